Source: an optimization exercise on an open RTL-to-GDS flow (aim: small area). Production flows keep margins and buffers that such runs may drop. RTL that was checked went through simulation tests only; none was proved equivalent to the original. Runs are listed by start time; runs that overlapped did not see each other's results, and the first one shown may already differ from the original design. Some runs may be left out. An edit can pass the tests and still lose a function that they never use. For runs 3, 4 and 14 to 17, only the layout was checked, not whether the RTL still works.

<file path="design/flow/run.sh">
#!/bin/bash
# synth_recipe.tcl (not shown) runs the flow's synth.tcl, then flattens the netlist and writes it again
# the make line also repeats each setting of config.mk as NAME=value (left out here)
make -C /OpenROAD-flow-scripts/flow DESIGN_CONFIG=/design/flow/config.mk WORK_HOME=/design/flow/orfs CLKGATE_MAP_FILE= SYNTH_SCRIPT=/design/flow/synth_recipe.tcl finish
</file>
<file path="design/flow/config.mk">
export PLATFORM = sky130hd
export DESIGN_NAME = missile_predictor_fpga
export DESIGN_NICKNAME = missile_predictor_fpga
export VERILOG_FILES = /design/flow/design.v
export SDC_FILE = /design/flow/constraint.sdc
export NUM_CORES = 4
export LEC_CHECK = 0
export CAP_MARGIN = 20
export CORE_MARGIN = 2
export CORE_UTILIZATION = 40
export SLEW_MARGIN = 20
</file>
<file path="design/flow/constraint.sdc">
create_clock -name core_clock -period 20.0 [get_ports {clk50mhz}]
set_input_delay 4.0000 -clock core_clock [delete_from_list [all_inputs] [get_ports {clk50mhz}]]
set_output_delay 4.0000 -clock core_clock [all_outputs]
set_load 0.01 [all_outputs]
</file>
<file path="design/flow/design.v">
module missile_predictor_fpga(
    input clk50mhz,
    input rst,
    input uart_rx,
    output reg servo_pwm_out_x,
    output reg servo_pwm_out_y
);
    parameter CLK_FREQ = 50000000;
    parameter BAUD_RATE = 9600;
    parameter BAUD_TICK = CLK_FREQ / BAUD_RATE;
    reg [12:0] baud_cnt;
    reg [3:0] bit_cnt;
    reg [9:0] rx_shift;
    reg receiving;
    reg [7:0] rx_data;
    reg data_ready;
    reg byte_state;
    reg [7:0] uart_x;
    reg [7:0] uart_y;
    always @(posedge clk50mhz) begin
        if (rst) begin
            baud_cnt <= 0;
            bit_cnt <= 0;
            rx_shift <= 10'b1111111111;
            receiving <= 0;
            rx_data <= 0;
            data_ready <= 0;
        end else begin
        data_ready <= 0;
        if (!receiving) begin
            if (uart_rx == 0) begin
                receiving <= 1;
                baud_cnt <= BAUD_TICK / 2;
                bit_cnt <= 0;
            end
        end else begin
            if (baud_cnt == 0) begin
                baud_cnt <= BAUD_TICK - 1;
                rx_shift <= {uart_rx, rx_shift[9:1]};
                bit_cnt <= bit_cnt + 1;
                if (bit_cnt == 9) begin
                    receiving <= 0;
                    rx_data <= rx_shift[8:1];
                    data_ready <= 1;
                end
            end else begin
                baud_cnt <= baud_cnt - 1;
            end
        end
        end
    end
    reg [7:0] x_history [0:19];
    reg [7:0] y_history [0:19];
    integer i;
    reg [4:0] sample_count;
    reg [7:0] last_x;
    reg [7:0] last_y;
    reg [3:0] predict_counter;
    reg [7:0] x_pos;
    reg [7:0] y_pos;
    reg reset_samples;
    wire signed [8:0] dx = x_history[19] - x_history[0];
    wire signed [8:0] dy = y_history[19] - y_history[0];
    wire signed [8:0] vx = dx >>> 4;   
    wire signed [8:0] vy = dy >>> 4;
    wire signed [8:0] pred_x = x_history[19] + vx * 10;
    wire signed [8:0] pred_y = y_history[19] + vy * 10;
    wire [7:0] final_x = (pred_x < 0) ? 0 : (pred_x > 255) ? 255 : pred_x[7:0];
    wire [7:0] final_y = (pred_y < 0) ? 0 : (pred_y > 255) ? 255 : pred_y[7:0];
    always @(posedge clk50mhz) begin
        if (rst) begin
            byte_state <= 0;
            uart_x <= 128;
            uart_y <= 128;
            sample_count <= 0;
            last_x <= 128;
            last_y <= 128;
            predict_counter <= 0;
            x_pos <= 128;
            y_pos <= 128;
            reset_samples <= 0;
        end else begin
        if (reset_samples) begin
            sample_count <= 0;
            reset_samples <= 0;
        end
        if (data_ready) begin
            if (byte_state == 0) begin
                uart_x <= rx_data;
                byte_state <= 1;
            end else begin
                uart_y <= rx_data;
                byte_state <= 0;
                if ((uart_x != last_x) || (uart_y != last_y)) begin
                    last_x <= uart_x;
                    last_y <= uart_y;
                    if (sample_count < 20)
                        sample_count <= sample_count + 1;
                    for (i = 0; i < 19; i = i + 1) begin
                        x_history[i] <= x_history[i+1];
                        y_history[i] <= y_history[i+1];
                    end
                    x_history[19] <= uart_x;
                    y_history[19] <= uart_y;
                end
            end
        end
        if (data_ready && byte_state == 0 && sample_count == 20) begin
            predict_counter <= predict_counter + 1;
            if (predict_counter == 10) begin
                x_pos <= final_x;
                y_pos <= final_y;
                predict_counter <= 0;
                reset_samples <= 1;
            end
        end
        end
    end
    reg [19:0] pwm_cnt;
    always @(posedge clk50mhz) begin
        if (rst)
            pwm_cnt <= 0;
        else if (pwm_cnt >= 20'd999_999)
            pwm_cnt <= 0;
        else
            pwm_cnt <= pwm_cnt + 1;
    end
    wire [19:0] pulse_x = 20'd25000 + x_pos * 20'd294;  
    wire [19:0] pulse_y = 20'd50000 + y_pos * 20'd294;
    always @(posedge clk50mhz) begin
        if (rst) begin
            servo_pwm_out_x <= 0;
            servo_pwm_out_y <= 0;
        end else begin
            servo_pwm_out_x <= (pwm_cnt < pulse_x);
            servo_pwm_out_y <= (pwm_cnt < pulse_y);
        end
    end
endmodule
</file>
==> impl_results.md, run 1 <==
- Total CTS buffers: 46
- Sequential-to-total area share from yosys stat: 0.628
- Post-CTS resize count: 0
- R2r startpoint: y_pos[4]$_SDFFE_PP0P_
- Hold-fix buffers, CTS: 0
- Total track usage: 0.126
- N_diodes: 0
- I/O pin cnt: 5
- Vias in the first global route: 9978
- Sink Count: 437
- Critical path origin: rst
- GP Congestion: 0.760
- Synth unique cells: 66
- CTS tree: yes
- Minimum clock period: 5890 ps
- First-pass GRT wire length: 50.8 mm
- CP startpoint kind: primary input
- Core area: 46800 sq um
- Post-route ant nets: 0
- Flop2flop setup slack: 15100 ps
- DRT Pass-1 Iters: 5
- Synth async-reset ratio: 0
- DRC viols: 0
- Top-count cell post-synth: edfxtp_1
- Via count: 10500
- Synth area leaders: edfxtp_1 50%, dfxtp_1 12%, ha_1 11%, xnor2_1 2.7%, nand2_1 2.2%
- Max Slew Vio Count: 0
- Critical path endpoint: y_history[6][6]$_DFFE_PP_
- Yosys warnings: 3
- Syn-to-layout area delta: 12.3%
- H-tree Lvls: 2
- DIE AREA: 49400 sq um
- Clk buf depth: 3
- Placed insts: 2025
- IO Port Bufs: 4
- Slew headroom: 0.224
- WP data required: 20200 ps
- Final Cycle Share: 0.294
- Reg2reg end: servo_pwm_out_y$_SDFF_PP0_
- Worst slew pin tran: 1150 ps
- Mapped Nets: 1614
- Top cell type by total area after synthesis: edfxtp_1
- GRT overflow: 0
- Clock slew at reported path FFs: 60 ps
- Top_reg_cell synth: edfxtp_1
- Yosys reg bits: 437
- Max FO, Critical Path: 85
- FF-to-FF path depth: 18
- Core Util, Final: 0.457
- Layout filler cell count: 4161
- Gate Count Post-Synth: 1433
- Max cap viols: 0
- Syn avg cell area: 13.3 sq um
- Post-DP HPWL: 19.9 mm
- Crit Path Class: primary input to register
- Via density: 4.98
- Postcts setup bufs: 0
- Number of enable flip-flop cells after synthesis: 320
- Row count: 79
- Final wirelength: 30.7 mm
- Die W: 222 microns
- Final non-filler cell total: 2107
- Initial antenna violation count: 0
- # nets final: 1647
- Final TNS setup: 0 ps
- Status: timing/DRC/antenna clean
- Drt wl/cell: 14.6 microns
- Ratio of cells with drive above 1 in the final layout: 0.0680
- RSZ-0062 raised after global routing: false
- First DRT Iteration DRCs: 643
- Fmax: 0.170 GHz
- Largest net degree at the start of global routing: 96
- Final setup viols: 0
- Starting Density: 0.407
- CTS root buffer: clkbuf_16
- Crit path capture type: register
- Fin. Hold Viols: 0
- Critical Path AT: 6080 ps
- Synth top cells by count: 320 x edfxtp_1, 162 x ha_1, 117 x dfxtp_1
- Hold crit path type: register to register
- Chip Height: 222 microns
- Fin Clk Skew: 24.1 ps
- Synth top area share: 0.505
- Worst skew pair latency: 580 ps
- Cell Area, Synth: 19000 sq um
-- critical path, stage by stage --
cell and delay [ps]:
buf_2 140, nor3_4 170, buf_4 790, buf_4 900
-- kinds of logic (layout without fill, tap and decap cells) --
family,count (synthesis),after routing,synth area share
buffers and inverters,108,175,0.0216
AND/OR/NAND/NOR,369,369,0.0945
AO/OA/AOI/OAI,231,231,0.0803
adder cells (fa/ha/maj),178,178,0.123
flip-flops,437,437,0.628
XOR/XNOR,95,95,0.0449
multiplexers,15,15,0.00795
-- sequential cells by signal, summed over array words and instances (netlist names), 4 cells and up --
signal and count:
sample_count 5, rx_data 8, last_x 8, rx_shift 9
y_pos 8, last_y 8, uart_y 8, pwm_cnt 20
predict_counter 4, bit_cnt 4, y_history 160, x_pos 8
x_history 160, uart_x 8, baud_cnt 13
-- layout by cell type, fill, tap and decap left out, types with 7 or more instances in the layout --
cell type | netlist | routed
edfxtp_1 | 320 | 320
ha_1 | 162 | 162
dfxtp_1 | 117 | 117
nand2_1 | 111 | 111
nor2_1 | 104 | 103
inv_1 | 81 | 81
a21oi_1 | 76 | 76
xnor2_1 | 58 | 58
clkbuf_16 | 0 | 46
o21ai_0 | 36 | 36
xor2_1 | 34 | 34
a21o_1 | 31 | 31
nor2b_1 | 22 | 22
nor3_1 | 20 | 19
nand3_1 | 19 | 19
fa_1 | 16 | 16
nand2b_1 | 15 | 15
o21a_1 | 15 | 15
mux2i_1 | 14 | 14
nand4_1 | 13 | 13
nand3b_1 | 12 | 12
o31ai_1 | 11 | 11
or3_1 | 10 | 10
clkbuf_1 | 22 | 9
and3_1 | 8 | 8
a31oi_1 | 8 | 8
a22o_1 | 8 | 8
bufinv_16 | 0 | 8
o211ai_1 | 7 | 7
clkinv_2 | 0 | 7
buf_4 | 1 | 7
-- metrics by stage --
| step | area [sq um] | setup WS (ps) | hold slack [ps] |
|---|---|---|---|
| CTS | 21400 | 13960 | 405 |
| detailed placement | 19800 | 13340 | 405 |
| global route | 21400 | 13940 | 404 |
| global placement | 19800 | 13470 | 401 |
| finish | 21400 | 14110 | 405 |
| floorplan | 19100 | 2360 | 400 |
-- final cells by class --
class                      count  area [sq um]  share of cell area
sequential                   437         12000               0.559
multi-input combinational    888          6700               0.313
clock buffer                  56          1200              0.0561
tap                          607           759              0.0355
clock inverter                26           370              0.0173
inverter                      81           304              0.0142
timing repair buffer          12          98.8             0.00462
-- worst min path at each step --
stage                                           from                         end  cells after the start
after floorplan            x_history[1][0]$_DFFE_PP_   x_history[0][0]$_DFFE_PP_                      0
after global placement    x_history[18][1]$_DFFE_PP_  x_history[17][1]$_DFFE_PP_                      0
after detailed placement  x_history[13][3]$_DFFE_PP_  x_history[12][3]$_DFFE_PP_                      0
after CTS                 y_history[17][4]$_DFFE_PP_  y_history[16][4]$_DFFE_PP_                      0
after global routing      y_history[17][4]$_DFFE_PP_  y_history[16][4]$_DFFE_PP_                      0
final                     y_history[11][2]$_DFFE_PP_  y_history[10][2]$_DFFE_PP_                      0
-- metal layers --
metal  vias to the layer above  global-route usage  wire (microns)
li1                       5272                   -               -
met1                      5061               0.184           15600
met2                       112               0.186           13300
met3                        52              0.0286            1220
met4                         0              0.0368             611
met5                         -                   0               0
Power of run 1 is not shown: the default activity estimate is doubtful for this run.
==> run 2: changes to the inputs <==
==> design/flow/design.v (replaced) <==
module missile_predictor_fpga(
    input clk50mhz,
    input rst,
    input uart_rx,
    output reg servo_pwm_out_x,
    output reg servo_pwm_out_y
);
    reg [12:0] baud_cnt;
    reg [3:0]  bit_cnt;
    reg        byte_state;      
    reg        diff_x;          
    reg [7:0]  last_x;
    reg [7:0]  last_y;
    reg [7:0]  uart_y;
    wire rx_idle = bit_cnt[3] & bit_cnt[1];
    wire done    = rx_idle & ~bit_cnt[0];
    wire tick    = ~rx_idle & (baud_cnt == 13'd0);
    wire shift   = tick & ~bit_cnt[3];
    always @(posedge clk50mhz) begin
        if (rx_idle)
            baud_cnt <= 13'd2604;
        else if (baud_cnt == 13'd0)
            baud_cnt <= 13'd5207;
        else
            baud_cnt <= baud_cnt - 13'd1;
    end
    always @(posedge clk50mhz) begin
        if (rst)
            bit_cnt <= 4'd15;
        else if (rx_idle)
            bit_cnt <= uart_rx ? 4'd15 : 4'd0;
        else if (baud_cnt == 13'd0)
            bit_cnt <= bit_cnt + 4'd1;
    end
    always @(posedge clk50mhz) begin
        if (shift & ~byte_state)
            diff_x <= ((bit_cnt[2:0] != 3'd0) & diff_x) | (last_x[0] ^ uart_rx);
    end
    reg [4:0] cnt;
    wire x_done  = done & ~byte_state;
    wire push    = diff_x | (uart_y != last_y);
    wire cnt_hi  = cnt[4] & (cnt[3] | cnt[2]);           
    wire cnt_end = cnt[4] & cnt[3] & cnt[2] & cnt[1];    
    wire predict = x_done & cnt_end;
    wire pop     = x_done & push & cnt_hi & ~cnt_end;
    always @(posedge clk50mhz) begin
        if (rst) begin
            byte_state <= 1'b0;
            last_x <= 8'd128;
            last_y <= 8'd128;
            uart_y <= 8'd128;
            cnt <= 5'd0;
        end else begin
            if (done)
                byte_state <= ~byte_state;
            if (shift & ~byte_state)
                last_x <= {uart_rx, last_x[7:1]};
            if (shift & byte_state)
                uart_y <= {uart_rx, uart_y[7:1]};
            if (x_done) begin
                last_y <= uart_y;
                if (cnt_end)
                    cnt <= {4'd0, push};
                else if (cnt_hi | push)
                    cnt <= cnt + 5'd1;
            end
        end
    end
    reg [7:0] ring_x [0:10];
    reg [7:0] ring_y [0:10];
    reg [3:0] slot;
    integer i;
    always @(posedge clk50mhz) begin
        if (rst)
            slot <= 4'd0;
        else if (!pop)
            slot <= (slot == 4'd10) ? 4'd0 : slot + 4'd1;
    end
    wire wr = byte_state & ({1'b0, slot} + 5'd1 == cnt);
    always @(posedge clk50mhz) begin
        for (i = 0; i < 10; i = i + 1) begin
            ring_x[i] <= ring_x[i+1];
            ring_y[i] <= ring_y[i+1];
        end
        ring_x[10] <= wr ? last_x : ring_x[0];
        ring_y[10] <= wr ? last_y : ring_y[0];
    end
    function [7:0] extrap(input [7:0] h19, input [7:0] h0);
        reg [8:0] d, v, p;
        begin
            d = {1'b0, h19} - {1'b0, h0};
            v = {{4{d[8]}}, d[8:4]};
            p = {1'b0, h19} + {v[5:0], 3'b000} + {v[7:0], 1'b0};
            extrap = p[7:0] & {8{~p[8]}};
        end
    endfunction
    reg [7:0] pred_x, pred_y;
    always @(posedge clk50mhz) begin
        if (byte_state & (slot == 4'd0)) begin
            pred_x <= extrap(last_x, ring_x[0]);
            pred_y <= extrap(last_y, ring_y[0]);
        end
    end
    reg [7:0] x_pos, y_pos;
    always @(posedge clk50mhz) begin
        if (rst) begin
            x_pos <= 8'd128;
            y_pos <= 8'd128;
        end else if (predict) begin
            x_pos <= pred_x;
            y_pos <= pred_y;
        end
    end
    reg [8:0]  pr;
    reg [11:0] pq;
    wire pr_end = &(pr | ~9'd293);
    wire pq_end = &(pq | ~12'd3401);
    always @(posedge clk50mhz) begin
        if (rst | (pq_end & (pr == 9'd105))) begin
            pr <= 9'd0;
            pq <= 12'd0;
        end else if (pr_end) begin
            pr <= 9'd0;
            pq <= pq + 12'd1;
        end else
            pr <= pr + 9'd1;
    end
    wire [8:0] kx = {1'b0, x_pos} + 9'd85;
    wire [8:0] ky = {1'b0, y_pos} + 9'd170;
    always @(posedge clk50mhz) begin
        if (rst) begin
            servo_pwm_out_x <= 1'b0;
            servo_pwm_out_y <= 1'b0;
        end else begin
            servo_pwm_out_x <= {pq, pr >= 9'd10} < {3'b000, kx, 1'b1};
            servo_pwm_out_y <= {pq, pr >= 9'd20} < {3'b000, ky, 1'b1};
        end
    end
endmodule
==> impl_results.md, run 2 <==
- Synth area leaders: dfxtp_1 52%, ha_1 7.9%, edfxtp_1 5.0%, xor2_1 4.4%, a21oi_1 2.8%
- # nets final: 1029
- Clock slew at reported path FFs: 70 ps
- CP startpoint kind: register
- Core Util, Final: 0.462
- Largest net degree at the start of global routing: 53
- H-tree Lvls: 1
- Total track usage: 0.132
- Top_reg_cell synth: dfxtp_1
- Top-count cell post-synth: dfxtp_1
- Hold crit path type: register to register
- Mapped Nets: 1019
- Syn-to-layout area delta: 13.6%
- First DRT Iteration DRCs: 189
- Synth top area share: 0.520
- Synth unique cells: 55
- First-pass GRT wire length: 29.1 mm
- Max FO, Critical Path: 1
- Slowest CP cell: clkdlybuf4s50_1
- Syn avg cell area: 10.8 sq um
- Core area: 25200 sq um
- Yosys warnings: 3
- Ratio of cells with drive above 1 in the final layout: 0.0869
- Drt wl/cell: 13.1 microns
- Post-CTS resize count: 0
- DIE AREA: 26900 sq um
- Fmax: 0.186 GHz
- Yosys reg bits: 283
- Initial antenna violation count: 0
- Number of enable flip-flop cells after synthesis: 17
- Sequential-to-total area share from yosys stat: 0.570
- WP data required: 16000 ps
- Clk buf depth: 3
- Post-DP HPWL: 11.6 mm
- Hold-fix buffers, CTS: 0
- DRT Pass-1 Iters: 4
- Row count: 58
- Post-route ant nets: 0
- Max cap viols: 0
- Max Slew Vio Count: 0
- I/O pin cnt: 5
- Top cell type by total area after synthesis: dfxtp_1
- Synth async-reset ratio: 0
- Total CTS buffers: 29
- Fin. Hold Viols: 0
- Biggest regs: ring_x: 88 flops, ring_y: 88 flops, baud_cnt: 13 flops
- Die W: 164 microns
- Gate Count Post-Synth: 945
- Via count: 6271
- Status: timing/DRC/antenna clean
- GRT overflow: 0
- Final wirelength: 17.1 mm
- Minimum clock period: 5370 ps
- Crit path capture type: primary output
- RSZ-0062 raised after global routing: false
- Worst skew pair latency: 540 ps
- CTS tree: yes
- Postcts setup bufs: 0
- Starting Density: 0.407
- Chip Height: 164 microns
- Cell Area, Synth: 10200 sq um
- Final setup viols: 0
- Critical Path Max Stage Delay: 520 ps
- Sink Count: 283
- CTS root buffer: clkbuf_16
- Vias in the first global route: 6112
- DRC viols: 0
- N_diodes: 0
- Commonest non-fill, non-tap cell in the layout: dfxtp_1
- GP Congestion: 0.783
- Largest delay share family, worst path: buffers and inverters
- Final TNS setup: 0 ps
- Slew headroom: 0.289
- Via density: 4.79
- Commonest non-fill, non-tap cells in the layout: 266 x dfxtp_1, 74 x nand2_1, 65 x ha_1
- Final Cycle Share: 0.268
- Synth top cells by count: 266 x dfxtp_1, 74 x nand2_1, 65 x ha_1
- Critical Path AT: 1370 ps
- Crit path cell chain: clkdlybuf4s50_1
- Worst path bufs/invs: 1
- Fin Clk Skew: 10.0 ps
- Crit Path Class: register to primary output
- Worst slew pin tran: 1060 ps
- IO Port Bufs: 4
## run 2: cell count changes after synthesis, sizes merged, moves of 22 or more
| cell | delta |
|---|---|
| dfxtp | +149 |
| nand2 | -37 |
| nor2 | -45 |
| inv | -29 |
| a21o | -22 |
| edfxtp | -303 |
| xnor2 | -41 |
| ha | -97 |
## run 2: path summary, 6_finish.rpt
path                            depth (start not counted)                       start  slack, ps                    to
worst min-delay path                                    0        ring_x[3][3]$_DFF_P_        320  ring_x[2][3]$_DFF_P_
worst max-delay path                                    1  servo_pwm_out_y$_SDFF_PP0_      14630       servo_pwm_out_y
worst max register to register                         14      last_x[2]$_SDFFE_PP0P_      15700   pred_x[6]$_DFFE_PP_
worst min register to register                          0        ring_x[3][3]$_DFF_P_        320  ring_x[2][3]$_DFF_P_
## run 2: worst register-to-register path: stages (launching register included)
cell	delay, ps
dfxtp_1	370
ha_1	240
or3_1	360
a21oi_1	180
nor3_1	90
a211oi_1	710
xor2_1	140
ha_1	220
a21o_1	150
ha_1	310
o21a_1	130
o31a_1	150
o22ai_1	90
or3_1	440
a221oi_1	460
## run 2: metal layers
layer	track usage	routed length [microns]
met1	0.183	8880
met2	0.212	7430
met3	0.0232	516
met4	0.0375	252
met5	0	0
## run 2: through the flow
stage / cells / instance area (sq um) / setup slack [ps] / hold slack (ps)
2_1_floorplan: 945 / 10200 / 15040 / 310
3_3_place_gp: 1254 / 10600 / 14180 / 310
3_5_place_dp: 1254 / 10600 / 14130 / 312
4_1_cts: 1308 / 11600 / 14590 / 323
5_1_grt: 1308 / 11600 / 14530 / 329
6_report: 1308 / 11600 / 14630 / 325
## run 2: final cells by class
class                      instances  area, sq um
fill                            2312        13500
tap                              330          413
sequential                       283         5840
inverter                          52          195
timing repair buffer               7         57.6
clock buffer                      32          778
clock inverter                    22          236
multi-input combinational        582         4120
## run 2: cells by family (layout without fill, tap and decap cells)
| family | after synthesis | count (layout) | synth area share |
|---|---|---|---|
| flip-flops | 283 | 283 | 0.570 |
| AND/OR/NAND/NOR | 261 | 261 | 0.127 |
| AO/OA/AOI/OAI | 145 | 145 | 0.0864 |
| buffers and inverters | 80 | 113 | 0.0301 |
| XOR/XNOR | 72 | 72 | 0.0616 |
| adder cells (fa/ha/maj) | 71 | 71 | 0.0912 |
| multiplexers | 33 | 33 | 0.0337 |
Power of run 2 is not shown: the default activity estimate is doubtful for this run.
==> run 3: changes to the inputs <==
==> design/flow/design.v (replaced) <==
module missile_predictor_fpga(
    input clk50mhz,
    input rst,
    input uart_rx,
    output reg servo_pwm_out_x,
    output reg servo_pwm_out_y
);
    reg [12:0] baud;
    reg [3:0]  bit_cnt;
    reg        byte_state;      
    reg        diff;            
    reg [7:0]  last_x;
    reg [7:0]  uart_y;
    wire rx_idle = bit_cnt[3] & bit_cnt[1];
    wire done    = rx_idle & ~bit_cnt[0];
    wire tick    = ~rx_idle & (&baud);
    wire shift   = tick & ~bit_cnt[3];
    always @(posedge clk50mhz) begin
        if (rx_idle)
            baud <= 13'h1b8b;
        else if (&baud)
            baud <= 13'h08ea;
        else
            baud <= {baud[11:0], baud[12] ^ baud[11] ^ baud[10] ^ baud[7]};
    end
    always @(posedge clk50mhz) begin
        if (rst)
            bit_cnt <= 4'd15;
        else if (rx_idle)
            bit_cnt <= uart_rx ? 4'd15 : 4'd0;
        else if (&baud)
            bit_cnt <= bit_cnt + 4'd1;
    end
    reg [4:0] cnt;
    wire x_done  = done & ~byte_state;
    wire cnt_hi  = cnt[4] & (cnt[3] | cnt[2]);           
    wire cnt_end = cnt[4] & cnt[3] & cnt[2] & cnt[1];    
    wire predict = x_done & cnt_end;
    wire pop     = x_done & diff & cnt_hi & ~cnt_end;
    wire win     = byte_state & ((bit_cnt == 4'd0) | (bit_cnt == 4'd15));
    wire old_bit = byte_state ? uart_y[0] : last_x[0];
    always @(posedge clk50mhz) begin
        if (rst) begin
            byte_state <= 1'b0;
            diff <= 1'b0;
            last_x <= 8'd128;
            uart_y <= 8'd128;
            cnt <= 5'd0;
        end else begin
            if (done)
                byte_state <= ~byte_state;
            if (shift)
                diff <= (diff & ~(byte_state & (bit_cnt[2:0] == 3'd0))) | (old_bit ^ uart_rx);
            if (shift & ~byte_state)
                last_x <= {uart_rx, last_x[7:1]};
            if (shift & byte_state)
                uart_y <= {uart_rx, uart_y[7:1]};
            if (x_done) begin
                if (cnt_end)
                    cnt <= {4'd0, diff};
                else if (cnt_hi | diff)
                    cnt <= cnt + 5'd1;
            end
        end
    end
    reg [7:0] ring_x [0:10];
    reg [7:0] ring_y [0:10];
    reg [3:0] slot;
    integer i;
    always @(posedge clk50mhz) begin
        if (rst)
            slot <= 4'd0;
        else if (!pop)
            slot <= (slot == 4'd10) ? 4'd0 : slot + 4'd1;
    end
    wire wr = win & ({1'b0, slot} + 5'd1 == cnt);
    always @(posedge clk50mhz) begin
        for (i = 0; i < 10; i = i + 1) begin
            ring_x[i] <= ring_x[i+1];
            ring_y[i] <= ring_y[i+1];
        end
        ring_x[10] <= wr ? last_x : ring_x[0];
        ring_y[10] <= wr ? uart_y : ring_y[0];
    end
    function [7:0] extrap(input [7:0] h19, input [7:0] h0);
        reg [8:0] d, v, p;
        begin
            d = {1'b0, h19} - {1'b0, h0};
            v = {{4{d[8]}}, d[8:4]};
            p = {1'b0, h19} + {v[5:0], 3'b000} + {v[7:0], 1'b0};
            extrap = p[7:0] & {8{~p[8]}};
        end
    endfunction
    reg [7:0] pred_x, pred_y;
    always @(posedge clk50mhz) begin
        if (win & (slot == 4'd0)) begin
            pred_x <= extrap(last_x, ring_x[0]);
            pred_y <= extrap(uart_y, ring_y[0]);
        end
    end
    reg [7:0] x_pos, y_pos;
    always @(posedge clk50mhz) begin
        if (rst) begin
            x_pos <= 8'd128;
            y_pos <= 8'd128;
        end else if (predict) begin
            x_pos <= pred_x;
            y_pos <= pred_y;
        end
    end
    reg [8:0]  pr;
    reg [11:0] pq;
    wire pr_end = &(pr | ~9'd293);
    wire pq_end = &(pq | ~12'd3316) & ~pq[8];
    wire pq_neg = &pq[11:8];
    always @(posedge clk50mhz) begin
        if (rst | (pq_end & pr_end)) begin
            pr <= 9'd188;
            pq <= 12'd4011;
        end else if (pr_end) begin
            pr <= 9'd0;
            pq <= pq + 12'd1;
        end else
            pr <= pr + 9'd1;
    end
    wire [8:0] ky = {1'b0, y_pos} + 9'd85;
    always @(posedge clk50mhz) begin
        if (rst) begin
            servo_pwm_out_x <= 1'b0;
            servo_pwm_out_y <= 1'b0;
        end else begin
            servo_pwm_out_x <= pq_neg | ({pq, pr >= 9'd198} < {4'b0000, x_pos, 1'b1});
            servo_pwm_out_y <= pq_neg | ({pq, pr >= 9'd208} < {3'b000, ky, 1'b1});
        end
    end
endmodule
--- a/design/flow/config.mk
+++ b/design/flow/config.mk
@@ -6,6 +6,9 @@
 export NUM_CORES = 4
 export LEC_CHECK = 0
+export ABC_AREA = 1
 export CAP_MARGIN = 20
 export CORE_MARGIN = 2
-export CORE_UTILIZATION = 40
+export CORE_UTILIZATION = 60
+export CTS_BUF_LIST = sky130_fd_sc_hd__clkbuf_2 sky130_fd_sc_hd__clkbuf_4
+export CTS_CLUSTER_SIZE = 30
 export SLEW_MARGIN = 20
==> impl_results.md, run 3 <==
- Starting Density: 0.615
- First DRT Iteration DRCs: 301
- DIE AREA: 17400 sq um
- Clk buf depth: 3
- Max Slew Vio Count: 0
- Final TNS setup: 0 ps
- Synth top cells by count: 259 x dfxtp_1, 185 x nand2_1, 137 x inv_1
- Commonest non-fill, non-tap cells in the layout: 259 x dfxtp_1, 185 x nand2_1, 137 x inv_1
- Hold depth: 0
- Via density: 4.87
- Layout filler cell count: 1321
- Postcts setup bufs: 0
- Chip Height: 132 microns
- Yosys reg bits: 275
- I/O pin cnt: 5
- Core area: 15900 sq um
- CTS tree: yes
- Sequential-to-total area share from yosys stat: 0.578
- Slowest CP cell: clkdlybuf4s50_1
- CP startpoint kind: register
- Largest net degree at the start of global routing: 37
- Mapped Nets: 1117
- Initial antenna violation count: 1
- Total track usage: 0.203
- Post-route ant nets: 0
- Biggest regs: ring_x: 88 flops, ring_y: 88 flops, baud: 13 flops
- Xor/xnor share of the synthesized area: 0.0349
- Synth top area share: 0.529
- Final Cycle Share: 0.275
- Top cell type by total area after synthesis: dfxtp_1
- Crit Path Class: register to primary output
- Final setup viols: 0
- Drt wl/cell: 12.2 microns
- FF-to-FF path depth: 19
- Max cap viols: 0
- Worst skew pair latency: 660 ps
- Crit path cell chain: clkdlybuf4s50_1
- Vias in the first global route: 6259
- Largest delay share family, worst path: buffers and inverters
- Post-CTS resize count: 0
- Fmax: 0.182 GHz
- H-tree Lvls: 3
- WP data required: 16000 ps
- Die W: 132 microns
- Max FO, Critical Path: 1
- Minimum clock period: 5490 ps
- Hold crit path type: register to register
- CTS root buffer: clkbuf_4
- IO Port Bufs: 4
- First-pass GRT wire length: 28.8 mm
- Placed cell area: 10100 sq um
- Simple-gate portion of the synthesized area: 0.164
- Fin Clk Skew: 40.2 ps
- Compound-Gate Fraction of Synth Area: 0.0738
- Largest family of logic cells by synthesized area: simple AND/OR/NAND/NOR gates
- Synth Area in Adders: 0.0902
- Synth unique cells: 35
- Post-DP HPWL: 11.3 mm
- Yosys warnings: 3
- Cell Area, Synth: 9800 sq um
- Crit path capture type: primary output
- Hold-fix buffers, CTS: 0
- Top_reg_cell synth: dfxtp_1
- RSZ-0062 raised after global routing: false
- Number of enable flip-flop cells after synthesis: 16
- Syn-to-layout area delta: 11.0%
- Critical path depth: 1
- Fin area: 10900 sq um
- Syn avg cell area: 9.36 sq um
- Sink Count: 275
- DRC viols: 0
- Critical Path Max Stage Delay: 520 ps
- Ratio of cells with drive above 1 in the final layout: 0.0983
- Final wirelength: 16.6 mm
- Status: timing/DRC/antenna clean
- Commonest non-fill, non-tap cell in the layout: dfxtp_1
- Gate Count Post-Synth: 1047
- Synth area leaders: dfxtp_1 53%, ha_1 7.8%, nand2_1 7.1%, inv_1 5.2%, edfxtp_1 4.9%
- DRT Pass-1 Iters: 5
- Critical Path AT: 1490 ps
- Synth async-reset ratio: 0
- Worst path bufs/invs: 1
- Fin. Hold Viols: 0
- Via count: 6660
- Slew headroom: 0.392
- Worst slew pin tran: 911 ps
- GP Congestion: 0.871
- GRT overflow: 0
- Total CTS buffers: 66
- # nets final: 1179
- Top-count cell post-synth: dfxtp_1
- Row count: 46
- Post-synthesis mux area share: 0
- Clock slew at reported path FFs: 70 ps
-- run 3: cell types whose count changed after synthesis, sizes merged, moves of 21 or more --
cell   before  now
o21ai      29   57
mux2i      21    0
inv        52  138
nor2       61  100
nand3      26   63
nand2      74  187
xor2       52   24
-- run 3: per-stage QoR --
step / utilization / setup slack (ps) / cells / hold slack [ps]
after floorplan: - / 15290 / 1047 / 310
after global placement: 0.632 / 13960 / 1257 / 310
after detailed placement: 0.632 / 13950 / 1257 / 312
after CTS: 0.682 / 14450 / 1366 / 308
after global routing: 0.682 / 14420 / 1367 / 318
final: 0.682 / 14510 / 1367 / 310
-- run 3: kinds of logic after synthesis --
kind of cell / Yosys count
and+or+nand+nor: 382
DFF: 275
buffers and inverters: 151
AOI/OAI and AO/OA: 133
adders and majority gates: 67
xor gates and xnor gates: 39
-- run 3: layout make-up --
cell class	count	area [sq um]	share of cell area
Sequential cell	275	5670	0.521
Inverter	139	522	0.0480
Multi-Input combinational cell	621	3560	0.327
Antenna cell	1	2.50	0.000230
Clock inverter	17	115	0.0106
Tap cell	216	270	0.0248
Clock buffer	92	691	0.0635
Timing Repair Buffer	6	55.1	0.00506
-- run 3: metal layers --
| layer | GRT usage | part of all wire |
|---|---|---|
| met1 | 0.272 | 0.49 |
| met2 | 0.305 | 0.43 |
| met3 | 0.0515 | 0.040 |
| met4 | 0.104 | 0.032 |
| met5 | 0 | 0 |
-- run 3: final timing paths --
kind                                                 start              endpoint  slack (ps)
worst max-delay path            servo_pwm_out_x$_SDFF_PP0_       servo_pwm_out_x       14510
worst min-delay path                  ring_x[3][0]$_DFF_P_  ring_x[2][0]$_DFF_P_         310
worst max register to register      last_x[5]$_SDFFE_PP0P_   pred_x[7]$_DFFE_PP_       16560
worst min register to register        ring_x[3][0]$_DFF_P_  ring_x[2][0]$_DFF_P_         310
Power of run 3 is not shown: the default activity estimate is doubtful for this run.
==> run 4: changes to the inputs <==
--- a/design/flow/config.mk
+++ b/design/flow/config.mk
@@ -9,6 +9,5 @@
 export CAP_MARGIN = 20
 export CORE_MARGIN = 2
-export CORE_UTILIZATION = 60
-export CTS_BUF_LIST = sky130_fd_sc_hd__clkbuf_2 sky130_fd_sc_hd__clkbuf_4
-export CTS_CLUSTER_SIZE = 30
+export CORE_UTILIZATION = 40
+export CTS_BUF_LIST = sky130_fd_sc_hd__clkbuf_4
 export SLEW_MARGIN = 20
==> impl_results.md, run 4 <==
- Status: timing/DRC/antenna clean
- Via density: 4.46
- IO Port Bufs: 4
- DRC viols: 0
- GRT overflow: 0
- Total CTS buffers: 69
- Top_reg_cell synth: dfxtp_1
- Top cell type by total area after synthesis: dfxtp_1
- Crit Path Class: primary input to register
- I/O pin cnt: 5
- Yosys warnings: 3
- Worst skew pair latency: 660 ps
- Post-route setup slack: 14500 ps
- Chip Height: 161 microns
- RSZ-0062 raised after global routing: false
- Critical Path Max Stage Delay: 860 ps
- Largest net degree at the start of global routing: 37
- Commonest non-fill, non-tap cells in the layout: 259 x dfxtp_1, 185 x nand2_1, 137 x inv_1
- Sink Count: 275
- Worst slew pin tran: 978 ps
- Slew headroom: 0.348
- Fin. Hold Viols: 0
- Gate Count Post-Synth: 1047
- Biggest regs: ring_x: 88 flops, ring_y: 88 flops, baud: 13 flops
- Critical Path AT: 6010 ps
- DRT Pass-1 Iters: 5
- H-tree Lvls: 3
- Postcts setup bufs: 0
- Crit path capture type: register
- Max FO, Critical Path: 36
- Post-CTS resize count: 0
- Synth top area share: 0.529
- Vias in the first global route: 6351
- Synth top cells by count: 259 x dfxtp_1, 185 x nand2_1, 137 x inv_1
- Commonest non-fill, non-tap cell in the layout: dfxtp_1
- Top-count cell post-synth: dfxtp_1
- Via count: 6642
- Max Slew Vio Count: 0
- Die W: 161 microns
- CP startpoint kind: primary input
- Drt wl/cell: 11.2 microns
- Initial antenna violation count: 1
- Most used cell, CP: inv_1
- Hold crit path type: register to register
- Final Cycle Share: 0.275
- CTS tree: yes
- Mapped Nets: 1117
- Starting Density: 0.405
- First DRT Iteration DRCs: 310
- GP Congestion: 0.829
- Post-DP HPWL: 11.3 mm
- Core area: 24200 sq um
- Hold Slack: 299 ps
- Final TNS setup: 0 ps
- DIE AREA: 25800 sq um
- Minimum clock period: 5500 ps
- First-pass GRT wire length: 28.9 mm
- Cell Area, Synth: 9800 sq um
- Syn avg cell area: 9.36 sq um
- Row count: 57
- Fmax: 0.182 GHz
- Sequential-to-total area share from yosys stat: 0.578
- Synth async-reset ratio: 0
- Fin Clk Skew: 33.5 ps
- Slowest CP cell: inv_1
- Core Util, Final: 0.459
- Total track usage: 0.135
- Syn-to-layout area delta: 13.4%
- Hold-fix buffers, CTS: 0
- Largest delay share family, worst path: buffers and inverters
- CTS root buffer: clkbuf_4
- Number of enable flip-flop cells after synthesis: 16
- Clk buf depth: 3
- Synth unique cells: 35
- Clock slew at reported path FFs: 60 ps
- Worst path bufs/invs: 3
- Post-route ant nets: 0
- Synth area leaders: dfxtp_1 53%, ha_1 7.8%, nand2_1 7.1%, inv_1 5.2%, edfxtp_1 4.9%
- # nets final: 1183
- Crit path cell chain: clkdlybuf4s50_1 > inv_1 > o21ai_0 > inv_1 > o211ai_1
- Max cap viols: 0
- Yosys reg bits: 275
- WP data required: 20510 ps
- Final wirelength: 16.8 mm
- Final setup viols: 0
- Setup WS pre-CTS: 13840 ps
- Ratio of cells with drive above 1 in the final layout: 0.106
[run 4: cell counts after synthesis]
No cell type changed its count.
[run 4: worst paths after layout]
check	endpoint	cells after the start	startpoint	slack, ps
max	bit_cnt[2]$_SDFFE_PP1P_	5	rst	14500
min	ring_y[0][2]$_DFF_P_	0	ring_y[1][2]$_DFF_P_	300
max reg2reg	pred_x[7]$_DFFE_PP_	19	last_x[5]$_SDFFE_PP0P_	16520
min reg2reg	ring_y[0][2]$_DFF_P_	0	ring_y[1][2]$_DFF_P_	300
[run 4: layout make-up]
cell class | instances | area (sq um)
Inverter | 139 | 522
Antenna cell | 1 | 2.50
Tap cell | 324 | 405
Multi-Input combinational cell | 621 | 3560
Clock inverter | 22 | 141
Sequential cell | 275 | 5670
Fill cell | 2337 | 13100
Timing Repair Buffer | 7 | 62.6
Clock buffer | 100 | 751
[run 4: metal layers]
metal  track usage  share of wire  vias to the layer above
li1              -              -                     3545
met1         0.182           0.51                     2972
met2         0.200           0.43                       88
met3        0.0369          0.033                       37
met4        0.0708          0.024                        0
met5             0              0                        -
[run 4: logic make-up after synthesis]
group / Yosys count / share of synthesized area
adders and majority gates: 67 / 0.0902
and+or+nand+nor: 382 / 0.164
AOI/OAI and AO/OA: 133 / 0.0738
buffers and inverters: 151 / 0.0586
xor gates and xnor gates: 39 / 0.0349
DFF: 275 / 0.578
[run 4: worst register-to-register path: stages, from the launching register on]
cell and delay (ps):
dfxtp_1 370, ha_1 400, nand2_1 90, inv_1 70, nand3_1 60, or2_2 300
nand2_1 60, nand2_1 100, nand2_1 130, nand2_1 60, nand2_1 60, inv_1 40
ha_1 270, ha_1 350, a21oi_1 190, o21ai_0 100, nor2_1 140, nand3_1 100
nand2_1 230, nor2_1 90
[run 4: through the flow]
stage	std cells	area [sq um]
final	1489	11100
after global routing	1489	11100
after detailed placement	1366	10200
after global placement	1366	10200
after floorplan	1047	9800
after CTS	1488	11100
Power of run 4 is not shown: the default activity estimate is doubtful for this run.
==> run 5: changes to the inputs <==
--- a/design/flow/design.v
+++ b/design/flow/design.v
@@ -64,22 +64,29 @@
         end
     end
-    reg [7:0] ring_x [0:10];
-    reg [7:0] ring_y [0:10];
+    reg [7:0] ring [0:21];
     reg [3:0] slot;
+    reg       slot_y;
+    reg       pop_d;
     integer i;
     always @(posedge clk50mhz) begin
-        if (rst)
+        if (rst) begin
             slot <= 4'd0;
-        else if (!pop)
-            slot <= (slot == 4'd10) ? 4'd0 : slot + 4'd1;
+            slot_y <= 1'b0;
+            pop_d <= 1'b0;
+        end else begin
+            pop_d <= pop;
+            if (!(pop | pop_d)) begin
+                slot_y <= ~slot_y;
+                if (slot_y)
+                    slot <= (slot == 4'd10) ? 4'd0 : slot + 4'd1;
+            end
+        end
     end
+    wire [7:0] newest = slot_y ? uart_y : last_x;
     wire wr = win & ({1'b0, slot} + 5'd1 == cnt);
     always @(posedge clk50mhz) begin
-        for (i = 0; i < 10; i = i + 1) begin
-            ring_x[i] <= ring_x[i+1];
-            ring_y[i] <= ring_y[i+1];
-        end
-        ring_x[10] <= wr ? last_x : ring_x[0];
-        ring_y[10] <= wr ? uart_y : ring_y[0];
+        for (i = 0; i < 21; i = i + 1)
+            ring[i] <= ring[i+1];
+        ring[21] <= wr ? newest : ring[0];
     end
     function [7:0] extrap(input [7:0] h19, input [7:0] h0);
@@ -92,10 +99,11 @@
         end
     endfunction
+    wire [7:0] pred = extrap(newest, ring[0]);
     reg [7:0] pred_x, pred_y;
     always @(posedge clk50mhz) begin
-        if (win & (slot == 4'd0)) begin
-            pred_x <= extrap(last_x, ring_x[0]);
-            pred_y <= extrap(uart_y, ring_y[0]);
-        end
+        if (win & (slot == 4'd0) & ~slot_y)
+            pred_x <= pred;
+        if (win & (slot == 4'd0) & slot_y)
+            pred_y <= pred;
     end
     reg [7:0] x_pos, y_pos;
--- a/design/flow/config.mk
+++ b/design/flow/config.mk
@@ -6,8 +6,6 @@
 export NUM_CORES = 4
 export LEC_CHECK = 0
-export ABC_AREA = 1
 export CAP_MARGIN = 20
 export CORE_MARGIN = 2
 export CORE_UTILIZATION = 40
-export CTS_BUF_LIST = sky130_fd_sc_hd__clkbuf_4
 export SLEW_MARGIN = 20
==> impl_results.md, run 5 <==
- Status: timing/DRC/antenna clean
- Fmax: 0.187 GHz
- Sink Count: 277
- Critical path depth: 1
- Syn-to-layout area delta: 14.9%
- Gate Count Post-Synth: 771
- Hold Path Sink: ring[5][7]$_DFF_P_
- Slowest CP cell: clkdlybuf4s50_1
- Top cell type by total area after synthesis: dfxtp_1
- I/O pin cnt: 5
- Critical Path Max Stage Delay: 530 ps
- CTS tree: yes
- Row count: 55
- Worst skew pair latency: 520 ps
- DRC viols: 0
- Sequential-to-total area share from yosys stat: 0.630
- Worst path bufs/invs: 1
- Slew headroom: 0.425
- Post-DP HPWL: 9.16 mm
- Yosys reg bits: 277
- Fin. Hold Viols: 0
- Via density: 4.68
- Hold depth: 0
- Crit path cell chain: clkdlybuf4s50_1
- Synth unique cells: 64
- Flop2flop setup slack: 14850 ps
- Mapped Nets: 822
- Total CTS buffers: 26
- Top-count cell post-synth: dfxtp_1
- Syn avg cell area: 11.7 sq um
- Biggest regs: ring: 176 flops, baud: 13 flops, pq: 12 flops
- Ratio of cells with drive above 1 in the final layout: 0.0954
- Post-CTS resize count: 0
- Synth async-reset ratio: 0
- Total track usage: 0.122
- H-tree Lvls: 1
- # nets final: 838
- Initial antenna violation count: 0
- CP startpoint kind: register
- Max cap viols: 0
- Synth top area share: 0.577
- Post-route ant nets: 0
- Largest register FFs: 176
- First DRT Iteration DRCs: 218
- Reg2reg end: pred_x[6]$_DFFE_PP_
- R2r startpoint: slot_y$_SDFFE_PP0N_
- Hold crit path type: register to register
- Yosys warnings: 2
- RSZ-0062 raised after global routing: false
- Postcts setup bufs: 0
- Clock slew at reported path FFs: 70 ps
- GRT overflow: 0
- Layout filler cell count: 2037
- IO Port Bufs: 4
- Fin Clk Skew: 7.38 ps
- Final wirelength: 14.2 mm
- Final setup viols: 0
- Max FO, Critical Path: 1
- FF-to-FF path depth: 15
- Via count: 5110
- Drt wl/cell: 13.0 microns
- N_diodes: 0
- Crit path capture type: primary output
- DIE AREA: 23900 sq um
- Synth top cells by count: 261 x dfxtp_1, 47 x nor2_1, 45 x ha_1, 45 x inv_1, 42 x nand2_1
- Top_reg_cell synth: dfxtp_1
- Final TNS setup: 0 ps
- Cell Area, Synth: 9060 sq um
- Die W: 154 microns
- DRT Pass-1 Iters: 4
- Worst hold start: ring[6][7]$_DFF_P_
- WP data required: 16000 ps
- Chip Height: 154 microns
- Largest delay share family, worst path: buffers and inverters
- Vias in the first global route: 4988
- Commonest non-fill, non-tap cell in the layout: dfxtp_1
- Minimum clock period: 5350 ps
- Final Cycle Share: 0.268
- Top reg by flops: ring
- Starting Density: 0.404
- Worst slew pin tran: 852 ps
- Clk buf depth: 3
- Max Slew Vio Count: 0
- Largest net degree at the start of global routing: 51
- First-pass GRT wire length: 24.3 mm
- Commonest non-fill, non-tap cells in the layout: 261 x dfxtp_1, 46 x nor2_1, 45 x inv_1, 45 x ha_1, 42 x nand2_1
- Critical Path AT: 1350 ps
- Hold-fix buffers, CTS: 0
- GP Congestion: 0.764
- Core area: 22400 sq um
- Synth area leaders: dfxtp_1 58%, ha_1 6.2%, edfxtp_1 5.3%, mux2i_1 3.2%, xor2_1 2.6%
- CTS root buffer: clkbuf_16
- Crit Path Class: register to primary output
- Number of enable flip-flop cells after synthesis: 16
-- run 5: worst max path at each step --
| stage | startpoint | to | slack (ps) |
|---|---|---|---|
| after floorplan | rst | cnt[3]$_SDFFE_PP0P_ | 15240 |
| after global placement | rst | pr[7]$_SDFF_PP1_ | 14540 |
| after detailed placement | rst | pr[4]$_SDFF_PP1_ | 14460 |
| after CTS | servo_pwm_out_x$_SDFF_PP0_ | servo_pwm_out_x | 14610 |
| after global routing | slot_y$_SDFFE_PP0N_ | pred_x[6]$_DFFE_PP_ | 14560 |
| final | servo_pwm_out_x$_SDFF_PP0_ | servo_pwm_out_x | 14650 |
-- run 5: cell type report --
| type | count | area [sq um] | area share |
|---|---|---|---|
| multi-input cells | 427 | 3100 | 0.298 |
| repair buffers | 9 | 72.6 | 0.00697 |
| well taps | 285 | 357 | 0.0343 |
| clock inverters | 14 | 243 | 0.0233 |
| clock buffers | 34 | 761 | 0.0731 |
| inverters | 46 | 173 | 0.0166 |
| flip-flops and latches | 277 | 5710 | 0.548 |
-- run 5: metrics by stage --
step	area, sq um	util	hold slack (ps)	setup slack (ps)	std cells
final	10400	0.464	322	14650	1092
after CTS	10400	0.464	323	14610	1092
after global routing	10400	0.464	329	14560	1092
after detailed placement	9400	0.419	312	14460	1044
after global placement	9400	0.419	311	14540	1044
after floorplan	9060	-	310	15240	771
-- run 5: cell families after synthesis --
| logic type | synth area share |
|---|---|
| DFF | 0.630 |
| and+or+nand+nor | 0.0982 |
| AOI/OAI and AO/OA | 0.0816 |
| buffers and inverters | 0.0285 |
| adders and majority gates | 0.0688 |
| xor gates and xnor gates | 0.0445 |
| muxes | 0.0485 |
-- run 5: routing by layer --
metal / track usage / up-vias / routed length [microns]
met3: 0.0247 / 25 / 425
met5: 0 / - / 0
met1: 0.169 / 2349 / 7270
li1: - / 2678 / -
met4: 0.0410 / 0 / 425
met2: 0.191 / 58 / 6120
Power of run 5 is not shown: the default activity estimate is doubtful for this run.
==> run 6: changes to the inputs <==
--- a/design/flow/config.mk
+++ b/design/flow/config.mk
@@ -8,4 +8,6 @@
 export CAP_MARGIN = 20
 export CORE_MARGIN = 2
-export CORE_UTILIZATION = 40
+export CORE_UTILIZATION = 60
+export CTS_BUF_LIST = sky130_fd_sc_hd__clkbuf_2 sky130_fd_sc_hd__clkbuf_4
+export CTS_CLUSTER_SIZE = 30
 export SLEW_MARGIN = 20
==> impl_results.md, run 6 <==
- Post-route ant nets: 0
- Simple-gate portion of the synthesized area: 0.0982
- Slew headroom: 0.469
- Yosys reg bits: 277
- Top_reg_cell synth: dfxtp_1
- Final TNS setup: 0 ps
- Hold-fix buffers, CTS: 0
- WP data required: 16000 ps
- Flop2flop setup slack: 14800 ps
- Mapped Nets: 822
- Total track usage: 0.199
- Max FO, Critical Path: 1
- RSZ-0062 raised after global routing: false
- Core area: 14600 sq um
- DRC viols: 0
- Postcts setup bufs: 0
- Area of the multi-input gates: 3100 sq um
- Largest family of logic cells by synthesized area: simple AND/OR/NAND/NOR gates
- Crit Path Class: register to primary output
- Via density: 5.24
- Number of enable flip-flop cells after synthesis: 16
- Post-CTS resize count: 0
- Largest net degree at the start of global routing: 51
- Max Slew Vio Count: 0
- Hold depth: 0
- Xor/xnor share of the synthesized area: 0.0445
- DRT Pass-1 Iters: 4
- Status: timing/DRC/antenna clean
- IO Port Bufs: 4
- Post-DP HPWL: 9.55 mm
- Row count: 44
- Final wirelength: 14.8 mm
- Max cap viols: 0
- Post-synthesis mux area share: 0.0485
- Starting Density: 0.619
- Critical Path AT: 1460 ps
- Sink Count: 277
- Synth area leaders: dfxtp_1 58%, ha_1 6.2%, edfxtp_1 5.3%, mux2i_1 3.2%, xor2_1 2.6%
- Critical path depth: 1
- Critical Path Max Stage Delay: 520 ps
- Minimum clock period: 5460 ps
- Synth Area in Adders: 0.0688
- Slowest CP cell: clkdlybuf4s50_1
- Layout filler cell count: 1024
- Chip Height: 127 microns
- Via count: 5594
- FF-to-FF path depth: 15
- Largest delay share family, worst path: buffers and inverters
- Largest register FFs: 176
- Worst slew pin tran: 793 ps
- Gate Count Post-Synth: 771
- Crit path cell chain: clkdlybuf4s50_1
- Ratio of cells with drive above 1 in the final layout: 0.160
- H-tree Lvls: 3
- CTS root buffer: clkbuf_4
- Drt wl/cell: 13.9 microns
- Synth top cells by count: 261 x dfxtp_1, 47 x nor2_1, 45 x ha_1, 45 x inv_1, 42 x nand2_1
- Synth top area share: 0.577
- Total CTS buffers: 69
- Commonest non-fill, non-tap cells in the layout: 261 x dfxtp_1, 104 x clkbuf_4, 46 x nor2_1
- Yosys warnings: 2
- Cell Area, Synth: 9060 sq um
- Final setup viols: 0
- CTS tree: yes
- Commonest non-fill, non-tap cell in the layout: dfxtp_1
- Fin area: 10200 sq um
- Top reg by flops: ring
- DIE AREA: 16100 sq um
- Worst skew pair latency: 650 ps
- Syn avg cell area: 11.7 sq um
- Sequential-to-total area share from yosys stat: 0.630
- Placed cell area: 9280 sq um
- # nets final: 880
- GRT overflow: 0
- Fin Clk Skew: 26.5 ps
- Synth unique cells: 64
- Biggest regs: ring: 176 flops, baud: 13 flops, pq: 12 flops
- Synth async-reset ratio: 0
- Initial antenna violation count: 0
- Crit path capture type: primary output
- I/O pin cnt: 5
- Clock slew at reported path FFs: 60 ps
- Clk buf depth: 3
- GP Congestion: 0.816
- Final Cycle Share: 0.273
- First-pass GRT wire length: 26.0 mm
- Fmax: 0.183 GHz
- Hold crit path type: register to register
- First DRT Iteration DRCs: 241
- CP startpoint kind: register
- Register Area: 5710 sq um
- Syn-to-layout area delta: 12.8%
- Die W: 127 microns
- Fin. Hold Viols: 0
- Top cell type by total area after synthesis: dfxtp_1
- Vias in the first global route: 5771
- Worst path bufs/invs: 1
- Compound-Gate Fraction of Synth Area: 0.0816
- Top-count cell post-synth: dfxtp_1
run 6: cell count changes in the layout (fill, tap and decap cells not counted), sizes merged:
cell | before | now
clkinvlp | 3 | 2
clkinv | 5 | 16
clkbuf | 34 | 104
bufinv | 6 | 2
buf | 6 | 4
diode | 0 | 1
clkdlybuf4s50 | 3 | 4
inv | 46 | 47
run 6: per-stage QoR:
stage	std cells	hold WS, ps	setup slack [ps]	util
after floorplan	771	310	15240	-
after global placement	941	311	14200	0.633
after detailed placement	942	312	14170	0.634
after CTS	1067	318	14490	0.697
after global routing	1067	322	14450	0.697
final	1068	316	14540	0.697
run 6: kinds of logic after synthesis:
group	count (synthesis)
AOI/OAI and AO/OA	115
xor gates and xnor gates	46
adders and majority gates	48
buffers and inverters	67
DFF	277
muxes	42
and+or+nand+nor	176
run 6: worst paths after layout:
kind	startpoint	to
setup reg to reg	slot_y$_SDFFE_PP0N_	pred_y[6]$_DFFE_PP_
hold / removal	ring[1][1]$_DFF_P_	ring[0][1]$_DFF_P_
hold reg to reg	ring[1][1]$_DFF_P_	ring[0][1]$_DFF_P_
setup / recovery	servo_pwm_out_y$_SDFF_PP0_	servo_pwm_out_y
run 6: metal layers:
metal / part of all wire / vias up / wire length (microns) / global-route usage
met5: 0 / - / 0 / 0
li1: - / 2818 / - / -
met2: 0.47 / 93 / 6950 / 0.308
met1: 0.47 / 2653 / 7040 / 0.256
met4: 0.020 / 0 / 292 / 0.103
met3: 0.037 / 30 / 548 / 0.0553
run 6: area by class of cell:
type	instances	share of cell area
flip-flops and latches	277	0.559
repair buffers	8	0.00723
multi-input cells	427	0.304
diodes	1	0.000245
inverters	46	0.0169
clock buffers	104	0.0765
clock inverters	21	0.0142
well taps	184	0.0225
Power of run 6 is not shown: the default activity estimate is doubtful for this run.
==> run 7: changes to the inputs <==
--- a/design/flow/config.mk
+++ b/design/flow/config.mk
@@ -9,5 +9,6 @@
 export CORE_MARGIN = 2
 export CORE_UTILIZATION = 60
-export CTS_BUF_LIST = sky130_fd_sc_hd__clkbuf_2 sky130_fd_sc_hd__clkbuf_4
+export CTS_BUF_LIST = sky130_fd_sc_hd__clkbuf_8 sky130_fd_sc_hd__clkbuf_16
+export CTS_CLUSTER_DIAMETER = 80
 export CTS_CLUSTER_SIZE = 30
 export SLEW_MARGIN = 20
==> impl_results.md, run 7 <==
- Max Slew Vio Count: 0
- N_diodes: 0
- First DRT Iteration DRCs: 263
- Crit path capture type: primary output
- Vias in the first global route: 5203
- Chip Height: 127 microns
- Clk buf depth: 3
- Max cap viols: 0
- DRT Pass-1 Iters: 4
- Post-CTS resize count: 0
- GP Congestion: 0.816
- Initial antenna violation count: 0
- IO Port Bufs: 4
- Final setup viols: 0
- Status: timing/DRC/antenna clean
- Mapped Nets: 822
- Synth unique cells: 64
- Top reg by flops: ring
- Fmax: 0.188 GHz
- DR WL met2: 6.51 mm
- Largest delay share family, worst path: buffers and inverters
- Crit Path Class: register to primary output
- Synth async-reset ratio: 0
- Syn avg cell area: 11.7 sq um
- Gate Count Post-Synth: 771
- Total CTS buffers: 14
- Yosys warnings: 2
- Met1 wire length: 6.98 mm
- CP startpoint kind: register
- Hold Path Sink: ring[19][3]$_DFF_P_
- Slew headroom: 0.463
- I/O pin cnt: 5
- Total track usage: 0.184
- Drt wl/cell: 14.7 microns
- Clock slew at reported path FFs: 110 ps
- H-tree Lvls: 1
- Synth top area share: 0.577
- Reg2reg end: pred_y[6]$_DFFE_PP_
- Commonest non-fill, non-tap cell in the layout: dfxtp_1
- Top cell type by total area after synthesis: dfxtp_1
- First-pass GRT wire length: 24.6 mm
- Postcts setup bufs: 0
- Yosys reg bits: 277
- Worst path bufs/invs: 1
- Hold-fix buffers, CTS: 0
- Top_reg_cell synth: dfxtp_1
- Sink Count: 277
- Hold crit path type: register to register
- Largest net degree at the start of global routing: 51
- Starting Density: 0.619
- Fin. Hold Viols: 0
- WL met3: 417 microns
- Via count: 5226
- R2r startpoint: slot_y$_SDFFE_PP0N_
- WP data required: 16000 ps
- Final wirelength: 14.2 mm
- Final Cycle Share: 0.266
- Crit path cell chain: clkdlybuf4s50_1
- # nets final: 825
- Flop2flop setup slack: 14780 ps
- Biggest regs: ring: 176 flops, baud: 13 flops, pq: 12 flops
- Final TNS setup: 0 ps
- Die W: 127 microns
- Setup WS pre-CTS: 14170 ps
- Via density: 5.42
- Sequential-to-total area share from yosys stat: 0.630
- DRC viols: 0
- Number of enable flip-flop cells after synthesis: 16
- Cell Area, Synth: 9060 sq um
- Worst hold start: ring[20][3]$_DFF_P_
- DIE AREA: 16100 sq um
- Slowest CP cell: clkdlybuf4s50_1
- FF-to-FF path depth: 15
- GRT overflow: 0
- RSZ-0062 raised after global routing: false
- Synth top cells by count: 261 x dfxtp_1, 47 x nor2_1, 45 x ha_1, 45 x inv_1, 42 x nand2_1
- Synth area leaders: dfxtp_1 58%, ha_1 6.2%, edfxtp_1 5.3%, mux2i_1 3.2%, xor2_1 2.6%
- CTS root buffer: clkbuf_16
- Post-DP HPWL: 9.55 mm
- Max FO, Critical Path: 1
- Critical Path Max Stage Delay: 520 ps
- Row count: 44
- Critical Path AT: 1320 ps
- Post-route setup slack: 14680 ps
- Syn-to-layout area delta: 7.40%
- Ratio of cells with drive above 1 in the final layout: 0.0628
- Worst slew pin tran: 802 ps
- Top-count cell post-synth: dfxtp_1
- Hold depth: 0
- Max Used Layer: met4
- Largest register FFs: 176
- Commonest non-fill, non-tap cells in the layout: 261 x dfxtp_1, 47 x inv_1, 46 x nor2_1
- Post-route ant nets: 0
- Minimum clock period: 5320 ps
- Core area: 14600 sq um
- Fin Clk Skew: 25.6 ps
- CTS tree: yes
- Worst skew pair latency: 470 ps
- Critical path depth: 1
==> run 7: cell count changes in the layout (fill, tap and decap cells not counted), moves of 2 or more <==
cell | before | now
clkbuf_4 | 104 | 0
clkinvlp_4 | 2 | 0
clkinv_1 | 14 | 1
bufinv_16 | 2 | 0
inv_1 | 45 | 47
clkbuf_16 | 0 | 15
inv_2 | 2 | 0
==> run 7: stage by stage <==
| step | hold WS (ps) | std cells | area [sq um] | util |
|---|---|---|---|---|
| floorplan | 310 | 771 | 9060 | - |
| global placement | 311 | 941 | 9270 | 0.633 |
| detailed placement | 312 | 942 | 9280 | 0.634 |
| CTS | 314 | 964 | 9730 | 0.664 |
| global route | 317 | 964 | 9730 | 0.664 |
| finish | 318 | 964 | 9730 | 0.664 |
==> run 7: worst max-delay path by stage <==
stage / to / startpoint
6_report: servo_pwm_out_y / servo_pwm_out_y$_SDFF_PP0_
2_1_floorplan: cnt[3]$_SDFFE_PP0P_ / rst
5_1_grt: pred_x[6]$_DFFE_PP_ / slot_y$_SDFFE_PP0N_
3_5_place_dp: diff$_SDFFE_PP0P_ / rst
4_1_cts: servo_pwm_out_y / servo_pwm_out_y$_SDFF_PP0_
3_3_place_gp: diff$_SDFFE_PP0P_ / rst
==> run 7: kinds of logic after synthesis <==
family,share of synthesized area
compound gates,0.0816
xor+xnor,0.0445
fa+ha+maj,0.0688
buf+inv,0.0285
flops,0.630
mux,0.0485
simple gates,0.0982
==> run 7: metal layers <==
| metal | GRT usage | vias to the layer above |
|---|---|---|
| li1 | - | 2649 |
| met1 | 0.264 | 2493 |
| met2 | 0.295 | 57 |
| met3 | 0.0270 | 27 |
| met4 | 0.0485 | 0 |
| met5 | 0 | - |
==> run 7: final cells by class <==
cell class              count  area [sq um]
flip-flops and latches    277          5710
fillers                  1062          4920
multi-input cells         427          3100
clock buffers              15           375
well taps                 184           230
inverters                  46           173
repair buffers              8          73.8
clock inverters             7          68.8
Power of run 7 is not shown: the default activity estimate is doubtful for this run.
==> run 8: changes to the inputs <==
--- a/design/flow/config.mk
+++ b/design/flow/config.mk
@@ -9,6 +9,6 @@
 export CORE_MARGIN = 2
 export CORE_UTILIZATION = 60
-export CTS_BUF_LIST = sky130_fd_sc_hd__clkbuf_8 sky130_fd_sc_hd__clkbuf_16
-export CTS_CLUSTER_DIAMETER = 80
-export CTS_CLUSTER_SIZE = 30
+export CTS_BUF_LIST = sky130_fd_sc_hd__clkbuf_16
+export CTS_CLUSTER_DIAMETER = 200
+export CTS_CLUSTER_SIZE = 20
 export SLEW_MARGIN = 20
==> impl_results.md, run 8 <==
- Status: timing/DRC/antenna clean
- Register Area: 5710 sq um
- Hold-fix buffers, CTS: 0
- H-tree Lvls: 1
- Largest net degree at the start of global routing: 51
- Ratio of cells with drive above 1 in the final layout: 0.0615
- Sequential-to-total area share from yosys stat: 0.630
- Worst path bufs/invs: 1
- I/O pin cnt: 5
- Chip Height: 127 microns
- Commonest non-fill, non-tap cells in the layout: 261 x dfxtp_1, 49 x inv_1, 46 x nor2_1
- Fin Clk Skew: 11.3 ps
- Fin. Hold Viols: 0
- First DRT Iteration DRCs: 216
- Crit path capture type: primary output
- DRT Pass-1 Iters: 5
- Max cap viols: 0
- Sink Count: 277
- Synth top cells by count: 261 x dfxtp_1, 47 x nor2_1, 45 x ha_1, 45 x inv_1, 42 x nand2_1
- Top_reg_cell synth: dfxtp_1
- WP data required: 16000 ps
- Vias in the first global route: 5269
- Starting Density: 0.619
- Post-route ant nets: 0
- Final wirelength: 14.6 mm
- Die W: 127 microns
- Slew headroom: 0.459
- Final setup viols: 0
- Final Cycle Share: 0.266
- Crit Path Class: register to primary output
- Max FO, Critical Path: 1
- Biggest regs: ring: 176 flops, baud: 13 flops, pq: 12 flops
- DIE AREA: 16100 sq um
- Top reg by flops: ring
- Gate Count Post-Synth: 771
- Top cell type by total area after synthesis: dfxtp_1
- Area of the multi-input gates: 3100 sq um
- GP Congestion: 0.816
- Reg2reg end: pred_y[6]$_DFFE_PP_
- Yosys warnings: 2
- Largest register FFs: 176
- Synth top area share: 0.577
- Syn-to-layout area delta: 7.51%
- Critical Path AT: 1330 ps
- Critical Path Max Stage Delay: 520 ps
- GRT overflow: 0
- Drt wl/cell: 15.1 microns
- Via density: 5.44
- Clock slew at reported path FFs: 90 ps
- N_diodes: 0
- Largest delay share family, worst path: buffers and inverters
- # nets final: 828
- DRC viols: 0
- Mapped Nets: 822
- Worst slew pin tran: 809 ps
- Total track usage: 0.189
- CTS tree: yes
- Hold crit path type: register to register
- Number of enable flip-flop cells after synthesis: 16
- Synth area leaders: dfxtp_1 58%, ha_1 6.2%, edfxtp_1 5.3%, mux2i_1 3.2%, xor2_1 2.6%
- Final TNS setup: 0 ps
- Post-CTS resize count: 0
- Clk buf depth: 3
- Total CTS buffers: 17
- Top-count cell post-synth: dfxtp_1
- Critical path origin: servo_pwm_out_y$_SDFF_PP0_
- Synth async-reset ratio: 0
- CP startpoint kind: register
- Layout filler cell count: 1059
- Crit path cell chain: clkdlybuf4s50_1
- FF-to-FF path depth: 15
- Fmax: 0.188 GHz
- Core Util, Final: 0.665
- Cell Area, Synth: 9060 sq um
- First-pass GRT wire length: 25.1 mm
- IO Port Bufs: 4
- Slowest CP cell: clkdlybuf4s50_1
- Initial antenna violation count: 0
- Via count: 5250
- Core area: 14600 sq um
- Synth unique cells: 64
- Worst hold start: ring[9][4]$_DFF_P_
- Worst skew pair latency: 490 ps
- Row count: 44
- Flop2flop setup slack: 14830 ps
- Minimum clock period: 5330 ps
- Syn avg cell area: 11.7 sq um
- Postcts setup bufs: 0
- Max Slew Vio Count: 0
- Post-DP HPWL: 9.55 mm
- Hold depth: 0
- R2r startpoint: slot_y$_SDFFE_PP0N_
- Yosys reg bits: 277
- Hold Path Sink: ring[8][4]$_DFF_P_
- Commonest non-fill, non-tap cell in the layout: dfxtp_1
- RSZ-0062 raised after global routing: false
- CTS root buffer: clkbuf_16
run 8: cell types whose count changed in the layout (fill, tap and decap cells not counted), sizes merged:
cell	delta
clkinv	-1
clkbuf	+2
run 8: layout make-up:
cell class	instances	area share
inverter	46	0.0177
tap	184	0.0236
timing repair buffer	8	0.00758
clock inverter	6	0.00296
clock buffer	17	0.0437
sequential	277	0.586
multi-input combinational	427	0.319
run 8: stage by stage:
stage               cell area (sq um)  cells  hold slack [ps]  setup slack [ps]
finish                           9740    965              323             14670
global route                     9740    965              324             14510
detailed placement               9280    942              312             14170
floorplan                        9060    771              310             15240
CTS                              9740    965              324             14660
global placement                 9270    941              311             14200
run 8: cells by family (layout without fill, tap and decap cells):
family | count (synthesis) | in the layout | share of synthesized area
AOI/OAI and AO/OA | 115 | 115 | 0.0816
xor gates and xnor gates | 46 | 46 | 0.0445
adders and majority gates | 48 | 48 | 0.0688
buffers and inverters | 67 | 77 | 0.0285
DFF | 277 | 277 | 0.630
muxes | 42 | 42 | 0.0485
and+or+nand+nor | 176 | 176 | 0.0982
run 8: worst max path at each step:
| stage | endpoint | slack, ps | cells after the start |
|---|---|---|---|
| detailed placement | diff$_SDFFE_PP0P_ | 14170 | 5 |
| floorplan | cnt[3]$_SDFFE_PP0P_ | 15240 | 3 |
| global route | pred_y[1]$_DFFE_PP_ | 14510 | 15 |
| finish | servo_pwm_out_y | 14670 | 1 |
| CTS | servo_pwm_out_y | 14660 | 1 |
| global placement | diff$_SDFFE_PP0P_ | 14200 | 5 |
run 8: per-layer routing:
layer | global-route usage | wire length (microns) | up-vias
met5 | 0 | 0 | -
met4 | 0.0478 | 263 | 0
met3 | 0.0342 | 445 | 24
met2 | 0.309 | 6890 | 77
met1 | 0.262 | 6990 | 2507
li1 | - | - | 2642
Power of run 8 is not shown: the default activity estimate is doubtful for this run.
==> run 9: changes to the inputs <==
--- a/design/flow/config.mk
+++ b/design/flow/config.mk
@@ -8,7 +8,7 @@
 export CAP_MARGIN = 20
 export CORE_MARGIN = 2
-export CORE_UTILIZATION = 60
+export CORE_UTILIZATION = 70
 export CTS_BUF_LIST = sky130_fd_sc_hd__clkbuf_16
-export CTS_CLUSTER_DIAMETER = 200
-export CTS_CLUSTER_SIZE = 20
+export CTS_CLUSTER_DIAMETER = 80
+export CTS_CLUSTER_SIZE = 35
 export SLEW_MARGIN = 20
==> impl_results.md, run 9 <==
- Syn avg cell area: 11.7 sq um
- Top reg by flops: ring
- Placed cell area: 9250 sq um
- Max cap viols: 0
- Total track usage: 0.224
- Hold depth: 0
- Post-DP HPWL: 9.97 mm
- Post-route ant nets: 0
- Slowest CP cell: dfxtp_1
- Fin area: 9640 sq um
- CP startpoint kind: register
- DRT Pass-1 Iters: 4
- # nets final: 820
- Core area: 12600 sq um
- Area of the multi-input gates: 3110 sq um
- Drt wl/cell: 16.1 microns
- Slew headroom: 0.398
- Sink Count: 277
- Final TNS setup: 0 ps
- Final setup viols: 0
- Biggest regs: ring: 176 flops, baud: 13 flops, pq: 12 flops
- GRT met1 Usage: 0.293
- Ratio of cells with drive above 1 in the final layout: 0.0568
- Die W: 118 microns
- Worst slew pin tran: 896 ps
- Gate Count Post-Synth: 771
- Total CTS buffers: 12
- Top cell type by total area after synthesis: dfxtp_1
- Synth area leaders: dfxtp_1 58%, ha_1 6.2%, edfxtp_1 5.3%, mux2i_1 3.2%, xor2_1 2.6%
- Commonest non-fill, non-tap cell in the layout: dfxtp_1
- Status: timing/DRC/antenna clean
- Critical Path AT: 5680 ps
- FF-to-FF path depth: 15
- Crit path capture type: register
- RSZ-0062 raised after global routing: false
- DIE AREA: 13900 sq um
- Synth top area share: 0.577
- Post-CTS resize count: 0
- GRT overflow: 0
- Largest register FFs: 176
- N_diodes: 0
- DRC viols: 0
- I/O pin cnt: 5
- Max Slew Vio Count: 0
- Worst skew pair latency: 470 ps
- Hold crit path type: register to register
- Largest net degree at the start of global routing: 51
- CTS root buffer: clkbuf_16
- Fin Clk Skew: 12.1 ps
- Fmax: 0.186 GHz
- Via density: 5.59
- GP Congestion: 0.828
- WP data required: 20300 ps
- Row count: 41
- Yosys reg bits: 277
- Sequential-to-total area share from yosys stat: 0.630
- Synth unique cells: 64
- Hold-fix buffers, CTS: 0
- First DRT Iteration DRCs: 380
- Commonest non-fill, non-tap cells in the layout: 261 x dfxtp_1, 47 x inv_1, 46 x nor2_1
- H-tree Lvls: 1
- Minimum clock period: 5380 ps
- Synth top cells by count: 261 x dfxtp_1, 47 x nor2_1, 45 x ha_1, 45 x inv_1, 42 x nand2_1
- Number of enable flip-flop cells after synthesis: 16
- Clk buf depth: 3
- Global Route met2 Usage: 0.387
- IO Port Bufs: 4
- Layout filler cell count: 819
- Top-count cell post-synth: dfxtp_1
- Critical Path Max Stage Delay: 670 ps
- Mapped Nets: 822
- Starting Density: 0.718
- CTS tree: yes
- Yosys warnings: 2
- Initial antenna violation count: 0
- Final wirelength: 15.2 mm
- Gr busiest metal: met2
- Synth async-reset ratio: 0
- Postcts setup bufs: 0
- Fin. Hold Viols: 0
- Vias in the first global route: 5311
- Most used cell, CP: ha_1
- Clock slew at reported path FFs: 120 ps
- Crit Path Class: register to register
- Final Cycle Share: 0.269
- Met3 Resource Use GR: 0.0315
- Max FO, Critical Path: 12
- Cell Area, Synth: 9060 sq um
- Register Area: 5710 sq um
- Crit path cell chain: mux2_2 > ha_1 > o21ai_0 > a21oi_1 > o211ai_1 > or4b_2 > o311a_1 > fa_1 > inv_1 > ha_1 > o21a_1 > o31a_1 > o22ai_1 > or3_1 > a221oi_2
- Via count: 5285
- Top_reg_cell synth: dfxtp_1
- Syn-to-layout area delta: 6.38%
- First-pass GRT wire length: 25.8 mm
- Chip Height: 118 microns
run 9: cell counts after synthesis:
No cell type changed its count.
run 9: logic make-up after synthesis:
logic type      share of synthesized area
simple gates                       0.0982
compound gates                     0.0816
flops                               0.630
xor+xnor                           0.0445
buf+inv                            0.0285
mux                                0.0485
fa+ha+maj                          0.0688
run 9: critical path, delay by kind of cell, from the launching register on:
family | cells | cell delay, ps
AOI/OAI and AO/OA | 8 | 1760
adders and majority gates | 3 | 1170
and+or+nand+nor | 2 | 1110
DFF | 1 | 670
muxes | 1 | 460
buffers and inverters | 1 | 40
run 9: per-layer routing:
metal,routed length [microns],up-vias
met1,6970,2520
met5,0,-
met4,407,0
met3,478,35
met2,7370,94
li1,-,2636
run 9: worst paths after layout:
check        slack (ps)           startpoint                   to
max               14620  slot_y$_SDFFE_PP0N_  pred_y[6]$_DFFE_PP_
min reg2reg         320   ring[3][7]$_DFF_P_   ring[2][7]$_DFF_P_
max reg2reg       14620  slot_y$_SDFFE_PP0N_  pred_y[6]$_DFFE_PP_
min                 320   ring[3][7]$_DFF_P_   ring[2][7]$_DFF_P_
run 9: stage by stage:
| step | hold slack [ps] | utilization | setup slack [ps] | cells |
|---|---|---|---|---|
| 2_1_floorplan | 310 | - | 15240 | 771 |
| 3_3_place_gp | 310 | 0.732 | 14260 | 927 |
| 3_5_place_dp | 312 | 0.733 | 14220 | 927 |
| 4_1_cts | 329 | 0.763 | 14650 | 946 |
| 5_1_grt | 330 | 0.764 | 14390 | 946 |
| 6_report | 323 | 0.764 | 14620 | 946 |
run 9: area by class of cell:
type / count / share of cell area
clock inverters: 6 / 0.00597
inverters: 46 / 0.0179
repair buffers: 5 / 0.00493
well taps: 172 / 0.0223
clock buffers: 13 / 0.0338
multi-input cells: 427 / 0.323
flip-flops and latches: 277 / 0.592
Power of run 9 is not shown: the default activity estimate is doubtful for this run.
==> run 10: changes to the inputs <==
--- a/design/flow/config.mk
+++ b/design/flow/config.mk
@@ -8,7 +8,7 @@
 export CAP_MARGIN = 20
 export CORE_MARGIN = 2
-export CORE_UTILIZATION = 70
+export CORE_UTILIZATION = 60
 export CTS_BUF_LIST = sky130_fd_sc_hd__clkbuf_16
-export CTS_CLUSTER_DIAMETER = 80
-export CTS_CLUSTER_SIZE = 35
+export CTS_CLUSTER_DIAMETER = 100
+export CTS_CLUSTER_SIZE = 30
 export SLEW_MARGIN = 20
==> impl_results.md, run 10 <==
- Status: timing/DRC/antenna clean
- Final Cycle Share: 0.267
- Critical Path AT: 1330 ps
- First DRT Iteration DRCs: 258
- Crit path cell chain: clkdlybuf4s50_1
- GRT overflow: 0
- GP Congestion: 0.816
- Total track usage: 0.183
- Final wirelength: 14.2 mm
- Sink Count: 277
- Minimum clock period: 5330 ps
- Syn avg cell area: 11.7 sq um
- Crit Path Class: register to primary output
- Layout filler cell count: 1074
- Cell Area, Synth: 9060 sq um
- Fmax: 0.188 GHz
- Hold depth: 0
- Post-DP HPWL: 9.55 mm
- IO Port Bufs: 4
- Crit path capture type: primary output
- Post-CTS resize count: 0
- WP data required: 16000 ps
- DIE AREA: 16100 sq um
- Via count: 5179
- Worst hold start: ring[9][7]$_DFF_P_
- Final non-filler cell total: 960
- Yosys reg bits: 277
- Chip Height: 127 microns
- Largest delay share family, worst path: buffers and inverters
- Biggest regs: ring: 176 flops, baud: 13 flops, pq: 12 flops
- Worst skew pair latency: 490 ps
- Sequential-to-total area share from yosys stat: 0.630
- Core area: 14600 sq um
- Total CTS buffers: 13
- Top cell type by total area after synthesis: dfxtp_1
- DRC viols: 0
- RSZ-0062 raised after global routing: false
- Clk buf depth: 3
- Via density: 5.39
- Drt wl/cell: 14.8 microns
- Post-route ant nets: 0
- Commonest non-fill, non-tap cell in the layout: dfxtp_1
- R2r startpoint: slot_y$_SDFFE_PP0N_
- Top-count cell post-synth: dfxtp_1
- Max cap viols: 0
- Synth unique cells: 64
- Syn-to-layout area delta: 6.53%
- Fin Clk Skew: 28.7 ps
- I/O pin cnt: 5
- Largest register FFs: 176
- Slowest CP cell: clkdlybuf4s50_1
- Mapped Nets: 822
- Fin. Hold Viols: 0
- Ratio of cells with drive above 1 in the final layout: 0.0593
- Placed insts: 942
- Largest net degree at the start of global routing: 51
- Max FO, Critical Path: 1
- Slew headroom: 0.463
- Max Slew Vio Count: 0
- Top_reg_cell synth: dfxtp_1
- Final TNS setup: 0 ps
- Number of enable flip-flop cells after synthesis: 16
- Hold-fix buffers, CTS: 0
- N_diodes: 0
- Worst slew pin tran: 803 ps
- Commonest non-fill, non-tap cells in the layout: 261 x dfxtp_1, 46 x inv_1, 46 x nor2_1
- CTS root buffer: clkbuf_16
- Final setup viols: 0
- CP startpoint kind: register
- Hold crit path type: register to register
- Hold Path Sink: ring[8][7]$_DFF_P_
- Synth top cells by count: 261 x dfxtp_1, 47 x nor2_1, 45 x ha_1, 45 x inv_1, 42 x nand2_1
- Vias in the first global route: 5199
- Postcts setup bufs: 0
- Critical Path Max Stage Delay: 520 ps
- Initial antenna violation count: 0
- Hold Slack: 316 ps
- Flop2flop setup slack: 14790 ps
- Gate Count Post-Synth: 771
- FF-to-FF path depth: 15
- Reg2reg end: pred_y[6]$_DFFE_PP_
- Starting Density: 0.619
- First-pass GRT wire length: 24.6 mm
- Yosys warnings: 2
- DRT Pass-1 Iters: 4
- Synth area leaders: dfxtp_1 58%, ha_1 6.2%, edfxtp_1 5.3%, mux2i_1 3.2%, xor2_1 2.6%
- Clock slew at reported path FFs: 110 ps
- H-tree Lvls: 1
- Synth async-reset ratio: 0
- # nets final: 824
- Synth top area share: 0.577
- Die W: 127 microns
- CTS tree: yes
- Worst path bufs/invs: 1
- Row count: 44
- Top reg by flops: ring
[run 10: per-stage QoR]
| step | setup slack, ps | utilization | area (sq um) |
|---|---|---|---|
| after floorplan | 15240 | - | 9060 |
| after global placement | 14200 | 0.633 | 9270 |
| final | 14670 | 0.659 | 9650 |
| after CTS | 14650 | 0.659 | 9650 |
| after detailed placement | 14170 | 0.634 | 9280 |
| after global routing | 14500 | 0.659 | 9650 |
[run 10: logic make-up after synthesis]
kind of cell,synth area share
AOI/OAI and AO/OA,0.0816
xor gates and xnor gates,0.0445
adders and majority gates,0.0688
buffers and inverters,0.0285
DFF,0.630
muxes,0.0485
and+or+nand+nor,0.0982
[run 10: area by class of cell]
class                           count  area, sq um  share of cell area
Clock buffer                       13          325              0.0337
Clock inverter                      5         40.0             0.00415
Inverter                           46          173              0.0179
Multi-Input combinational cell    427         3100               0.321
Sequential cell                   277         5710               0.591
Tap cell                          184          230              0.0239
Timing Repair Buffer                8         73.8             0.00765
[run 10: worst max path at each step]
stage                               startpoint             endpoint  slack [ps]  cells past startpoint
floorplan                                  rst  cnt[3]$_SDFFE_PP0P_       15240                      3
global placement                           rst    diff$_SDFFE_PP0P_       14200                      5
detailed placement                         rst    diff$_SDFFE_PP0P_       14170                      5
CTS                 servo_pwm_out_y$_SDFF_PP0_      servo_pwm_out_y       14650                      1
global route               slot_y$_SDFFE_PP0N_  pred_x[1]$_DFFE_PP_       14500                     15
finish              servo_pwm_out_y$_SDFF_PP0_      servo_pwm_out_y       14670                      1
[run 10: per-layer routing]
| metal | share of wire | global-route usage | vias up |
|---|---|---|---|
| li1 | - | - | 2643 |
| met3 | 0.028 | 0.0240 | 20 |
| met2 | 0.46 | 0.298 | 57 |
| met4 | 0.017 | 0.0478 | 0 |
| met1 | 0.49 | 0.261 | 2459 |
| met5 | 0 | 0 | - |
Power of run 10 is not shown: the default activity estimate is doubtful for this run.
==> run 11: changes to the inputs <==
--- a/design/flow/config.mk
+++ b/design/flow/config.mk
@@ -8,7 +8,7 @@
 export CAP_MARGIN = 20
 export CORE_MARGIN = 2
-export CORE_UTILIZATION = 60
-export CTS_BUF_LIST = sky130_fd_sc_hd__clkbuf_16
-export CTS_CLUSTER_DIAMETER = 100
+export CORE_UTILIZATION = 70
+export CTS_BUF_LIST = sky130_fd_sc_hd__clkbuf_8 sky130_fd_sc_hd__clkbuf_16
+export CTS_CLUSTER_DIAMETER = 80
 export CTS_CLUSTER_SIZE = 30
 export SLEW_MARGIN = 20
==> impl_results.md, run 11 <==
- Row count: 41
- Synth async-reset ratio: 0
- Critical Path AT: 5700 ps
- Max Slew Vio Count: 0
- Post-CTS resize count: 0
- Synth top cells by count: 261 x dfxtp_1, 47 x nor2_1, 45 x ha_1, 45 x inv_1, 42 x nand2_1
- RSZ-0062 raised after global routing: false
- Mapped Nets: 822
- Yosys warnings: 2
- Commonest non-fill, non-tap cell in the layout: dfxtp_1
- Hold crit path type: register to register
- Fmax: 0.185 GHz
- I/O pin cnt: 5
- CTS root buffer: clkbuf_16
- Layout filler cell count: 807
- IO Port Bufs: 4
- Max cap viols: 0
- Syn avg cell area: 11.7 sq um
- Fin Clk Skew: 21.5 ps
- DRT Pass-1 Iters: 4
- R2r startpoint: slot_y$_SDFFE_PP0N_
- CTS tree: yes
- Top reg by flops: ring
- Total CTS buffers: 13
- Post-route ant nets: 0
- Fin area: 9620 sq um
- DIE AREA: 13900 sq um
- GRT overflow: 0
- Via count: 5308
- DRC viols: 0
- Top_reg_cell synth: dfxtp_1
- Sequential-to-total area share from yosys stat: 0.630
- First DRT Iteration DRCs: 382
- Cell Area, Synth: 9060 sq um
- Slew headroom: 0.404
- Total track usage: 0.230
- Minimum clock period: 5400 ps
- Die W: 118 microns
- Initial antenna violation count: 0
- Worst slew pin tran: 886 ps
- Max FO, Critical Path: 12
- Commonest non-fill, non-tap cells in the layout: 261 x dfxtp_1, 48 x inv_1, 46 x nor2_1
- Status: timing/DRC/antenna clean
- Via density: 5.61
- WP data required: 20300 ps
- Fin. Hold Viols: 0
- Vias in the first global route: 5312
- GP Congestion: 0.828
- Hold-fix buffers, CTS: 0
- Final TNS setup: 0 ps
- Postcts setup bufs: 0
- Critical path endpoint: pred_x[6]$_DFFE_PP_
- CP startpoint kind: register
- # nets final: 821
- Final setup viols: 0
- Syn-to-layout area delta: 6.20%
- Synth top area share: 0.577
- Yosys reg bits: 277
- Flop2flop setup slack: 14600 ps
- Sink Count: 277
- Largest net degree at the start of global routing: 51
- Biggest regs: ring: 176 flops, baud: 13 flops, pq: 12 flops
- Synth unique cells: 64
- Critical path origin: slot_y$_SDFFE_PP0N_
- Crit path capture type: register
- Top cell type by total area after synthesis: dfxtp_1
- Worst skew pair latency: 470 ps
- Chip Height: 118 microns
- Synth area leaders: dfxtp_1 58%, ha_1 6.2%, edfxtp_1 5.3%, mux2i_1 3.2%, xor2_1 2.6%
- Number of enable flip-flop cells after synthesis: 16
- Placed cell area: 9250 sq um
- H-tree Lvls: 1
- Starting Density: 0.718
- Core area: 12600 sq um
- Ratio of cells with drive above 1 in the final layout: 0.0556
- Clock slew at reported path FFs: 110 ps
- Crit Path Class: register to register
- Drt wl/cell: 16.4 microns
- Post-DP HPWL: 9.97 mm
- N_diodes: 0
- Largest register FFs: 176
- Top-count cell post-synth: dfxtp_1
- Final Cycle Share: 0.270
- Gate Count Post-Synth: 771
- FF-to-FF path depth: 15
- Reg2reg end: pred_x[6]$_DFFE_PP_
- Final wirelength: 15.5 mm
- First-pass GRT wire length: 26.3 mm
- Clk buf depth: 3
-- run 11: cell counts after synthesis --
Identical to the previous run, type by type.
-- run 11: worst max-delay path, stage by stage, from the launching register on --
cell      delay (ps)
dfxtp_1          690
mux2_2           480
ha_1             300
o21ai_0          330
a21oi_1          130
o211ai_1         380
or4b_2           640
o311a_1          180
fa_1             490
inv_1             40
ha_1             310
nor2b_1          190
o31a_1           190
o22ai_1          100
or3_1            460
a221oi_2         320
-- run 11: per-stage QoR --
stage | hold slack (ps) | utilization | cells | setup WS (ps)
after detailed placement | 312 | 0.733 | 927 | 14220
after global placement | 310 | 0.732 | 927 | 14260
after floorplan | 310 | - | 771 | 15240
after global routing | 313 | 0.762 | 946 | 14320
final | 310 | 0.762 | 946 | 14600
after CTS | 316 | 0.762 | 946 | 14620
-- run 11: cell families (layout without fill, tap and decap cells) --
logic type      after synthesis  count (layout)  synth area share
simple gates                176             176            0.0982
flops                       277             277             0.630
mux                          42              42            0.0485
fa+ha+maj                    48              48            0.0688
buf+inv                      67              70            0.0285
compound gates              115             115            0.0816
xor+xnor                     46              46            0.0445
-- run 11: cell type report --
| class | count | area (sq um) | share of cell area |
|---|---|---|---|
| clock buffers | 13 | 325 | 0.0338 |
| well taps | 172 | 215 | 0.0224 |
| repair buffers | 5 | 47.5 | 0.00494 |
| inverters | 46 | 173 | 0.0180 |
| flip-flops and latches | 277 | 5710 | 0.593 |
| clock inverters | 6 | 41.3 | 0.00429 |
| multi-input cells | 427 | 3110 | 0.323 |
-- run 11: routing by layer --
| layer | track usage | vias to the layer above | routed length, microns |
|---|---|---|---|
| met5 | 0 | - | 0 |
| met4 | 0.0633 | 0 | 361 |
| met3 | 0.0291 | 28 | 491 |
| met2 | 0.406 | 94 | 7690 |
| met1 | 0.299 | 2554 | 6970 |
| li1 | - | 2632 | - |
-- run 11: how the worst min path moves through the flow --
stage | startpoint | endpoint | slack, ps | cells after the start
after floorplan | ring[1][0]$_DFF_P_ | ring[0][0]$_DFF_P_ | 310 | 0
after global routing | ring[5][7]$_DFF_P_ | ring[4][7]$_DFF_P_ | 310 | 0
after global placement | ring[10][4]$_DFF_P_ | ring[9][4]$_DFF_P_ | 310 | 0
after CTS | ring[5][7]$_DFF_P_ | ring[4][7]$_DFF_P_ | 320 | 0
final | ring[5][7]$_DFF_P_ | ring[4][7]$_DFF_P_ | 310 | 0
after detailed placement | ring[11][0]$_DFF_P_ | ring[10][0]$_DFF_P_ | 310 | 0
Power of run 11 is not shown: the default activity estimate is doubtful for this run.
==> run 12: changes to the inputs <==
==> design/flow/flow/run.sh (new file) <==
#!/bin/bash
set -euo pipefail
export CTS_ARGS="-sink_clustering_enable -repair_clock_nets -sink_clustering_size 30 -sink_clustering_max_diameter 80 -buf_list sky130_fd_sc_hd__clkbuf_16 -dont_use_dummy_load"
bash standard.sh > orfs_flow.log 2>&1
==> design/flow/standard.sh (new file) <==
#!/bin/bash
# synth_recipe.tcl (not shown) runs the flow's synth.tcl, then flattens the netlist and writes it again
# the make line also repeats each setting of config.mk as NAME=value (left out here)
make -C /OpenROAD-flow-scripts/flow DESIGN_CONFIG=/design/flow/config.mk WORK_HOME=/design/flow/orfs CLKGATE_MAP_FILE= SYNTH_SCRIPT=/design/flow/synth_recipe.tcl "${@:-finish}"
--- a/design/flow/config.mk
+++ b/design/flow/config.mk
@@ -9,6 +9,3 @@
 export CORE_MARGIN = 2
 export CORE_UTILIZATION = 70
-export CTS_BUF_LIST = sky130_fd_sc_hd__clkbuf_8 sky130_fd_sc_hd__clkbuf_16
-export CTS_CLUSTER_DIAMETER = 80
-export CTS_CLUSTER_SIZE = 30
 export SLEW_MARGIN = 20
removed: design/flow/run.sh
==> impl_results.md, run 12 <==
- CP startpoint kind: register
- Via count: 5330
- Worst hold start: ring[5][7]$_DFF_P_
- Final wirelength: 15.5 mm
- GRT overflow: 0
- Final TNS setup: 0 ps
- Slew headroom: 0.403
- Die W: 118 microns
- GP Congestion: 0.828
- Row count: 41
- Crit Path Class: register to register
- First-pass GRT wire length: 26.0 mm
- Reg2reg end: pred_x[6]$_DFFE_PP_
- IO Port Bufs: 4
- Starting Density: 0.718
- Yosys reg bits: 277
- I/O pin cnt: 5
- DRT Pass-1 Iters: 4
- # nets final: 821
- Top-count cell post-synth: dfxtp_1
- First DRT Iteration DRCs: 385
- DIE AREA: 13900 sq um
- Yosys warnings: 2
- Worst slew pin tran: 889 ps
- Top cell type by total area after synthesis: dfxtp_1
- Fin Clk Skew: 39.3 ps
- FF-to-FF path depth: 15
- Final Cycle Share: 0.269
- Top reg by flops: ring
- Final setup viols: 0
- Mapped Nets: 822
- Flop2flop setup slack: 14620 ps
- R2r startpoint: slot_y$_SDFFE_PP0N_
- Ratio of cells with drive above 1 in the final layout: 0.0521
- Initial antenna violation count: 0
- Syn-to-layout area delta: 5.75%
- Post-DP HPWL: 9.97 mm
- Gate Count Post-Synth: 771
- Hold crit path type: register to register
- Critical Path AT: 5680 ps
- Sequential-to-total area share from yosys stat: 0.630
- Core area: 12600 sq um
- Fin. Hold Viols: 0
- Commonest non-fill, non-tap cell in the layout: dfxtp_1
- Biggest regs: ring: 176 flops, baud: 13 flops, pq: 12 flops
- DRC viols: 0
- Chip Height: 118 microns
- N_diodes: 0
- Number of enable flip-flop cells after synthesis: 16
- CTS tree: yes
- Commonest non-fill, non-tap cells in the layout: 261 x dfxtp_1, 46 x nor2_1, 45 x inv_1, 45 x ha_1, 42 x nand2_1
- Post-route ant nets: 0
- Total CTS buffers: 13
- Drt wl/cell: 16.5 microns
- Synth top cells by count: 261 x dfxtp_1, 47 x nor2_1, 45 x ha_1, 45 x inv_1, 42 x nand2_1
- Crit path capture type: register
- Sink Count: 277
- Synth unique cells: 64
- Synth area leaders: dfxtp_1 58%, ha_1 6.2%, edfxtp_1 5.3%, mux2i_1 3.2%, xor2_1 2.6%
- Syn avg cell area: 11.7 sq um
- Worst skew pair latency: 470 ps
- Synth async-reset ratio: 0
- Cell Area, Synth: 9060 sq um
- Hold-fix buffers, CTS: 0
- H-tree Lvls: 1
- Layout filler cell count: 821
- WP data required: 20290 ps
- RSZ-0062 raised after global routing: false
- Hold depth: 0
- Top_reg_cell synth: dfxtp_1
- Clk buf depth: 3
- Postcts setup bufs: 0
- Largest register FFs: 176
- Largest net degree at the start of global routing: 51
- Total track usage: 0.228
- Max FO, Critical Path: 12
- Minimum clock period: 5380 ps
- Via density: 5.67
- CTS root buffer: clkbuf_16
- Synth top area share: 0.577
- Hold Path Sink: ring[4][7]$_DFF_P_
- Max Slew Vio Count: 0
- Post-CTS resize count: 0
- Status: timing/DRC/antenna clean
- Fmax: 0.186 GHz
- Vias in the first global route: 5265
- Clock slew at reported path FFs: 110 ps
- Max cap viols: 0
==> run 12: final cells by class <==
| class | count | area (sq um) | area share |
|---|---|---|---|
| clock buffers | 13 | 325 | 0.0340 |
| inverters | 46 | 173 | 0.0180 |
| multi-input cells | 427 | 3110 | 0.325 |
| flip-flops and latches | 277 | 5710 | 0.596 |
| well taps | 172 | 215 | 0.0225 |
| repair buffers | 5 | 47.5 | 0.00496 |
==> run 12: how the worst max path moves through the flow <==
stage                        startpoint                  end  slack [ps]  depth (start not counted)
detailed placement                  rst    diff$_SDFFE_PP0P_       14220                          5
finish              slot_y$_SDFFE_PP0N_  pred_x[6]$_DFFE_PP_       14620                         15
global placement                    rst    diff$_SDFFE_PP0P_       14260                          5
global route        slot_y$_SDFFE_PP0N_  pred_x[6]$_DFFE_PP_       14400                         15
floorplan                           rst  cnt[3]$_SDFFE_PP0P_       15240                          3
CTS                 slot_y$_SDFFE_PP0N_  pred_x[6]$_DFFE_PP_       14650                         15
==> run 12: critical path, cell delays in order, from the launching register on <==
cell and delay, ps:
dfxtp_1 690, mux2_2 470, ha_1 280, o21ai_0 330
a21oi_1 120, o211ai_1 380, or4b_2 640, o311a_1 170
fa_1 520, inv_1 40, ha_1 340, o21a_1 140
o31a_1 170, o22ai_1 100, or3_1 470, a221oi_2 330
==> run 12: routing by layer <==
metal  track usage  vias to the layer above  wire length [microns]
li1              -                     2629                      -
met1         0.299                     2574                   7120
met2         0.398                       96                   7560
met3        0.0310                       31                    478
met4        0.0617                        0                    336
met5             0                        -                      0
==> run 12: logic make-up (layout without fill, tap and decap cells) <==
family	count (synthesis)	in the layout	share of synthesized area
DFF	277	277	0.630
and+or+nand+nor	176	176	0.0982
muxes	42	42	0.0485
adders and majority gates	48	48	0.0688
buffers and inverters	67	64	0.0285
AOI/OAI and AO/OA	115	115	0.0816
xor gates and xnor gates	46	46	0.0445
==> run 12: through the flow <==
stage / setup slack, ps / cell area [sq um] / instances / hold slack (ps) / util
final: 14620 / 9580 / 940 / 287 / 0.759
after global placement: 14260 / 9240 / 927 / 310 / 0.732
after CTS: 14650 / 9570 / 940 / 294 / 0.759
after floorplan: 15240 / 9060 / 771 / 310 / -
after global routing: 14400 / 9580 / 940 / 292 / 0.759
after detailed placement: 14220 / 9250 / 927 / 312 / 0.733
Power of run 12 is not shown: the default activity estimate is doubtful for this run.
==> run 13: changes to the inputs <==
==> design/flow/flow/run.sh (replaced) <==
#!/bin/bash
set -euo pipefail
export CTS_ARGS="-sink_clustering_enable -repair_clock_nets -sink_clustering_size 30 -sink_clustering_max_diameter 80 -buf_list {sky130_fd_sc_hd__clkbuf_8 sky130_fd_sc_hd__clkbuf_16} -dont_use_dummy_load"
bash standard.sh > orfs_flow.log 2>&1
==> impl_results.md, run 13 <==
- Ratio of cells with drive above 1 in the final layout: 0.0521
- N_diodes: 0
- Sink Count: 277
- Reg2reg end: pred_x[6]$_DFFE_PP_
- Crit path cell chain: mux2_2 > ha_1 > o21ai_0 > a21oi_1 > o211ai_1 > or4b_2 > o311a_1 > fa_1 > inv_1 > ha_1 > o21a_1 > o31a_1 > o22ai_1 > or3_1 > a221oi_2
- H-tree Lvls: 1
- Via density: 5.67
- Final Cycle Share: 0.269
- Syn avg cell area: 11.7 sq um
- Hold Slack: 287 ps
- Mapped Nets: 822
- Worst slew pin tran: 889 ps
- Hold crit path type: register to register
- GRT overflow: 0
- Fin. Hold Viols: 0
- Biggest regs: ring: 176 flops, baud: 13 flops, pq: 12 flops
- Post-DP HPWL: 9.97 mm
- Most used cell, CP: ha_1
- RSZ-0062 raised after global routing: false
- Max cap viols: 0
- Max FO, Critical Path: 12
- WP data required: 20290 ps
- Vias in the first global route: 5265
- Max Slew Vio Count: 0
- Top reg by flops: ring
- Largest register FFs: 176
- Setup WS pre-CTS: 14220 ps
- Commonest non-fill, non-tap cell in the layout: dfxtp_1
- Top cell type by total area after synthesis: dfxtp_1
- Synth area leaders: dfxtp_1 58%, ha_1 6.2%, edfxtp_1 5.3%, mux2i_1 3.2%, xor2_1 2.6%
- Slew headroom: 0.403
- Slowest CP cell: dfxtp_1
- Crit Path Class: register to register
- Flop2flop setup slack: 14620 ps
- Via count: 5330
- CTS tree: yes
- Core area: 12600 sq um
- Fmax: 0.186 GHz
- Synth top cells by count: 261 x dfxtp_1, 47 x nor2_1, 45 x ha_1, 45 x inv_1, 42 x nand2_1
- Sequential-to-total area share from yosys stat: 0.630
- CTS root buffer: clkbuf_16
- R2r startpoint: slot_y$_SDFFE_PP0N_
- Final non-filler cell total: 940
- DIE AREA: 13900 sq um
- Postcts setup bufs: 0
- DRC viols: 0
- Fin Clk Skew: 39.3 ps
- I/O pin cnt: 5
- Clk buf depth: 3
- IO Port Bufs: 4
- Total track usage: 0.228
- Hold depth: 0
- Chip Height: 118 microns
- Yosys reg bits: 277
- CP startpoint kind: register
- Final wirelength: 15.5 mm
- Synth async-reset ratio: 0
- Largest delay share family, worst path: compound AO/OA/AOI/OAI gates
- Largest net degree at the start of global routing: 51
- Row count: 41
- Worst path bufs/invs: 1
- Hold-fix buffers, CTS: 0
- Crit path capture type: register
- First DRT Iteration DRCs: 385
- Starting Density: 0.718
- First-pass GRT wire length: 26.0 mm
- FF-to-FF path depth: 15
- Clock slew at reported path FFs: 110 ps
- Worst skew pair latency: 470 ps
- Hold Path Sink: ring[4][7]$_DFF_P_
- Gate Count Post-Synth: 771
- # nets final: 821
- Yosys warnings: 2
- Cell Area, Synth: 9060 sq um
- Total CTS buffers: 13
- Placed insts: 927
- Status: timing/DRC/antenna clean
- Final setup viols: 0
- Initial antenna violation count: 0
- DRT Pass-1 Iters: 4
- Top-count cell post-synth: dfxtp_1
- Synth top area share: 0.577
- Syn-to-layout area delta: 5.75%
- Post-CTS resize count: 0
- Post-route setup slack: 14620 ps
- Minimum clock period: 5380 ps
- Worst hold start: ring[5][7]$_DFF_P_
- Number of enable flip-flop cells after synthesis: 16
- Critical Path AT: 5680 ps
- Top_reg_cell synth: dfxtp_1
- Die W: 118 microns
- Drt wl/cell: 16.5 microns
- Synth unique cells: 64
- Post-route ant nets: 0
- Commonest non-fill, non-tap cells in the layout: 261 x dfxtp_1, 46 x nor2_1, 45 x inv_1, 45 x ha_1, 42 x nand2_1
- Final TNS setup: 0 ps
- GP Congestion: 0.828
- Critical Path Max Stage Delay: 690 ps
-- run 13: worst max path at each step --
stage,startpoint,endpoint,cells after the start
floorplan,rst,cnt[3]$_SDFFE_PP0P_,3
global placement,rst,diff$_SDFFE_PP0P_,5
detailed placement,rst,diff$_SDFFE_PP0P_,5
CTS,slot_y$_SDFFE_PP0N_,pred_x[6]$_DFFE_PP_,15
global route,slot_y$_SDFFE_PP0N_,pred_x[6]$_DFFE_PP_,15
finish,slot_y$_SDFFE_PP0N_,pred_x[6]$_DFFE_PP_,15
-- run 13: final cells by class --
class / instances / area, sq um
fillers: 821 / 3040
well taps: 172 / 215
clock buffers: 13 / 325
repair buffers: 5 / 47.5
inverters: 46 / 173
multi-input cells: 427 / 3110
flip-flops and latches: 277 / 5710
-- run 13: kinds of logic (layout without fill, tap and decap cells) --
kind of cell | after synthesis | count (layout) | synth area share
compound gates | 115 | 115 | 0.0816
xor+xnor | 46 | 46 | 0.0445
fa+ha+maj | 48 | 48 | 0.0688
buf+inv | 67 | 64 | 0.0285
flops | 277 | 277 | 0.630
mux | 42 | 42 | 0.0485
simple gates | 176 | 176 | 0.0982
-- run 13: worst reg2reg max path: cells and delay by family, from the launching register on --
kind	cells	cell delay (ps)
and+or+nand+nor	2	1110
AOI/OAI and AO/OA	8	1740
adders and majority gates	3	1140
DFF	1	690
buffers and inverters	1	40
muxes	1	470
-- run 13: per-stage QoR --
step,util,area (sq um)
after floorplan,-,9060
final,0.759,9580
after global routing,0.759,9580
after global placement,0.732,9240
after CTS,0.759,9570
after detailed placement,0.733,9250
-- run 13: layer usage --
layer | GRT usage | share of wire | wire, microns | vias to the layer above
met1 | 0.299 | 0.46 | 7120 | 2574
met3 | 0.0310 | 0.031 | 478 | 31
met2 | 0.398 | 0.49 | 7560 | 96
met4 | 0.0617 | 0.022 | 336 | 0
li1 | - | - | - | 2629
met5 | 0 | 0 | 0 | -
Power of run 13 is not shown: the default activity estimate is doubtful for this run.
==> run 14: changes to the inputs <==
--- a/design/flow/design.v
+++ b/design/flow/design.v
@@ -123,7 +123,7 @@
     wire pq_neg = &pq[11:8];
     always @(posedge clk50mhz) begin
-        if (rst | (pq_end & pr_end)) begin
-            pr <= 9'd188;
-            pq <= 12'd4011;
+        if (rst | (pq_end & (pr == 9'd95))) begin
+            pr <= 9'd284;
+            pq <= 12'd4010;
         end else if (pr_end) begin
             pr <= 9'd0;
@@ -138,6 +138,6 @@
             servo_pwm_out_y <= 1'b0;
         end else begin
-            servo_pwm_out_x <= pq_neg | ({pq, pr >= 9'd198} < {4'b0000, x_pos, 1'b1});
-            servo_pwm_out_y <= pq_neg | ({pq, pr >= 9'd208} < {3'b000, ky, 1'b1});
+            servo_pwm_out_x <= pq_neg | (pq < {4'b0000, x_pos});
+            servo_pwm_out_y <= pq_neg | ({pq, pr >= 9'd10} < {3'b000, ky, 1'b1});
         end
     end
==> design/flow/flow/run.sh (replaced) <==
#!/bin/bash
set -euo pipefail
export CTS_ARGS="-sink_clustering_enable -repair_clock_nets -sink_clustering_size 20 -sink_clustering_max_diameter 60 -buf_list {sky130_fd_sc_hd__clkbuf_8 sky130_fd_sc_hd__clkbuf_16} -sink_clustering_buffer sky130_fd_sc_hd__clkbuf_8 -dont_use_dummy_load"
bash standard.sh > orfs_flow.log 2>&1
==> impl_results.md, run 14 <==
- Status: timing/DRC/antenna clean
- Fin Clk Skew: 78.1 ps
- Setup WS pre-CTS: 14160 ps
- Total CTS buffers: 18
- First DRT Iteration DRCs: 246
- Hold Slack: 304 ps
- Sink Count: 277
- DIE AREA: 13800 sq um
- Post-DP HPWL: 9.76 mm
- DRC viols: 0
- Top cell type by total area after synthesis: dfxtp_1
- Biggest regs: ring: 176 flops, baud: 13 flops, pq: 12 flops
- Number of enable flip-flop cells after synthesis: 16
- CTS tree: yes
- Minimum clock period: 5390 ps
- Fin area: 9500 sq um
- GRT overflow: 0
- Starting Density: 0.715
- Clk buf depth: 3
- Core area: 12600 sq um
- Mapped Nets: 824
- Via density: 5.46
- Initial antenna violation count: 0
- Fmax: 0.185 GHz
- Commonest non-fill, non-tap cells in the layout: 261 x dfxtp_1, 56 x nor2_1, 45 x inv_1
- Gate Count Post-Synth: 774
- Final setup viols: 0
- H-tree Lvls: 1
- Synth area leaders: dfxtp_1 58%, ha_1 6.1%, edfxtp_1 5.3%, mux2i_1 3.1%, nor2_1 2.3%
- WP data required: 20230 ps
- IO Port Bufs: 4
- Top_reg_cell synth: dfxtp_1
- Max Slew Vio Count: 0
- # nets final: 828
- Ratio of cells with drive above 1 in the final layout: 0.0528
- First-pass GRT wire length: 24.4 mm
- N_diodes: 0
- Synth unique cells: 55
- CP startpoint kind: register
- Placed cell area: 9220 sq um
- Sequential-to-total area share from yosys stat: 0.632
- Top reg by flops: ring
- Synth async-reset ratio: 0
- RSZ-0062 raised after global routing: false
- Via count: 5172
- Synth top area share: 0.579
- Syn avg cell area: 11.7 sq um
- Post-CTS resize count: 0
- Synth top cells by count: 261 x dfxtp_1, 56 x nor2_1, 45 x inv_1
- DRT Pass-1 Iters: 4
- Max cap viols: 0
- Clock slew at reported path FFs: 120 ps
- Vias in the first global route: 5174
- Final wirelength: 14.2 mm
- Drt wl/cell: 15.0 microns
- Post-route ant nets: 0
- Chip Height: 118 microns
- Row count: 41
- Worst skew pair latency: 490 ps
- Top-count cell post-synth: dfxtp_1
- Final Cycle Share: 0.270
- Crit Path Class: register to register
- CTS root buffer: clkbuf_16
- Yosys reg bits: 277
- Hold crit path type: register to register
- Hold-fix buffers, CTS: 0
- Total track usage: 0.212
- Final TNS setup: 0 ps
- Cell Area, Synth: 9020 sq um
- Postcts setup bufs: 0
- Worst slew pin tran: 930 ps
- Slew headroom: 0.376
- Max FO, Critical Path: 14
- Yosys warnings: 2
- Die W: 118 microns
- Fin. Hold Viols: 0
- Post-route setup slack: 14610 ps
- Critical Path AT: 5620 ps
- Syn-to-layout area delta: 5.30%
- GP Congestion: 0.873
- Largest register FFs: 176
- Crit path capture type: register
- Largest net degree at the start of global routing: 54
- Commonest non-fill, non-tap cell in the layout: dfxtp_1
- I/O pin cnt: 5
-- run 14: cell types whose count changed in the layout (fill, tap and decap cells not counted), moves of 5 or more --
cell       delta
clkbuf_8     +15
clkbuf_16    -10
nor2_1       +10
a21oi_1       +9
o21ai_0       -9
nand2_1       -7
nand3_1       +7
or3_1         +5
-- run 14: metrics by stage --
step                utilization  cells
floorplan                     -    774
global placement          0.730    930
detailed placement        0.730    930
CTS                       0.753    948
global route              0.753    948
finish                    0.753    948
-- run 14: routing by layer --
layer  global-route usage  up-vias  wire length [microns]
li1                     -     2625                      -
met1                0.290     2457                   6910
met2                0.355       71                   6520
met3               0.0315       19                    458
met4               0.0587        0                    312
met5                    0        -                      0
-- run 14: worst max-delay path, cell delays in order, from the launching register on --
cell	delay [ps]
dfxtp_1	750
mux2_2	460
ha_1	290
o21ai_0	360
a22o_1	270
nor2_1	70
a311oi_1	720
xor2_1	170
ha_1	320
ha_1	370
o21a_1	220
o31a_1	130
o21a_1	190
or3_1	430
a221oi_1	420
-- run 14: cell type report --
| cell class | instances | area, sq um |
|---|---|---|
| Clock buffer | 18 | 282 |
| Fill cell | 857 | 3120 |
| Inverter | 45 | 169 |
| Multi-Input combinational cell | 429 | 3070 |
| Sequential cell | 277 | 5710 |
| Tap cell | 172 | 215 |
| Timing Repair Buffer | 7 | 62.6 |
-- run 14: worst paths after layout --
path                            slack, ps             endpoint  cells after the start           startpoint
worst min register to register        300   ring[9][6]$_DFF_P_                      0  ring[10][6]$_DFF_P_
worst min-delay path                  300   ring[9][6]$_DFF_P_                      0  ring[10][6]$_DFF_P_
worst max register to register      14610  pred_x[6]$_DFFE_PP_                     14  slot_y$_SDFFE_PP0N_
worst max-delay path                14610  pred_x[6]$_DFFE_PP_                     14  slot_y$_SDFFE_PP0N_
-- run 14: cells by family after synthesis --
family / after synthesis / synth area share
xor+xnor: 43 / 0.0417
mux: 40 / 0.0460
compound gates: 114 / 0.0811
flops: 277 / 0.632
simple gates: 185 / 0.102
fa+ha+maj: 47 / 0.0677
buf+inv: 68 / 0.0284
Power of run 14 is not shown: the default activity estimate is doubtful for this run.
==> run 15: changes to the inputs <==
==> design/flow/flow/run.sh (replaced) <==
#!/bin/bash
set -euo pipefail
export CTS_ARGS="-sink_clustering_enable -repair_clock_nets -sink_clustering_size 30 -sink_clustering_max_diameter 80 -buf_list sky130_fd_sc_hd__clkbuf_16 -dont_use_dummy_load"
bash standard.sh > orfs_flow.log 2>&1
==> impl_results.md, run 15 <==
- DRC viols: 0
- Syn-to-layout area delta: 5.78%
- CTS tree: yes
- Starting Density: 0.715
- Layout filler cell count: 844
- Yosys reg bits: 277
- CTS root buffer: clkbuf_16
- Reg2reg end: pred_x[6]$_DFFE_PP_
- Top cell type by total area after synthesis: dfxtp_1
- N_diodes: 0
- Worst slew pin tran: 937 ps
- Top reg by flops: ring
- Final non-filler cell total: 943
- Top-count cell post-synth: dfxtp_1
- GRT overflow: 0
- Sequential-to-total area share from yosys stat: 0.632
- Fin. Hold Viols: 0
- Synth top cells by count: 261 x dfxtp_1, 56 x nor2_1, 45 x inv_1
- Slowest CP cell: dfxtp_1
- Crit path capture type: register
- Fin Clk Skew: 29.4 ps
- Final Cycle Share: 0.272
- Critical Path AT: 5670 ps
- Total CTS buffers: 13
- Yosys warnings: 2
- Crit path cell chain: mux2_2 > ha_1 > o21ai_0 > a22o_1 > nor2_1 > a311oi_1 > xor2_1 > ha_1 > ha_1 > o21a_1 > o31a_1 > o21a_1 > or3_1 > a221oi_1
- GP Congestion: 0.873
- Synth area leaders: dfxtp_1 58%, ha_1 6.1%, edfxtp_1 5.3%, mux2i_1 3.1%, nor2_1 2.3%
- Row count: 41
- Placed insts: 930
- Clk buf depth: 3
- Clock slew at reported path FFs: 100 ps
- FF-to-FF path depth: 14
- Commonest non-fill, non-tap cells in the layout: 261 x dfxtp_1, 56 x nor2_1, 45 x inv_1
- Minimum clock period: 5430 ps
- Synth top area share: 0.579
- Die W: 118 microns
- I/O pin cnt: 5
- Post-route ant nets: 0
- Setup WS pre-CTS: 14160 ps
- Total track usage: 0.223
- Core area: 12600 sq um
- Hold depth: 0
- Fmax: 0.184 GHz
- Via density: 5.56
- DRT Pass-1 Iters: 4
- Postcts setup bufs: 0
- Post-CTS resize count: 0
- Ratio of cells with drive above 1 in the final layout: 0.0467
- Final wirelength: 15.1 mm
- Flop2flop setup slack: 14570 ps
- Synth unique cells: 55
- DIE AREA: 13800 sq um
- Syn avg cell area: 11.7 sq um
- R2r startpoint: slot_y$_SDFFE_PP0N_
- Cell Area, Synth: 9020 sq um
- Max cap viols: 0
- Hold-fix buffers, CTS: 0
- Post-DP HPWL: 9.76 mm
- Post-route setup slack: 14570 ps
- Largest net degree at the start of global routing: 54
- Commonest non-fill, non-tap cell in the layout: dfxtp_1
- Worst hold start: ring[19][6]$_DFF_P_
- Crit Path Class: register to register
- RSZ-0062 raised after global routing: false
- Final setup viols: 0
- First-pass GRT wire length: 25.6 mm
- Top_reg_cell synth: dfxtp_1
- Sink Count: 277
- Critical Path Max Stage Delay: 740 ps
- Hold crit path type: register to register
- Status: timing/DRC/antenna clean
- Gate Count Post-Synth: 774
- Mapped Nets: 824
- IO Port Bufs: 4
- # nets final: 823
- Initial antenna violation count: 0
- Synth async-reset ratio: 0
- Worst skew pair latency: 470 ps
- Vias in the first global route: 5251
- Chip Height: 118 microns
- Largest register FFs: 176
- Final TNS setup: 0 ps
- H-tree Lvls: 1
- WP data required: 20240 ps
- Drt wl/cell: 16.0 microns
- Most used cell, CP: ha_1
- Max FO, Critical Path: 14
- First DRT Iteration DRCs: 262
- Via count: 5243
- Hold Path Sink: ring[18][6]$_DFF_P_
- Biggest regs: ring: 176 flops, baud: 13 flops, pq: 12 flops
- Number of enable flip-flop cells after synthesis: 16
- CP startpoint kind: register
- Slew headroom: 0.376
- Max Slew Vio Count: 0
## run 15: worst max-delay path: cells and delay by family (launching register included)
family	cells	cell delay, ps
DFF	1	740
adders and majority gates	3	1000
muxes	1	470
and+or+nand+nor	2	510
AOI/OAI and AO/OA	7	2330
xor gates and xnor gates	1	170
## run 15: per-stage QoR
stage | instance area [sq um] | utilization | hold slack [ps]
3_3_place_gp | 9210 | 0.730 | 312
5_1_grt | 9540 | 0.756 | 308
6_report | 9540 | 0.756 | 311
3_5_place_dp | 9220 | 0.730 | 312
2_1_floorplan | 9020 | - | 310
4_1_cts | 9540 | 0.756 | 312
## run 15: logic make-up after synthesis
logic type	after synthesis	share of synthesized area
AO/OA/AOI/OAI	114	0.0811
XOR/XNOR	43	0.0417
adder cells (fa/ha/maj)	47	0.0677
buffers and inverters	68	0.0284
flip-flops	277	0.632
multiplexers	40	0.0460
AND/OR/NAND/NOR	185	0.102
## run 15: how the worst max path moves through the flow
stage                     endpoint  slack (ps)                start  cells past startpoint
3_5_place_dp      pr[5]$_SDFF_PP0_       14160                  rst                      5
6_report       pred_x[6]$_DFFE_PP_       14570  slot_y$_SDFFE_PP0N_                     14
4_1_cts        pred_x[6]$_DFFE_PP_       14620  slot_y$_SDFFE_PP0N_                     14
2_1_floorplan     pr[3]$_SDFF_PP1_       14990                  rst                      4
5_1_grt        pred_x[6]$_DFFE_PP_       14380  slot_y$_SDFFE_PP0N_                     14
3_3_place_gp      pr[7]$_SDFF_PP0_       13840                  rst                      5
## run 15: metal layers
| layer | vias to the layer above | global-route usage | routed length (microns) |
|---|---|---|---|
| li1 | 2621 | - | - |
| met1 | 2497 | 0.300 | 7140 |
| met2 | 92 | 0.385 | 7200 |
| met3 | 33 | 0.0296 | 434 |
| met4 | 0 | 0.0580 | 317 |
| met5 | - | 0 | 0 |
## run 15: cell type report
| cell class | instances | area (sq um) | share of cell area |
|---|---|---|---|
| clock buffer | 13 | 325 | 0.0341 |
| multi-input combinational | 429 | 3070 | 0.321 |
| sequential | 277 | 5710 | 0.598 |
| tap | 172 | 215 | 0.0226 |
| inverter | 45 | 169 | 0.0177 |
| timing repair buffer | 7 | 62.6 | 0.00656 |
Power of run 15 is not shown: the default activity estimate is doubtful for this run.
==> run 16: changes to the inputs <==
==> design/flow/flow/run.sh (replaced) <==
#!/bin/bash
set -euo pipefail
export CTS_ARGS="-sink_clustering_enable -repair_clock_nets -sink_clustering_size 30 -sink_clustering_max_diameter 80 -buf_list {sky130_fd_sc_hd__clkbuf_8 sky130_fd_sc_hd__clkbuf_16} -sink_clustering_buffer sky130_fd_sc_hd__clkbuf_16 -root_buf sky130_fd_sc_hd__clkbuf_8 -dont_use_dummy_load"
bash standard.sh > orfs_flow.log 2>&1
==> impl_results.md, run 16 <==
- Vias in the first global route: 5235
- Slowest CP cell: dfxtp_1
- DRT Pass-1 Iters: 4
- Critical Path AT: 5750 ps
- Synth async-reset ratio: 0
- Sink Count: 277
- Final setup viols: 0
- Top reg by flops: ring
- Yosys reg bits: 277
- Top-count cell post-synth: dfxtp_1
- Fmax: 0.183 GHz
- Clk buf depth: 3
- Status: timing/DRC/antenna clean
- Largest net degree at the start of global routing: 54
- Synth top cells by count: 261 x dfxtp_1, 56 x nor2_1, 45 x inv_1
- Core Util, Final: 0.754
- Number of enable flip-flop cells after synthesis: 16
- CTS root buffer: clkbuf_8
- Row count: 41
- Hold-fix buffers, CTS: 0
- Postcts setup bufs: 0
- Hold crit path type: register to register
- Fin. Hold Viols: 0
- Placed insts: 930
- Total CTS buffers: 13
- Critical Path Max Stage Delay: 750 ps
- # nets final: 823
- Largest register FFs: 176
- Crit Path Class: register to register
- Cell Area, Synth: 9020 sq um
- Post-route ant nets: 0
- Sequential-to-total area share from yosys stat: 0.632
- Commonest non-fill, non-tap cells in the layout: 261 x dfxtp_1, 56 x nor2_1, 45 x inv_1
- Max cap viols: 0
- Chip Height: 118 microns
- Minimum clock period: 5480 ps
- Worst skew pair latency: 510 ps
- DIE AREA: 13800 sq um
- I/O pin cnt: 5
- Mapped Nets: 824
- RSZ-0062 raised after global routing: false
- N_diodes: 0
- Fin Clk Skew: 29.9 ps
- Max Slew Vio Count: 0
- FF-to-FF path depth: 14
- Starting Density: 0.715
- Post-CTS resize count: 0
- Reg2reg end: pred_x[6]$_DFFE_PP_
- GRT overflow: 0
- Crit path capture type: register
- Synth unique cells: 55
- DRC viols: 0
- Via density: 5.56
- Slew headroom: 0.366
- Flop2flop setup slack: 14520 ps
- H-tree Lvls: 1
- Placed cell area: 9220 sq um
- R2r startpoint: slot_y$_SDFFE_PP0N_
- Yosys warnings: 2
- Commonest non-fill, non-tap cell in the layout: dfxtp_1
- Syn-to-layout area delta: 5.41%
- Gate Count Post-Synth: 774
- Syn avg cell area: 11.7 sq um
- Initial antenna violation count: 0
- Final TNS setup: 0 ps
- Top_reg_cell synth: dfxtp_1
- CTS tree: yes
- Worst path bufs/invs: 0
- First DRT Iteration DRCs: 296
- Final wirelength: 15.1 mm
- Synth top area share: 0.579
- Via count: 5245
- Fin area: 9510 sq um
- Clock slew at reported path FFs: 100 ps
- Crit path cell chain: mux2_2 > ha_1 > o21ai_0 > a22o_1 > nor2_1 > a311oi_1 > xor2_1 > ha_1 > ha_1 > o21a_1 > o31a_1 > o21a_1 > or3_1 > a221oi_1
- Largest delay share family, worst path: compound AO/OA/AOI/OAI gates
- Biggest regs: ring: 176 flops, baud: 13 flops, pq: 12 flops
- Layout filler cell count: 844
- Max FO, Critical Path: 14
- Hold depth: 0
- Final non-filler cell total: 943
- Synth area leaders: dfxtp_1 58%, ha_1 6.1%, edfxtp_1 5.3%, mux2i_1 3.1%, nor2_1 2.3%
- WP data required: 20280 ps
- Worst slew pin tran: 944 ps
- Core area: 12600 sq um
- Die W: 118 microns
- Post-DP HPWL: 9.76 mm
- CP startpoint kind: register
- Drt wl/cell: 16.0 microns
- Final Cycle Share: 0.274
- Top cell type by total area after synthesis: dfxtp_1
- Worst hold start: ring[19][6]$_DFF_P_
- First-pass GRT wire length: 25.5 mm
- Total track usage: 0.224
- Ratio of cells with drive above 1 in the final layout: 0.0467
- GP Congestion: 0.873
- IO Port Bufs: 4
- Most used cell, CP: ha_1
- Hold Path Sink: ring[18][6]$_DFF_P_
## run 16: changes by cell type in the layout (fill, tap and decap cells not counted)
cell / delta
clkbuf_16: -3
clkbuf_8: +3
## run 16: kinds of logic (layout without fill, tap and decap cells)
logic type                 count (synthesis)  after routing  synth area share
and+or+nand+nor                          185            185             0.102
DFF                                      277            277             0.632
AOI/OAI and AO/OA                        114            114            0.0811
buffers and inverters                     68             65            0.0284
xor gates and xnor gates                  43             43            0.0417
muxes                                     40             40            0.0460
adders and majority gates                 47             47            0.0677
## run 16: final cells by class
| class | instances | area [sq um] | share of cell area |
|---|---|---|---|
| inverter | 45 | 169 | 0.0178 |
| multi-input combinational | 429 | 3070 | 0.322 |
| tap | 172 | 215 | 0.0226 |
| clock buffer | 13 | 292 | 0.0307 |
| timing repair buffer | 7 | 62.6 | 0.00658 |
| sequential | 277 | 5710 | 0.600 |
## run 16: layer usage
layer,up-vias,track usage,part of all wire
met5,-,0,0
met4,0,0.0610,0.021
met3,31,0.0281,0.030
met2,89,0.386,0.48
met1,2507,0.301,0.47
li1,2618,-,-
## run 16: worst max path at each step
stage,from,endpoint,slack (ps),depth (start not counted)
6_report,slot_y$_SDFFE_PP0N_,pred_x[6]$_DFFE_PP_,14520,14
5_1_grt,slot_y$_SDFFE_PP0N_,pred_x[6]$_DFFE_PP_,14380,14
4_1_cts,slot_y$_SDFFE_PP0N_,pred_x[6]$_DFFE_PP_,14620,14
3_5_place_dp,rst,pr[5]$_SDFF_PP0_,14160,5
3_3_place_gp,rst,pr[7]$_SDFF_PP0_,13840,5
2_1_floorplan,rst,pr[3]$_SDFF_PP1_,14990,4
## run 16: per-stage QoR
step	setup WS, ps	hold slack [ps]
after floorplan	14990	310
after global placement	13840	312
after CTS	14620	312
after global routing	14380	308
after detailed placement	14160	312
final	14520	311
Power of run 16 is not shown: the default activity estimate is doubtful for this run.
==> run 17: changes to the inputs <==
==> design/flow/flow/run.sh (replaced) <==
#!/bin/bash
set -euo pipefail
export CTS_ARGS="-sink_clustering_enable -repair_clock_nets -dont_use_dummy_load -sink_clustering_size 12 -sink_clustering_max_diameter 40 -buf_list {sky130_fd_sc_hd__clkbuf_4 sky130_fd_sc_hd__clkbuf_8 sky130_fd_sc_hd__clkbuf_16} -sink_clustering_buffer sky130_fd_sc_hd__clkbuf_4"
bash standard.sh > orfs_flow.log 2>&1
==> impl_results.md, run 17 <==
- R2r startpoint: slot_y$_SDFFE_PP0N_
- Yosys reg bits: 277
- N_diodes: 0
- Final setup viols: 0
- Sequential-to-total area share from yosys stat: 0.632
- CTS tree: yes
- Biggest regs: ring: 176 flops, baud: 13 flops, pq: 12 flops
- Fin. Hold Viols: 0
- Met3 Resource Use GR: 0.0436
- Vias in the first global route: 5305
- GP Congestion: 0.873
- Ratio of cells with drive above 1 in the final layout: 0.0673
- Die W: 118 microns
- RSZ-0062 raised after global routing: false
- Clock slew at reported path FFs: 110 ps
- Worst skew pair latency: 500 ps
- Drt wl/cell: 15.1 microns
- First DRT Iteration DRCs: 279
- Fmax: 0.183 GHz
- Largest register FFs: 176
- CTS root buffer: clkbuf_16
- Postcts setup bufs: 0
- Commonest non-fill, non-tap cells in the layout: 261 x dfxtp_1, 56 x nor2_1, 45 x inv_1
- GRT met1 Usage: 0.292
- Max cap viols: 0
- Post-DP HPWL: 9.76 mm
- Reg2reg end: pred_x[6]$_DFFE_PP_
- Yosys warnings: 2
- # nets final: 840
- Gate Count Post-Synth: 774
- Status: timing/DRC/antenna clean
- Starting Density: 0.715
- Sink Count: 277
- Syn-to-layout area delta: 5.26%
- Largest net degree at the start of global routing: 54
- WP data required: 20220 ps
- Synth top area share: 0.579
- Max FO, Critical Path: 14
- Setup WS pre-CTS: 14160 ps
- Core area: 12600 sq um
- Cell Area, Synth: 9020 sq um
- Flop2flop setup slack: 14530 ps
- Final Cycle Share: 0.273
- DRC viols: 0
- Max Slew Vio Count: 0
- Critical path origin: slot_y$_SDFFE_PP0N_
- Minimum clock period: 5470 ps
- Total CTS buffers: 30
- Post-CTS resize count: 0
- Synth area leaders: dfxtp_1 58%, ha_1 6.1%, edfxtp_1 5.3%, mux2i_1 3.1%, nor2_1 2.3%
- IO Port Bufs: 4
- DIE AREA: 13800 sq um
- Critical Path AT: 5690 ps
- FF-to-FF path depth: 14
- Total track usage: 0.218
- Chip Height: 118 microns
- Row count: 41
- Slew headroom: 0.368
- Commonest non-fill, non-tap cell in the layout: dfxtp_1
- Synth unique cells: 55
- GRT overflow: 0
- Clk buf depth: 3
- CP startpoint kind: register
- Synth async-reset ratio: 0
- Hold crit path type: register to register
- DRT Pass-1 Iters: 4
- Gr busiest metal: met2
- Top-count cell post-synth: dfxtp_1
- First-pass GRT wire length: 25.0 mm
- Top reg by flops: ring
- Via count: 5274
- Post-route setup slack: 14530 ps
- Post-route ant nets: 0
- I/O pin cnt: 5
- Fin Clk Skew: 54.4 ps
- Final wirelength: 14.5 mm
- H-tree Lvls: 1
- Worst slew pin tran: 948 ps
- Initial antenna violation count: 0
- Synth top cells by count: 261 x dfxtp_1, 56 x nor2_1, 45 x inv_1
- Layout filler cell count: 847
- Critical path endpoint: pred_x[6]$_DFFE_PP_
- Via density: 5.49
- Top_reg_cell synth: dfxtp_1
- Top cell type by total area after synthesis: dfxtp_1
- Syn avg cell area: 11.7 sq um
- Mapped Nets: 824
- Hold-fix buffers, CTS: 0
- Global Route met2 Usage: 0.363
- Crit Path Class: register to register
- Crit path capture type: register
- Number of enable flip-flop cells after synthesis: 16
- Final TNS setup: 0 ps
-- run 17: cell counts after synthesis --
Identical to the previous run, type by type.
-- run 17: worst max-delay path, cell delays in order, from the launching register on --
cell	delay (ps)
dfxtp_1	740
mux2_2	460
ha_1	500
o21ai_0	180
a21oi_1	250
a31oi_1	90
a311oi_1	710
xor2_1	160
ha_1	320
ha_1	380
o21a_1	220
o31a_1	130
o21a_1	180
or3_1	440
a221oi_1	460
-- run 17: logic make-up after synthesis --
group           count (synthesis)  share of synthesized area
simple gates                  185                      0.102
compound gates                114                     0.0811
fa+ha+maj                      47                     0.0677
flops                         277                      0.632
buf+inv                        68                     0.0284
xor+xnor                       43                     0.0417
mux                            40                     0.0460
-- run 17: how the worst min path moves through the flow --
stage | cells after the start | slack (ps) | end | start
floorplan | 0 | 310 | ring[0][0]$_DFF_P_ | ring[1][0]$_DFF_P_
global placement | 0 | 310 | ring[12][0]$_DFF_P_ | ring[13][0]$_DFF_P_
detailed placement | 0 | 310 | ring[0][5]$_DFF_P_ | ring[1][5]$_DFF_P_
CTS | 0 | 290 | ring[20][6]$_DFF_P_ | ring[21][6]$_DFF_P_
global route | 0 | 290 | ring[20][6]$_DFF_P_ | ring[21][6]$_DFF_P_
finish | 0 | 290 | ring[20][6]$_DFF_P_ | ring[21][6]$_DFF_P_
-- run 17: routing by layer --
metal	routed length (microns)	up-vias
li1	-	2667
met1	6890	2479
met2	6680	92
met3	537	36
met4	376	0
met5	0	-
-- run 17: cell type report --
type | instances | area (sq um) | area share
sequential | 277 | 5710 | 0.601
tap | 172 | 215 | 0.0227
timing repair buffer | 7 | 62.6 | 0.00659
inverter | 45 | 169 | 0.0178
multi-input combinational | 429 | 3070 | 0.323
clock buffer | 30 | 278 | 0.0293
-- run 17: through the flow --
stage / instance area (sq um) / std cells / utilization / hold WS (ps)
after CTS: 9500 / 960 / 0.752 / 294
after floorplan: 9020 / 774 / - / 310
final: 9500 / 960 / 0.752 / 295
after detailed placement: 9220 / 930 / 0.730 / 312
after global routing: 9500 / 960 / 0.752 / 289
after global placement: 9210 / 930 / 0.730 / 312
Power of run 17 is not shown: the default activity estimate is doubtful for this run.
==> run 18: changes to the inputs <==
--- a/design/flow/design.v
+++ b/design/flow/design.v
@@ -67,5 +67,4 @@
     reg [3:0] slot;
     reg       slot_y;
-    reg       pop_d;
     integer i;
     always @(posedge clk50mhz) begin
@@ -73,12 +72,10 @@
             slot <= 4'd0;
             slot_y <= 1'b0;
-            pop_d <= 1'b0;
-        end else begin
-            pop_d <= pop;
-            if (!(pop | pop_d)) begin
+        end else if (!pop) begin
+            if (slot == 4'd10) begin
+                slot <= 4'd0;
                 slot_y <= ~slot_y;
-                if (slot_y)
-                    slot <= (slot == 4'd10) ? 4'd0 : slot + 4'd1;
-            end
+            end else
+                slot <= slot + 4'd1;
         end
     end
==> design/flow/flow/run.sh (replaced) <==
#!/bin/bash
# Own layout flow:
#  1. the standard synthesis (standard.sh synth);
#  2. its combinational logic re-mapped for area by ABC (flow/remap.tcl),
#     keeping every register cell and name of the standard synthesis;
#  3. the standard layout from floorplan on (standard.sh), with the
#     clock tree synthesis arguments overridden (no dummy loads).
# Each tool's output goes to a log file of its own in this folder.
set -euo pipefail
R=orfs/results/${FLOW_PLATFORM}/missile_predictor_fpga/base
export CTS_ARGS="-sink_clustering_enable -repair_clock_nets -dont_use_dummy_load -sink_clustering_size 30 -sink_clustering_max_diameter 80 -buf_list {sky130_fd_sc_hd__clkbuf_8 sky130_fd_sc_hd__clkbuf_16} -sink_clustering_buffer sky130_fd_sc_hd__clkbuf_16 -root_buf sky130_fd_sc_hd__clkbuf_8"

bash standard.sh synth > log_1_standard_synth.log 2>&1
cp "$R/1_2_yosys.v" standard_synth.v

export REMAP_LIB="${FLOW_HOME}/platforms/${FLOW_PLATFORM}/lib/sky130_fd_sc_hd__tt_025C_1v80.lib"
export REMAP_IN="$PWD/standard_synth.v"
export REMAP_OUT="$PWD/remapped.v"
"${FLOW_HOME}/../tools/install/yosys/bin/yosys" -c flow/remap.tcl > log_2_remap.log 2>&1

cp remapped.v "$R/1_2_yosys.v"
rm -f "$R/1_synth.odb" "$R/1_synth.sdc"
bash standard.sh > log_3_standard_layout.log 2>&1
==> design/flow/flow/remap.tcl (new file) <==
# Re-map the combinational logic of the standard synthesis for area.
# The registers stay the cells (and instance names) the standard synthesis
# gave them: their cell modules are black boxes, everything else is
# flattened back to gates and mapped again by ABC.
set lib $::env(REMAP_LIB)
yosys read_liberty -ignore_miss_func $lib
yosys read_verilog $::env(REMAP_IN)
yosys hierarchy -top $::env(FLOW_TOP)
yosys setattr -mod -set blackbox 1 sky130_fd_sc_hd__dfxtp_1 sky130_fd_sc_hd__edfxtp_1
yosys flatten -separator _
yosys opt_clean
yosys abc -liberty $lib -dont_use sky130_fd_sc_hd__probe_p_8 -dont_use sky130_fd_sc_hd__probec_p_8 -dont_use *lpflow* -script "+strash;dch,-f;amap;strash;dch,-f;amap;strash;dch,-f;amap;topo"
yosys hilomap -singleton -hicell sky130_fd_sc_hd__conb_1 HI -locell sky130_fd_sc_hd__conb_1 LO
yosys splitnets
yosys opt_clean -purge
yosys stat -liberty $lib
yosys write_verilog -noattr -noexpr -nohex -nodec $::env(REMAP_OUT)
==> impl_results.md, run 18 <==
- N_diodes: 0
- Layout filler cell count: 734
- Via density: 5.62
- Fmax: 0.169 GHz
- First DRT Iteration DRCs: 345
- Status: timing/DRC/antenna clean
- Worst slew pin tran: 824 ps
- Total CTS buffers: 13
- Gate Count Post-Synth: 743
- Chip Height: 111 microns
- Fin Clk Skew: 58.1 ps
- Total track usage: 0.223
- Hold crit path type: register to register
- Drt wl/cell: 15.1 microns
- Final Cycle Share: 0.297
- Starting Density: 0.708
- Post-DP HPWL: 8.59 mm
- Syn-to-layout area delta: 6.91%
- Post-route ant nets: 0
- Crit path capture type: register
- Fin. Hold Viols: 0
- Commonest non-fill, non-tap cells in the layout: 260 x dfxtp_1, 111 x nor2_1, 65 x clkinv_1
- CTS tree: yes
- Fin area: 8570 sq um
- Setup WS pre-CTS: 14010 ps
- Placed cell area: 8280 sq um
- CP startpoint kind: register
- Hold-fix buffers, CTS: 0
- Max cap viols: 0
- Yosys warnings: 2
- Largest register FFs: 176
- WP data required: 20200 ps
- Final setup viols: 0
- RSZ-0062 raised after global routing: false
- Cell Area, Synth: 8020 sq um
- Commonest non-fill, non-tap cell in the layout: dfxtp_1
- Worst skew pair latency: 510 ps
- I/O pin cnt: 5
- Max FO, Critical Path: 11
- # nets final: 769
- Clock slew at reported path FFs: 110 ps
- GRT overflow: 0
- Final TNS setup: 0 ps
- GP Congestion: 0.819
- Post-route setup slack: 14070 ps
- Core area: 11300 sq um
- Critical Path AT: 6140 ps
- Minimum clock period: 5930 ps
- Area of the multi-input gates: 2100 sq um
- Slew headroom: 0.449
- Initial antenna violation count: 0
- DIE AREA: 12300 sq um
- Max Slew Vio Count: 0
- Post-CTS resize count: 0
- Ratio of cells with drive above 1 in the final layout: 0.0249
- Die W: 111 microns
- Mapped Nets: 746
- Vias in the first global route: 4928
- Syn avg cell area: 10.8 sq um
- Clk buf depth: 3
- DRT Pass-1 Iters: 5
- Postcts setup bufs: 0
- Crit Path Class: register to register
- CTS root buffer: clkbuf_8
- Register Area: 5690 sq um
- Largest net degree at the start of global routing: 32
- H-tree Lvls: 1
- Top reg by flops: ring
- Final wirelength: 13.7 mm
- Biggest regs: ring: 176 flops, baud: 13 flops, pq: 12 flops
- IO Port Bufs: 4
- Via count: 5094
- DRC viols: 0
- Sink Count: 276
- Row count: 39
- First-pass GRT wire length: 22.9 mm
-- run 18: critical path, cell delays in order (launching register included) --
cell and delay (ps):
dfxtp_1 550, clkinv_1 380, o22ai_1 550, nor2_1 170
a221oi_1 280, o21ai_0 230, a21o_1 270, o32ai_1 400
o21ai_0 210, o22ai_1 300, clkinv_1 200, nor2_1 130
a21oi_1 60, nand2_1 80, o21ai_0 120, o21ai_0 230
nor2b_1 190, nand2b_1 170, o22ai_1 110, o21ai_0 260
nor2_1 70, a21oi_1 490, nor3_1 170
-- run 18: layer usage --
layer,routed length [microns],GRT usage,vias to the layer above,share of wire
met5,0,0,-,0
met4,299,0.0658,0,0.022
met3,579,0.0361,34,0.042
met2,6540,0.380,110,0.48
met1,6240,0.299,2365,0.46
li1,-,-,2585,-
-- run 18: per-stage QoR --
stage / utilization / hold slack, ps / std cells
global placement: 0.731 / 312 / 894
CTS: 0.757 / 305 / 907
finish: 0.757 / 294 / 907
detailed placement: 0.731 / 312 / 894
global route: 0.757 / 312 / 907
floorplan: - / 310 / 743
-- run 18: final timing paths --
| path | depth (start not counted) | to | start | slack (ps) |
|---|---|---|---|---|
| min reg2reg | 0 | ring[3][4]$_DFF_P_ | ring[4][4]$_DFF_P_ | 290 |
| max reg2reg | 22 | pred_y[5]$_DFFE_PP_ | slot_y$_SDFFE_PP0P_ | 14070 |
| max | 22 | pred_y[5]$_DFFE_PP_ | slot_y$_SDFFE_PP0P_ | 14070 |
| min | 0 | ring[3][4]$_DFF_P_ | ring[4][4]$_DFF_P_ | 290 |
-- run 18: layout make-up --
cell class,instances,area share
Tap cell,143,0.0209
Timing Repair Buffer,8,0.00817
Sequential cell,276,0.663
Multi-Input combinational cell,402,0.245
Inverter,65,0.0285
Clock buffer,13,0.0340
Power of run 18 is not shown: the default activity estimate is doubtful for this run.
==> run 19: changes to the inputs <==
--- a/design/flow/design.v
+++ b/design/flow/design.v
@@ -70,9 +70,9 @@
     always @(posedge clk50mhz) begin
         if (rst) begin
-            slot <= 4'd0;
+            slot <= 4'd1;
             slot_y <= 1'b0;
         end else if (!pop) begin
-            if (slot == 4'd10) begin
-                slot <= 4'd0;
+            if (slot == 4'd11) begin
+                slot <= 4'd1;
                 slot_y <= ~slot_y;
             end else
@@ -81,5 +81,5 @@
     end
     wire [7:0] newest = slot_y ? uart_y : last_x;
-    wire wr = win & ({1'b0, slot} + 5'd1 == cnt);
+    wire wr = win & ({1'b0, slot} == cnt);
     always @(posedge clk50mhz) begin
         for (i = 0; i < 21; i = i + 1)
@@ -99,7 +99,7 @@
     reg [7:0] pred_x, pred_y;
     always @(posedge clk50mhz) begin
-        if (win & (slot == 4'd0) & ~slot_y)
+        if (win & (slot == 4'd1) & ~slot_y)
             pred_x <= pred;
-        if (win & (slot == 4'd0) & slot_y)
+        if (win & (slot == 4'd1) & slot_y)
             pred_y <= pred;
     end
==> impl_results.md, run 19 <==
- Status: timing/DRC/antenna clean
- Worst slew pin tran: 774 ps
- Total CTS buffers: 13
- Final TNS setup: 0 ps
- Fin. Hold Viols: 0
- Mapped Nets: 722
- Commonest non-fill, non-tap cells in the layout: 260 x dfxtp_1, 101 x nor2_1, 61 x clkinv_1
- Final wirelength: 12.8 mm
- Drt wl/cell: 14.6 microns
- Max Slew Vio Count: 0
- Crit Path Class: primary input to register
- Syn-to-layout area delta: 6.71%
- Slowest CP cell: clkinv_1
- Via count: 4890
- Die W: 110 microns
- CTS root buffer: clkbuf_8
- First DRT Iteration DRCs: 365
- Max FO, Critical Path: 35
- Final setup viols: 0
- Post-CTS resize count: 0
- Most used cell, CP: clkinv_1
- Top reg by flops: ring
- Commonest non-fill, non-tap cell in the layout: dfxtp_1
- Critical Path AT: 6430 ps
- I/O pin cnt: 5
- IO Port Bufs: 4
- GP Congestion: 0.895
- Vias in the first global route: 4522
- Fin area: 8420 sq um
- H-tree Lvls: 1
- Via density: 5.57
- Fmax: 0.165 GHz
- WP data required: 20390 ps
- Largest delay share family, worst path: buffers and inverters
- Worst path bufs/invs: 4
- Biggest regs: ring: 176 flops, baud: 13 flops, pq: 12 flops
- Fin Clk Skew: 22.6 ps
- Worst skew pair latency: 500 ps
- Core area: 10900 sq um
- Setup WS pre-CTS: 13240 ps
- Sink Count: 276
- Post-DP HPWL: 8.56 mm
- Largest net degree at the start of global routing: 36
- Starting Density: 0.721
- Clock slew at reported path FFs: 100 ps
- CP startpoint kind: primary input
- Clk buf depth: 3
- Largest register FFs: 176
- First-pass GRT wire length: 21.0 mm
- Hold-fix buffers, CTS: 0
- RSZ-0062 raised after global routing: false
- Gate Count Post-Synth: 719
- Syn avg cell area: 11.0 sq um
- Total track usage: 0.219
- Yosys warnings: 2
- Post-route setup slack: 13950 ps
- Initial antenna violation count: 0
- DRT Pass-1 Iters: 4
- DIE AREA: 12100 sq um
- Placed cell area: 8120 sq um
- Cell Area, Synth: 7890 sq um
- Critical Path Max Stage Delay: 500 ps
- Final Cycle Share: 0.302
- N_diodes: 0
- Hold Slack: 322 ps
- DRC viols: 0
- Ratio of cells with drive above 1 in the final layout: 0.0217
- Crit path cell chain: clkdlybuf4s50_1 > buf_4 > clkinv_1 > o41ai_2 > clkinv_1 > nand2_1 > a211oi_1
- Slew headroom: 0.482
- Minimum clock period: 6050 ps
- Row count: 38
- # nets final: 743
- Post-route ant nets: 0
- Hold crit path type: register to register
- Crit path capture type: register
- Postcts setup bufs: 0
- CTS tree: yes
- GRT overflow: 0
- Chip Height: 110 microns
- Max cap viols: 0
run 19: changes by cell type in the layout (fill, tap and decap cells not counted), moves of 4 or more:
cell	delta
a21oi_1	-15
o22ai_1	+11
nor2_1	-10
o21ai_0	+10
a22oi_1	-8
o21bai_1	-5
and3_1	+4
clkinv_1	-4
nor4_1	-4
o21a_1	-4
run 19: metrics by stage:
step	cells	utilization
6_report	878	0.770
4_1_cts	878	0.769
3_5_place_dp	865	0.742
3_3_place_gp	865	0.742
5_1_grt	878	0.770
2_1_floorplan	719	-
run 19: layout make-up:
type | count | area [sq um]
Multi-Input combinational cell | 382 | 1980
Tap cell | 140 | 175
Timing Repair Buffer | 6 | 55.1
Inverter | 61 | 229
Fill cell | 722 | 2520
Clock buffer | 13 | 292
Sequential cell | 276 | 5690
run 19: path summary, 6_finish.rpt:
check,end,startpoint,cells past startpoint,slack (ps)
max reg2reg,pred_y[6]$_DFFE_PP_,slot_y$_SDFFE_PP0P_,23,14290
max,pr[5]$_SDFF_PP0_,rst,7,13950
min reg2reg,ring[9][1]$_DFF_P_,ring[10][1]$_DFF_P_,0,320
min,ring[9][1]$_DFF_P_,ring[10][1]$_DFF_P_,0,320
run 19: metal layers:
layer / global-route usage / routed length [microns] / vias to the layer above
li1: - / - / 2509
met1: 0.300 / 6150 / 2275
met2: 0.366 / 6090 / 84
met3: 0.0323 / 331 / 22
met4: 0.0607 / 214 / 0
met5: 0 / 0 / -
Power of run 19 is not shown: the default activity estimate is doubtful for this run.
==> run 20: changes to the inputs <==
--- a/design/flow/flow/run.sh
+++ b/design/flow/flow/run.sh
@@ -9,5 +9,5 @@
 set -euo pipefail
 R=orfs/results/${FLOW_PLATFORM}/missile_predictor_fpga/base
-export CTS_ARGS="-sink_clustering_enable -repair_clock_nets -dont_use_dummy_load -sink_clustering_size 30 -sink_clustering_max_diameter 80 -buf_list {sky130_fd_sc_hd__clkbuf_8 sky130_fd_sc_hd__clkbuf_16} -sink_clustering_buffer sky130_fd_sc_hd__clkbuf_16 -root_buf sky130_fd_sc_hd__clkbuf_8"
+export CTS_ARGS="-sink_clustering_enable -repair_clock_nets -dont_use_dummy_load -sink_clustering_size 40 -sink_clustering_max_diameter 50 -buf_list {sky130_fd_sc_hd__clkbuf_8 sky130_fd_sc_hd__clkbuf_16} -sink_clustering_buffer sky130_fd_sc_hd__clkbuf_16 -root_buf sky130_fd_sc_hd__clkbuf_8"
 
 bash standard.sh synth > log_1_standard_synth.log 2>&1
==> impl_results.md, run 20 <==
- Slew headroom: 0.463
- Fin. Hold Viols: 0
- Syn avg cell area: 11.0 sq um
- Sink Count: 276
- Max cap viols: 0
- First DRT Iteration DRCs: 349
- CTS tree: yes
- Via count: 4943
- Ratio of cells with drive above 1 in the final layout: 0.0243
- Cell Area, Synth: 7890 sq um
- Via density: 5.62
- Fmax: 0.164 GHz
- Reg2reg end: pred_x[2]$_DFFE_PP_
- Biggest regs: ring: 176 flops, baud: 13 flops, pq: 12 flops
- Hold crit path type: register to register
- Max FO, Critical Path: 35
- Final TNS setup: 0 ps
- Worst skew pair latency: 540 ps
- Core area: 10900 sq um
- IO Port Bufs: 4
- Top reg by flops: ring
- Worst slew pin tran: 802 ps
- CTS root buffer: clkbuf_8
- Critical path endpoint: pr[6]$_SDFF_PP0_
- Total CTS buffers: 15
- # nets final: 745
- R2r startpoint: slot_y$_SDFFE_PP0P_
- Met3 Resource Use GR: 0.0312
- FF-to-FF path depth: 23
- Starting Density: 0.721
- CP startpoint kind: primary input
- Crit Path Class: primary input to register
- Total track usage: 0.226
- DRC viols: 0
- Postcts setup bufs: 0
- Global Route met2 Usage: 0.386
- Status: timing/DRC/antenna clean
- Final Cycle Share: 0.305
- DRT Pass-1 Iters: 7
- H-tree Lvls: 1
- Largest register FFs: 176
- Post-CTS resize count: 0
- RSZ-0062 raised after global routing: false
- GRT overflow: 0
- Largest net degree at the start of global routing: 38
- Final wirelength: 13.2 mm
- Gate Count Post-Synth: 719
- Critical path origin: rst
- Final setup viols: 0
- First-pass GRT wire length: 21.7 mm
- Commonest non-fill, non-tap cells in the layout: 260 x dfxtp_1, 101 x nor2_1, 61 x clkinv_1
- Row count: 38
- Initial antenna violation count: 0
- Clk buf depth: 3
- Hold-fix buffers, CTS: 0
- Post-route ant nets: 0
- N_diodes: 0
- Drt wl/cell: 15.0 microns
- GP Congestion: 0.895
- Gr busiest metal: met2
- Post-DP HPWL: 8.56 mm
- I/O pin cnt: 5
- Vias in the first global route: 4600
- Syn-to-layout area delta: 7.35%
- Crit path capture type: register
- Chip Height: 110 microns
- Commonest non-fill, non-tap cell in the layout: dfxtp_1
- Critical Path AT: 6460 ps
- Flop2flop setup slack: 14330 ps
- GRT met1 Usage: 0.305
- Mapped Nets: 722
- Minimum clock period: 6090 ps
- Max Slew Vio Count: 0
- Die W: 110 microns
- Fin Clk Skew: 55.6 ps
- Core Util, Final: 0.774
- DIE AREA: 12100 sq um
- Clock slew at reported path FFs: 120 ps
- Yosys warnings: 2
- WP data required: 20370 ps
run 20: changes by cell type in the layout (fill, tap and decap cells not counted):
cell	delta
clkbuf_16	+2
run 20: metrics by stage:
stage               cells  hold WS [ps]  cell area [sq um]  worst slack [ps]
detailed placement    865           312               8120             13240
global placement      865           310               8120             13440
global route          880           255               8470             13590
floorplan             719           310               7890             14820
finish                880           264               8470             13910
CTS                   880           254               8460             13740
run 20: layer usage:
metal	up-vias	wire length, microns
li1	2512	-
met1	2313	6210
met2	95	6290
met3	23	464
met4	0	250
met5	-	0
run 20: worst min path at each step:
stage / from / end / slack [ps] / cells after the start
after floorplan: ring[1][0]$_DFF_P_ / ring[0][0]$_DFF_P_ / 310 / 0
after global placement: ring[20][2]$_DFF_P_ / ring[19][2]$_DFF_P_ / 310 / 0
after detailed placement: ring[15][6]$_DFF_P_ / ring[14][6]$_DFF_P_ / 310 / 0
after CTS: ring[13][2]$_DFF_P_ / ring[12][2]$_DFF_P_ / 250 / 0
after global routing: ring[21][4]$_DFF_P_ / ring[20][4]$_DFF_P_ / 260 / 0
final: ring[13][2]$_DFF_P_ / ring[12][2]$_DFF_P_ / 260 / 0
run 20: cell type report:
type | count | area (sq um)
Sequential cell | 276 | 5690
Fill cell | 710 | 2470
Multi-Input combinational cell | 382 | 1980
Clock buffer | 15 | 342
Inverter | 61 | 229
Tap cell | 140 | 175
Timing Repair Buffer | 6 | 55.1
run 20: critical path, cell delays in order:
cell             delay, ps
clkdlybuf4s50_1        460
buf_4                  330
clkinv_1               500
o41ai_2                290
clkinv_1               510
nand2_1                270
nor3_1                  90
Power of run 20 is not shown: the default activity estimate is doubtful for this run.
==> run 21: changes to the inputs <==
--- a/design/flow/flow/run.sh
+++ b/design/flow/flow/run.sh
@@ -9,5 +9,5 @@
 set -euo pipefail
 R=orfs/results/${FLOW_PLATFORM}/missile_predictor_fpga/base
-export CTS_ARGS="-sink_clustering_enable -repair_clock_nets -dont_use_dummy_load -sink_clustering_size 40 -sink_clustering_max_diameter 50 -buf_list {sky130_fd_sc_hd__clkbuf_8 sky130_fd_sc_hd__clkbuf_16} -sink_clustering_buffer sky130_fd_sc_hd__clkbuf_16 -root_buf sky130_fd_sc_hd__clkbuf_8"
+export CTS_ARGS="-sink_clustering_enable -repair_clock_nets -dont_use_dummy_load -sink_clustering_size 35 -sink_clustering_max_diameter 60 -buf_list {sky130_fd_sc_hd__clkbuf_8 sky130_fd_sc_hd__clkbuf_16} -sink_clustering_buffer sky130_fd_sc_hd__clkbuf_16 -root_buf sky130_fd_sc_hd__clkbuf_8"
 
 bash standard.sh synth > log_1_standard_synth.log 2>&1
--- a/design/flow/config.mk
+++ b/design/flow/config.mk
@@ -8,4 +8,4 @@
 export CAP_MARGIN = 20
 export CORE_MARGIN = 2
-export CORE_UTILIZATION = 70
+export CORE_UTILIZATION = 80
 export SLEW_MARGIN = 20
==> impl_results.md, run 21 <==
- Core area: 9680 sq um
- Syn avg cell area: 11.0 sq um
- RSZ-0062 raised after global routing: false
- Max Slew Vio Count: 0
- N_diodes: 0
- Crit path cell chain: clkinv_1 > o22ai_1 > clkinv_1 > o221ai_1 > a31oi_1 > o21ai_0 > o22ai_1 > o22ai_1 > o21ai_0 > o21ai_0 > clkinv_1 > nor2_1 > a21oi_1 > o21ai_0 > o21ai_0 > and2_0 > nor2_1 > o21ai_0 > and2_0 > nor2_1 > nor2_1 > a21oi_1 > nor3_1
- Yosys warnings: 2
- Cell Area, Synth: 7890 sq um
- Final TNS setup: 0 ps
- Postcts setup bufs: 0
- Row count: 36
- Sink Count: 276
- Largest register FFs: 176
- Fmax: 0.163 GHz
- First-pass GRT wire length: 26.4 mm
- Via density: 6.37
- Status: timing/DRC/antenna clean
- Gate Count Post-Synth: 719
- WP data required: 20190 ps
- Worst slew pin tran: 773 ps
- Post-DP HPWL: 10.8 mm
- Chip Height: 103 microns
- Ratio of cells with drive above 1 in the final layout: 0.0217
- Hold depth: 0
- Worst skew pair latency: 520 ps
- Clock slew at reported path FFs: 110 ps
- Final Cycle Share: 0.307
- Mapped Nets: 722
- Crit Path Class: register to register
- Fin Clk Skew: 37.9 ps
- GP Congestion: 0.840
- Initial antenna violation count: 0
- First DRT Iteration DRCs: 440
- Fin. Hold Viols: 0
- Starting Density: 0.814
- Hold crit path type: register to register
- Top reg by flops: ring
- Setup WS pre-CTS: 13270 ps
- Crit path capture type: register
- Biggest regs: ring: 176 flops, baud: 13 flops, pq: 12 flops
- Minimum clock period: 6140 ps
- Post-route ant nets: 0
- # nets final: 743
- Slowest CP cell: dfxtp_1
- Total CTS buffers: 13
- Total track usage: 0.326
- DRT Pass-1 Iters: 8
- CTS tree: yes
- CP startpoint kind: register
- Commonest non-fill, non-tap cells in the layout: 260 x dfxtp_1, 101 x nor2_1, 61 x clkinv_1
- H-tree Lvls: 1
- Most used cell, CP: o21ai_0
- Critical Path AT: 6330 ps
- CTS root buffer: clkbuf_8
- Final wirelength: 17.3 mm
- DIE AREA: 10700 sq um
- Commonest non-fill, non-tap cell in the layout: dfxtp_1
- Clk buf depth: 3
- Die W: 103 microns
- Post-route setup slack: 13860 ps
- Via count: 5549
- Post-CTS resize count: 0
- Final setup viols: 0
- Syn-to-layout area delta: 6.60%
- GRT overflow: 0
- Vias in the first global route: 5226
- Max cap viols: 0
- IO Port Bufs: 4
- Drt wl/cell: 19.8 microns
- Hold-fix buffers, CTS: 0
- Critical Path Max Stage Delay: 580 ps
- FF-to-FF path depth: 23
- Largest net degree at the start of global routing: 36
- Slew headroom: 0.483
- DRC viols: 0
- Max FO, Critical Path: 12
- I/O pin cnt: 5
-- run 21: worst max-delay path: cells and delay by family (launching register included) --
family | cells | cell delay (ps)
AOI/OAI and AO/OA | 13 | 3400
and+or+nand+nor | 7 | 1080
buffers and inverters | 3 | 800
DFF | 1 | 580
-- run 21: final timing paths --
| kind | startpoint | endpoint | slack (ps) |
|---|---|---|---|
| max reg2reg | slot_y$_SDFFE_PP0P_ | pred_y[7]$_DFFE_PP_ | 13860 |
| min | ring[5][2]$_DFF_P_ | ring[4][2]$_DFF_P_ | 320 |
| min reg2reg | ring[5][2]$_DFF_P_ | ring[4][2]$_DFF_P_ | 320 |
| max | slot_y$_SDFFE_PP0P_ | pred_y[7]$_DFFE_PP_ | 13860 |
-- run 21: metal layers --
metal | routed length [microns] | global-route usage | vias up
li1 | - | - | 2513
met1 | 6390 | 0.382 | 2549
met2 | 8740 | 0.596 | 379
met3 | 1310 | 0.0464 | 108
met4 | 829 | 0.146 | 0
met5 | 0 | 0 | -
-- run 21: final cells by class --
cell class,count,area [sq um]
Multi-Input combinational cell,382,1980
Inverter,61,229
Sequential cell,276,5690
Clock buffer,13,292
Fill cell,443,1280
Tap cell,133,166
Timing Repair Buffer,6,55.1
-- run 21: per-stage QoR --
stage / instance area (sq um) / hold slack [ps] / cells / utilization
2_1_floorplan: 7890 / 310 / 719 / -
4_1_cts: 8400 / 312 / 871 / 0.867
3_5_place_dp: 8110 / 312 / 858 / 0.837
6_report: 8410 / 318 / 871 / 0.868
3_3_place_gp: 8110 / 311 / 858 / 0.837
5_1_grt: 8410 / 317 / 871 / 0.868
Power of run 21 is not shown: the default activity estimate is doubtful for this run.
==> run 22: changes to the inputs <==
--- a/design/flow/flow/run.sh
+++ b/design/flow/flow/run.sh
@@ -9,5 +9,5 @@
 set -euo pipefail
 R=orfs/results/${FLOW_PLATFORM}/missile_predictor_fpga/base
-export CTS_ARGS="-sink_clustering_enable -repair_clock_nets -dont_use_dummy_load -sink_clustering_size 35 -sink_clustering_max_diameter 60 -buf_list {sky130_fd_sc_hd__clkbuf_8 sky130_fd_sc_hd__clkbuf_16} -sink_clustering_buffer sky130_fd_sc_hd__clkbuf_16 -root_buf sky130_fd_sc_hd__clkbuf_8"
+export CTS_ARGS="-sink_clustering_enable -repair_clock_nets -dont_use_dummy_load -sink_clustering_size 30 -sink_clustering_max_diameter 80 -buf_list {sky130_fd_sc_hd__clkbuf_8 sky130_fd_sc_hd__clkbuf_16} -sink_clustering_buffer sky130_fd_sc_hd__clkbuf_16 -root_buf sky130_fd_sc_hd__clkbuf_8"
 
 bash standard.sh synth > log_1_standard_synth.log 2>&1
==> impl_results.md, run 22 <==
- Status: timing/DRC/antenna clean
- Core area: 9680 sq um
- Worst hold start: ring[12][1]$_DFF_P_
- DIE AREA: 10700 sq um
- Final Cycle Share: 0.308
- Post-DP HPWL: 10.8 mm
- Via density: 6.30
- Critical path origin: rst
- Critical Path Max Stage Delay: 510 ps
- Row count: 36
- Total track usage: 0.344
- Crit path capture type: register
- Post-route ant nets: 0
- Post-CTS resize count: 0
- H-tree Lvls: 1
- Chip Height: 103 microns
- Largest net degree at the start of global routing: 36
- Biggest regs: ring: 176 flops, baud: 13 flops, pq: 12 flops
- DRC viols: 0
- Worst path bufs/invs: 4
- Final wirelength: 17.5 mm
- First-pass GRT wire length: 27.4 mm
- Cell Area, Synth: 7890 sq um
- Gate Count Post-Synth: 719
- DRT Pass-1 Iters: 8
- R2r startpoint: slot_y$_SDFFE_PP0P_
- Final TNS setup: 0 ps
- Drt wl/cell: 20.1 microns
- Hold-fix buffers, CTS: 0
- CTS root buffer: clkbuf_8
- I/O pin cnt: 5
- Fin. Hold Viols: 0
- Initial antenna violation count: 0
- Fin Clk Skew: 51.2 ps
- Critical Path AT: 6540 ps
- Hold crit path type: register to register
- CP startpoint kind: primary input
- N_diodes: 0
- Via count: 5485
- Final setup viols: 0
- GP Congestion: 0.840
- Ratio of cells with drive above 1 in the final layout: 0.0217
- Most used cell, CP: clkinv_1
- IO Port Bufs: 4
- Max Slew Vio Count: 0
- Largest register FFs: 176
- GRT overflow: 0
- Worst skew pair latency: 530 ps
- WP data required: 20390 ps
- Die W: 103 microns
- Sink Count: 276
- Fmax: 0.162 GHz
- Slowest CP cell: clkinv_1
- Hold Slack: 269 ps
- Max cap viols: 0
- Slew headroom: 0.439
- Worst slew pin tran: 839 ps
- Postcts setup bufs: 0
- Total CTS buffers: 13
- Max FO, Critical Path: 35
- RSZ-0062 raised after global routing: false
- Layout filler cell count: 435
- CTS tree: yes
- Largest delay share family, worst path: buffers and inverters
- Starting Density: 0.814
- Syn-to-layout area delta: 6.60%
- Mapped Nets: 722
- Syn avg cell area: 11.0 sq um
- First DRT Iteration DRCs: 546
- Crit path cell chain: clkdlybuf4s50_1 > buf_4 > clkinv_1 > o41ai_2 > clkinv_1 > nand2_1 > nor3_1
- Crit Path Class: primary input to register
- Commonest non-fill, non-tap cells in the layout: 260 x dfxtp_1, 101 x nor2_1, 61 x clkinv_1
- Clk buf depth: 3
- Yosys warnings: 2
- # nets final: 743
- Top reg by flops: ring
- Vias in the first global route: 5344
- Clock slew at reported path FFs: 110 ps
- Commonest non-fill, non-tap cell in the layout: dfxtp_1
- Minimum clock period: 6150 ps
-- run 22: per-layer routing --
metal / wire length (microns) / global-route usage
met5: 0 / 0
met2: 8800 / 0.605
met4: 1040 / 0.193
met1: 6450 / 0.404
met3: 1230 / 0.0517
-- run 22: path summary, 6_finish.rpt --
check             slack [ps]                   to  cells past startpoint
setup / recovery       13850     pr[6]$_SDFF_PP0_                      7
hold / removal           270  ring[11][1]$_DFF_P_                      0
setup reg to reg       13870  pred_y[2]$_DFFE_PP_                     23
hold reg to reg          270  ring[11][1]$_DFF_P_                      0
-- run 22: cell type report --
type | instances | area, sq um | area share
sequential | 276 | 5690 | 0.676
multi-input combinational | 382 | 1980 | 0.235
clock buffer | 13 | 292 | 0.0347
inverter | 61 | 229 | 0.0272
tap | 133 | 166 | 0.0198
timing repair buffer | 6 | 55.1 | 0.00655
-- run 22: metrics by stage --
stage	util	instance area, sq um	worst slack [ps]	cells
floorplan	-	7890	14820	719
global placement	0.837	8110	13470	858
detailed placement	0.837	8110	13270	858
CTS	0.867	8400	13730	871
global route	0.868	8410	13410	871
finish	0.868	8410	13850	871
Power of run 22 is not shown: the default activity estimate is doubtful for this run.
==> run 23: changes to the inputs <==
--- a/design/flow/config.mk
+++ b/design/flow/config.mk
@@ -8,4 +8,6 @@
 export CAP_MARGIN = 20
 export CORE_MARGIN = 2
-export CORE_UTILIZATION = 80
+export CORE_UTILIZATION = 70
+export GPL_ROUTABILITY_DRIVEN = 0
+export GPL_TIMING_DRIVEN = 0
 export SLEW_MARGIN = 20
==> impl_results.md, run 23 <==
- Postcts setup bufs: 0
- Slowest CP cell: clkinv_1
- Largest net degree at the start of global routing: 36
- Core area: 10900 sq um
- Final setup viols: 0
- Worst path bufs/invs: 3
- Starting Density: 0.721
- Core Util, Final: 0.768
- Minimum clock period: 5920 ps
- Total CTS buffers: 13
- Row count: 38
- Worst slew pin tran: 1110 ps
- DR WL met2: 6.65 mm
- Post-route setup slack: 14080 ps
- H-tree Lvls: 1
- Most used cell, CP: clkinv_1
- Clk buf depth: 3
- Final wirelength: 13.2 mm
- Hold Slack: 291 ps
- Vias in the first global route: 4613
- Crit path capture type: register
- First DRT Iteration DRCs: 400
- Die W: 110 microns
- Initial antenna violation count: 0
- WL met3: 483 microns
- Yosys warnings: 2
- # nets final: 741
- Via count: 4915
- First-pass GRT wire length: 21.3 mm
- Max Used Layer: met4
- Worst skew pair latency: 530 ps
- Met1 wire length: 5.66 mm
- Max cap viols: 0
- Sink Count: 276
- Status: timing/DRC/antenna clean
- Via density: 5.61
- N_diodes: 0
- Fmax: 0.169 GHz
- Final Cycle Share: 0.296
- DRT Pass-1 Iters: 5
- Post-route ant nets: 0
- Slew headroom: 0.254
- RSZ-0062 raised after global routing: false
- DIE AREA: 12100 sq um
- IO Port Bufs: 4
- I/O pin cnt: 5
- DRC viols: 0
- Gate Count Post-Synth: 719
- Crit Path Class: primary input to register
- Biggest regs: ring: 176 flops, baud: 13 flops, pq: 12 flops
- CP startpoint kind: primary input
- Fin Clk Skew: 70.4 ps
- Post-CTS resize count: 0
- Hold-fix buffers, CTS: 0
- Setup WS pre-CTS: 13570 ps
- Final TNS setup: 0 ps
- Mapped Nets: 722
- Commonest non-fill, non-tap cell in the layout: dfxtp_1
- Syn-to-layout area delta: 6.46%
- Crit path cell chain: buf_2 > clkinv_1 > o41ai_2 > clkinv_1 > nand2_1 > nor3_1
- Clock slew at reported path FFs: 100 ps
- Fin. Hold Viols: 0
- Max Slew Vio Count: 0
- Chip Height: 110 microns
- Max FO, Critical Path: 35
- Largest register FFs: 176
- Hold crit path type: register to register
- Total track usage: 0.225
- CTS tree: yes
- Critical Path AT: 6270 ps
- Post-DP HPWL: 8.38 mm
- Cell Area, Synth: 7890 sq um
- Syn avg cell area: 11.0 sq um
- Drt wl/cell: 15.1 microns
- Critical Path Max Stage Delay: 600 ps
- Ratio of cells with drive above 1 in the final layout: 0.0204
- GRT overflow: 0
- Largest delay share family, worst path: buffers and inverters
- Commonest non-fill, non-tap cells in the layout: 260 x dfxtp_1, 101 x nor2_1, 61 x clkinv_1
- WP data required: 20350 ps
- CTS root buffer: clkbuf_8
- Top reg by flops: ring
- Layout filler cell count: 702
-- run 23: layer usage --
| layer | vias up | GRT usage |
|---|---|---|
| met5 | - | 0 |
| met4 | 0 | 0.0777 |
| li1 | 2513 | - |
| met1 | 2262 | 0.274 |
| met3 | 34 | 0.0276 |
| met2 | 106 | 0.413 |
-- run 23: cell type report --
| class | instances | area (sq um) | area share |
|---|---|---|---|
| Clock buffer | 13 | 292 | 0.0347 |
| Sequential cell | 276 | 5690 | 0.677 |
| Timing Repair Buffer | 4 | 35.0 | 0.00417 |
| Tap cell | 140 | 175 | 0.0209 |
| Inverter | 61 | 229 | 0.0273 |
| Multi-Input combinational cell | 382 | 1980 | 0.236 |
-- run 23: metrics by stage --
stage	cells	cell area [sq um]
after detailed placement	863	8100
after CTS	876	8400
after floorplan	719	7890
after global routing	876	8400
final	876	8400
after global placement	863	8100
-- run 23: final timing paths --
kind | endpoint | start | depth (start not counted) | slack (ps)
worst min register to register | ring[8][2]$_DFF_P_ | ring[9][2]$_DFF_P_ | 0 | 290
worst max register to register | pred_y[6]$_DFFE_PP_ | slot_y$_SDFFE_PP0P_ | 23 | 14390
worst min-delay path | ring[8][2]$_DFF_P_ | ring[9][2]$_DFF_P_ | 0 | 290
worst max-delay path | pr[6]$_SDFF_PP0_ | rst | 6 | 14080
Power of run 23 is not shown: the default activity estimate is doubtful for this run.
==> run 24: changes to the inputs <==
--- a/design/flow/flow/run.sh
+++ b/design/flow/flow/run.sh
@@ -9,4 +9,5 @@
 set -euo pipefail
 R=orfs/results/${FLOW_PLATFORM}/missile_predictor_fpga/base
+export BUFFER_PORTS_ARGS="-buffer_cell sky130_fd_sc_hd__buf_1"
 export CTS_ARGS="-sink_clustering_enable -repair_clock_nets -dont_use_dummy_load -sink_clustering_size 30 -sink_clustering_max_diameter 80 -buf_list {sky130_fd_sc_hd__clkbuf_8 sky130_fd_sc_hd__clkbuf_16} -sink_clustering_buffer sky130_fd_sc_hd__clkbuf_16 -root_buf sky130_fd_sc_hd__clkbuf_8"
 
--- a/design/flow/config.mk
+++ b/design/flow/config.mk
@@ -9,5 +9,3 @@
 export CORE_MARGIN = 2
 export CORE_UTILIZATION = 70
-export GPL_ROUTABILITY_DRIVEN = 0
-export GPL_TIMING_DRIVEN = 0
 export SLEW_MARGIN = 20
==> impl_results.md, run 24 <==
- Worst path bufs/invs: 3
- Final setup viols: 0
- Ratio of cells with drive above 1 in the final layout: 0.0217
- Gate Count Post-Synth: 719
- Clock slew at reported path FFs: 110 ps
- Post-CTS resize count: 0
- Area of the multi-input gates: 1990 sq um
- RSZ-0062 raised after global routing: false
- Commonest non-fill, non-tap cells in the layout: 260 x dfxtp_1, 101 x nor2_1, 61 x clkinv_1
- I/O pin cnt: 5
- Register Area: 5690 sq um
- Hold crit path type: register to register
- Mapped Nets: 722
- Critical Path Max Stage Delay: 590 ps
- Vias in the first global route: 4596
- Crit Path Class: register to register
- Yosys warnings: 2
- Initial antenna violation count: 0
- Clk buf depth: 3
- DIE AREA: 12100 sq um
- Slowest CP cell: dfxtp_1
- Post-route setup slack: 14240 ps
- Cell Area, Synth: 7890 sq um
- Fin Clk Skew: 20.9 ps
- # nets final: 742
- Max Slew Vio Count: 0
- Syn-to-layout area delta: 6.38%
- Most used cell, CP: o21ai_0
- Chip Height: 110 microns
- Commonest non-fill, non-tap cell in the layout: dfxtp_1
- DRT Pass-1 Iters: 5
- Largest net degree at the start of global routing: 36
- Biggest regs: ring: 176 flops, baud: 13 flops, pq: 12 flops
- Top reg by flops: ring
- Postcts setup bufs: 0
- Largest register FFs: 176
- Status: timing/DRC/antenna clean
- Starting Density: 0.721
- Post-route ant nets: 0
- Post-DP HPWL: 8.92 mm
- Fin area: 8390 sq um
- Final Cycle Share: 0.288
- Worst skew pair latency: 500 ps
- Total CTS buffers: 13
- Slew headroom: 0.460
- WP data required: 20210 ps
- Fmax: 0.174 GHz
- Syn avg cell area: 11.0 sq um
- Fin. Hold Viols: 0
- Largest delay share family, worst path: compound AO/OA/AOI/OAI gates
- Sink Count: 276
- Crit path cell chain: clkinv_1 > o22ai_1 > clkinv_1 > o221ai_1 > a31oi_1 > o21ai_0 > o22ai_1 > o22ai_1 > o21ai_0 > o21ai_0 > clkinv_1 > nor2_1 > a21oi_1 > o21ai_0 > o21ai_0 > and2_0 > nor2_1 > o21ai_0 > and2_0 > nor2_1 > nor2_1 > a21oi_1 > nor2_1
- Layout filler cell count: 734
- CP startpoint kind: register
- First-pass GRT wire length: 21.2 mm
- Placed insts: 864
- CTS tree: yes
- IO Port Bufs: 4
- First DRT Iteration DRCs: 419
- Worst slew pin tran: 807 ps
- Final TNS setup: 0 ps
- GP Congestion: 0.941
- GRT overflow: 0
- H-tree Lvls: 1
- Minimum clock period: 5760 ps
- CTS root buffer: clkbuf_8
- Via density: 5.69
- Core area: 10900 sq um
- Critical Path AT: 5960 ps
- DRC viols: 0
- Final non-filler cell total: 877
- Hold-fix buffers, CTS: 0
- Setup WS pre-CTS: 13710 ps
- Max cap viols: 0
- Final wirelength: 13.7 mm
- Drt wl/cell: 15.6 microns
- Via count: 4990
- Max FO, Critical Path: 12
- N_diodes: 0
- Crit path capture type: register
- Placed cell area: 8080 sq um
- Die W: 110 microns
- Total track usage: 0.223
- Row count: 38
[run 24: final timing paths]
kind	from	endpoint	slack, ps	cells after the start
hold reg to reg	ring[3][1]$_DFF_P_	ring[2][1]$_DFF_P_	320	0
setup / recovery	slot_y$_SDFFE_PP0P_	pred_x[2]$_DFFE_PP_	14240	23
hold / removal	ring[3][1]$_DFF_P_	ring[2][1]$_DFF_P_	320	0
setup reg to reg	slot_y$_SDFFE_PP0P_	pred_x[2]$_DFFE_PP_	14240	23
[run 24: metrics by stage]
stage                      util  hold slack [ps]
after global placement    0.739              310
final                     0.767              325
after detailed placement  0.739              312
after CTS                 0.766              328
after floorplan               -              310
after global routing      0.767              333
[run 24: layout make-up]
type                            instances  area share
Timing Repair Buffer                    5     0.00268
Sequential cell                       276       0.678
Clock buffer                           13      0.0348
Multi-Input combinational cell        382       0.237
Inverter                               61      0.0273
Tap cell                              140      0.0209
[run 24: routing by layer]
layer  global-route usage  routed length (microns)  up-vias
met5                    0                        0        -
met4               0.0759                      369        0
met3               0.0335                      530       34
met2                0.386                     6630      119
met1                0.286                     6130     2339
li1                     -                        -     2498
[run 24: worst register-to-register path, stage by stage, from the launching register on]
cell and delay [ps]:
dfxtp_1 590, clkinv_1 340, o22ai_1 480, clkinv_1 180
o221ai_1 180, a31oi_1 60, o21ai_0 290, o22ai_1 170
o22ai_1 250, o21ai_0 190, o21ai_0 330, clkinv_1 210
nor2_1 130, a21oi_1 60, o21ai_0 280, o21ai_0 180
and2_0 200, nor2_1 160, o21ai_0 120, and2_0 200
nor2_1 150, nor2_1 60, a21oi_1 490, nor2_1 160
Power of run 24 is not shown: the default activity estimate is doubtful for this run.
==> run 25: changes to the inputs <==
--- a/design/flow/config.mk
+++ b/design/flow/config.mk
@@ -9,3 +9,5 @@
 export CORE_MARGIN = 2
 export CORE_UTILIZATION = 70
+export GPL_ROUTABILITY_DRIVEN = 0
+export GPL_TIMING_DRIVEN = 0
 export SLEW_MARGIN = 20
==> impl_results.md, run 25 <==
- H-tree Lvls: 1
- Starting Density: 0.721
- Syn-to-layout area delta: 6.22%
- FF-to-FF path depth: 23
- Largest register FFs: 176
- Yosys warnings: 2
- CTS root buffer: clkbuf_8
- DRT Pass-1 Iters: 5
- Fin. Hold Viols: 0
- RSZ-0062 raised after global routing: false
- Initial antenna violation count: 0
- Commonest non-fill, non-tap cells in the layout: 260 x dfxtp_1, 101 x nor2_1, 61 x clkinv_1
- Worst hold start: ring[8][2]$_DFF_P_
- Worst slew pin tran: 1110 ps
- GRT overflow: 0
- Top reg by flops: ring
- # nets final: 741
- Syn avg cell area: 11.0 sq um
- DRC viols: 0
- Post-DP HPWL: 8.34 mm
- Max Slew Vio Count: 0
- Clock slew at reported path FFs: 110 ps
- IO Port Bufs: 4
- Post-CTS resize count: 0
- Hold crit path type: register to register
- N_diodes: 0
- Final TNS setup: 0 ps
- Reg2reg end: pred_y[7]$_DFFE_PP_
- Worst skew pair latency: 540 ps
- Postcts setup bufs: 0
- Post-route ant nets: 0
- Max cap viols: 0
- Total track usage: 0.214
- Final setup viols: 0
- CP startpoint kind: primary input
- Mapped Nets: 722
- Vias in the first global route: 4470
- CTS tree: yes
- Via density: 5.57
- Minimum clock period: 5870 ps
- Crit path capture type: register
- Die W: 110 microns
- WP data required: 20370 ps
- Max FO, Critical Path: 35
- Ratio of cells with drive above 1 in the final layout: 0.0204
- Core area: 10900 sq um
- Final wirelength: 12.7 mm
- Total CTS buffers: 13
- First DRT Iteration DRCs: 389
- Drt wl/cell: 14.5 microns
- Critical Path AT: 6240 ps
- Cell Area, Synth: 7890 sq um
- First-pass GRT wire length: 20.4 mm
- R2r startpoint: slot_y$_SDFFE_PP0P_
- Via count: 4875
- Hold-fix buffers, CTS: 0
- Chip Height: 110 microns
- Crit Path Class: primary input to register
- Row count: 38
- Gate Count Post-Synth: 719
- Biggest regs: ring: 176 flops, baud: 13 flops, pq: 12 flops
- Flop2flop setup slack: 14370 ps
- Hold depth: 0
- Critical path origin: rst
- Status: timing/DRC/antenna clean
- I/O pin cnt: 5
- Fmax: 0.170 GHz
- Clk buf depth: 3
- Sink Count: 276
- Hold Path Sink: ring[7][2]$_DFF_P_
- Largest net degree at the start of global routing: 36
- Final Cycle Share: 0.293
- Fin Clk Skew: 65.8 ps
- Slew headroom: 0.254
- Commonest non-fill, non-tap cell in the layout: dfxtp_1
- DIE AREA: 12100 sq um
run 25: worst max path at each step:
stage,cells past startpoint,endpoint
after floorplan,5,pr[1]$_SDFF_PP0_
after detailed placement,6,pr[5]$_SDFF_PP0_
after CTS,6,pr[1]$_SDFF_PP0_
final,6,pr[1]$_SDFF_PP0_
after global routing,23,pred_x[7]$_DFFE_PP_
after global placement,6,pr[6]$_SDFF_PP0_
run 25: area by class of cell:
| type | count | area, sq um |
|---|---|---|
| Timing Repair Buffer | 4 | 16.3 |
| Clock buffer | 13 | 292 |
| Inverter | 61 | 229 |
| Tap cell | 140 | 175 |
| Fill cell | 705 | 2560 |
| Multi-Input combinational cell | 382 | 1980 |
| Sequential cell | 276 | 5690 |
run 25: worst max-delay path, stage by stage:
cell and delay, ps:
buf_2 500, clkinv_1 580, o41ai_2 300, clkinv_1 480
nand2_1 270, nor3_1 80
run 25: metal layers:
| metal | part of all wire | GRT usage | up-vias |
|---|---|---|---|
| li1 | - | - | 2503 |
| met5 | 0 | 0 | - |
| met3 | 0.036 | 0.0317 | 30 |
| met2 | 0.48 | 0.378 | 95 |
| met4 | 0.030 | 0.0786 | 0 |
| met1 | 0.46 | 0.268 | 2247 |
run 25: per-stage QoR:
step           utilization  hold slack, ps  instances  cell area [sq um]  setup slack [ps]
3_5_place_dp         0.739             312        863               8090             13650
2_1_floorplan            -             310        719               7890             14820
3_3_place_gp         0.739             310        863               8080             12490
6_report             0.766             267        876               8380             14130
4_1_cts              0.766             273        876               8380             14150
5_1_grt              0.766             281        876               8380             13760
Power of run 25 is not shown: the default activity estimate is doubtful for this run.
==> run 26: changes to the inputs <==
--- a/design/flow/flow/run.sh
+++ b/design/flow/flow/run.sh
@@ -10,5 +10,5 @@
 R=orfs/results/${FLOW_PLATFORM}/missile_predictor_fpga/base
 export BUFFER_PORTS_ARGS="-buffer_cell sky130_fd_sc_hd__buf_1"
-export CTS_ARGS="-sink_clustering_enable -repair_clock_nets -dont_use_dummy_load -sink_clustering_size 30 -sink_clustering_max_diameter 80 -buf_list {sky130_fd_sc_hd__clkbuf_8 sky130_fd_sc_hd__clkbuf_16} -sink_clustering_buffer sky130_fd_sc_hd__clkbuf_16 -root_buf sky130_fd_sc_hd__clkbuf_8"
+export CTS_ARGS="-sink_clustering_enable -repair_clock_nets -dont_use_dummy_load -sink_clustering_size 18 -sink_clustering_max_diameter 50 -buf_list {sky130_fd_sc_hd__clkbuf_8 sky130_fd_sc_hd__clkbuf_16} -sink_clustering_buffer sky130_fd_sc_hd__clkbuf_8 -root_buf sky130_fd_sc_hd__clkbuf_8"
 
 bash standard.sh synth > log_1_standard_synth.log 2>&1
==> impl_results.md, run 26 <==
- Starting Density: 0.721
- Via count: 4823
- Total CTS buffers: 20
- Syn-to-layout area delta: 6.01%
- FF-to-FF path depth: 23
- Gate Count Post-Synth: 719
- Reg2reg end: pred_y[7]$_DFFE_PP_
- First DRT Iteration DRCs: 290
- Hold crit path type: register to register
- Final Cycle Share: 0.293
- DIE AREA: 12100 sq um
- Top reg by flops: ring
- R2r startpoint: slot_y$_SDFFE_PP0P_
- Syn avg cell area: 11.0 sq um
- Fmax: 0.171 GHz
- Fin Clk Skew: 32.4 ps
- Post-CTS resize count: 0
- DRT Pass-1 Iters: 5
- Max Slew Vio Count: 0
- Hold depth: 0
- Max cap viols: 0
- Worst slew pin tran: 1120 ps
- Yosys warnings: 2
- Chip Height: 110 microns
- Minimum clock period: 5860 ps
- Initial antenna violation count: 0
- Crit Path Class: primary input to register
- Worst skew pair latency: 510 ps
- I/O pin cnt: 5
- Post-DP HPWL: 8.34 mm
- WP data required: 20380 ps
- Cell Area, Synth: 7890 sq um
- Flop2flop setup slack: 14390 ps
- Crit path capture type: register
- Slew headroom: 0.244
- Status: timing/DRC/antenna clean
- Max FO, Critical Path: 35
- Layout filler cell count: 733
- CTS root buffer: clkbuf_8
- Commonest non-fill, non-tap cells in the layout: 260 x dfxtp_1, 101 x nor2_1, 61 x clkinv_1
- Hold Path Sink: ring[6][0]$_DFF_P_
- N_diodes: 0
- Hold-fix buffers, CTS: 0
- Via density: 5.46
- Largest net degree at the start of global routing: 36
- Row count: 38
- Total track usage: 0.207
- Worst hold start: ring[7][0]$_DFF_P_
- Largest register FFs: 176
- CP startpoint kind: primary input
- Vias in the first global route: 4455
- DRC viols: 0
- Post-route ant nets: 0
- Final wirelength: 12.3 mm
- RSZ-0062 raised after global routing: false
- Mapped Nets: 722
- Clk buf depth: 3
- # nets final: 748
- Die W: 110 microns
- Core area: 10900 sq um
- Biggest regs: ring: 176 flops, baud: 13 flops, pq: 12 flops
- First-pass GRT wire length: 20.0 mm
- Drt wl/cell: 14.0 microns
- Sink Count: 276
- Final TNS setup: 0 ps
- Postcts setup bufs: 0
- GRT overflow: 0
- Commonest non-fill, non-tap cell in the layout: dfxtp_1
- IO Port Bufs: 4
- H-tree Lvls: 1
- Ratio of cells with drive above 1 in the final layout: 0.0296
- Clock slew at reported path FFs: 100 ps
- Critical Path AT: 6240 ps
- Fin. Hold Viols: 0
- Final setup viols: 0
- CTS tree: yes
-- run 26: layout make-up --
type | instances | area [sq um] | area share
clock buffers | 20 | 275 | 0.0329
inverters | 61 | 229 | 0.0274
multi-input cells | 382 | 1980 | 0.237
flip-flops and latches | 276 | 5690 | 0.680
well taps | 140 | 175 | 0.0210
repair buffers | 4 | 16.3 | 0.00195
-- run 26: worst max-delay path, stage by stage --
cell      delay (ps)
buf_2            500
clkinv_1         580
o41ai_2          310
clkinv_1         490
nand2_1          260
nor3_1            80
-- run 26: how the worst max path moves through the flow --
| stage | depth (start not counted) | end | start |
|---|---|---|---|
| final | 6 | pr[6]$_SDFF_PP0_ | rst |
| after global routing | 23 | pred_y[7]$_DFFE_PP_ | slot_y$_SDFFE_PP0P_ |
| after CTS | 6 | pr[7]$_SDFF_PP0_ | rst |
| after detailed placement | 6 | pr[5]$_SDFF_PP0_ | rst |
| after global placement | 6 | pr[6]$_SDFF_PP0_ | rst |
| after floorplan | 5 | pr[1]$_SDFF_PP0_ | rst |
-- run 26: metal layers --
layer | track usage | vias up | part of all wire
li1 | - | 2518 | -
met1 | 0.268 | 2184 | 0.48
met2 | 0.357 | 98 | 0.46
met3 | 0.0317 | 23 | 0.036
met4 | 0.0714 | 0 | 0.025
met5 | 0 | - | 0
-- run 26: through the flow --
stage | setup slack [ps] | util | area (sq um) | cells | hold slack [ps]
final | 14140 | 0.765 | 8360 | 883 | 331
after global routing | 13770 | 0.765 | 8360 | 883 | 329
after CTS | 14190 | 0.765 | 8360 | 883 | 330
after detailed placement | 13650 | 0.739 | 8090 | 863 | 312
after global placement | 12490 | 0.739 | 8080 | 863 | 310
after floorplan | 14820 | - | 7890 | 719 | 310
Power of run 26 is not shown: the default activity estimate is doubtful for this run.
==> run 27: changes to the inputs <==
--- a/design/flow/design.v
+++ b/design/flow/design.v
@@ -129,5 +129,5 @@
             pr <= pr + 9'd1;
     end
-    wire [8:0] ky = {1'b0, y_pos} + 9'd85;
+    wire [13:0] ysum = {5'b0, y_pos, 1'b1} + 14'd170 + {1'b0, ~{pq, pr >= 9'd10}};
     always @(posedge clk50mhz) begin
         if (rst) begin
@@ -136,5 +136,5 @@
         end else begin
             servo_pwm_out_x <= pq_neg | (pq < {4'b0000, x_pos});
-            servo_pwm_out_y <= pq_neg | ({pq, pr >= 9'd10} < {3'b000, ky, 1'b1});
+            servo_pwm_out_y <= pq_neg | ysum[13];
         end
     end
==> design/flow/flow/remap.tcl (replaced) <==
# Re-map the combinational logic of the standard synthesis for area.
# The registers stay the cells (and instance names) the standard synthesis
# gave them: their cell modules are black boxes, everything else is
# flattened back to gates and mapped again by ABC. Several ABC scripts are
# tried; the mapping with the smallest cell area is kept.
set lib $::env(REMAP_LIB)
set out $::env(REMAP_OUT)
yosys read_liberty -ignore_miss_func $lib
yosys read_verilog $::env(REMAP_IN)
yosys hierarchy -top $::env(FLOW_TOP)
yosys setattr -mod -set blackbox 1 sky130_fd_sc_hd__dfxtp_1 sky130_fd_sc_hd__edfxtp_1
yosys flatten -separator _
yosys opt_clean
yosys design -save flat

set d "strash;dch,-f"
set e "strash;dch"
set scripts [list \
  "+$d;amap;$d;amap;$d;amap;topo" \
  "+$d;amap;$d;amap;$d;amap;$d;amap;$d;amap;topo" \
  "+$d;amap,-m;$d;amap,-m;$d;amap,-m;topo" \
  "+$e;amap;$e;amap;$e;amap;topo" \
  "+$e;amap;$e;amap;$e;amap;$e;amap;$e;amap;topo" \
  "+strash;dc2;dc2;$d;amap;$d;amap;$d;amap;topo" \
]
set best_area ""
set best_i -1
set i 0
foreach s $scripts {
  yosys design -load flat
  yosys abc -liberty $lib -dont_use sky130_fd_sc_hd__probe_p_8 -dont_use sky130_fd_sc_hd__probec_p_8 -dont_use *lpflow* -script $s
  yosys hilomap -singleton -hicell sky130_fd_sc_hd__conb_1 HI -locell sky130_fd_sc_hd__conb_1 LO
  yosys splitnets
  yosys opt_clean -purge
  yosys tee -o $out.stat$i stat -liberty $lib
  set f [open $out.stat$i r]
  set txt [read $f]
  close $f
  regexp {Chip area for module [^:]*: ([0-9.]+)} $txt -> area
  puts "remap script $i area $area: $s"
  if { $best_area eq "" || $area < $best_area } {
    set best_area $area
    set best_i $i
    yosys write_verilog -noattr -noexpr -nohex -nodec $out
  }
  incr i
}
puts "remap best: script $best_i area $best_area"
==> impl_results.md, run 27 <==
- Status: timing/DRC/antenna clean
- Syn avg cell area: 11.0 sq um
- Critical Path AT: 6350 ps
- Clock slew at reported path FFs: 100 ps
- Final Cycle Share: 0.309
- Top reg by flops: ring
- Final non-filler cell total: 875
- Cell Area, Synth: 7830 sq um
- CP startpoint kind: register
- Area of the multi-input gates: 1960 sq um
- First DRT Iteration DRCs: 639
- Commonest non-fill, non-tap cells in the layout: 260 x dfxtp_1, 110 x nor2_1, 55 x clkinv_1
- WP data required: 20170 ps
- Post-CTS resize count: 0
- Fin Clk Skew: 88.4 ps
- Sink Count: 276
- I/O pin cnt: 5
- IO Port Bufs: 4
- Worst slew pin tran: 978 ps
- Vias in the first global route: 4584
- Layout filler cell count: 686
- Slew headroom: 0.346
- Ratio of cells with drive above 1 in the final layout: 0.0340
- DRT Pass-1 Iters: 9
- Minimum clock period: 6180 ps
- Fin. Hold Viols: 0
- Mapped Nets: 712
- Max Slew Vio Count: 0
- Yosys warnings: 2
- Placed insts: 855
- Postcts setup bufs: 0
- Row count: 38
- Max FO, Critical Path: 12
- Worst hold start: ring[5][6]$_DFF_P_
- Crit path capture type: register
- DRC viols: 0
- Met3 Resource Use GR: 0.0409
- Syn-to-layout area delta: 6.37%
- Setup WS pre-CTS: 14030 ps
- Gr busiest metal: met2
- Fmax: 0.162 GHz
- CTS root buffer: clkbuf_8
- Crit Path Class: register to register
- Via count: 5034
- Final setup viols: 0
- Global Route met2 Usage: 0.359
- GRT met1 Usage: 0.301
- H-tree Lvls: 1
- Chip Height: 110 microns
- Register Area: 5690 sq um
- GRT overflow: 0
- Die W: 110 microns
- Final wirelength: 12.9 mm
- Hold-fix buffers, CTS: 0
- Drt wl/cell: 14.8 microns
- Max cap viols: 0
- Post-route ant nets: 0
- Initial antenna violation count: 0
- Critical path origin: slot_y$_SDFFE_PP0P_
- Total track usage: 0.221
- Largest net degree at the start of global routing: 21
- # nets final: 740
- First-pass GRT wire length: 21.2 mm
- Core area: 10900 sq um
- R2r startpoint: slot_y$_SDFFE_PP0P_
- Via density: 5.75
- DIE AREA: 12100 sq um
- Total CTS buffers: 20
- Clk buf depth: 3
- CTS tree: yes
- N_diodes: 0
- Hold Slack: 288 ps
- Starting Density: 0.719
- Largest register FFs: 176
- Final TNS setup: 0 ps
- Post-DP HPWL: 8.45 mm
- Biggest regs: ring: 176 flops, baud: 13 flops, pq: 12 flops
- FF-to-FF path depth: 25
- Hold crit path type: register to register
- Gate Count Post-Synth: 709
- RSZ-0062 raised after global routing: false
- Worst skew pair latency: 540 ps
- Commonest non-fill, non-tap cell in the layout: dfxtp_1
- Post-route setup slack: 13820 ps
- Hold depth: 0
## run 27: final cells by class
class / count / area share
Multi-Input combinational cell: 378 / 0.235
Sequential cell: 276 / 0.682
Tap cell: 140 / 0.0210
Inverter: 55 / 0.0248
Timing Repair Buffer: 6 / 0.00405
Clock buffer: 20 / 0.0330
## run 27: critical path, stage by stage (launching register included)
cell	delay, ps
dfxtp_1	610
clkinv_1	380
o22ai_1	470
clkinv_1	160
o21ai_0	230
a31oi_1	70
nor2_1	140
a21oi_1	80
nor2_1	140
a21oi_1	90
o21ai_0	390
o22ai_1	170
o21ai_0	450
clkinv_1	220
nor2_1	170
a21oi_1	60
nand2_1	90
o21ai_0	150
o21ai_0	230
nor2b_1	210
a21oi_1	90
o21ai_0	210
and2_0	190
nor2_1	60
o21ai_0	630
a211oi_1	180
## run 27: layer usage
layer | up-vias | part of all wire
met5 | - | 0
met3 | 37 | 0.053
met2 | 179 | 0.46
met1 | 2324 | 0.46
li1 | 2494 | -
met4 | 0 | 0.026
## run 27: per-stage QoR
| stage | instance area [sq um] | utilization |
|---|---|---|
| 2_1_floorplan | 7830 | - |
| 3_3_place_gp | 8020 | 0.737 |
| 3_5_place_dp | 8050 | 0.739 |
| 4_1_cts | 8320 | 0.764 |
| 5_1_grt | 8330 | 0.765 |
| 6_report | 8330 | 0.765 |
## run 27: path summary, 6_finish.rpt
path | end | slack, ps
setup / recovery | pred_x[4]$_DFFE_PP_ | 13820
hold / removal | ring[4][6]$_DFF_P_ | 290
setup reg to reg | pred_x[4]$_DFFE_PP_ | 13820
hold reg to reg | ring[4][6]$_DFF_P_ | 290
Power of run 27 is not shown: the default activity estimate is doubtful for this run.
==> run 28: changes to the inputs <==
--- a/design/flow/flow/run.sh
+++ b/design/flow/flow/run.sh
@@ -10,5 +10,5 @@
 R=orfs/results/${FLOW_PLATFORM}/missile_predictor_fpga/base
 export BUFFER_PORTS_ARGS="-buffer_cell sky130_fd_sc_hd__buf_1"
-export CTS_ARGS="-sink_clustering_enable -repair_clock_nets -dont_use_dummy_load -sink_clustering_size 18 -sink_clustering_max_diameter 50 -buf_list {sky130_fd_sc_hd__clkbuf_8 sky130_fd_sc_hd__clkbuf_16} -sink_clustering_buffer sky130_fd_sc_hd__clkbuf_8 -root_buf sky130_fd_sc_hd__clkbuf_8"
+export CTS_ARGS="-sink_clustering_enable -repair_clock_nets -dont_use_dummy_load -sink_clustering_size 12 -sink_clustering_max_diameter 40 -buf_list {sky130_fd_sc_hd__clkbuf_4 sky130_fd_sc_hd__clkbuf_8 sky130_fd_sc_hd__clkbuf_16} -sink_clustering_buffer sky130_fd_sc_hd__clkbuf_4 -root_buf sky130_fd_sc_hd__clkbuf_8"
 
 bash standard.sh synth > log_1_standard_synth.log 2>&1
==> impl_results.md, run 28 <==
- Critical Path Max Stage Delay: 650 ps
- Post-route ant nets: 0
- Sink Count: 276
- Worst skew pair latency: 530 ps
- Chip Height: 110 microns
- Most used cell, CP: o21ai_0
- Met3 Resource Use GR: 0.0433
- Max FO, Critical Path: 12
- Commonest non-fill, non-tap cell in the layout: dfxtp_1
- Mapped Nets: 712
- Vias in the first global route: 4631
- First DRT Iteration DRCs: 499
- Top reg by flops: ring
- Biggest regs: ring: 176 flops, baud: 13 flops, pq: 12 flops
- Clock slew at reported path FFs: 100 ps
- Commonest non-fill, non-tap cells in the layout: 260 x dfxtp_1, 110 x nor2_1, 55 x clkinv_1
- Status: timing/DRC/antenna clean
- Syn avg cell area: 11.0 sq um
- I/O pin cnt: 5
- Crit Path Class: register to register
- IO Port Bufs: 4
- Via count: 5027
- Yosys warnings: 2
- Fin Clk Skew: 64.4 ps
- Core area: 10900 sq um
- GRT met1 Usage: 0.293
- Largest net degree at the start of global routing: 21
- Die W: 110 microns
- Largest delay share family, worst path: compound AO/OA/AOI/OAI gates
- Hold-fix buffers, CTS: 0
- N_diodes: 0
- GRT overflow: 0
- Gr busiest metal: met2
- CP startpoint kind: register
- Hold crit path type: register to register
- Final setup viols: 0
- DIE AREA: 12100 sq um
- Largest register FFs: 176
- H-tree Lvls: 1
- Total CTS buffers: 29
- Row count: 38
- WP data required: 20200 ps
- Crit path capture type: register
- Final wirelength: 12.9 mm
- Worst slew pin tran: 990 ps
- Fmax: 0.163 GHz
- Final TNS setup: 0 ps
- Critical Path AT: 6340 ps
- CTS root buffer: clkbuf_8
- Total track usage: 0.220
- CTS tree: yes
- Final Cycle Share: 0.307
- DRC viols: 0
- Max Slew Vio Count: 0
- RSZ-0062 raised after global routing: false
- Initial antenna violation count: 0
- Cell Area, Synth: 7830 sq um
- DRT Pass-1 Iters: 5
- Worst path bufs/invs: 3
- Slowest CP cell: o21ai_0
- Post-DP HPWL: 8.45 mm
- # nets final: 749
- Minimum clock period: 6150 ps
- Drt wl/cell: 14.6 microns
- Post-CTS resize count: 0
- Starting Density: 0.719
- First-pass GRT wire length: 21.2 mm
- Max cap viols: 0
- Global Route met2 Usage: 0.363
- Gate Count Post-Synth: 709
- Via density: 5.69
- Clk buf depth: 3
- Ratio of cells with drive above 1 in the final layout: 0.0457
- Slew headroom: 0.337
- Fin. Hold Viols: 0
- Postcts setup bufs: 0
- Syn-to-layout area delta: 5.88%
[run 28: layout make-up]
cell class / count / area, sq um
Inverter: 55 / 206
Timing Repair Buffer: 6 / 33.8
Multi-Input combinational cell: 378 / 1960
Clock buffer: 29 / 236
Fill cell: 684 / 2590
Tap cell: 140 / 175
Sequential cell: 276 / 5690
[run 28: path summary, 6_finish.rpt]
check	start	to	slack, ps	depth (start not counted)
worst max-delay path	slot_y$_SDFFE_PP0P_	pred_y[5]$_DFFE_PP_	13850	25
worst max register to register	slot_y$_SDFFE_PP0P_	pred_y[5]$_DFFE_PP_	13850	25
worst min register to register	ring[16][7]$_DFF_P_	ring[15][7]$_DFF_P_	300	0
worst min-delay path	ring[16][7]$_DFF_P_	ring[15][7]$_DFF_P_	300	0
[run 28: per-layer routing]
metal	up-vias	share of wire
li1	2525	-
met1	2314	0.46
met2	154	0.46
met3	34	0.049
met4	0	0.026
met5	-	0
[run 28: worst register-to-register path, delay by kind of cell, from the launching register on]
family	cells	cell delay [ps]
flops	1	580
buf+inv	3	760
compound gates	14	3320
simple gates	8	1190
[run 28: through the flow]
| stage | hold WS, ps | instance area, sq um | cells | setup slack (ps) | utilization |
|---|---|---|---|---|---|
| finish | 298 | 8290 | 884 | 13850 | 0.762 |
| floorplan | 310 | 7830 | 709 | 14850 | - |
| CTS | 304 | 8280 | 884 | 14160 | 0.761 |
| global placement | 312 | 8020 | 853 | 13670 | 0.737 |
| detailed placement | 312 | 8050 | 855 | 14030 | 0.739 |
| global route | 300 | 8290 | 884 | 13320 | 0.762 |
Power of run 28 is not shown: the default activity estimate is doubtful for this run.
==> run 29: changes to the inputs <==
--- a/design/flow/flow/run.sh
+++ b/design/flow/flow/run.sh
@@ -10,5 +10,5 @@
 R=orfs/results/${FLOW_PLATFORM}/missile_predictor_fpga/base
 export BUFFER_PORTS_ARGS="-buffer_cell sky130_fd_sc_hd__buf_1"
-export CTS_ARGS="-sink_clustering_enable -repair_clock_nets -dont_use_dummy_load -sink_clustering_size 12 -sink_clustering_max_diameter 40 -buf_list {sky130_fd_sc_hd__clkbuf_4 sky130_fd_sc_hd__clkbuf_8 sky130_fd_sc_hd__clkbuf_16} -sink_clustering_buffer sky130_fd_sc_hd__clkbuf_4 -root_buf sky130_fd_sc_hd__clkbuf_8"
+export CTS_ARGS="-sink_clustering_enable -repair_clock_nets -dont_use_dummy_load -sink_clustering_size 25 -sink_clustering_max_diameter 40 -buf_list {sky130_fd_sc_hd__clkbuf_8 sky130_fd_sc_hd__clkbuf_16} -sink_clustering_buffer sky130_fd_sc_hd__clkbuf_8 -root_buf sky130_fd_sc_hd__clkbuf_8"
 
 bash standard.sh synth > log_1_standard_synth.log 2>&1
==> impl_results.md, run 29 <==
- Status: timing/DRC/antenna clean
- Vias in the first global route: 4584
- Layout filler cell count: 673
- Cell Area, Synth: 7830 sq um
- Starting Density: 0.719
- First DRT Iteration DRCs: 483
- Yosys warnings: 2
- Initial antenna violation count: 0
- Top reg by flops: ring
- RSZ-0062 raised after global routing: false
- Max cap viols: 0
- Chip Height: 110 microns
- CP startpoint kind: register
- Slew headroom: 0.344
- R2r startpoint: slot_y$_SDFFE_PP0P_
- Gr busiest metal: met2
- Final setup viols: 0
- Fmax: 0.162 GHz
- I/O pin cnt: 5
- WP data required: 20210 ps
- Final wirelength: 12.9 mm
- GRT met1 Usage: 0.299
- Met3 Resource Use GR: 0.0385
- Syn avg cell area: 11.0 sq um
- Reg2reg end: pred_y[5]$_DFFE_PP_
- Postcts setup bufs: 0
- Largest register FFs: 176
- Max Slew Vio Count: 0
- Die W: 110 microns
- IO Port Bufs: 4
- Gate Count Post-Synth: 709
- Drt wl/cell: 14.6 microns
- Worst slew pin tran: 980 ps
- GRT overflow: 0
- Total CTS buffers: 26
- Post-DP HPWL: 8.45 mm
- Crit path capture type: register
- Total track usage: 0.221
- Minimum clock period: 6160 ps
- CTS tree: yes
- # nets final: 746
- N_diodes: 0
- Mapped Nets: 712
- Syn-to-layout area delta: 7.43%
- Final TNS setup: 0 ps
- Commonest non-fill, non-tap cells in the layout: 260 x dfxtp_1, 110 x nor2_1, 55 x clkinv_1
- Fin Clk Skew: 83.8 ps
- Post-CTS resize count: 0
- Hold-fix buffers, CTS: 0
- Core area: 10900 sq um
- Via count: 5030
- DIE AREA: 12100 sq um
- Critical path endpoint: pred_y[5]$_DFFE_PP_
- H-tree Lvls: 1
- Largest net degree at the start of global routing: 22
- Row count: 38
- DRT Pass-1 Iters: 6
- Hold crit path type: register to register
- Worst skew pair latency: 550 ps
- DRC viols: 0
- Critical Path AT: 6370 ps
- CTS root buffer: clkbuf_8
- Max FO, Critical Path: 12
- Crit Path Class: register to register
- FF-to-FF path depth: 25
- Clk buf depth: 3
- Fin. Hold Viols: 0
- Final Cycle Share: 0.308
- Clock slew at reported path FFs: 100 ps
- First-pass GRT wire length: 21.2 mm
- Flop2flop setup slack: 13840 ps
- Biggest regs: ring: 176 flops, baud: 13 flops, pq: 12 flops
- Global Route met2 Usage: 0.362
- Via density: 5.71
- Sink Count: 276
- Post-route ant nets: 0
- Commonest non-fill, non-tap cell in the layout: dfxtp_1
- Ratio of cells with drive above 1 in the final layout: 0.0418
- Critical path origin: slot_y$_SDFFE_PP0P_
## run 29: critical path: stages, from the launching register on
cell	delay, ps
dfxtp_1	580
clkinv_1	370
o22ai_1	470
clkinv_1	160
o21ai_0	240
a31oi_1	70
nor2_1	150
a21oi_1	80
nor2_1	120
a21oi_1	70
o21ai_0	370
o22ai_1	170
o21ai_0	460
clkinv_1	230
nor2_1	180
a21oi_1	70
nand2_1	90
o21ai_0	140
o21ai_0	220
nor2b_1	210
a21oi_1	100
o21ai_0	220
and2_0	200
nor2_1	70
o21ai_0	640
nor3_1	190
## run 29: layer usage
layer  share of wire  routed length, microns
met2            0.46                    5920
met5               0                       0
met4           0.025                     323
met1            0.47                    6040
met3           0.048                     616
## run 29: stage by stage
stage,util,hold WS (ps),cell area [sq um],std cells,setup WS (ps)
4_1_cts,0.772,256,8410,881,14180
2_1_floorplan,-,310,7830,709,14850
6_report,0.773,255,8420,881,13840
5_1_grt,0.773,252,8420,881,13320
3_3_place_gp,0.737,312,8020,853,13670
3_5_place_dp,0.739,312,8050,855,14030
## run 29: final cells by class
cell class	count	area (sq um)	share of cell area
flip-flops and latches	276	5690	0.676
multi-input cells	378	1960	0.233
clock buffers	26	358	0.0425
inverters	55	206	0.0245
well taps	140	175	0.0208
repair buffers	6	33.8	0.00401
## run 29: worst min-delay path by stage
stage,cells past startpoint,from,endpoint,slack [ps]
after floorplan,0,ring[1][0]$_DFF_P_,ring[0][0]$_DFF_P_,310
after CTS,0,ring[12][7]$_DFF_P_,ring[11][7]$_DFF_P_,260
after global routing,0,ring[12][7]$_DFF_P_,ring[11][7]$_DFF_P_,250
final,0,ring[12][7]$_DFF_P_,ring[11][7]$_DFF_P_,260
after global placement,0,ring[7][2]$_DFF_P_,ring[6][2]$_DFF_P_,310
after detailed placement,0,ring[13][3]$_DFF_P_,ring[12][3]$_DFF_P_,310
Power of run 29 is not shown: the default activity estimate is doubtful for this run.
==> run 30: changes to the inputs <==
--- a/design/flow/flow/run.sh
+++ b/design/flow/flow/run.sh
@@ -10,5 +10,5 @@
 R=orfs/results/${FLOW_PLATFORM}/missile_predictor_fpga/base
 export BUFFER_PORTS_ARGS="-buffer_cell sky130_fd_sc_hd__buf_1"
-export CTS_ARGS="-sink_clustering_enable -repair_clock_nets -dont_use_dummy_load -sink_clustering_size 25 -sink_clustering_max_diameter 40 -buf_list {sky130_fd_sc_hd__clkbuf_8 sky130_fd_sc_hd__clkbuf_16} -sink_clustering_buffer sky130_fd_sc_hd__clkbuf_8 -root_buf sky130_fd_sc_hd__clkbuf_8"
+export CTS_ARGS="-sink_clustering_enable -repair_clock_nets -dont_use_dummy_load -sink_clustering_size 10 -sink_clustering_max_diameter 35 -buf_list {sky130_fd_sc_hd__clkbuf_4 sky130_fd_sc_hd__clkbuf_8 sky130_fd_sc_hd__clkbuf_16} -sink_clustering_buffer sky130_fd_sc_hd__clkbuf_4 -root_buf sky130_fd_sc_hd__clkbuf_8"
 
 bash standard.sh synth > log_1_standard_synth.log 2>&1
==> impl_results.md, run 30 <==
- Status: timing/DRC/antenna clean
- Max cap viols: 0
- # nets final: 757
- Biggest regs: ring: 176 flops, baud: 13 flops, pq: 12 flops
- Initial antenna violation count: 0
- First-pass GRT wire length: 21.4 mm
- Clock slew at reported path FFs: 100 ps
- Crit Path Class: register to register
- First DRT Iteration DRCs: 438
- Post-CTS resize count: 0
- Top reg by flops: ring
- Hold-fix buffers, CTS: 0
- Final TNS setup: 0 ps
- Commonest non-fill, non-tap cell in the layout: dfxtp_1
- Gate Count Post-Synth: 709
- Worst path bufs/invs: 3
- Critical Path AT: 6310 ps
- Via density: 5.70
- Yosys warnings: 2
- Slowest CP cell: o21ai_0
- Minimum clock period: 6120 ps
- N_diodes: 0
- Ratio of cells with drive above 1 in the final layout: 0.0559
- Vias in the first global route: 4703
- Hold crit path type: register to register
- FF-to-FF path depth: 25
- H-tree Lvls: 2
- Core Util, Final: 0.768
- Starting Density: 0.719
- IO Port Bufs: 4
- Clk buf depth: 3
- CTS root buffer: clkbuf_8
- Worst skew pair latency: 490 ps
- WP data required: 20190 ps
- Total track usage: 0.227
- Final Cycle Share: 0.306
- Slew headroom: 0.324
- Row count: 38
- Final setup viols: 0
- Cell Area, Synth: 7830 sq um
- Max Slew Vio Count: 0
- Worst slew pin tran: 1010 ps
- Critical Path Max Stage Delay: 630 ps
- Largest net degree at the start of global routing: 21
- RSZ-0062 raised after global routing: false
- Sink Count: 276
- Max FO, Critical Path: 12
- Flop2flop setup slack: 13880 ps
- Critical path origin: slot_y$_SDFFE_PP0P_
- GRT overflow: 0
- DIE AREA: 12100 sq um
- Syn avg cell area: 11.0 sq um
- Worst hold start: ring[11][7]$_DFF_P_
- Reg2reg end: pred_y[5]$_DFFE_PP_
- I/O pin cnt: 5
- Fin Clk Skew: 49.9 ps
- Fin area: 8370 sq um
- Post-route ant nets: 0
- Total CTS buffers: 37
- Final wirelength: 13.0 mm
- Commonest non-fill, non-tap cells in the layout: 260 x dfxtp_1, 110 x nor2_1, 55 x clkinv_1
- Placed cell area: 8050 sq um
- CP startpoint kind: register
- Drt wl/cell: 14.6 microns
- Die W: 110 microns
- R2r startpoint: slot_y$_SDFFE_PP0P_
- DRC viols: 0
- Fin. Hold Viols: 0
- Hold Path Sink: ring[10][7]$_DFF_P_
- Syn-to-layout area delta: 6.80%
- Chip Height: 110 microns
- Fmax: 0.163 GHz
- Postcts setup bufs: 0
- Crit path capture type: register
- Most used cell, CP: o21ai_0
- Post-DP HPWL: 8.45 mm
- Largest register FFs: 176
- Largest delay share family, worst path: compound AO/OA/AOI/OAI gates
- Mapped Nets: 712
- CTS tree: yes
- Via count: 5087
- DRT Pass-1 Iters: 5
- Hold depth: 0
- Core area: 10900 sq um
run 30: changes by cell type in the layout (fill, tap and decap cells not counted), sizes merged:
cell | previous run | this run
clkbuf | 26 | 37
run 30: layout make-up:
cell class                 instances  area [sq um]
clock buffer                      37           309
fill                             674          2520
inverter                          55           206
multi-input combinational        378          1960
sequential                       276          5690
tap                              140           175
timing repair buffer               6          33.8
run 30: metal layers:
metal  part of all wire  vias to the layer above  routed length [microns]  track usage
met2               0.46                      162                     6000        0.364
met3              0.058                       32                      758       0.0611
met1               0.46                     2352                     5970        0.293
li1                   -                     2541                        -            -
met4              0.022                        0                      281       0.0913
met5                  0                        -                        0            0
run 30: worst max-delay path by stage:
stage               cells after the start  slack (ps)                    end
CTS                                    25       14190    pred_x[5]$_DFFE_PP_
floorplan                               3       14850    cnt[0]$_SDFFE_PP0P_
global route                           25       13350    pred_x[5]$_DFFE_PP_
global placement                        3       13670  y_pos[4]$_SDFFE_PP0P_
detailed placement                      4       14030    cnt[0]$_SDFFE_PP0P_
finish                                 25       13880    pred_y[5]$_DFFE_PP_
run 30: through the flow:
| stage | hold slack, ps | instances | worst slack, ps |
|---|---|---|---|
| after floorplan | 310 | 709 | 14850 |
| after CTS | 291 | 892 | 14190 |
| final | 285 | 892 | 13880 |
| after global placement | 312 | 853 | 13670 |
| after detailed placement | 312 | 855 | 14030 |
| after global routing | 282 | 892 | 13350 |
Power of run 30 is not shown: the default activity estimate is doubtful for this run.
==> run 31: changes to the inputs <==
--- a/design/flow/flow/run.sh
+++ b/design/flow/flow/run.sh
@@ -10,5 +10,5 @@
 R=orfs/results/${FLOW_PLATFORM}/missile_predictor_fpga/base
 export BUFFER_PORTS_ARGS="-buffer_cell sky130_fd_sc_hd__buf_1"
-export CTS_ARGS="-sink_clustering_enable -repair_clock_nets -dont_use_dummy_load -sink_clustering_size 10 -sink_clustering_max_diameter 35 -buf_list {sky130_fd_sc_hd__clkbuf_4 sky130_fd_sc_hd__clkbuf_8 sky130_fd_sc_hd__clkbuf_16} -sink_clustering_buffer sky130_fd_sc_hd__clkbuf_4 -root_buf sky130_fd_sc_hd__clkbuf_8"
+export CTS_ARGS="-sink_clustering_enable -repair_clock_nets -dont_use_dummy_load -sink_clustering_size 13 -sink_clustering_max_diameter 35 -buf_list {sky130_fd_sc_hd__clkbuf_4 sky130_fd_sc_hd__clkbuf_8 sky130_fd_sc_hd__clkbuf_16} -sink_clustering_buffer sky130_fd_sc_hd__clkbuf_4 -root_buf sky130_fd_sc_hd__clkbuf_8"
 
 bash standard.sh synth > log_1_standard_synth.log 2>&1
==> impl_results.md, run 31 <==
- Status: timing/DRC/antenna clean
- Most used cell, CP: o21ai_0
- Max cap viols: 0
- Core Util, Final: 0.763
- Total CTS buffers: 31
- First DRT Iteration DRCs: 507
- N_diodes: 0
- Row count: 38
- I/O pin cnt: 5
- Crit Path Class: register to register
- Drt wl/cell: 15.0 microns
- Critical path origin: slot_y$_SDFFE_PP0P_
- Clock slew at reported path FFs: 120 ps
- IO Port Bufs: 4
- # nets final: 751
- WL met3: 678 microns
- Syn avg cell area: 11.0 sq um
- Fin. Hold Viols: 0
- Hold crit path type: register to register
- Total track usage: 0.230
- Critical Path AT: 6270 ps
- Final TNS setup: 0 ps
- Syn-to-layout area delta: 6.07%
- Final Cycle Share: 0.304
- Starting Density: 0.719
- Top reg by flops: ring
- Largest register FFs: 176
- Worst slew pin tran: 989 ps
- DIE AREA: 12100 sq um
- Ratio of cells with drive above 1 in the final layout: 0.0483
- Minimum clock period: 6080 ps
- Via density: 5.70
- Critical Path Max Stage Delay: 640 ps
- Mapped Nets: 712
- Layout filler cell count: 678
- Worst hold start: ring[6][0]$_DFF_P_
- Post-CTS resize count: 0
- Hold Slack: 318 ps
- Final setup viols: 0
- DR WL met2: 6.32 mm
- Max FO, Critical Path: 12
- Clk buf depth: 3
- CTS tree: yes
- Hold-fix buffers, CTS: 0
- Slowest CP cell: o21ai_0
- Die W: 110 microns
- Met1 wire length: 5.98 mm
- Final wirelength: 13.3 mm
- Fin Clk Skew: 61.1 ps
- Commonest non-fill, non-tap cell in the layout: dfxtp_1
- Gate Count Post-Synth: 709
- Vias in the first global route: 4679
- WP data required: 20200 ps
- Yosys warnings: 2
- Largest net degree at the start of global routing: 21
- DRT Pass-1 Iters: 5
- Sink Count: 276
- CTS root buffer: clkbuf_8
- Slew headroom: 0.338
- Initial antenna violation count: 0
- Cell Area, Synth: 7830 sq um
- Via count: 5049
- R2r startpoint: slot_y$_SDFFE_PP0P_
- Max Used Layer: met4
- Post-DP HPWL: 8.45 mm
- Worst skew pair latency: 540 ps
- First-pass GRT wire length: 21.8 mm
- Placed insts: 855
- H-tree Lvls: 1
- Crit path capture type: register
- Core area: 10900 sq um
- Biggest regs: ring: 176 flops, baud: 13 flops, pq: 12 flops
- GRT overflow: 0
- DRC viols: 0
- Chip Height: 110 microns
- Max Slew Vio Count: 0
- Post-route ant nets: 0
- Postcts setup bufs: 0
- Fmax: 0.165 GHz
- Final non-filler cell total: 886
- RSZ-0062 raised after global routing: false
- CP startpoint kind: register
- Commonest non-fill, non-tap cells in the layout: 260 x dfxtp_1, 110 x nor2_1, 55 x clkinv_1
==> run 31: area by class of cell <==
| cell class | instances | area (sq um) | share of cell area |
|---|---|---|---|
| Clock buffer | 31 | 251 | 0.0303 |
| Inverter | 55 | 206 | 0.0248 |
| Tap cell | 140 | 175 | 0.0211 |
| Sequential cell | 276 | 5690 | 0.684 |
| Multi-Input combinational cell | 378 | 1960 | 0.236 |
| Timing Repair Buffer | 6 | 33.8 | 0.00407 |
==> run 31: per-stage QoR <==
stage          worst slack [ps]  cell area, sq um
2_1_floorplan             14850              7830
6_report                  13920              8310
3_3_place_gp              13670              8020
5_1_grt                   13380              8310
3_5_place_dp              14030              8050
4_1_cts                   14210              8300
==> run 31: metal layers <==
layer  global-route usage  up-vias
li1                     -     2524
met1                0.299     2345
met2                0.385      147
met3               0.0528       33
met4               0.0669        0
met5                    0        -
==> run 31: worst paths after layout <==
| path | end | slack, ps | depth (start not counted) |
|---|---|---|---|
| worst max-delay path | pred_y[3]$_DFFE_PP_ | 13920 | 25 |
| worst min-delay path | ring[5][0]$_DFF_P_ | 320 | 0 |
| worst max register to register | pred_y[3]$_DFFE_PP_ | 13920 | 25 |
| worst min register to register | ring[5][0]$_DFF_P_ | 320 | 0 |
==> run 31: worst max-delay path: cells and delay by family (launching register included) <==
family                 cells  cell delay [ps]
AOI/OAI and AO/OA         14             3290
and+or+nand+nor            8             1140
buffers and inverters      3              740
DFF                        1              580
Power of run 31 is not shown: the default activity estimate is doubtful for this run.
==> run 32: changes to the inputs <==
--- a/design/flow/flow/run.sh
+++ b/design/flow/flow/run.sh
@@ -10,5 +10,5 @@
 R=orfs/results/${FLOW_PLATFORM}/missile_predictor_fpga/base
 export BUFFER_PORTS_ARGS="-buffer_cell sky130_fd_sc_hd__buf_1"
-export CTS_ARGS="-sink_clustering_enable -repair_clock_nets -dont_use_dummy_load -sink_clustering_size 13 -sink_clustering_max_diameter 35 -buf_list {sky130_fd_sc_hd__clkbuf_4 sky130_fd_sc_hd__clkbuf_8 sky130_fd_sc_hd__clkbuf_16} -sink_clustering_buffer sky130_fd_sc_hd__clkbuf_4 -root_buf sky130_fd_sc_hd__clkbuf_8"
+export CTS_ARGS="-sink_clustering_enable -repair_clock_nets -dont_use_dummy_load -sink_clustering_size 12 -sink_clustering_max_diameter 32 -buf_list {sky130_fd_sc_hd__clkbuf_4 sky130_fd_sc_hd__clkbuf_8 sky130_fd_sc_hd__clkbuf_16} -sink_clustering_buffer sky130_fd_sc_hd__clkbuf_4 -root_buf sky130_fd_sc_hd__clkbuf_8"
 
 bash standard.sh synth > log_1_standard_synth.log 2>&1
==> impl_results.md, run 32 <==
- Status: timing/DRC/antenna clean
- N_diodes: 0
- Critical path origin: slot_y$_SDFFE_PP0P_
- Drt wl/cell: 14.5 microns
- Via density: 5.71
- Syn-to-layout area delta: 6.61%
- Mapped Nets: 712
- Max cap viols: 0
- Final Cycle Share: 0.303
- Starting Density: 0.719
- Top reg by flops: ring
- CTS root buffer: clkbuf_8
- IO Port Bufs: 4
- Hold crit path type: register to register
- Max FO, Critical Path: 12
- Crit path capture type: register
- Chip Height: 110 microns
- WP data required: 20190 ps
- Die W: 110 microns
- Largest net degree at the start of global routing: 21
- Clock slew at reported path FFs: 110 ps
- Total CTS buffers: 35
- Reg2reg end: pred_x[7]$_DFFE_PP_
- Max Slew Vio Count: 0
- Post-route ant nets: 0
- Commonest non-fill, non-tap cell in the layout: dfxtp_1
- Sink Count: 276
- H-tree Lvls: 2
- Fin Clk Skew: 48.6 ps
- Initial antenna violation count: 0
- Post-CTS resize count: 0
- Slew headroom: 0.299
- Syn avg cell area: 11.0 sq um
- CP startpoint kind: register
- Crit Path Class: register to register
- Worst slew pin tran: 1050 ps
- First-pass GRT wire length: 21.3 mm
- Fin. Hold Viols: 0
- DIE AREA: 12100 sq um
- Commonest non-fill, non-tap cells in the layout: 260 x dfxtp_1, 110 x nor2_1, 55 x clkinv_1
- Flop2flop setup slack: 13950 ps
- Worst hold start: ring[8][2]$_DFF_P_
- I/O pin cnt: 5
- Clk buf depth: 3
- Biggest regs: ring: 176 flops, baud: 13 flops, pq: 12 flops
- Row count: 38
- Final TNS setup: 0 ps
- Final setup viols: 0
- Core area: 10900 sq um
- Yosys warnings: 2
- Largest register FFs: 176
- DRC viols: 0
- FF-to-FF path depth: 25
- Final wirelength: 12.9 mm
- Layout filler cell count: 681
- Critical Path AT: 6250 ps
- Via count: 5085
- Critical path endpoint: pred_x[7]$_DFFE_PP_
- Ratio of cells with drive above 1 in the final layout: 0.0533
- Total track usage: 0.225
- Hold-fix buffers, CTS: 0
- Minimum clock period: 6050 ps
- CTS tree: yes
- Postcts setup bufs: 0
- Vias in the first global route: 4700
- R2r startpoint: slot_y$_SDFFE_PP0P_
- Worst skew pair latency: 500 ps
- RSZ-0062 raised after global routing: false
- GRT overflow: 0
- First DRT Iteration DRCs: 491
- Gate Count Post-Synth: 709
- Cell Area, Synth: 7830 sq um
- DRT Pass-1 Iters: 5
- # nets final: 755
- Post-DP HPWL: 8.45 mm
- Fmax: 0.165 GHz
## run 32: area by class of cell
cell class	instances	area, sq um	area share
multi-input combinational	378	1960	0.234
inverter	55	206	0.0247
timing repair buffer	6	33.8	0.00404
tap	140	175	0.0210
clock buffer	35	294	0.0352
sequential	276	5690	0.681
## run 32: worst min-delay path by stage
stage | end | slack [ps] | cells after the start
floorplan | ring[0][0]$_DFF_P_ | 310 | 0
global placement | ring[6][2]$_DFF_P_ | 310 | 0
detailed placement | ring[12][3]$_DFF_P_ | 310 | 0
CTS | ring[7][2]$_DFF_P_ | 300 | 0
global route | ring[5][2]$_DFF_P_ | 310 | 0
finish | ring[7][2]$_DFF_P_ | 300 | 0
## run 32: critical path, stage by stage, from the launching register on
cell	delay, ps
dfxtp_1	580
clkinv_1	360
o22ai_1	460
clkinv_1	160
o21ai_0	230
a31oi_1	70
nor2_1	150
a21oi_1	80
nor2_1	120
a21oi_1	70
o21ai_0	370
o22ai_1	170
o21ai_0	450
clkinv_1	240
nor2_1	160
a21oi_1	60
nand2_1	90
o21ai_0	140
o21ai_0	220
nor2b_1	220
a21oi_1	100
o21ai_0	210
and2_0	190
nor2_1	60
o21ai_0	640
nor3_1	180
## run 32: stage by stage
stage | cells | hold slack, ps | setup WS [ps] | utilization | instance area, sq um
5_1_grt | 890 | 306 | 13390 | 0.767 | 8350
3_5_place_dp | 855 | 312 | 14030 | 0.739 | 8050
4_1_cts | 890 | 305 | 14200 | 0.766 | 8340
3_3_place_gp | 853 | 312 | 13670 | 0.737 | 8020
6_report | 890 | 303 | 13950 | 0.767 | 8350
2_1_floorplan | 709 | 310 | 14850 | - | 7830
## run 32: per-layer routing
layer,share of wire,up-vias,global-route usage,wire [microns]
met2,0.47,149,0.362,6030
li1,-,2542,-,-
met3,0.050,33,0.0533,642
met4,0.023,0,0.0877,294
met5,0,-,0,0
met1,0.46,2361,0.296,5950
Power of run 32 is not shown: the default activity estimate is doubtful for this run.
==> run 33: changes to the inputs <==
--- a/design/flow/flow/run.sh
+++ b/design/flow/flow/run.sh
@@ -10,5 +10,5 @@
 R=orfs/results/${FLOW_PLATFORM}/missile_predictor_fpga/base
 export BUFFER_PORTS_ARGS="-buffer_cell sky130_fd_sc_hd__buf_1"
-export CTS_ARGS="-sink_clustering_enable -repair_clock_nets -dont_use_dummy_load -sink_clustering_size 12 -sink_clustering_max_diameter 32 -buf_list {sky130_fd_sc_hd__clkbuf_4 sky130_fd_sc_hd__clkbuf_8 sky130_fd_sc_hd__clkbuf_16} -sink_clustering_buffer sky130_fd_sc_hd__clkbuf_4 -root_buf sky130_fd_sc_hd__clkbuf_8"
+export CTS_ARGS="-sink_clustering_enable -repair_clock_nets -dont_use_dummy_load -sink_clustering_size 11 -sink_clustering_max_diameter 40 -buf_list {sky130_fd_sc_hd__clkbuf_4 sky130_fd_sc_hd__clkbuf_8 sky130_fd_sc_hd__clkbuf_16} -sink_clustering_buffer sky130_fd_sc_hd__clkbuf_4 -root_buf sky130_fd_sc_hd__clkbuf_8"
 
 bash standard.sh synth > log_1_standard_synth.log 2>&1
==> impl_results.md, run 33 <==
- Status: timing/DRC/antenna clean
- GRT overflow: 0
- Total CTS buffers: 30
- Vias in the first global route: 4650
- Biggest regs: ring: 176 flops, baud: 13 flops, pq: 12 flops
- # nets final: 750
- Total track usage: 0.223
- Gate Count Post-Synth: 709
- DIE AREA: 12100 sq um
- Clock slew at reported path FFs: 100 ps
- Largest delay share family, worst path: compound AO/OA/AOI/OAI gates
- Most used cell, CP: o21ai_0
- Worst slew pin tran: 968 ps
- CP startpoint kind: register
- First DRT Iteration DRCs: 481
- Ratio of cells with drive above 1 in the final layout: 0.0470
- Commonest non-fill, non-tap cell in the layout: dfxtp_1
- Drt wl/cell: 14.7 microns
- Largest register FFs: 176
- Max FO, Critical Path: 12
- Yosys warnings: 2
- Post-CTS resize count: 0
- I/O pin cnt: 5
- Core Util, Final: 0.762
- Critical Path Max Stage Delay: 630 ps
- Placed insts: 855
- Postcts setup bufs: 0
- Slowest CP cell: o21ai_0
- Crit Path Class: register to register
- Post-route ant nets: 0
- Minimum clock period: 6120 ps
- Mapped Nets: 712
- DRT Pass-1 Iters: 5
- Sink Count: 276
- Fmax: 0.163 GHz
- WP data required: 20200 ps
- Hold crit path type: register to register
- Fin Clk Skew: 56.9 ps
- Final non-filler cell total: 885
- Crit path capture type: register
- Top reg by flops: ring
- Post-DP HPWL: 8.45 mm
- Hold-fix buffers, CTS: 0
- H-tree Lvls: 1
- First-pass GRT wire length: 21.5 mm
- Clk buf depth: 3
- Via count: 5044
- Final setup viols: 0
- Syn avg cell area: 11.0 sq um
- Row count: 38
- DRC viols: 0
- IO Port Bufs: 4
- Cell Area, Synth: 7830 sq um
- CTS root buffer: clkbuf_8
- Max cap viols: 0
- CTS tree: yes
- Slew headroom: 0.352
- Worst path bufs/invs: 3
- Via density: 5.70
- RSZ-0062 raised after global routing: false
- Final Cycle Share: 0.306
- Final TNS setup: 0 ps
- Chip Height: 110 microns
- Worst skew pair latency: 530 ps
- Die W: 110 microns
- Critical Path AT: 6320 ps
- Final wirelength: 13.0 mm
- Max Slew Vio Count: 0
- Core area: 10900 sq um
- Commonest non-fill, non-tap cells in the layout: 260 x dfxtp_1, 110 x nor2_1, 55 x clkinv_1
- Fin. Hold Viols: 0
- Syn-to-layout area delta: 5.97%
- Initial antenna violation count: 0
- N_diodes: 0
- Largest net degree at the start of global routing: 21
- Starting Density: 0.719
==> run 33: cell type report <==
class / instances / area (sq um)
clock buffers: 30 / 244
fillers: 686 / 2590
inverters: 55 / 206
multi-input cells: 378 / 1960
flip-flops and latches: 276 / 5690
well taps: 140 / 175
repair buffers: 6 / 33.8
==> run 33: path summary, 6_finish.rpt <==
| check | start | cells after the start | endpoint | slack [ps] |
|---|---|---|---|---|
| setup / recovery | slot_y$_SDFFE_PP0P_ | 25 | pred_y[5]$_DFFE_PP_ | 13880 |
| hold reg to reg | ring[15][7]$_DFF_P_ | 0 | ring[14][7]$_DFF_P_ | 280 |
| hold / removal | ring[15][7]$_DFF_P_ | 0 | ring[14][7]$_DFF_P_ | 280 |
| setup reg to reg | slot_y$_SDFFE_PP0P_ | 25 | pred_y[5]$_DFFE_PP_ | 13880 |
==> run 33: per-stage QoR <==
step                hold WS [ps]  area (sq um)  setup slack, ps
floorplan                    310          7830            14850
global placement             312          8020            13670
detailed placement           312          8050            14030
CTS                          287          8290            14170
global route                 285          8300            13330
finish                       284          8300            13880
==> run 33: worst register-to-register path: stages, from the launching register on <==
cell      delay, ps
dfxtp_1         600
clkinv_1        370
o22ai_1         470
clkinv_1        160
o21ai_0         240
a31oi_1          70
nor2_1          150
a21oi_1          90
nor2_1          140
a21oi_1          70
o21ai_0         360
o22ai_1         170
o21ai_0         450
clkinv_1        220
nor2_1          170
a21oi_1          70
nand2_1          90
o21ai_0         140
o21ai_0         220
nor2b_1         210
a21oi_1         100
o21ai_0         210
and2_0          190
nor2_1           60
o21ai_0         630
nor3_1          200
==> run 33: layer usage <==
| metal | track usage | up-vias | wire [microns] |
|---|---|---|---|
| met1 | 0.304 | 2336 | 6020 |
| met2 | 0.359 | 149 | 6000 |
| met3 | 0.0445 | 35 | 669 |
| met4 | 0.0750 | 0 | 296 |
| met5 | 0 | - | 0 |
| li1 | - | 2524 | - |
Power of run 33 is not shown: the default activity estimate is doubtful for this run.
==> run 34: changes to the inputs <==
--- a/design/flow/design.v
+++ b/design/flow/design.v
@@ -10,6 +10,5 @@
     reg        byte_state;      
     reg        diff;            
-    reg [7:0]  last_x;
-    reg [7:0]  uart_y;
+    reg [15:0] sr;
     wire rx_idle = bit_cnt[3] & bit_cnt[1];
     wire done    = rx_idle & ~bit_cnt[0];
@@ -39,11 +38,9 @@
     wire pop     = x_done & diff & cnt_hi & ~cnt_end;
     wire win     = byte_state & ((bit_cnt == 4'd0) | (bit_cnt == 4'd15));
-    wire old_bit = byte_state ? uart_y[0] : last_x[0];
     always @(posedge clk50mhz) begin
         if (rst) begin
             byte_state <= 1'b0;
             diff <= 1'b0;
-            last_x <= 8'd128;
-            uart_y <= 8'd128;
+            sr <= 16'h8080;
             cnt <= 5'd0;
         end else begin
@@ -51,9 +48,7 @@
                 byte_state <= ~byte_state;
             if (shift)
-                diff <= (diff & ~(byte_state & (bit_cnt[2:0] == 3'd0))) | (old_bit ^ uart_rx);
-            if (shift & ~byte_state)
-                last_x <= {uart_rx, last_x[7:1]};
-            if (shift & byte_state)
-                uart_y <= {uart_rx, uart_y[7:1]};
+                diff <= (diff & ~(byte_state & (bit_cnt[2:0] == 3'd0))) | (sr[0] ^ uart_rx);
+            if (shift)
+                sr <= {uart_rx, sr[15:1]};
             if (x_done) begin
                 if (cnt_end)
@@ -80,5 +75,5 @@
         end
     end
-    wire [7:0] newest = slot_y ? uart_y : last_x;
+    wire [7:0] newest = slot_y ? sr[7:0] : sr[15:8];
     wire wr = win & ({1'b0, slot} == cnt);
     always @(posedge clk50mhz) begin
--- a/design/flow/flow/run.sh
+++ b/design/flow/flow/run.sh
@@ -3,7 +3,10 @@
 #  1. the standard synthesis (standard.sh synth);
 #  2. its combinational logic re-mapped for area by ABC (flow/remap.tcl),
-#     keeping every register cell and name of the standard synthesis;
-#  3. the standard layout from floorplan on (standard.sh), with the
-#     clock tree synthesis arguments overridden (no dummy loads).
+#     keeping every register cell and instance name of the standard
+#     synthesis;
+#  3. the standard layout from floorplan on (standard.sh), with two
+#     overrides: every port still gets a buffer, but a buf_1
+#     (BUFFER_PORTS_ARGS), and clock tree synthesis uses small clusters of
+#     clkbuf_4 sink buffers and no dummy loads (CTS_ARGS).
 # Each tool's output goes to a log file of its own in this folder.
 set -euo pipefail
==> impl_results.md, run 34 <==
- Final TNS setup: 0 ps
- Hold crit path type: register to register
- Ratio of cells with drive above 1 in the final layout: 0.0466
- Mapped Nets: 696
- Crit path capture type: register
- Worst skew pair latency: 530 ps
- Largest net degree at the start of global routing: 29
- Max cap viols: 0
- Final non-filler cell total: 869
- Biggest regs: ring: 176 flops, sr: 16 flops, baud: 13 flops
- Row count: 38
- Cell Area, Synth: 7790 sq um
- DIE AREA: 12000 sq um
- Final Cycle Share: 0.304
- Critical Path AT: 6470 ps
- Final wirelength: 12.4 mm
- First-pass GRT wire length: 20.8 mm
- Chip Height: 109 microns
- Yosys warnings: 2
- Postcts setup bufs: 0
- DRC viols: 0
- Clock slew at reported path FFs: 100 ps
- Top reg by flops: ring
- Total CTS buffers: 30
- Fmax: 0.164 GHz
- Vias in the first global route: 4643
- RSZ-0062 raised after global routing: false
- CP startpoint kind: primary input
- GRT overflow: 0
- Final setup viols: 0
- CTS root buffer: clkbuf_8
- Commonest non-fill, non-tap cell in the layout: dfxtp_1
- H-tree Lvls: 1
- Hold-fix buffers, CTS: 0
- Core Util, Final: 0.760
- Max Slew Vio Count: 0
- Via count: 4882
- Crit Path Class: primary input to register
- Die W: 109 microns
- DRT Pass-1 Iters: 5
- CTS tree: yes
- I/O pin cnt: 5
- First DRT Iteration DRCs: 447
- Worst hold start: ring[14][3]$_DFF_P_
- Max FO, Critical Path: 28
- Largest register FFs: 176
- Core area: 10800 sq um
- Drt wl/cell: 14.3 microns
- Post-route ant nets: 0
- Gate Count Post-Synth: 693
- Minimum clock period: 6090 ps
- Total track usage: 0.219
- Starting Density: 0.718
- Syn avg cell area: 11.2 sq um
- WP data required: 20390 ps
- Via density: 5.62
- Sink Count: 276
- IO Port Bufs: 4
- Clk buf depth: 3
- Status: timing/DRC/antenna clean
- # nets final: 734
- Syn-to-layout area delta: 5.80%
- N_diodes: 0
- Fin Clk Skew: 53.8 ps
- Post-DP HPWL: 8.21 mm
- Placed insts: 839
- Commonest non-fill, non-tap cells in the layout: 260 x dfxtp_1, 106 x nor2_1, 53 x o21ai_0
- Critical path origin: rst
- Worst slew pin tran: 1050 ps
- Placed cell area: 7990 sq um
- Initial antenna violation count: 0
- Fin. Hold Viols: 0
- R2r startpoint: slot_y$_SDFFE_PP0P_
- Slew headroom: 0.294
- Post-CTS resize count: 0
- Fin area: 8240 sq um
-- run 34: cell count changes in the layout (fill, tap and decap cells not counted), moves of 4 or more --
cell      delta
o21ai_0      +5
nand2_1      +4
a21oi_1      -9
a31oi_1      -4
o21a_1       -4
nand3_1      +4
nor2_1       -4
clkinv_1     -7
nor3_1       -6
-- run 34: cell type report --
| type | count | area, sq um |
|---|---|---|
| clock buffers | 30 | 244 |
| flip-flops and latches | 276 | 5690 |
| inverters | 48 | 180 |
| well taps | 140 | 175 |
| fillers | 694 | 2600 |
| repair buffers | 6 | 26.3 |
| multi-input cells | 369 | 1930 |
-- run 34: worst max-delay path, cell delays in order --
cell and delay [ps]:
clkbuf_2 440, clkinv_1 650, o41ai_1 430, clkinv_1 570, nand2_1 300, a211oi_1 70
-- run 34: metal layers --
layer  track usage  routed length [microns]  up-vias
met4        0.0732                      233        0
met3        0.0492                      478       20
li1              -                        -     2481
met1         0.285                     5750     2286
met5             0                        0        -
met2         0.363                     5950       95
-- run 34: through the flow --
step	hold slack, ps	setup WS, ps
6_report	315	13910
5_1_grt	321	13640
4_1_cts	312	13240
3_5_place_dp	312	12690
3_3_place_gp	312	12820
2_1_floorplan	310	14710
-- run 34: final timing paths --
path                         endpoint  cells past startpoint  slack [ps]
hold reg to reg   ring[13][3]$_DFF_P_                      0         310
hold / removal    ring[13][3]$_DFF_P_                      0         310
setup reg to reg  pred_y[7]$_DFFE_PP_                     22       14470
setup / recovery     pr[5]$_SDFF_PP0_                      6       13910
Power of run 34 is not shown: the default activity estimate is doubtful for this run.
==> run 35: changes to the inputs <==
--- a/design/flow/flow/run.sh
+++ b/design/flow/flow/run.sh
@@ -13,5 +13,5 @@
 R=orfs/results/${FLOW_PLATFORM}/missile_predictor_fpga/base
 export BUFFER_PORTS_ARGS="-buffer_cell sky130_fd_sc_hd__buf_1"
-export CTS_ARGS="-sink_clustering_enable -repair_clock_nets -dont_use_dummy_load -sink_clustering_size 11 -sink_clustering_max_diameter 40 -buf_list {sky130_fd_sc_hd__clkbuf_4 sky130_fd_sc_hd__clkbuf_8 sky130_fd_sc_hd__clkbuf_16} -sink_clustering_buffer sky130_fd_sc_hd__clkbuf_4 -root_buf sky130_fd_sc_hd__clkbuf_8"
+export CTS_ARGS="-sink_clustering_enable -repair_clock_nets -dont_use_dummy_load -sink_clustering_size 11 -sink_clustering_max_diameter 40 -buf_list {sky130_fd_sc_hd__clkbuf_4 sky130_fd_sc_hd__clkbuf_8} -sink_clustering_buffer sky130_fd_sc_hd__clkbuf_4 -root_buf sky130_fd_sc_hd__clkbuf_8"
 
 bash standard.sh synth > log_1_standard_synth.log 2>&1
==> impl_results.md, run 35 <==
- Status: timing/DRC/antenna clean
- Minimum clock period: 6090 ps
- Worst path bufs/invs: 3
- First DRT Iteration DRCs: 447
- Most used cell, CP: clkinv_1
- DRC viols: 0
- Post-DP HPWL: 8.21 mm
- Hold depth: 0
- Crit Path Class: primary input to register
- Max Slew Vio Count: 0
- Drt wl/cell: 14.3 microns
- Via count: 4882
- Initial antenna violation count: 0
- Commonest non-fill, non-tap cell in the layout: dfxtp_1
- H-tree Lvls: 1
- Fin Clk Skew: 53.8 ps
- Final wirelength: 12.4 mm
- Hold-fix buffers, CTS: 0
- Die W: 109 microns
- Final setup viols: 0
- Largest register FFs: 176
- Biggest regs: ring: 176 flops, sr: 16 flops, baud: 13 flops
- First-pass GRT wire length: 20.8 mm
- Total CTS buffers: 30
- Total track usage: 0.219
- Crit path cell chain: clkbuf_2 > clkinv_1 > o41ai_1 > clkinv_1 > nand2_1 > a211oi_1
- Critical Path AT: 6470 ps
- CTS tree: yes
- Hold Slack: 315 ps
- Row count: 38
- Max Used Layer: met4
- Clk buf depth: 3
- IO Port Bufs: 4
- Sink Count: 276
- Yosys warnings: 2
- WP data required: 20390 ps
- Postcts setup bufs: 0
- Largest net degree at the start of global routing: 29
- Slew headroom: 0.294
- Layout filler cell count: 694
- Largest delay share family, worst path: buffers and inverters
- Fin. Hold Viols: 0
- Hold crit path type: register to register
- Final Cycle Share: 0.304
- N_diodes: 0
- Max FO, Critical Path: 28
- Slowest CP cell: clkinv_1
- Via density: 5.62
- Vias in the first global route: 4643
- Syn-to-layout area delta: 5.80%
- Fmax: 0.164 GHz
- Met1 wire length: 5.75 mm
- CP startpoint kind: primary input
- Core area: 10800 sq um
- Chip Height: 109 microns
- Post-CTS resize count: 0
- Max cap viols: 0
- Top reg by flops: ring
- Gate Count Post-Synth: 693
- Starting Density: 0.718
- I/O pin cnt: 5
- # nets final: 734
- Critical Path Max Stage Delay: 650 ps
- FF-to-FF path depth: 22
- Final TNS setup: 0 ps
- GRT overflow: 0
- Worst slew pin tran: 1050 ps
- Commonest non-fill, non-tap cells in the layout: 260 x dfxtp_1, 106 x nor2_1, 53 x o21ai_0
- Crit path capture type: register
- Mapped Nets: 696
- DRT Pass-1 Iters: 5
- DR WL met2: 5.95 mm
- Syn avg cell area: 11.2 sq um
- CTS root buffer: clkbuf_8
- Clock slew at reported path FFs: 100 ps
- Critical path depth: 6
- DIE AREA: 12000 sq um
- Flop2flop setup slack: 14470 ps
- Worst skew pair latency: 530 ps
- Post-route ant nets: 0
- Ratio of cells with drive above 1 in the final layout: 0.0466
- RSZ-0062 raised after global routing: false
- WL met3: 478 microns
- Cell Area, Synth: 7790 sq um
[run 35: area by class of cell]
cell class,count,area (sq um),area share
sequential,276,5690,0.690
multi-input combinational,369,1930,0.234
clock buffer,30,244,0.0296
inverter,48,180,0.0219
tap,140,175,0.0213
timing repair buffer,6,26.3,0.00319
[run 35: through the flow]
stage	setup slack (ps)	cell area, sq um	utilization	instances
final	13910	8240	0.760	869
after detailed placement	12690	7990	0.737	839
after floorplan	14710	7790	-	693
after global placement	12820	7980	0.736	837
after global routing	13640	8240	0.760	869
after CTS	13240	8240	0.760	869
[run 35: path summary, 6_finish.rpt]
path | from | end
worst max-delay path | rst | pr[5]$_SDFF_PP0_
worst min register to register | ring[14][3]$_DFF_P_ | ring[13][3]$_DFF_P_
worst max register to register | slot_y$_SDFFE_PP0P_ | pred_y[7]$_DFFE_PP_
worst min-delay path | ring[14][3]$_DFF_P_ | ring[13][3]$_DFF_P_
[run 35: layer usage]
layer,track usage,vias to the layer above
met5,0,-
met4,0.0732,0
met3,0.0492,20
met2,0.363,95
met1,0.285,2286
li1,-,2481
Power of run 35 is not shown: the default activity estimate is doubtful for this run.
==> run 36: changes to the inputs <==
--- a/design/flow/flow/run.sh
+++ b/design/flow/flow/run.sh
@@ -13,5 +13,5 @@
 R=orfs/results/${FLOW_PLATFORM}/missile_predictor_fpga/base
 export BUFFER_PORTS_ARGS="-buffer_cell sky130_fd_sc_hd__buf_1"
-export CTS_ARGS="-sink_clustering_enable -repair_clock_nets -dont_use_dummy_load -sink_clustering_size 11 -sink_clustering_max_diameter 40 -buf_list {sky130_fd_sc_hd__clkbuf_4 sky130_fd_sc_hd__clkbuf_8} -sink_clustering_buffer sky130_fd_sc_hd__clkbuf_4 -root_buf sky130_fd_sc_hd__clkbuf_8"
+export CTS_ARGS="-sink_clustering_enable -repair_clock_nets -dont_use_dummy_load -sink_clustering_size 11 -sink_clustering_max_diameter 40 -buf_list {sky130_fd_sc_hd__clkbuf_4} -sink_clustering_buffer sky130_fd_sc_hd__clkbuf_4 -root_buf sky130_fd_sc_hd__clkbuf_4"
 
 bash standard.sh synth > log_1_standard_synth.log 2>&1
==> impl_results.md, run 36 <==
- Status: timing/DRC/antenna clean
- Max cap viols: 0
- Crit Path Class: primary input to register
- Via density: 5.58
- Core area: 10800 sq um
- Postcts setup bufs: 0
- Starting Density: 0.718
- Syn avg cell area: 11.2 sq um
- Vias in the first global route: 4596
- Largest register FFs: 176
- Max Slew Vio Count: 0
- Layout filler cell count: 697
- DRT Pass-1 Iters: 5
- DRC viols: 0
- Initial antenna violation count: 0
- Via count: 4849
- GRT overflow: 0
- Fmax: 0.167 GHz
- Hold-fix buffers, CTS: 0
- Final Cycle Share: 0.299
- Total CTS buffers: 30
- Top reg by flops: ring
- Chip Height: 109 microns
- DIE AREA: 12000 sq um
- First-pass GRT wire length: 20.6 mm
- Syn-to-layout area delta: 5.56%
- Commonest non-fill, non-tap cell in the layout: dfxtp_1
- Minimum clock period: 5980 ps
- Fin. Hold Viols: 0
- Post-DP HPWL: 8.21 mm
- Worst hold start: ring[14][3]$_DFF_P_
- Mapped Nets: 696
- Clock slew at reported path FFs: 100 ps
- Biggest regs: ring: 176 flops, sr: 16 flops, baud: 13 flops
- Row count: 38
- Hold Path Sink: ring[13][3]$_DFF_P_
- CTS tree: yes
- # nets final: 734
- R2r startpoint: slot_y$_SDFFE_PP0P_
- Yosys warnings: 2
- WP data required: 20500 ps
- Flop2flop setup slack: 14470 ps
- N_diodes: 0
- Final wirelength: 12.3 mm
- Ratio of cells with drive above 1 in the final layout: 0.0466
- IO Port Bufs: 4
- Total track usage: 0.216
- Max FO, Critical Path: 28
- Final TNS setup: 0 ps
- FF-to-FF path depth: 22
- Sink Count: 276
- Hold depth: 0
- CTS root buffer: clkbuf_4
- Fin Clk Skew: 65.5 ps
- Gate Count Post-Synth: 693
- Hold crit path type: register to register
- Commonest non-fill, non-tap cells in the layout: 260 x dfxtp_1, 106 x nor2_1, 53 x o21ai_0
- Final setup viols: 0
- Slew headroom: 0.293
- Worst skew pair latency: 650 ps
- Critical Path AT: 6480 ps
- Cell Area, Synth: 7790 sq um
- CP startpoint kind: primary input
- H-tree Lvls: 1
- Worst slew pin tran: 1050 ps
- Drt wl/cell: 14.2 microns
- Post-route ant nets: 0
- Crit path capture type: register
- Die W: 109 microns
- Post-CTS resize count: 0
- Clk buf depth: 3
- First DRT Iteration DRCs: 483
- Reg2reg end: pred_y[7]$_DFFE_PP_
- I/O pin cnt: 5
- RSZ-0062 raised after global routing: false
- Largest net degree at the start of global routing: 29
[run 36: cell count changes in the layout (fill, tap and decap cells not counted)]
cell / before / now
clkbuf_4: 27 / 30
clkbuf_8: 3 / 0
[run 36: per-layer routing]
layer / wire (microns) / vias to the layer above / GRT usage / share of wire
met2: 5860 / 91 / 0.359 / 0.47
met5: 0 / - / 0 / 0
met3: 538 / 22 / 0.0468 / 0.044
met1: 5720 / 2260 / 0.283 / 0.46
li1: - / 2476 / - / -
met4: 223 / 0 / 0.0705 / 0.018
[run 36: cell type report]
cell class | instances | area (sq um) | area share
clock buffer | 30 | 225 | 0.0274
inverter | 48 | 180 | 0.0219
multi-input combinational | 369 | 1930 | 0.235
sequential | 276 | 5690 | 0.692
tap | 140 | 175 | 0.0213
timing repair buffer | 6 | 26.3 | 0.00320
[run 36: critical path, cell delays in order]
cell and delay, ps:
clkbuf_2 440, clkinv_1 650, o41ai_1 430, clkinv_1 570, nand2_1 300, a211oi_1 70
[run 36: worst max path at each step]
stage / from / endpoint / slack (ps) / cells past startpoint
6_report: rst / pr[5]$_SDFF_PP0_ / 14020 / 6
5_1_grt: rst / pr[6]$_SDFF_PP0_ / 13760 / 6
4_1_cts: rst / pr[5]$_SDFF_PP0_ / 13360 / 6
3_5_place_dp: rst / pr[5]$_SDFF_PP0_ / 12690 / 6
3_3_place_gp: rst / pr[6]$_SDFF_PP0_ / 12820 / 6
2_1_floorplan: rst / pr[5]$_SDFF_PP0_ / 14710 / 5
[run 36: metrics by stage]
stage / setup slack, ps / hold slack, ps / util / area [sq um] / cells
6_report: 14020 / 302 / 0.758 / 8220 / 869
3_5_place_dp: 12690 / 312 / 0.737 / 7990 / 839
2_1_floorplan: 14710 / 310 / - / 7790 / 693
3_3_place_gp: 12820 / 312 / 0.736 / 7980 / 837
4_1_cts: 13360 / 291 / 0.758 / 8220 / 869
5_1_grt: 13760 / 300 / 0.758 / 8220 / 869
Power of run 36 is not shown: the default activity estimate is doubtful for this run.
==> run 37: changes to the inputs <==
--- a/design/flow/flow/run.sh
+++ b/design/flow/flow/run.sh
@@ -13,5 +13,5 @@
 R=orfs/results/${FLOW_PLATFORM}/missile_predictor_fpga/base
 export BUFFER_PORTS_ARGS="-buffer_cell sky130_fd_sc_hd__buf_1"
-export CTS_ARGS="-sink_clustering_enable -repair_clock_nets -dont_use_dummy_load -sink_clustering_size 11 -sink_clustering_max_diameter 40 -buf_list {sky130_fd_sc_hd__clkbuf_4} -sink_clustering_buffer sky130_fd_sc_hd__clkbuf_4 -root_buf sky130_fd_sc_hd__clkbuf_4"
+export CTS_ARGS="-sink_clustering_enable -repair_clock_nets -dont_use_dummy_load -sink_clustering_size 12 -sink_clustering_max_diameter 40 -buf_list {sky130_fd_sc_hd__clkbuf_4} -sink_clustering_buffer sky130_fd_sc_hd__clkbuf_4 -root_buf sky130_fd_sc_hd__clkbuf_4"
 
 bash standard.sh synth > log_1_standard_synth.log 2>&1
--- a/design/flow/config.mk
+++ b/design/flow/config.mk
@@ -11,3 +11,4 @@
 export GPL_ROUTABILITY_DRIVEN = 0
 export GPL_TIMING_DRIVEN = 0
+export PLACE_DENSITY = 0.9
 export SLEW_MARGIN = 20
==> impl_results.md, run 37 <==
- Status: timing/DRC/antenna clean
- Gate Count Post-Synth: 693
- Cell Area, Synth: 7790 sq um
- Via count: 5047
- Total CTS buffers: 29
- Commonest non-fill, non-tap cells in the layout: 260 x dfxtp_1, 106 x nor2_1, 53 x o21ai_0
- Worst skew pair latency: 630 ps
- Fin Clk Skew: 71.3 ps
- Max cap viols: 0
- Post-DP HPWL: 8.57 mm
- GRT overflow: 0
- Hold Path Sink: ring[0][2]$_DFF_P_
- Worst hold start: ring[1][2]$_DFF_P_
- Max FO, Critical Path: 28
- Slew headroom: 0.302
- Drt wl/cell: 14.9 microns
- Post-CTS resize count: 0
- Ratio of cells with drive above 1 in the final layout: 0.0440
- DIE AREA: 12000 sq um
- Sink Count: 276
- Final TNS setup: 0 ps
- H-tree Lvls: 1
- Fin. Hold Viols: 0
- Row count: 38
- Top reg by flops: ring
- Layout filler cell count: 662
- Crit Path Class: primary input to register
- WP data required: 20450 ps
- Largest register FFs: 176
- Final wirelength: 12.9 mm
- Core area: 10800 sq um
- N_diodes: 0
- Clock slew at reported path FFs: 110 ps
- I/O pin cnt: 5
- Initial antenna violation count: 0
- Hold Slack: 288 ps
- Hold depth: 0
- Area of the multi-input gates: 1930 sq um
- Clk buf depth: 3
- Biggest regs: ring: 176 flops, sr: 16 flops, baud: 13 flops
- DRC viols: 0
- Mapped Nets: 696
- Die W: 109 microns
- Final non-filler cell total: 867
- FF-to-FF path depth: 22
- DRT Pass-1 Iters: 6
- Postcts setup bufs: 0
- CTS root buffer: clkbuf_4
- Commonest non-fill, non-tap cell in the layout: dfxtp_1
- Largest net degree at the start of global routing: 29
- Placed cell area: 7990 sq um
- Vias in the first global route: 4713
- Post-route ant nets: 0
- Max Slew Vio Count: 0
- Syn avg cell area: 11.2 sq um
- CP startpoint kind: primary input
- Chip Height: 109 microns
- Fin area: 8210 sq um
- Reg2reg end: pred_y[3]$_DFFE_PP_
- Placed insts: 838
- Via density: 5.82
- Worst slew pin tran: 1040 ps
- # nets final: 732
- Final Cycle Share: 0.299
- CTS tree: yes
- Final setup viols: 0
- Starting Density: 0.718
- Critical Path AT: 6430 ps
- Minimum clock period: 5980 ps
- Total track usage: 0.223
- IO Port Bufs: 4
- Crit path capture type: register
- Hold-fix buffers, CTS: 0
- Fmax: 0.167 GHz
- Yosys warnings: 2
- Hold crit path type: register to register
- RSZ-0062 raised after global routing: false
- First DRT Iteration DRCs: 580
- Syn-to-layout area delta: 5.40%
- Flop2flop setup slack: 14590 ps
- R2r startpoint: slot_y$_SDFFE_PP0P_
- First-pass GRT wire length: 21.3 mm
- Register Area: 5690 sq um
-- run 37: final cells by class --
type,instances,area share
Sequential cell,276,0.693
Multi-Input combinational cell,369,0.235
Clock buffer,29,0.0265
Inverter,48,0.0220
Tap cell,140,0.0213
Timing Repair Buffer,5,0.00259
-- run 37: metrics by stage --
| stage | setup slack (ps) | util |
|---|---|---|
| 2_1_floorplan | 14710 | - |
| 3_3_place_gp | 12890 | 0.736 |
| 3_5_place_dp | 12820 | 0.737 |
| 4_1_cts | 13420 | 0.757 |
| 5_1_grt | 13840 | 0.757 |
| 6_report | 14020 | 0.757 |
-- run 37: how the worst max path moves through the flow --
stage                     startpoint                to  cells past startpoint
after floorplan                  rst  pr[5]$_SDFF_PP0_                      5
after global placement           rst  pr[1]$_SDFF_PP0_                      6
after detailed placement         rst  pr[6]$_SDFF_PP0_                      6
after CTS                        rst  pr[6]$_SDFF_PP0_                      6
after global routing             rst  pr[6]$_SDFF_PP0_                      6
final                            rst  pr[6]$_SDFF_PP0_                      6
-- run 37: worst max-delay path: stages --
cell	delay (ps)
clkbuf_2	440
clkinv_1	630
o41ai_1	410
clkinv_1	570
nand2_1	290
nor2_1	70
-- run 37: routing by layer --
metal  GRT usage  share of wire  wire length [microns]
met1       0.278           0.44                   5630
met5           0              0                      0
met4      0.0796          0.033                    428
met3      0.0421          0.046                    598
met2       0.389           0.48                   6220
Power of run 37 is not shown: the default activity estimate is doubtful for this run.

-- port drivers added, routing unchanged --
The flow's constraints put no driver on any port. The routed layouts listed below were extracted and timed again, unchanged, in two steps.
Step 1 assumes that a clkbuf_16 drives the clock port and a buf_2 every other input.
Step 2, shift: input delay + t, output delay - t, t = (earliest + latest rising clock arrival at the registers) / 2. This alone moves slack from input paths to output paths.
a / b / c = ideal ports / drivers / drivers and shift; a / b = the first two.
| run | shift t [ns] | setup WS [ns] | worst setup path after step 2 | latest minus earliest clock arrival (ns) | worst slew at a driven data input, ns |
|---|---|---|---|---|---|
| run 1 | 0.621 | 14.114 / 14.147 / 13.525 | input to register | 0.026 / 0.025 | 0.03 |
| run 2 | 0.579 | 14.634 / 14.587 / 14.166 | input to register | 0.011 / 0.011 | 0.05 |
| run 3 | 0.679 | 14.508 / 14.470 / 13.952 | input to register | 0.043 / 0.042 | 0.04 |
| run 4 | 0.674 | 14.501 / 14.500 / 13.840 | input to register | 0.040 / 0.040 | 0.03 |
| run 5 | 0.563 | 14.649 / 14.605 / 14.501 | input to register | 0.009 / 0.010 | 0.03 |
| run 6 | 0.671 | 14.536 / 14.500 / 14.164 | input to register | 0.027 / 0.027 | 0.03 |
| run 7 | 0.506 | 14.679 / 14.638 / 14.195 | input to register | 0.036 / 0.035 | 0.03 |
| run 8 | 0.528 | 14.672 / 14.631 / 14.188 | input to register | 0.015 / 0.016 | 0.03 |
| run 9 | 0.510 | 14.621 / 14.621 / 14.218 | input to register | 0.016 / 0.017 | 0.03 |
| run 10 | 0.518 | 14.668 / 14.627 / 14.190 | input to register | 0.034 / 0.033 | 0.03 |
| run 11 | 0.500 | 14.597 / 14.597 / 14.195 | input to register | 0.023 / 0.022 | 0.03 |
| run 12 | 0.493 | 14.615 / 14.615 / 14.192 | input to register | 0.042 / 0.043 | 0.03 |
| run 13 | 0.493 | 14.615 / 14.615 / 14.192 | input to register | 0.042 / 0.043 | 0.03 |
| run 14 | 0.493 | 14.607 / 14.607 / 14.187 | input to register | 0.079 / 0.078 | 0.03 |
| run 15 | 0.495 | 14.568 / 14.568 / 14.165 | input to register | 0.031 / 0.030 | 0.03 |
| run 16 | 0.536 | 14.524 / 14.524 / 14.160 | input to register | 0.032 / 0.033 | 0.03 |
| run 17 | 0.515 | 14.534 / 14.534 / 14.193 | input to register | 0.062 / 0.062 | 0.03 |
| run 18 | 0.513 | 14.067 / 14.067 / 13.952 | input to register | 0.062 / 0.062 | 0.03 |
| run 19 | 0.524 | 13.954 / 13.965 / 13.440 | input to register | 0.023 / 0.023 | 0.03 |
| run 20 | 0.549 | 13.909 / 13.920 / 13.370 | input to register | 0.060 / 0.059 | 0.03 |
| run 21 | 0.536 | 13.859 / 13.859 / 13.392 | input to register | 0.039 / 0.039 | 0.04 |
| run 22 | 0.540 | 13.846 / 13.832 / 13.292 | input to register | 0.052 / 0.052 | 0.05 |
| run 23 | 0.526 | 14.076 / 14.089 / 13.563 | input to register | 0.072 / 0.072 | 0.03 |
| run 24 | 0.526 | 14.242 / 14.242 / 13.901 | input to register | 0.023 / 0.023 | 0.03 |
| run 25 | 0.538 | 14.132 / 14.146 / 13.608 | input to register | 0.067 / 0.068 | 0.03 |
| run 26 | 0.526 | 14.141 / 14.155 / 13.629 | input to register | 0.033 / 0.033 | 0.03 |
| run 27 | 0.529 | 13.820 / 13.820 / 13.820 | register to register | 0.089 / 0.089 | 0.03 |
| run 28 | 0.532 | 13.854 / 13.854 / 13.854 | register to register | 0.066 / 0.065 | 0.03 |
| run 29 | 0.541 | 13.839 / 13.839 / 13.839 | register to register | 0.086 / 0.086 | 0.03 |
| run 30 | 0.506 | 13.878 / 13.878 / 13.878 | register to register | 0.050 / 0.050 | 0.03 |
| run 31 | 0.550 | 13.923 / 13.923 / 13.923 | register to register | 0.065 / 0.065 | 0.03 |
| run 32 | 0.508 | 13.947 / 13.947 / 13.947 | register to register | 0.061 / 0.061 | 0.03 |
| run 33 | 0.534 | 13.881 / 13.881 / 13.881 | register to register | 0.058 / 0.059 | 0.03 |
| run 34 | 0.536 | 13.913 / 13.924 / 13.388 | input to register | 0.054 / 0.054 | 0.03 |
| run 35 | 0.536 | 13.913 / 13.924 / 13.388 | input to register | 0.054 / 0.054 | 0.03 |
| run 36 | 0.649 | 14.016 / 14.024 / 13.376 | input to register | 0.066 / 0.067 | 0.03 |
| run 37 | 0.629 | 14.022 / 14.027 / 13.398 | input to register | 0.073 / 0.073 | 0.03 |
After both steps every run listed still meets setup and hold. The setup slack of run 4, which loses most, moves by -0.001 ns with the drivers and by -0.661 ns with both steps.
